This design comes from an exercise in tuning for small area on the open sky130 flow, not from production work. Where RTL was checked, it was by simulation tests only, not by an equivalence proof against the original. Order is by start time. A run may have started before the one above it ended, and the first run may already hold edits. Not every run is shown, and edits may drop behaviour that the tests do not exercise. The RTL of runs 1 to 8 was laid out without a check of its function. Power is estimated from default activity; no workload was simulated.

==> design/flow/design.v <==
module ecc_enc #(
  parameter K       = 4,  
  parameter P0_LSB  = 1,  
  parameter m = calculate_m(K),
  parameter n = m + K
)
(
  input  [K-1:0] d_i,       
  output [n  :0] q_o,       
  output [m  :1] p_o,       
  output         p0_o       
);
/*verilator lint_off VARHIDDEN*/
function integer calculate_m;
  input integer k;
  integer m;
begin
  m=1;
  while (2**m < m+k+1) m++;
  calculate_m = m;
end
endfunction  
/*verilator lint_on VARHIDDEN*/
function [n:1] store_dbits_in_codeword;
  input [K-1:0] d;
  integer bit_idx, cw_idx;
begin
    store_dbits_in_codeword = 0;
    bit_idx=0;  
    for (cw_idx=1; cw_idx<=n; cw_idx++)
      if (2**$clog2(cw_idx) != cw_idx)
        store_dbits_in_codeword[cw_idx] = d[bit_idx++];
end
endfunction  
function [m:1] calculate_p;
  input [n:1] cw;
  integer p_idx, cw_idx;
begin
    calculate_p = 0;
    for (p_idx =1; p_idx <=m; p_idx++)   
    for (cw_idx=1; cw_idx<=n; cw_idx++)  
      if (|(2**(p_idx-1) & cw_idx)) calculate_p[p_idx] = calculate_p[p_idx] ^ cw[cw_idx];
end
endfunction  
function [n:1] store_p_in_codeword;
  input [n:1] cw;
  input [m:1] p;
  integer i;
begin
    store_p_in_codeword = cw;
    for (i=1; i<=m; i=i+1)
      store_p_in_codeword[2**(i-1)] = p[i];
end
endfunction  
logic [n:1] cw_w_dbits;  
logic [n:1] cw;          
assign cw_w_dbits = store_dbits_in_codeword(d_i);
assign p_o = calculate_p(cw_w_dbits);
assign cw = store_p_in_codeword(cw_w_dbits, p_o);
assign p0_o = ^cw;
assign q_o  = P0_LSB ? {cw,p0_o} : {p0_o,cw};
endmodule
module ecc_dec #(
  parameter K       = 4,  
  parameter LATENCY = 0,  
  parameter P0_LSB  = 1,  
  parameter m = calculate_m(K),
  parameter n = m + K
)
(
  input              rst_ni,      
  input              clk_i,       
  input              clkena_i,    
  input      [n  :0] d_i,         
  output reg [K-1:0] q_o,         
  output reg [m  :0] syndrome_o,  
  output reg         sb_err_o,    
  output reg         db_err_o,    
  output reg         sb_fix_o     
);
/*verilator lint_off VARHIDDEN*/
function integer calculate_m(input integer k);
  integer m;
begin
  m=1;
  while (2**m < m+k+1) m++;
  calculate_m = m;
end
endfunction  
/*verilator lint_on VARHIDDEN*/
function [m:1] calculate_syndrome(input [n:0] cw);
  integer p_idx, cw_idx;
begin
    calculate_syndrome = 0;
    for (p_idx =1; p_idx <=m; p_idx++)   
    for (cw_idx=1; cw_idx<=n; cw_idx++)  
      if (|(2**(p_idx-1) & cw_idx)) calculate_syndrome[p_idx] = calculate_syndrome[p_idx] ^ cw[cw_idx];
end
endfunction  
function [n:0] correct_codeword(input [n:0] cw, input [m:1] syndrome);
    correct_codeword = cw;
    correct_codeword[syndrome] = ~correct_codeword[syndrome];
endfunction  
function [K-1:0] extract_q(input [n:0] cw);
  integer bit_idx, cw_idx;
begin
    bit_idx=0;  
    for (cw_idx=1; cw_idx<=n; cw_idx++)  
      if (2**$clog2(cw_idx) != cw_idx)
        extract_q[bit_idx++] = cw[cw_idx];
end
endfunction  
function is_power_of_2(input int arg);
    is_power_of_2 = (arg & (arg-1)) == 0;
endfunction
function information_error(input [m:1] syndrome);
begin
    information_error = |syndrome & !is_power_of_2(syndrome);
end
endfunction  
wire          parity;       
logic         parity_reg;
wire  [m  :1] syndrome;     
logic [m  :1] syndrome_reg;
wire  [n  :0] cw_fixed;     
wire  [n  :0] d;
logic [n  :0] d_reg;
wire  [K-1:0] q;
wire          sb_err;
wire          db_err;
wire          sb_fix;
assign d = P0_LSB ? d_i : {d_i[n-1:0],d_i[n]};
assign parity = ^d;
assign syndrome = calculate_syndrome(d);
generate
  if (LATENCY > 1)
  begin : gen_regi
      always @(posedge clk_i or negedge rst_ni)
        if (!rst_ni)
        begin
            d_reg        <= {n+1{1'b0}};
            parity_reg   <= 1'b0;
            syndrome_reg <= {m{1'b0}};
        end
        else if (clkena_i)
        begin
            d_reg        <= d;
            parity_reg   <= parity;
            syndrome_reg <= syndrome;
        end
  end
  else
  begin : gen_noregi
      assign d_reg        = d;
      assign parity_reg   = parity;
      assign syndrome_reg = syndrome;
  end
endgenerate
assign cw_fixed = correct_codeword(d_reg, syndrome_reg); 
assign q = extract_q(cw_fixed);
assign sb_err =  parity_reg & |syndrome_reg;
assign db_err = ~parity_reg & |syndrome_reg;
assign sb_fix =  parity_reg & |information_error(syndrome_reg);
generate
  if (LATENCY > 0) 
  begin : gen_rego  
      always @(posedge clk_i or negedge rst_ni)
        if (!rst_ni)
        begin
            q_o        <= {K{1'b0}};
            syndrome_o <= {m+1{1'b0}};
            sb_err_o   <= 1'b0;
            db_err_o   <= 1'b0;
            sb_fix_o   <= 1'b0;
        end
        else if (clkena_i)
        begin
            q_o        <= q;
            syndrome_o <= P0_LSB ? {syndrome_reg, parity_reg} : {parity_reg, syndrome_reg};
            sb_err_o   <= sb_err;
            db_err_o   <= db_err;
            sb_fix_o   <= sb_fix;
        end
  end
  else
  begin : gen_norego  
      always_comb
      begin
          q_o        = q;
          syndrome_o = P0_LSB ? {syndrome_reg, parity_reg} : {parity_reg, syndrome_reg};
          sb_err_o   = sb_err;
          db_err_o   = db_err;
          sb_fix_o   = sb_fix;
      end
  end
endgenerate
endmodule
module ecc_codec (
  input  logic        clk,
  input  logic        rst_n,      
  input  logic        en,         
  input  logic [71:0] enc_d,      
  output logic [79:0] enc_q,      
  input  logic [79:0] dec_d,      
  output logic [71:0] dec_q,      
  output logic [7:0]  dec_syndrome,
  output logic        dec_sb_err,
  output logic        dec_db_err,
  output logic        dec_sb_fix
);
  logic [79:0] enc_cw;
  ecc_enc #(
    .K      ( 72 ),
    .P0_LSB ( 0  ))
  enc_inst (
    .d_i  ( enc_d  ),
    .q_o  ( enc_cw ),
    .p_o  (        ),
    .p0_o (        ));
  always_ff @(posedge clk or negedge rst_n)
    if (!rst_n)  enc_q <= 80'h0;
    else if (en) enc_q <= enc_cw;
  ecc_dec #(
    .K       ( 72 ),
    .LATENCY ( 2  ),
    .P0_LSB  ( 0  ))
  dec_inst (
    .rst_ni     ( rst_n        ),
    .clk_i      ( clk          ),
    .clkena_i   ( en           ),
    .d_i        ( dec_d        ),
    .q_o        ( dec_q        ),
    .syndrome_o ( dec_syndrome ),
    .sb_err_o   ( dec_sb_err   ),
    .db_err_o   ( dec_db_err   ),
    .sb_fix_o   ( dec_sb_fix   ));
endmodule
==> design/flow/run.sh <==
#!/bin/bash
# synth_recipe.tcl (not shown) runs the flow's synth.tcl, then flattens the netlist and writes it again
# the make line also repeats each setting of config.mk as NAME=value (left out here)
make -C /OpenROAD-flow-scripts/flow DESIGN_CONFIG=/design/flow/config.mk WORK_HOME=/design/flow/orfs CLKGATE_MAP_FILE= SYNTH_SCRIPT=/design/flow/synth_recipe.tcl finish
==> design/flow/config.mk <==
export PLATFORM = sky130hd
export DESIGN_NAME = ecc_codec
export DESIGN_NICKNAME = ecc_codec
export VERILOG_FILES = /design/flow/design.v
export SDC_FILE = /design/flow/constraint.sdc
export NUM_CORES = 4
export LEC_CHECK = 0
export CAP_MARGIN = 20
export CORE_MARGIN = 2
export CORE_UTILIZATION = 40
export SLEW_MARGIN = 20
==> design/flow/constraint.sdc <==
create_clock -name core_clock -period 4.0 [get_ports {clk}]
set_input_delay 0.8000 -clock core_clock [delete_from_list [all_inputs] [get_ports {clk}]]
set_output_delay 0.8000 -clock core_clock [all_outputs]
set_load 0.01 [all_outputs]
==> results of run 1 <==
-- logic make-up after synthesis --
group / count (synthesis) / share of synthesized area
compound gates: 139 / 0.0601
xor+xnor: 286 / 0.200
fa+ha+maj: 5 / 0.00427
buf+inv: 75 / 0.0230
flops: 251 / 0.447
mux: 230 / 0.201
simple gates: 206 / 0.0653
-- final timing paths --
kind / start / endpoint / slack, ns / depth (start not counted)
min: rst_n / enc_q[32]$_DFFE_PN0P_ / 0.27 / 1
max in group asynchronous: rst_n / enc_q[10]$_DFFE_PN0P_ / 2.68 / 2
min in group core_clock: enc_q[64]$_DFFE_PN0P_ / enc_q[64]$_DFFE_PN0P_ / 0.50 / 1
max: dec_inst.syndrome_reg[3]$_DFFE_PN0P_ / dec_inst.q_o[14]$_DFFE_PN0P_ / 0.51 / 7
max reg2reg: dec_inst.syndrome_reg[3]$_DFFE_PN0P_ / dec_inst.q_o[14]$_DFFE_PN0P_ / 0.51 / 7
min reg2reg: enc_q[64]$_DFFE_PN0P_ / enc_q[64]$_DFFE_PN0P_ / 0.50 / 1
-- metal layers --
metal  wire (um)  global-route usage  vias up
met5           0                   0        -
met1       19200               0.323     5191
met3        3340              0.0409       73
met2       21500               0.412      434
li1            -                   -     4776
met4        1170              0.0624        0
-- placed cells by master (no fill, tap or decap), drive strengths merged, types with 5 or more instances in the layout --
cell type / instances
clkdlybuf4s50: 315
dfrtp: 251
xnor2: 231
mux2: 202
nor2: 85
nand2: 63
o21ai: 52
a31oi: 45
xor2: 37
clkbuf: 36
buf: 32
mux4: 21
xnor3: 18
nand3: 15
a21oi: 14
inv: 12
nor2b: 8
bufinv: 8
mux2i: 7
and3: 7
clkinv: 7
or3: 5
a22oi: 5
nor3: 5
-- power groups by stage --
stage	Clock [mW]	Sequential (mW)	Combinational [mW]
CTS	3.14	3.33	5.16
detailed placement	0	3.37	5.13
global route	3.24	3.38	5.51
floorplan	0	3.35	3.12
global placement	0	3.36	5.12
finish	3.08	3.33	5.17
-- per-stage QoR --
| stage | hold slack, ns | area (sq um) | setup WS, ns | utilization | std cells |
|---|---|---|---|---|---|
| 6_report | 0.271 | 18900 | 0.513 | 0.548 | 1983 |
| 5_1_grt | 0.344 | 18900 | 0.302 | 0.548 | 1983 |
| 4_1_cts | 0.314 | 18900 | 0.657 | 0.548 | 1983 |
| 3_5_place_dp | 0.494 | 17800 | 0.215 | 0.516 | 1930 |
| 3_3_place_gp | 0.486 | 17800 | 0.207 | 0.516 | 1930 |
| 2_1_floorplan | 0.475 | 14100 | 0.909 | - | 1192 |
-- layout make-up --
class,count,area [sq um]
timing repair buffer,347,3460
sequential,251,6280
clock inverter,17,303
tap,455,569
fill,3013,15600
inverter,11,41.3
clock buffer,36,812
multi-input combinational,866,7460
==> notes.md, run 1 <==
Outcome:
- The run finished with no timing, DRC or antenna violations.

CTS:
- The hold buffer count at cts is 0.
- The TritonCTS buffer count is 29.
- The post-cts sizing count is 0.
- The clock passes through at most 3 buffers.
- Buffers added to address setup during post-CTS repair amount to 0.
- TritonCTS built the clock tree.
- Clock-pin slew was measured on the worst setup and hold paths at 0.06 ns.
- The cell chosen for the clock root is clkbuf_16.
- Clock tree synthesis found a total of 251 sinks.
- The clock latency at the later pin of the worst-skew pair is 0.55 ns.
- The deepest level of the CTS H-tree is 1.

Placed design:
- Port buffering added 317 buffers.
- The placer's final routability congestion estimate is 0.915.
- The HPWL after detailed placement is 34.5 mm.

Timing:
- The number of hold violations in the final report is 0.
- For the pin with the worst max-slew slack, the measured transition is 0.806 ns.
- The count of final max-slew check failures is 0.
- The max-slew headroom at the worst pin is 0.463.
- Setup violations remaining at the end of the flow were counted as 0.
- The share of the clock period used by the worst path after layout is 0.872.
- The setup total negative slack is 0 ns.
- The worst setup skew after layout is 0.00861 ns.
- The maximum achievable frequency is 287 MHz.
- Setup repair after global routing left no endpoint under its margin.
- Subtracting the final worst setup slack from the clock period gives 3.49 ns.

Floorplanning:
- The core outline area is 0.0345 sq mm.
- During I/O placement, the number of pins put on the boundary was 318.
- The die area is 0.0367 sq mm.
- The die is 192 um tall.
- The initial cell density of the core is 0.407.
- In this run the horizontal extent of the chip is 192 um.
- The standard-cell row count is 68.

Route:
- The count of unresolved DRC violations after routing is 0.
- In this run the remaining antenna-violating nets after routing total 0.
- The first routing iteration left 521 violations.
- The number of optimization iterations in the first detailed-route pass is 5.
- The routed design has 45.3 mm of wire.
- The average wire length per cell after detail routing is 22.8 um.
- The routed layout has 10500 vias.
- Using the TritonRoute via totals, the vias-per-cell ratio works out to 5.28.

Logic synthesis:
- The fraction of post-synthesis cell area in the top cell type by area is 0.447.
- The number of flip-flops and latches in the synthesized netlist is 251.
- In the synthesized netlist, the cells that appear most often are 251 x dfrtp_1, 226 x xnor2_1, 199 x mux2_2.
- Yosys attributes the largest share of cell area to dfrtp_1 45%, mux2_2 16%, xnor2_1 14%.
- Summed over all instances, the cell type with the most area after synthesis is dfrtp_1.
- In this run the cell area of the synthesized design comes to 0.0141 sq mm.
- For this run, the number of Yosys warnings is 3.
- The proportion of synthesized flip-flops having asynchronous set or reset is 1.00.
- The most instantiated library cell after synthesis is dfrtp_1.
- The share of the yosys chip area belonging to registers is 0.447.
- The netlist uses 60 different library cells.
- The synthesized instance count is 1192.
- A synthesized cell averages 11.8 sq um.
- The prevailing post-synth register cell is dfrtp_1.
- The number of flops mapped to enable cells by yosys is 0.
- Counting every net in the synthesized netlist gives 1351.

Job:
- Max-cap violations in this run came to 0.

Setup path:
- The largest individual stage delay along the critical path comes from the cell nor3b_2.
- The data arrival time at the worst-slack endpoint is 3.96 ns.
- Along the worst path, the maximum fanout reaches 16.
- The worst setup path category is reg2reg.
- STA classifies the critical path endpoint as a flip-flop.
- On the worst path, the slowest cell contributes a delay of 0.70 ns.
- Together, buffers and inverters on the worst path number 0.
- The kind of cell adding the most delay to the critical path is simple AND/OR/NAND/NOR gates.
- Walking the worst path, the cells encountered are nor3_1, nand3_1, xor2_1, o211ai_1, nor3b_2, nand2_1, a31oi_1.
- STA classifies the critical path startpoint as a flip-flop.
- Data on the critical path is required at its endpoint by 4.47 ns.

Global routing:
- The via count of the first global-routing pass came to 10600.
- The number of antenna violations at the first check in global routing is 0.
- The global-route wire length before repair is 66.9 mm.
- Entering global routing, the biggest net connects 104 pins.
- In the global route stage, overall resource usage came out at 0.243.
- The remaining global-route overflow is 0.

Layout:
- At the end of the flow, the number of nets in the layout was 1665.
- Compared with the post-synthesis result, the final layout area differs by 34.6%.
- The repair_antennas step left the layout with diodes totalling 0.
- Of the cells placed in the final design, the portion with a size suffix greater than 1 is 0.213.

Power and ir drop:
- For this design the total switching power over the nets is 4.09 mW.
- The share of total power dissipated in sequential elements is 0.288.
- In this run the power density over the cells is 612 mW/mm^2.
- Of the total power, the clock network draws 0.266.
- Of the total power, combinational logic draws 0.447.
- The peak supply drop is 0.362 mV.
- Internal power comes to 7.48 mW.
- The design draws 11.6 mW.
- Of the total power, the share spent switching nets is 0.353.
- In this run the static leakage power is 7.38 nW.

Hold path:
- The min-delay analysis places its worst path in the category in2async.
==> inputs of run 2 (changes only) <==
==> design/flow/design.v (replaced) <==
module ecc_enc (
  input  [71:0] d_i,
  output [79:0] q_o
);
  wire e0 = d_i[11] ^ d_i[12];
  wire e1 = d_i[13] ^ d_i[14];
  wire e2 = d_i[15] ^ d_i[16];
  wire e3 = d_i[17] ^ d_i[18];
  wire e4 = d_i[19] ^ d_i[20];
  wire e5 = d_i[21] ^ d_i[22];
  wire e6 = d_i[23] ^ d_i[24];
  wire e7 = d_i[25] ^ d_i[41];
  wire e8 = d_i[42] ^ d_i[43];
  wire e9 = d_i[44] ^ d_i[45];
  wire e10 = d_i[46] ^ d_i[47];
  wire e11 = d_i[48] ^ d_i[49];
  wire e12 = d_i[50] ^ d_i[51];
  wire e13 = d_i[52] ^ d_i[53];
  wire e14 = d_i[54] ^ d_i[55];
  wire e15 = e0 ^ e1;
  wire e16 = e2 ^ e3;
  wire e17 = e4 ^ e5;
  wire e18 = e6 ^ e7;
  wire e19 = e8 ^ e9;
  wire e20 = e10 ^ e11;
  wire e21 = e12 ^ e13;
  wire e22 = e14 ^ d_i[56];
  wire e23 = e15 ^ e16;
  wire e24 = e17 ^ e18;
  wire e25 = e19 ^ e20;
  wire e26 = e21 ^ e22;
  wire e27 = e23 ^ e24;
  wire e28 = e25 ^ e26;
  wire e29 = e27 ^ e28;
  wire e30 = d_i[0] ^ d_i[13];
  wire e31 = d_i[1] ^ d_i[15];
  wire e32 = d_i[2] ^ d_i[16];
  wire e33 = d_i[3] ^ d_i[17];
  wire e34 = d_i[4] ^ d_i[19];
  wire e35 = d_i[5] ^ d_i[20];
  wire e36 = d_i[6] ^ d_i[21];
  wire e37 = d_i[7] ^ d_i[22];
  wire e38 = d_i[8] ^ d_i[23];
  wire e39 = d_i[9] ^ d_i[24];
  wire e40 = d_i[10] ^ d_i[25];
  wire e41 = d_i[26] ^ d_i[42];
  wire e42 = d_i[27] ^ d_i[43];
  wire e43 = d_i[28] ^ d_i[44];
  wire e44 = d_i[29] ^ d_i[45];
  wire e45 = d_i[30] ^ d_i[46];
  wire e46 = d_i[31] ^ d_i[47];
  wire e47 = d_i[32] ^ d_i[48];
  wire e48 = d_i[33] ^ d_i[49];
  wire e49 = d_i[34] ^ d_i[50];
  wire e50 = d_i[35] ^ d_i[51];
  wire e51 = d_i[36] ^ d_i[52];
  wire e52 = d_i[37] ^ d_i[53];
  wire e53 = d_i[38] ^ d_i[54];
  wire e54 = d_i[39] ^ d_i[55];
  wire e55 = d_i[40] ^ d_i[56];
  wire e56 = d_i[41] ^ e41;
  wire e57 = e42 ^ e43;
  wire e58 = e44 ^ e45;
  wire e59 = e46 ^ e47;
  wire e60 = e48 ^ e49;
  wire e61 = e50 ^ e51;
  wire e62 = e52 ^ e53;
  wire e63 = e54 ^ e55;
  wire e64 = e56 ^ e57;
  wire e65 = e58 ^ e59;
  wire e66 = e60 ^ e61;
  wire e67 = e62 ^ e63;
  wire e68 = e64 ^ e65;
  wire e69 = e66 ^ e67;
  wire e70 = e68 ^ e69;
  wire e71 = d_i[11] ^ e41;
  wire e72 = d_i[12] ^ e42;
  wire e73 = e30 ^ e43;
  wire e74 = d_i[14] ^ e44;
  wire e75 = e31 ^ e45;
  wire e76 = e32 ^ e46;
  wire e77 = e33 ^ e47;
  wire e78 = d_i[18] ^ e48;
  wire e79 = e34 ^ e49;
  wire e80 = e35 ^ e50;
  wire e81 = e36 ^ e51;
  wire e82 = e37 ^ e52;
  wire e83 = e38 ^ e53;
  wire e84 = e39 ^ e54;
  wire e85 = e40 ^ e55;
  wire e86 = d_i[57] ^ d_i[58];
  wire e87 = d_i[59] ^ d_i[60];
  wire e88 = d_i[61] ^ d_i[62];
  wire e89 = d_i[63] ^ d_i[64];
  wire e90 = d_i[65] ^ d_i[66];
  wire e91 = d_i[67] ^ d_i[68];
  wire e92 = d_i[69] ^ d_i[70];
  wire e93 = e86 ^ e87;
  wire e94 = e88 ^ e89;
  wire e95 = e90 ^ e91;
  wire e96 = e92 ^ d_i[71];
  wire e97 = e93 ^ e94;
  wire e98 = e95 ^ e96;
  wire e99 = e97 ^ e98;
  wire e100 = e71 ^ d_i[57];
  wire e101 = e72 ^ d_i[58];
  wire e102 = e73 ^ d_i[59];
  wire e103 = e74 ^ d_i[60];
  wire e104 = e75 ^ d_i[61];
  wire e105 = e76 ^ d_i[62];
  wire e106 = e77 ^ d_i[63];
  wire e107 = e78 ^ d_i[64];
  wire e108 = e79 ^ d_i[65];
  wire e109 = e80 ^ d_i[66];
  wire e110 = e81 ^ d_i[67];
  wire e111 = e82 ^ d_i[68];
  wire e112 = e83 ^ d_i[69];
  wire e113 = e84 ^ d_i[70];
  wire e114 = e85 ^ d_i[71];
  wire e115 = e100 ^ e102;
  wire e116 = e104 ^ e106;
  wire e117 = e108 ^ e110;
  wire e118 = e112 ^ e114;
  wire e119 = e115 ^ e116;
  wire e120 = e117 ^ e118;
  wire e121 = e119 ^ e120;
  wire e122 = d_i[41] ^ e100;
  wire e123 = e101 ^ e102;
  wire e124 = e103 ^ e104;
  wire e125 = e105 ^ e106;
  wire e126 = e107 ^ e108;
  wire e127 = e109 ^ e110;
  wire e128 = e111 ^ e112;
  wire e129 = e113 ^ e114;
  wire e130 = e123 ^ e125;
  wire e131 = e127 ^ e129;
  wire e132 = e130 ^ e131;
  wire e133 = e122 ^ e123;
  wire e134 = e124 ^ e125;
  wire e135 = e126 ^ e127;
  wire e136 = e128 ^ e129;
  wire e137 = e134 ^ e136;
  wire e138 = e133 ^ e134;
  wire e139 = e135 ^ e136;
  wire e140 = e138 ^ e139;
  wire e141 = e140 ^ e121;
  wire e142 = e132 ^ e137;
  wire e143 = e139 ^ e29;
  wire e144 = e70 ^ e99;
  wire e145 = e141 ^ e142;
  wire e146 = e143 ^ e144;
  wire e147 = e145 ^ e146;
  assign q_o[2] = d_i[0];
  assign q_o[4] = d_i[1];
  assign q_o[5] = d_i[2];
  assign q_o[6] = d_i[3];
  assign q_o[8] = d_i[4];
  assign q_o[9] = d_i[5];
  assign q_o[10] = d_i[6];
  assign q_o[11] = d_i[7];
  assign q_o[12] = d_i[8];
  assign q_o[13] = d_i[9];
  assign q_o[14] = d_i[10];
  assign q_o[16] = d_i[11];
  assign q_o[17] = d_i[12];
  assign q_o[18] = d_i[13];
  assign q_o[19] = d_i[14];
  assign q_o[20] = d_i[15];
  assign q_o[21] = d_i[16];
  assign q_o[22] = d_i[17];
  assign q_o[23] = d_i[18];
  assign q_o[24] = d_i[19];
  assign q_o[25] = d_i[20];
  assign q_o[26] = d_i[21];
  assign q_o[27] = d_i[22];
  assign q_o[28] = d_i[23];
  assign q_o[29] = d_i[24];
  assign q_o[30] = d_i[25];
  assign q_o[32] = d_i[26];
  assign q_o[33] = d_i[27];
  assign q_o[34] = d_i[28];
  assign q_o[35] = d_i[29];
  assign q_o[36] = d_i[30];
  assign q_o[37] = d_i[31];
  assign q_o[38] = d_i[32];
  assign q_o[39] = d_i[33];
  assign q_o[40] = d_i[34];
  assign q_o[41] = d_i[35];
  assign q_o[42] = d_i[36];
  assign q_o[43] = d_i[37];
  assign q_o[44] = d_i[38];
  assign q_o[45] = d_i[39];
  assign q_o[46] = d_i[40];
  assign q_o[47] = d_i[41];
  assign q_o[48] = d_i[42];
  assign q_o[49] = d_i[43];
  assign q_o[50] = d_i[44];
  assign q_o[51] = d_i[45];
  assign q_o[52] = d_i[46];
  assign q_o[53] = d_i[47];
  assign q_o[54] = d_i[48];
  assign q_o[55] = d_i[49];
  assign q_o[56] = d_i[50];
  assign q_o[57] = d_i[51];
  assign q_o[58] = d_i[52];
  assign q_o[59] = d_i[53];
  assign q_o[60] = d_i[54];
  assign q_o[61] = d_i[55];
  assign q_o[62] = d_i[56];
  assign q_o[64] = d_i[57];
  assign q_o[65] = d_i[58];
  assign q_o[66] = d_i[59];
  assign q_o[67] = d_i[60];
  assign q_o[68] = d_i[61];
  assign q_o[69] = d_i[62];
  assign q_o[70] = d_i[63];
  assign q_o[71] = d_i[64];
  assign q_o[72] = d_i[65];
  assign q_o[73] = d_i[66];
  assign q_o[74] = d_i[67];
  assign q_o[75] = d_i[68];
  assign q_o[76] = d_i[69];
  assign q_o[77] = d_i[70];
  assign q_o[78] = d_i[71];
  assign q_o[0] = e121;
  assign q_o[1] = e132;
  assign q_o[3] = e137;
  assign q_o[7] = e139;
  assign q_o[15] = e29;
  assign q_o[31] = e70;
  assign q_o[63] = e99;
  assign q_o[79] = e147;
endmodule
module ecc_dec (
  input             rst_ni,
  input             clk_i,
  input             clkena_i,
  input      [79:0] d_i,
  output reg [71:0] q_o,
  output     [7:0]  syndrome_o,
  output            sb_err_o,
  output            db_err_o,
  output            sb_fix_o
);
  wire x0 = d_i[0] ^ d_i[2];
  wire x1 = d_i[4] ^ d_i[6];
  wire x2 = d_i[8] ^ d_i[10];
  wire x3 = d_i[12] ^ d_i[14];
  wire x4 = d_i[16] ^ d_i[18];
  wire x5 = d_i[20] ^ d_i[22];
  wire x6 = d_i[24] ^ d_i[26];
  wire x7 = d_i[28] ^ d_i[30];
  wire x8 = d_i[32] ^ d_i[34];
  wire x9 = d_i[36] ^ d_i[38];
  wire x10 = d_i[40] ^ d_i[42];
  wire x11 = d_i[44] ^ d_i[46];
  wire x12 = d_i[48] ^ d_i[50];
  wire x13 = d_i[52] ^ d_i[54];
  wire x14 = d_i[56] ^ d_i[58];
  wire x15 = d_i[60] ^ d_i[62];
  wire x16 = d_i[64] ^ d_i[66];
  wire x17 = d_i[68] ^ d_i[70];
  wire x18 = d_i[72] ^ d_i[74];
  wire x19 = d_i[76] ^ d_i[78];
  wire x20 = x0 ^ x1;
  wire x21 = x2 ^ x3;
  wire x22 = x4 ^ x5;
  wire x23 = x6 ^ x7;
  wire x24 = x8 ^ x9;
  wire x25 = x10 ^ x11;
  wire x26 = x12 ^ x13;
  wire x27 = x14 ^ x15;
  wire x28 = x16 ^ x17;
  wire x29 = x18 ^ x19;
  wire x30 = x20 ^ x21;
  wire x31 = x22 ^ x23;
  wire x32 = x24 ^ x25;
  wire x33 = x26 ^ x27;
  wire x34 = x28 ^ x29;
  wire x35 = x30 ^ x31;
  wire x36 = x32 ^ x33;
  wire x37 = x35 ^ x36;
  wire x38 = x37 ^ x34;
  wire x39 = d_i[79] ^ d_i[0];
  wire x40 = d_i[1] ^ d_i[2];
  wire x41 = d_i[3] ^ d_i[4];
  wire x42 = d_i[5] ^ d_i[6];
  wire x43 = d_i[7] ^ d_i[8];
  wire x44 = d_i[9] ^ d_i[10];
  wire x45 = d_i[11] ^ d_i[12];
  wire x46 = d_i[13] ^ d_i[14];
  wire x47 = d_i[15] ^ d_i[16];
  wire x48 = d_i[17] ^ d_i[18];
  wire x49 = d_i[19] ^ d_i[20];
  wire x50 = d_i[21] ^ d_i[22];
  wire x51 = d_i[23] ^ d_i[24];
  wire x52 = d_i[25] ^ d_i[26];
  wire x53 = d_i[27] ^ d_i[28];
  wire x54 = d_i[29] ^ d_i[30];
  wire x55 = d_i[31] ^ d_i[32];
  wire x56 = d_i[33] ^ d_i[34];
  wire x57 = d_i[35] ^ d_i[36];
  wire x58 = d_i[37] ^ d_i[38];
  wire x59 = d_i[39] ^ d_i[40];
  wire x60 = d_i[41] ^ d_i[42];
  wire x61 = d_i[43] ^ d_i[44];
  wire x62 = d_i[45] ^ d_i[46];
  wire x63 = d_i[47] ^ d_i[48];
  wire x64 = d_i[49] ^ d_i[50];
  wire x65 = d_i[51] ^ d_i[52];
  wire x66 = d_i[53] ^ d_i[54];
  wire x67 = d_i[55] ^ d_i[56];
  wire x68 = d_i[57] ^ d_i[58];
  wire x69 = d_i[59] ^ d_i[60];
  wire x70 = d_i[61] ^ d_i[62];
  wire x71 = d_i[63] ^ d_i[64];
  wire x72 = d_i[65] ^ d_i[66];
  wire x73 = d_i[67] ^ d_i[68];
  wire x74 = d_i[69] ^ d_i[70];
  wire x75 = d_i[71] ^ d_i[72];
  wire x76 = d_i[73] ^ d_i[74];
  wire x77 = d_i[75] ^ d_i[76];
  wire x78 = d_i[77] ^ d_i[78];
  wire x79 = x40 ^ x42;
  wire x80 = x44 ^ x46;
  wire x81 = x48 ^ x50;
  wire x82 = x52 ^ x54;
  wire x83 = x56 ^ x58;
  wire x84 = x60 ^ x62;
  wire x85 = x64 ^ x66;
  wire x86 = x68 ^ x70;
  wire x87 = x72 ^ x74;
  wire x88 = x76 ^ x78;
  wire x89 = x79 ^ x80;
  wire x90 = x81 ^ x82;
  wire x91 = x83 ^ x84;
  wire x92 = x85 ^ x86;
  wire x93 = x87 ^ x88;
  wire x94 = x89 ^ x90;
  wire x95 = x91 ^ x92;
  wire x96 = x94 ^ x95;
  wire x97 = x96 ^ x93;
  wire x98 = x39 ^ x40;
  wire x99 = x41 ^ x42;
  wire x100 = x43 ^ x44;
  wire x101 = x45 ^ x46;
  wire x102 = x47 ^ x48;
  wire x103 = x49 ^ x50;
  wire x104 = x51 ^ x52;
  wire x105 = x53 ^ x54;
  wire x106 = x55 ^ x56;
  wire x107 = x57 ^ x58;
  wire x108 = x59 ^ x60;
  wire x109 = x61 ^ x62;
  wire x110 = x63 ^ x64;
  wire x111 = x65 ^ x66;
  wire x112 = x67 ^ x68;
  wire x113 = x69 ^ x70;
  wire x114 = x71 ^ x72;
  wire x115 = x73 ^ x74;
  wire x116 = x75 ^ x76;
  wire x117 = x77 ^ x78;
  wire x118 = x99 ^ x101;
  wire x119 = x103 ^ x105;
  wire x120 = x107 ^ x109;
  wire x121 = x111 ^ x113;
  wire x122 = x115 ^ x117;
  wire x123 = x118 ^ x119;
  wire x124 = x120 ^ x121;
  wire x125 = x123 ^ x124;
  wire x126 = x125 ^ x122;
  wire x127 = x98 ^ x99;
  wire x128 = x100 ^ x101;
  wire x129 = x102 ^ x103;
  wire x130 = x104 ^ x105;
  wire x131 = x106 ^ x107;
  wire x132 = x108 ^ x109;
  wire x133 = x110 ^ x111;
  wire x134 = x112 ^ x113;
  wire x135 = x114 ^ x115;
  wire x136 = x116 ^ x117;
  wire x137 = x128 ^ x130;
  wire x138 = x132 ^ x134;
  wire x139 = x137 ^ x138;
  wire x140 = x139 ^ x136;
  wire x141 = x127 ^ x128;
  wire x142 = x129 ^ x130;
  wire x143 = x131 ^ x132;
  wire x144 = x133 ^ x134;
  wire x145 = x135 ^ x136;
  wire x146 = x142 ^ x144;
  wire x147 = x141 ^ x142;
  wire x148 = x143 ^ x144;
  wire x149 = x147 ^ x148;
  wire x150 = x149 ^ x145;
  wire [6:0] syn = {x145, x148, x146, x140, x126, x97, x38};
  wire [71:0] dat = {d_i[78], d_i[77], d_i[76], d_i[75], d_i[74], d_i[73], d_i[72], d_i[71], d_i[70], d_i[69], d_i[68], d_i[67], d_i[66], d_i[65], d_i[64], d_i[62], d_i[61], d_i[60], d_i[59], d_i[58], d_i[57], d_i[56], d_i[55], d_i[54], d_i[53], d_i[52], d_i[51], d_i[50], d_i[49], d_i[48], d_i[47], d_i[46], d_i[45], d_i[44], d_i[43], d_i[42], d_i[41], d_i[40], d_i[39], d_i[38], d_i[37], d_i[36], d_i[35], d_i[34], d_i[33], d_i[32], d_i[30], d_i[29], d_i[28], d_i[27], d_i[26], d_i[25], d_i[24], d_i[23], d_i[22], d_i[21], d_i[20], d_i[19], d_i[18], d_i[17], d_i[16], d_i[14], d_i[13], d_i[12], d_i[11], d_i[10], d_i[9], d_i[8], d_i[6], d_i[5], d_i[4], d_i[2]};
  reg [71:0] d1;
  reg [6:0]  s1;
  reg        p1;
  reg [6:0]  s2;
  reg        p2;
  wire [7:0] lo = 8'd1 << s1[2:0];
  wire [9:0] hi;
  genvar u;
  generate for (u = 0; u < 10; u = u + 1) begin : g_hi
    assign hi[u] = (s1[6:3] == u);
  end endgenerate
  wire [71:0] fix;
  assign fix[0] = hi[0] & lo[3];
  assign fix[1] = hi[0] & lo[5];
  assign fix[2] = hi[0] & lo[6];
  assign fix[3] = hi[0] & lo[7];
  assign fix[4] = hi[1] & lo[1];
  assign fix[5] = hi[1] & lo[2];
  assign fix[6] = hi[1] & lo[3];
  assign fix[7] = hi[1] & lo[4];
  assign fix[8] = hi[1] & lo[5];
  assign fix[9] = hi[1] & lo[6];
  assign fix[10] = hi[1] & lo[7];
  assign fix[11] = hi[2] & lo[1];
  assign fix[12] = hi[2] & lo[2];
  assign fix[13] = hi[2] & lo[3];
  assign fix[14] = hi[2] & lo[4];
  assign fix[15] = hi[2] & lo[5];
  assign fix[16] = hi[2] & lo[6];
  assign fix[17] = hi[2] & lo[7];
  assign fix[18] = hi[3] & lo[0];
  assign fix[19] = hi[3] & lo[1];
  assign fix[20] = hi[3] & lo[2];
  assign fix[21] = hi[3] & lo[3];
  assign fix[22] = hi[3] & lo[4];
  assign fix[23] = hi[3] & lo[5];
  assign fix[24] = hi[3] & lo[6];
  assign fix[25] = hi[3] & lo[7];
  assign fix[26] = hi[4] & lo[1];
  assign fix[27] = hi[4] & lo[2];
  assign fix[28] = hi[4] & lo[3];
  assign fix[29] = hi[4] & lo[4];
  assign fix[30] = hi[4] & lo[5];
  assign fix[31] = hi[4] & lo[6];
  assign fix[32] = hi[4] & lo[7];
  assign fix[33] = hi[5] & lo[0];
  assign fix[34] = hi[5] & lo[1];
  assign fix[35] = hi[5] & lo[2];
  assign fix[36] = hi[5] & lo[3];
  assign fix[37] = hi[5] & lo[4];
  assign fix[38] = hi[5] & lo[5];
  assign fix[39] = hi[5] & lo[6];
  assign fix[40] = hi[5] & lo[7];
  assign fix[41] = hi[6] & lo[0];
  assign fix[42] = hi[6] & lo[1];
  assign fix[43] = hi[6] & lo[2];
  assign fix[44] = hi[6] & lo[3];
  assign fix[45] = hi[6] & lo[4];
  assign fix[46] = hi[6] & lo[5];
  assign fix[47] = hi[6] & lo[6];
  assign fix[48] = hi[6] & lo[7];
  assign fix[49] = hi[7] & lo[0];
  assign fix[50] = hi[7] & lo[1];
  assign fix[51] = hi[7] & lo[2];
  assign fix[52] = hi[7] & lo[3];
  assign fix[53] = hi[7] & lo[4];
  assign fix[54] = hi[7] & lo[5];
  assign fix[55] = hi[7] & lo[6];
  assign fix[56] = hi[7] & lo[7];
  assign fix[57] = hi[8] & lo[1];
  assign fix[58] = hi[8] & lo[2];
  assign fix[59] = hi[8] & lo[3];
  assign fix[60] = hi[8] & lo[4];
  assign fix[61] = hi[8] & lo[5];
  assign fix[62] = hi[8] & lo[6];
  assign fix[63] = hi[8] & lo[7];
  assign fix[64] = hi[9] & lo[0];
  assign fix[65] = hi[9] & lo[1];
  assign fix[66] = hi[9] & lo[2];
  assign fix[67] = hi[9] & lo[3];
  assign fix[68] = hi[9] & lo[4];
  assign fix[69] = hi[9] & lo[5];
  assign fix[70] = hi[9] & lo[6];
  assign fix[71] = hi[9] & lo[7];
  always @(posedge clk_i or negedge rst_ni)
    if (!rst_ni) begin
      d1 <= 72'h0; s1 <= 7'h0; p1 <= 1'b0;
      q_o <= 72'h0; s2 <= 7'h0; p2 <= 1'b0;
    end else if (clkena_i) begin
      d1 <= dat; s1 <= syn; p1 <= x150;
      q_o <= d1 ^ fix; s2 <= s1; p2 <= p1;
    end
  wire nz = |s2;
  wire pow2 = ~|(s2 & (s2 - 7'd1));
  assign syndrome_o = {p2, s2};
  assign sb_err_o   =  p2 & nz;
  assign db_err_o   = ~p2 & nz;
  assign sb_fix_o   =  p2 & nz & ~pow2;
endmodule
module ecc_codec (
  input  logic        clk,
  input  logic        rst_n,      
  input  logic        en,         
  input  logic [71:0] enc_d,      
  output logic [79:0] enc_q,      
  input  logic [79:0] dec_d,      
  output logic [71:0] dec_q,      
  output logic [7:0]  dec_syndrome,
  output logic        dec_sb_err,
  output logic        dec_db_err,
  output logic        dec_sb_fix
);
  logic [71:0] enc_r;
  always_ff @(posedge clk or negedge rst_n)
    if (!rst_n)  enc_r <= 72'h0;
    else if (en) enc_r <= enc_d;
  ecc_enc enc_inst (
    .d_i ( enc_r ),
    .q_o ( enc_q ));
  ecc_dec dec_inst (
    .rst_ni     ( rst_n        ),
    .clk_i      ( clk          ),
    .clkena_i   ( en           ),
    .d_i        ( dec_d        ),
    .q_o        ( dec_q        ),
    .syndrome_o ( dec_syndrome ),
    .sb_err_o   ( dec_sb_err   ),
    .db_err_o   ( dec_db_err   ),
    .sb_fix_o   ( dec_sb_fix   ));
endmodule
==> run 2 against run 1 <==
Clock power down 17%. Via count down 18%. Hold slack worse by 0.0075 ns. Non-clock buffer count down 9. Register-to-register slack better by 1.3 ns. First-iteration DRC count down 17%. Cell count down 9.6%. Clock skew up 0.0025 ns. Combinational power up 6.4%. Power down 3.9%.
==> notes.md, run 2 <==
Outcome:
- The run finished with no timing, DRC or antenna violations.

Layout:
- In the layout the commonest cells are 314 x clkdlybuf4s50_1, 232 x dfrtp_1, 216 x xnor2_1.
- The ratio of cells with drive above 1 in the final layout was 0.179 (-0.0337).
- The most common library cell in the layout ignoring fill and taps is clkdlybuf4s50_1.
- The area growth from synthesis to layout is 38.1%.
- The footprint of the multi-input gates came to 0.00647 sq mm (-13%).
- The post-route cell area was 0.0171 sq mm (-9.8%).
- The layout net count is 1536 (-7.7%).
- The number of diodes added for antenna fixing came to 0 (unchanged).
- The area of all sequential standard cells was 0.00581 sq mm (-7.6%).
- The final-layout fill cell count was 2689 (-11%).

Placed design:
- The placed cell area is 0.0160 sq mm (-10%).
- The worst-case setup slack after placement is 0.170 ns (-0.0450 ns).
- The sum of net half-perimeters after detailed placement came to 28.1 mm (-19%).
- The placer's final routability congestion estimate is 0.837 (-8.4%).
- The quantity of I/O buffers inserted on ports is 317 (unchanged).

Hold path:
- In this run the worst hold path is classified as in2async.

Power and ir drop:
- The leakage power total is 6.63 nW (-10%).
- The power per standard cell area is 652 mW/mm^2 (+6.5%).
- The peak supply drop is 0.646 mV (+78%).

Logic synthesis:
- The average footprint of a synthesized cell is 11.6 sq um (-1.3%).
- The most instantiated library cell after synthesis is dfrtp_1.
- The number of flip-flops and latches in the synthesized netlist came to 232 (-7.6%).
- The post-synthesis share of cell area spent on full adders, half adders and majority gates is 0.000810 (-0.00346).
- The combinational family with the most area after synthesis is XOR/XNOR gates.
- The total nets after synthesis was 1216 (-10%).
- The number of warnings printed during yosys synthesis came to 2 (-1).
- By count the netlist is led by 232 x dfrtp_1, 226 x xnor2_1, 152 x mux2_2.
- The number of different library cells in the post-synthesis netlist is 27 (-55%).
- The simple-gate share of the synthesized area is 0.0598 (-0.00547).
- The synthesized instance count was 1061 (-11%).
- The proportion of synthesized flip-flops having asynchronous set or reset is 1.00 (unchanged).
- The synthesized design spends more area on one cell type than any other, namely dfrtp_1.
- The share of the yosys chip area belonging to registers is 0.470 (+0.0232).
- The xor and xnor fraction of the mapped netlist area is 0.279 (+0.0790).
- The fraction of the mapped netlist area in compound gates is 0.0344 (-0.0257).
- The number of flops mapped to enable cells by yosys was 0 (unchanged).
- The post-synthesis mux area share was 0.139 (-0.0621).
- By area the synthesized netlist is led by dfrtp_1 47%, xnor2_1 16%, mux2_2 14%.
- The prevailing post-synth register cell is dfrtp_1.
- The fraction of post-synthesis cell area in the top cell type by area is 0.470 (+0.0232).
- The synthesized cell area is 0.0124 sq mm (-12%).

Timing:
- Setup repair after global routing left no endpoint under its margin.
- The worst setup skew after layout is 0.0111 ns (+0.00251 ns).
- The setup total negative slack is 0 ns (unchanged).
- The number of hold violations in the final report is 0 (unchanged).
- The count of final max-slew check failures is 0 (unchanged).
- The maximum achievable frequency was 262 MHz (-8.5%).
- The max-slew headroom at the worst pin is 0.227 (-0.235).
- The measured slew at the worst slew-check pin is 1.15 ns (+0.344 ns).
- The final period demand of the worst path was 3.81 ns (+0.326 ns).
- The total setup violations reported at the end of the flow is 0 (unchanged).
- The share of the clock period used by the worst path after layout is 0.953 (+0.0814).
- The minimum setup slack in the final design is 0.187 ns (-0.326 ns).

Floorplanning:
- The die width was 180 um (-6.1%).
- The core outline area was 0.0305 sq mm (-12%).
- The initial cell density of the core is 0.405 (-0.00207).
- The standard-cell row count is 64 (-5.9%).
- The die area is 0.0323 sq mm (-12%).
- The boundary pin count is 318 (unchanged).
- The height of the die is 180 um (-6.1%).

Setup path:
- The cell at the slowest stage of the critical path is xnor3_1.
- The data arrival time at the worst-slack endpoint is 3.01 ns (-0.95 ns).
- Traced cell by cell, the critical path runs through xnor3_1, xor2_2, xnor2_2, xnor2_1, xor2_1, xnor2_1, xnor3_1, clkdlybuf4s15_2.
- STA classifies the critical path startpoint as a flip-flop.
- The worst setup slack for register-to-register paths came to 1.85 ns (+1.34 ns).
- The kind of cell adding the most delay to the critical path is XOR/XNOR gates.
- The largest stage delay on the critical path is 0.46 ns (-0.24 ns).
- The worst setup path is captured at an output pin.
- The highest fanout seen on the critical path was 4 (-12).
- The required time at the worst-slack endpoint was 3.20 ns (-1.27 ns).
- The number of buffer and inverter stages on the critical path came to 1 (+1).
- The critical path is of the reg2out type.

Route:
- The average wire length per cell after detail routing came to 20.7 um (-9.3%).
- The number of optimization iterations in the first detailed-route pass is 4 (-1).
- The count of unresolved DRC violations after routing is 0 (unchanged).
- The detail-routed via count per cell is 4.78 (-9.6%).
- The aggregate routed wire length is 37.1 mm (-18%).
- The number of nets with antenna violations after detailed routing is 0 (unchanged).
- The number of DRC violations after detailed-routing iteration 0 is 431 (-17%).
- The via count was 8565 (-18%).

CTS:
- The clock latency at the later pin of the worst-skew pair is 0.54 ns (about the same).
- The TritonCTS buffer count is 29 (unchanged).
- The deepest level of the CTS H-tree is 1 (unchanged).
- The number of buffers between clock root and the deepest sink is 3 (unchanged).
- The hold buffer count at cts is 0 (unchanged).
- The cell chosen for the clock root is clkbuf_16.
- The CTS sink count is 232 (-7.6%).
- The clock transition time at the flip-flop clock pins of the worst setup and hold paths is 0.05 ns (about the same).
- TritonCTS built the clock tree.

Global routing:
- The global-route wire length before repair was 56.7 mm (-15%).
- The via count of the first global-routing pass is 9094 (-14%).
- The pin count of the biggest net entering global routing is 92 (-12%).
- The remaining global-route overflow is 0 (unchanged).
- The total routing usage reported by global routing is 0.229 (-0.0145).
- The number of antenna violations at the first check in global routing is 2 (+2).

Job:
- The number of maximum-capacitance violations is 0 (unchanged).
[run 2: cell types whose count changed after synthesis, sizes merged, moves of 15 or more]
cell	before	now
a21oi	14	81
a31oi	45	0
dfrtp	251	232
mux2	202	152
mux4	21	0
nand3	15	0
o21ai	52	1
xor2	37	108
[run 2: area by class of cell]
cell class,instances,area share
clock buffer,41,0.0487
clock inverter,6,0.00491
multi-input combinational,780,0.379
sequential,232,0.340
tap,396,0.0290
timing repair buffer,338,0.198
[run 2: metrics by stage]
step / util / total power, mW / std cells / hold slack (ns)
2_1_floorplan: - / 6.72 / 1061 / 0.480
3_3_place_gp: 0.524 / 8.54 / 1742 / 0.491
3_5_place_dp: 0.524 / 8.60 / 1742 / 0.511
4_1_cts: 0.557 / 11.2 / 1793 / 0.284
5_1_grt: 0.559 / 11.7 / 1793 / 0.317
6_report: 0.559 / 11.1 / 1793 / 0.264
[run 2: timing repair]
action | CTS | global route
endpoints found under the setup margin | 1 | 1
endpoints found under the hold margin | 0 | 0
setup buffers | 4 | 0
resized for setup | 11 | 10
gates cloned | 0 | 0
pin swaps | 12 | 5
[run 2: logic make-up after synthesis]
family | after synthesis
compound gates | 84
xor+xnor | 358
fa+ha+maj | 1
buf+inv | 49
flops | 232
mux | 152
simple gates | 185
[run 2: routing by layer]
| metal | global-route usage | wire (um) | vias up |
|---|---|---|---|
| met5 | 0 | 25 | - |
| met4 | 0.0553 | 913 | 4 |
| met3 | 0.0490 | 2140 | 57 |
| met2 | 0.386 | 17700 | 259 |
| met1 | 0.301 | 16300 | 4140 |
| li1 | - | - | 4105 |
[run 2: worst paths after layout]
path                                                 to                          from  depth (start not counted)
min                        dec_inst.q_o[14]$_DFFE_PN0P_                         rst_n                          1
min reg2reg                dec_inst.q_o[53]$_DFFE_PN0P_  dec_inst.q_o[53]$_DFFE_PN0P_                          2
max in group asynchronous       dec_inst.p1$_DFFE_PN0P_                         rst_n                          2
max reg2reg                 dec_inst.q_o[6]$_DFFE_PN0P_    dec_inst.s1[4]$_DFFE_PN0P_                          5
min in group core_clock    dec_inst.q_o[53]$_DFFE_PN0P_  dec_inst.q_o[53]$_DFFE_PN0P_                          2
max                                           enc_q[79]         enc_r[13]$_DFFE_PN0P_                          8
[run 2: where the power goes]
group	internal [mW]	switching (mW)	leakage [nW]
sequential	2.69	0.384	2.67
combinational	3.02	2.48	3.51
clock	1.55	0.996	0.452
total	7.26	3.86	6.63
==> inputs of run 3 (changes only) <==
==> design/flow/flow/run.sh (new file) <==
#!/bin/bash
# The standard layout, with the smallest buffer (buf_1) on every input and output port.
set -euo pipefail
export BUFFER_PORTS_ARGS="-buffer_cell sky130_fd_sc_hd__buf_1"
bash standard.sh > standard_flow.log 2>&1
==> design/flow/standard.sh (new file) <==
#!/bin/bash
# synth_recipe.tcl (not shown) runs the flow's synth.tcl, then flattens the netlist and writes it again
# the make line also repeats each setting of config.mk as NAME=value (left out here)
make -C /OpenROAD-flow-scripts/flow DESIGN_CONFIG=/design/flow/config.mk WORK_HOME=/design/flow/orfs CLKGATE_MAP_FILE= SYNTH_SCRIPT=/design/flow/synth_recipe.tcl "${@:-finish}"
removed: design/flow/run.sh
==> run 3 against run 2 <==
Still clean. Utilization shrank 6.9 points. Synthesized cell count is the same. Register-to-register slack gained 0.02 ns. Die area is the same. Wire length shrank 7.5%. First-iteration DRC count shrank 27%. Critical path depth is the same. Via count is essentially flat. Clock power shrank 5%. Area after synthesis is the same. Critical endpoint unchanged.
==> notes.md, run 3 <==
Outcome:
- The flow ran to the end and the layout has no timing, DRC or antenna violations.

Placed design:
- The number of cells in the design after placement is 1744 (+0.11%).
- The quantity of I/O buffers inserted on ports is 317 (unchanged).
- The sum of net half-perimeters after detailed placement was 26.4 mm (-6.1%).
- The placed cell area is 0.0141 sq mm (-12%).
- The placer's final routability congestion estimate is 0.836 (-0.20%).

Global routing:
- In this run the most used layer during global routing was met2.
- The met3 routing resource usage after global routing was 0.0389 (-0.0101).
- The met2 routing resource usage after global routing was 0.358 (-0.0276).
- The via count of the first global-routing pass is 8824 (-3.0%).
- The global-route wire length before repair is 52.7 mm (-7.1%).
- The met1 global-route usage was 0.278 (-0.0221).
- The total routing usage reported by global routing was 0.210 (-0.0186).
- The pin count of the biggest net entering global routing is 58 (-37%).
- The remaining global-route overflow is 0 (unchanged).
- The number of antenna violations at the first check in global routing is 2 (unchanged).

Timing:
- The worst setup skew after layout is 0.0115 ns (+0.000403 ns).
- The measured slew at the worst slew-check pin was 1.14 ns (-0.00597 ns).
- The count of final max-slew check failures was 0 (unchanged).
- The max-slew headroom at the worst pin is 0.231 (+0.00401).
- The setup total negative slack came to 0 ns (unchanged).
- The number of hold violations in the final report was 0 (unchanged).
- The share of the clock period used by the worst path after layout was 0.977 (+0.0239).
- The final period demand of the worst path is 3.91 ns (+0.0957 ns).
- The maximum achievable frequency is 256 MHz (-2.4%).
- The total setup violations reported at the end of the flow is 0 (unchanged).
- Setup repair after global routing left no endpoint under its margin.

Logic synthesis:
- The average footprint of a synthesized cell is 11.6 sq um (unchanged).
- The number of different library cells in the post-synthesis netlist was 27 (unchanged).
- The share of the yosys chip area belonging to registers came to 0.470 (unchanged).
- The synthesized cell area is 0.0124 sq mm (unchanged).
- The most used flip-flop cell after synthesis is dfrtp_1.
- Sorting the synthesized cells by how often they occur yields 232 x dfrtp_1, 226 x xnor2_1, 152 x mux2_2.
- The number of flops mapped to enable cells by yosys came to 0 (unchanged).
- Sorting the synthesized cells by area gives the leading types as dfrtp_1 47%, xnor2_1 16%, mux2_2 14%.
- The fraction of post-synthesis cell area in the top cell type by area is 0.470 (unchanged).
- The total nets after synthesis is 1216 (unchanged).
- The synthesized instance count was 1061 (unchanged).
- The cell accounting for the most synthesized area is dfrtp_1.
- The number of warnings printed during yosys synthesis is 2 (unchanged).
- Among all cell types in the netlist, the one instantiated most often is dfrtp_1.
- The number of flip-flops and latches in the synthesized netlist came to 232 (unchanged).
- The proportion of synthesized flip-flops having asynchronous set or reset is 1.00 (unchanged).

CTS:
- The CTS tree is built.
- The TritonCTS buffer count is 27 (-6.9%).
- The clock transition time at the flip-flop clock pins of the worst setup and hold paths is 0.06 ns (about the same).
- The CTS sink count is 232 (unchanged).
- The deepest level of the CTS H-tree was 1 (unchanged).
- CTS placed an instance of clkbuf_16 at the clock tree root.
- The number of buffers between clock root and the deepest sink is 3 (unchanged).
- The number of buffers inserted by post-CTS setup repair is 0 (-4).
- The clock latency at the later pin of the worst-skew pair is 0.53 ns (about the same).

Floorplanning:
- The die area was 0.0323 sq mm (unchanged).
- The initial cell density of the core is 0.405 (unchanged).
- The standard-cell row count is 64 (unchanged).
- The die width is 180 um (unchanged).
- The boundary pin count is 318 (unchanged).
- The height of the die is 180 um (unchanged).
- The core outline area is 0.0305 sq mm (unchanged).

Layout:
- Leaving out fill and tap cells, the most frequent cells in the layout are 315 x buf_1, 232 x dfrtp_1, 223 x xnor2_1.
- The post-route cell area is 0.0150 sq mm (-12%).
- The most common library cell in the layout ignoring fill and taps is buf_1.
- The final-layout fill cell count was 2858 (+6.3%).
- The ratio of cells with drive above 1 in the final layout is 0.168 (-0.0105).
- The non-filler instance count after layout came to 1791 (-0.11%).
- The area of all sequential standard cells came to 0.00581 sq mm (unchanged).
- Compared with the post-synthesis result, the final layout area differs by 21.1%.
- The number of diodes added for antenna fixing was 0 (unchanged).
- The footprint of the multi-input gates is 0.00637 sq mm (-1.6%).
- The final standard cell utilization of the core was 0.491 (-0.0688).
- The layout net count is 1532 (-0.26%).

Setup path:
- The startpoint type of the worst setup path is a flip-flop.
- The type of element capturing the critical path is an output pin.
- The length in cells of the worst reg-to-reg path came to 5 (unchanged).
- The worst setup path is of the reg2out kind.
- The highest fanout seen on the critical path came to 4 (unchanged).
- The data arrival time at the worst-slack endpoint is 3.11 ns (+0.10 ns).
- The required time at the worst-slack endpoint is 3.20 ns (about the same).

Route:
- The number of nets with antenna violations after detailed routing is 0 (unchanged).
- The via count is 8560 (-0.058%).
- The count of unresolved DRC violations after routing was 0 (unchanged).
- The average wire length per cell after detail routing is 19.2 um (-7.4%).
- The detail-routed via count per cell is 4.78 (about the same).
- The number of DRC violations after detailed-routing iteration 0 is 316 (-27%).
- The number of optimization iterations in the first detailed-route pass is 4 (unchanged).
- The aggregate routed wire length is 34.3 mm (-7.5%).

Power and ir drop:
- The power per standard cell area is 676 mW/mm^2 (+3.7%).
- The leakage power total came to 5.69 nW (-14%).
- The peak supply drop is 0.796 mV (+23%).

Job:
- The number of maximum-capacitance violations is 0 (unchanged).

Hold path:
- The path class of the tightest hold or removal check is in2async.
-- run 3: worst max-delay path: stages, from the launching register on --
cell and delay (ns):
dfrtp_1 0.41, xnor3_2 0.50, xnor2_2 0.19, xor2_2 0.20, xnor2_1 0.26, xnor2_2 0.17
xor3_1 0.25, xnor3_1 0.43, buf_1 0.17
-- run 3: final timing paths --
kind	start	to	slack, ns
max	enc_r[66]$_DFFE_PN0P_	enc_q[79]	0.09
min	rst_n	dec_inst.d1[16]$_DFFE_PN0P_	0.41
max reg2reg	dec_inst.s1[3]$_DFFE_PN0P_	dec_inst.q_o[23]$_DFFE_PN0P_	1.87
min reg2reg	dec_inst.p1$_DFFE_PN0P_	dec_inst.p2$_DFFE_PN0P_	0.51
max in group asynchronous	rst_n	dec_inst.q_o[45]$_DFFE_PN0P_	2.73
min in group core_clock	enc_d[7]	enc_r[7]$_DFFE_PN0P_	0.50
-- run 3: metal layers --
| layer | vias up | share of wire |
|---|---|---|
| met1 | 4130 | 0.43 |
| met2 | 262 | 0.49 |
| met5 | - | 0.00055 |
| met3 | 46 | 0.056 |
| li1 | 4118 | - |
| met4 | 4 | 0.022 |
-- run 3: repair_timing --
action                                  4_1_cts  5_1_grt
resized for setup                             1        4
endpoints found under the setup margin        1        1
pin swaps                                     0        1
hold buffers                                  0        0
-- run 3: logic make-up after synthesis --
| logic type | after synthesis | share of synthesized area |
|---|---|---|
| compound gates | 84 | 0.0344 |
| xor+xnor | 358 | 0.279 |
| fa+ha+maj | 1 | 0.000810 |
| buf+inv | 49 | 0.0176 |
| flops | 232 | 0.470 |
| mux | 152 | 0.139 |
| simple gates | 185 | 0.0598 |
-- run 3: layout make-up --
class                           count  share of cell area
Multi-Input combinational cell    780               0.426
Tap cell                          396              0.0331
Sequential cell                   232               0.388
Clock buffer                       39              0.0515
Clock inverter                      8             0.00652
Timing Repair Buffer              336              0.0954
-- run 3: through the flow --
stage / hold slack (ns) / setup slack, ns / power, mW
after floorplan: 0.480 / 0.786 / 6.72
after global placement: 0.497 / 0.623 / 7.66
after detailed placement: 0.493 / 0.581 / 7.68
after CTS: 0.429 / 0.0245 / 10.2
after global routing: 0.466 / 0.00797 / 10.7
final: 0.414 / 0.0913 / 10.1
-- run 3: report_power, final --
part	internal (mW)	total, mW	leakage [nW]	switching [mW]
Sequential	2.69	3.06	2.67	0.375
Clock	1.46	2.43	0.429	0.976
Combinational	2.19	4.62	2.60	2.44
Total	6.33	10.1	5.69	3.79
==> inputs of run 4 (changes only) <==
--- a/design/flow/config.mk
+++ b/design/flow/config.mk
@@ -6,4 +6,5 @@
 export NUM_CORES = 4
 export LEC_CHECK = 0
+export ABC_AREA = 1
 export CAP_MARGIN = 20
 export CORE_MARGIN = 2
==> run 4 against run 3 <==
Die area increased by 11%. Still clean. Clock skew increased by 0.0079 ns. Sequential share of layout area decreased by 3.4 points. Setup slack improved by 0.29 ns. Combinational power decreased by 29%. Critical path depth increased by 14. Critical path type unchanged. Highest routed layer is now met4.
==> notes.md, run 4 <==
Setup path:
- The startpoint type of the worst setup path is a flip-flop.
- The type of element capturing the critical path is an output pin.
- The largest stage delay on the critical path is 0.49 ns (about the same).
- The worst setup path category is reg2out.
- The slowest stage of the critical path is the dfrtp_1 cell.
- The most numerous cell type found on the critical path is nand2_1.
- The required time at the worst-slack endpoint is 3.20 ns (about the same).
- The highest fanout seen on the critical path was 5 (+1).
- The critical path startpoint is enc_r[41]$_DFFE_PN0P_.
- The data arrival time at the worst-slack endpoint is 2.82 ns (-0.29 ns).
- Traced cell by cell, the critical path runs through inv_1, nand2_1, nand2_1, inv_1, nand2_1, nand2_1, nand2_1, nand2_1, inv_1, nand2_1, nand2_1, nand2_1, nand2_1, nand2_1, nand3_1, nand2_1, nand2_1, nand2_1, nand2_1, inv_1, nor2_2, buf_1.
- In this run the critical register-to-register path is launched from dec_inst.s1[0]$_DFFE_PN0P_.

Layout:
- The final-layout fill cell count came to 3424 (+20%).
- The layout net count is 2318 (+51%).
- The ratio of cells with drive above 1 in the final layout is 0.0426 (-0.126).
- The most common library cell in the layout ignoring fill and taps is nand2_1.
- The top cell types in the final layout, fill and taps aside, are 865 x nand2_1, 315 x buf_1, 231 x dfrtp_1.
- From synthesis to final layout, the design area changed by 19.8%.

Floorplanning:
- The boundary pin count came to 318 (unchanged).
- The die area is 0.0358 sq mm (+11%).
- The initial cell density of the core is 0.408 (+0.00287).
- The height of the die came to 189 um (+5.2%).
- The die width is 189 um (+5.2%).
- The standard-cell row count came to 67 (+4.7%).
- The core outline area is 0.0336 sq mm (+10%).

Job:
- The number of maximum-capacitance violations came to 0 (unchanged).

Timing:
- The measured slew at the worst slew-check pin is 1.12 ns (-0.0215 ns).
- The number of hold violations in the final report is 0 (unchanged).
- Setup repair after global routing left no endpoint under its margin.
- The final period demand of the worst path came to 3.62 ns (-0.294 ns).
- The setup total negative slack is 0 ns (unchanged).
- The count of final max-slew check failures is 0 (unchanged).
- The share of the clock period used by the worst path after layout is 0.904 (-0.0734).
- The maximum achievable frequency is 277 MHz (+8.1%).
- The max-slew headroom at the worst pin is 0.247 (+0.0161).
- The worst setup skew after layout was 0.0194 ns (+0.00789 ns).
- The total setup violations reported at the end of the flow came to 0 (unchanged).

Route:
- The average wire length per cell after detail routing was 15.4 um (-19%).
- The number of DRC violations after detailed-routing iteration 0 is 772 (+140%).
- The via count is 12400 (+45%).
- The number of optimization iterations in the first detailed-route pass is 8 (+4).
- The number of nets with antenna violations after detailed routing is 0 (unchanged).
- The aggregate routed wire length is 40.7 mm (+18%).
- The count of unresolved DRC violations after routing came to 0 (unchanged).
- The detail-routed via count per cell is 4.72 (-1.3%).

Global routing:
- The met1 global-route usage is 0.289 (+0.0110).
- The remaining global-route overflow is 0 (unchanged).
- The global-route wire length before repair is 63.5 mm (+21%).
- The layer carrying the most global-route usage is met2.
- The via count of the first global-routing pass was 11800 (+34%).
- The total routing usage reported by global routing is 0.223 (+0.0131).
- The met2 routing resource usage after global routing is 0.380 (+0.0217).
- The pin count of the biggest net entering global routing is 125 (+120%).
- The number of antenna violations at the first check in global routing is 2 (unchanged).
- The met3 routing resource usage after global routing came to 0.0447 (+0.00577).

Logic synthesis:
- The number of flops mapped to enable cells by yosys is 0 (unchanged).
- The number of warnings printed during yosys synthesis is 2 (unchanged).
- The synthesized cell area is 0.0137 sq mm (+11%).
- By area, the combinational part of the netlist is dominated by simple AND/OR/NAND/NOR gates.
- The simple-gate share of the synthesized area is 0.284 (+0.224).
- The number of different library cells in the post-synthesis netlist is 24 (-11%).
- The post-synthesis mux area share was 0 (-0.139).
- The cell accounting for the most synthesized area is dfrtp_1.
- Sorting the synthesized cells by area gives the leading types as dfrtp_1 42%, nand2_1 24%, xnor2_1 8.0%.
- The post-synthesis share of cell area spent on full adders, half adders and majority gates is 0 (-0.000810).
- The fraction of the mapped netlist area in compound gates came to 0.0656 (+0.0312).
- The fraction of post-synthesis cell area in the top cell type by area is 0.423 (-0.0464).
- The number of flip-flops and latches in the synthesized netlist was 232 (unchanged).
- The total nets after synthesis is 2019 (+66%).
- The prevailing post-synth register cell is dfrtp_1.
- The average footprint of a synthesized cell came to 7.36 sq um (-37%).
- In the synthesized netlist, the cells that appear most often are 865 x nand2_1, 232 x dfrtp_1, 162 x o21ai_0.
- The share of the yosys chip area belonging to registers is 0.423 (-0.0464).
- nand2_1 is the most common cell in the netlist.
- The synthesized instance count is 1864 (+76%).
- The proportion of synthesized flip-flops having asynchronous set or reset is 1.00 (unchanged).
- The xor and xnor fraction of the mapped netlist area is 0.168 (-0.111).

Placed design:
- The placer's final routability congestion estimate was 0.873 (+4.4%).
- The quantity of I/O buffers inserted on ports is 317 (unchanged).
- The sum of net half-perimeters after detailed placement is 30.5 mm (+16%).

Power and ir drop:
- The power per standard cell area is 551 mW/mm^2 (-19%).
- The peak supply drop is 0.355 mV (-55%).
- The total power of the final layout was 9.05 mW (-11%).
- The leakage power total is 7.91 nW (+39%).

CTS:
- The cell chosen for the clock root is clkbuf_16.
- The clock transition time at the flip-flop clock pins of the worst setup and hold paths is 0.06 ns (about the same).
- The number of buffers between clock root and the deepest sink is 3 (unchanged).
- The TritonCTS buffer count is 28 (+3.7%).
- The deepest level of the CTS H-tree is 1 (unchanged).
- The CTS tree is built.
- The clock latency at the later pin of the worst-skew pair came to 0.56 ns (+0.03 ns).
- The hold buffer count at cts is 0 (unchanged).
- The CTS sink count is 232 (unchanged).

Hold path:
- The path class of the tightest hold or removal check is in2async.

Outcome:
- The run finished with no timing, DRC or antenna violations.
[run 4: cell types whose count changed after synthesis, sizes merged, moves of 6 or more]
cell,change
nand2,+791
o21ai,+161
mux2,-152
inv,+137
xnor2,-102
a21oi,-79
nand3,+70
nor2,-48
xor2,+13
a31oi,+10
xnor3,-10
clkbuf,+9
buf,+7
nor3,+6
[run 4: final cells by class]
type | instances | area [sq um] | area share
clock buffers | 38 | 808 | 0.0492
flip-flops and latches | 232 | 5810 | 0.353
clock inverters | 14 | 214 | 0.0130
multi-input cells | 1427 | 7120 | 0.433
well taps | 448 | 561 | 0.0341
diodes | 1 | 2.50 | 0.000152
inverters | 140 | 531 | 0.0323
repair buffers | 334 | 1390 | 0.0844
[run 4: final timing paths]
path                            slack [ns]  cells after the start                            to
worst max-delay path                  0.38                     22                     enc_q[79]
worst max register to register        1.72                      5  dec_inst.q_o[50]$_DFFE_PN0P_
min in group core_clock               0.44                      3         enc_r[70]$_DFFE_PN0P_
worst min register to register        0.48                      2  dec_inst.q_o[55]$_DFFE_PN0P_
max in group asynchronous             2.70                      2         enc_r[15]$_DFFE_PN0P_
worst min-delay path                  0.37                      1         enc_r[54]$_DFFE_PN0P_
[run 4: report_power, final]
part           internal [mW]  switching (mW)
combinational           1.10            2.17
sequential              2.66           0.307
clock                   1.74            1.07
total                   5.50            3.55
[run 4: what timing repair did]
action / in CTS / in global routing
setup buffers: 0 / 0
gates resized for setup: 0 / 2
endpoints found under the hold margin: 0 / 0
setup endpoints to repair: 0 / 1
[run 4: cells by family after synthesis]
family                    count (synthesis)
and+or+nand+nor                         995
xor gates and xnor gates                256
DFF                                     232
buffers and inverters                   205
AOI/OAI and AO/OA                       176
[run 4: critical path: cells and delay by family (launching register included)]
| family | cells | cell delay (ns) |
|---|---|---|
| buffers and inverters | 5 | 0.58 |
| and+or+nand+nor | 17 | 1.20 |
| DFF | 1 | 0.49 |
[run 4: layer usage]
metal	vias to the layer above	wire [um]
met5	-	0
met4	0	997
met3	59	2810
met2	343	19300
met1	5696	17500
li1	6327	-
[run 4: stage by stage]
| stage | util | hold WS (ns) | setup slack [ns] | area [sq um] | cells |
|---|---|---|---|---|---|
| after global routing | 0.489 | 0.417 | 0.0296 | 16400 | 2633 |
| after detailed placement | 0.458 | 0.475 | 0.830 | 15400 | 2581 |
| final | 0.489 | 0.373 | 0.385 | 16400 | 2634 |
| after floorplan | - | 0.453 | 1.28 | 13700 | 1864 |
| after CTS | 0.488 | 0.385 | 0.229 | 16400 | 2633 |
| after global placement | 0.458 | 0.465 | 0.816 | 15400 | 2581 |
==> inputs of run 5 (changes only) <==
--- a/design/flow/config.mk
+++ b/design/flow/config.mk
@@ -6,7 +6,7 @@
 export NUM_CORES = 4
 export LEC_CHECK = 0
-export ABC_AREA = 1
 export CAP_MARGIN = 20
 export CORE_MARGIN = 2
 export CORE_UTILIZATION = 40
+export CTS_BUF_LIST = sky130_fd_sc_hd__clkbuf_4 sky130_fd_sc_hd__clkbuf_8
 export SLEW_MARGIN = 20
==> run 5 against run 4 <==
Still clean. Die area decreased by 9.7%. First-iteration DRC count fell by 53%. Register-to-register slack better by 0.20 ns. Combinational power increased by 43%. Clock power decreased by 22%. Clock skew rose by 0.0064 ns. Sequential share of layout area grew 3.4 points. Wire length decreased by 14%. Synthesized cell count decreased by 43%. Area after synthesis decreased by 9.9%. Sequential cell count is the same. Cell area fell by 8.9%. Highest routed layer is now met5.
==> notes.md, run 5 <==
Timing:
- The worst setup skew after layout is 0.0258 ns (+0.00641 ns).
- The setup total negative slack is 0 ns (unchanged).
- The max-slew headroom at the worst pin is 0.268 (+0.0210).
- The share of the clock period used by the worst path after layout is 0.974 (+0.0700).
- The maximum achievable frequency is 257 MHz (-7.2%).
- The post-route worst hold slack is 0.402 ns (+0.0286 ns).
- The total setup violations reported at the end of the flow is 0 (unchanged).
- The final period demand of the worst path came to 3.90 ns (+0.280 ns).
- The number of hold violations in the final report is 0 (unchanged).
- The measured slew at the worst slew-check pin is 1.09 ns (-0.0338 ns).
- The minimum setup slack in the final design is 0.105 ns (-0.280 ns).
- The count of final max-slew check failures came to 0 (unchanged).

Route:
- The number of nets with antenna violations after detailed routing was 0 (unchanged).
- The via count came to 8677 (-30%).
- The detail-routed via count per cell came to 4.78 (+1.4%).
- The number of DRC violations after detailed-routing iteration 0 is 363 (-53%).
- The average wire length per cell after detail routing is 19.2 um (+24%).
- The aggregate routed wire length is 34.8 mm (-14%).
- The number of optimization iterations in the first detailed-route pass is 4 (-4).
- The count of unresolved DRC violations after routing is 0 (unchanged).

Power and ir drop:
- The peak supply drop is 0.797 mV (+120%).
- The power per standard cell area is 663 mW/mm^2 (+20%).
- The leakage power total is 5.73 nW (-28%).

Global routing:
- The via count of the first global-routing pass is 9002 (-24%).
- The total routing usage reported by global routing is 0.213 (-0.0104).
- The pin count of the biggest net entering global routing came to 58 (-54%).
- The global-route wire length before repair is 53.0 mm (-17%).
- The remaining global-route overflow is 0 (unchanged).
- The number of antenna violations at the first check in global routing was 2 (unchanged).

Floorplanning:
- The core outline area came to 0.0305 sq mm (-9.2%).
- The initial cell density of the core is 0.405 (-0.00287).
- The die width is 180 um (-5.0%).
- The standard-cell row count is 64 (-4.5%).
- The height of the die is 180 um (-5.0%).
- The die area is 0.0323 sq mm (-9.7%).
- The boundary pin count came to 318 (unchanged).

Layout:
- The ratio of cells with drive above 1 in the final layout was 0.192 (+0.149).
- The post-route cell area is 0.0150 sq mm (-8.9%).
- The layout net count is 1548 (-33%).
- The library cells used most frequently in the layout, excluding fill and tap cells, are 315 x buf_1, 232 x dfrtp_1, 217 x xnor2_1.
- The area growth from synthesis to layout is 21.1%.
- Leaving out fill and tap cells, the most frequent cell in the layout is buf_1.
- The number of diodes added for antenna fixing came to 0 (-1).

CTS:
- The TritonCTS buffer count is 42 (+50%).
- The clock transition time at the flip-flop clock pins of the worst setup and hold paths came to 0.06 ns (about the same).
- The number of buffers between clock root and the deepest sink is 3 (unchanged).
- In this run the clock root is driven by a clkbuf_8.
- The hold buffer count at cts is 0 (unchanged).
- The clock latency at the later pin of the worst-skew pair is 0.56 ns (about the same).
- The deepest level of the CTS H-tree came to 2 (+1).
- The CTS sink count came to 232 (unchanged).
- TritonCTS built the clock tree.
- The number of buffers inserted by post-CTS setup repair came to 0 (unchanged).

Setup path:
- The most numerous cell type found on the critical path is xnor2_2.
- The required time at the worst-slack endpoint is 3.20 ns (about the same).
- The critical path in this run is classified as reg2out.
- Walking the worst path, the cells encountered are xnor3_2, xnor2_4, xor2_2, xnor2_2, xnor2_2, xor3_1, xnor3_1, buf_1.
- The largest individual stage delay along the critical path comes from the cell xnor3_2.
- The type of element capturing the critical path is an output pin.
- The largest stage delay on the critical path is 0.53 ns (+0.04 ns).
- The highest fanout seen on the critical path is 4 (-1).
- The startpoint type of the worst setup path is a flip-flop.
- The data arrival time at the worst-slack endpoint is 3.10 ns (+0.28 ns).

Job:
- The number of maximum-capacitance violations is 0 (unchanged).

Logic synthesis:
- The number of warnings printed during yosys synthesis is 2 (unchanged).
- The fraction of post-synthesis cell area in the top cell type by area came to 0.470 (+0.0464).
- The number of different library cells in the post-synthesis netlist was 27 (+13%).
- The prevailing post-synth register cell is dfrtp_1.
- The share of the yosys chip area belonging to registers is 0.470 (+0.0464).
- By area the synthesized netlist is led by dfrtp_1 47%, xnor2_1 16%, mux2_2 14%.
- The number of flops mapped to enable cells by yosys was 0 (unchanged).
- The number of flip-flops and latches in the synthesized netlist is 232 (unchanged).
- The synthesized cell area came to 0.0124 sq mm (-9.9%).
- The synthesized instance count is 1061 (-43%).
- The average footprint of a synthesized cell came to 11.6 sq um (+58%).
- The largest total area in the synthesized netlist belongs to dfrtp_1.
- The total nets after synthesis is 1216 (-40%).
- The most instantiated library cell after synthesis is dfrtp_1.
- The proportion of synthesized flip-flops having asynchronous set or reset came to 1.00 (unchanged).
- After synthesis, the most frequently instantiated cells are 232 x dfrtp_1, 226 x xnor2_1, 152 x mux2_2.

Hold path:
- The path category of the worst min-delay check is in2async.

Placed design:
- The sum of net half-perimeters after detailed placement is 26.4 mm (-14%).
- The quantity of I/O buffers inserted on ports is 317 (unchanged).
- The placed cell area is 0.0141 sq mm (-8.6%).
- The placer's final routability congestion estimate is 0.836 (-4.3%).
- The worst-case setup slack after placement came to 0.581 ns (-0.249 ns).

Outcome:
- The run finished with no timing, DRC or antenna violations.
-- run 5: changes by cell type in the layout (fill, tap and decap cells not counted), moves of 9 or more --
cell	previous run	this run
nand2_1	865	76
o21ai_0	162	1
mux2_2	0	152
inv_1	136	0
xnor2_1	126	217
a21oi_1	2	81
nand3_1	70	0
nor2_1	39	89
clkbuf_8	7	43
clkbuf_16	28	0
clkbuf_4	2	24
xor2_1	121	104
a31oi_1	10	0
nor3_2	9	0
-- run 5: metal layers --
layer / track usage / wire length, um / up-vias
met1: 0.277 / 14500 / 4179
li1: - / - / 4150
met2: 0.360 / 16900 / 289
met5: 0 / 21 / -
met4: 0.0491 / 667 / 4
met3: 0.0504 / 2690 / 55
-- run 5: cell families (layout without fill, tap and decap cells) --
logic type                 count (synthesis)  after routing  share of synthesized area
and+or+nand+nor                          185            185                     0.0598
xor gates and xnor gates                 358            358                      0.279
DFF                                      232            232                      0.470
AOI/OAI and AO/OA                         84             84                     0.0344
muxes                                    152            152                      0.139
adders and majority gates                  1              1                   0.000810
buffers and inverters                     49            406                     0.0176
-- run 5: worst max-delay path: cells and delay by family (launching register included) --
family | cells | cell delay [ns]
buf+inv | 1 | 0.16
flops | 1 | 0.41
xor+xnor | 7 | 1.98
-- run 5: path summary, 6_finish.rpt --
check,slack (ns),from,end,cells past startpoint
max reg2reg,1.92,dec_inst.s1[3]$_DFFE_PN0P_,dec_inst.q_o[23]$_DFFE_PN0P_,5
max,0.10,enc_r[66]$_DFFE_PN0P_,enc_q[79],8
min reg2reg,0.51,dec_inst.p1$_DFFE_PN0P_,dec_inst.p2$_DFFE_PN0P_,1
min,0.40,rst_n,dec_inst.q_o[29]$_DFFE_PN0P_,1
min in group core_clock,0.47,enc_d[7],enc_r[7]$_DFFE_PN0P_,2
max in group asynchronous,2.73,rst_n,dec_inst.d1[41]$_DFFE_PN0P_,2
-- run 5: timing repair --
action,CTS,global route
cloned,0,0
endpoints found under the setup margin,1,1
resized for setup,2,13
pin swaps,0,4
-- run 5: per-stage QoR --
stage           util  std cells  power [mW]
2_1_floorplan      -       1061        6.72
3_3_place_gp   0.461       1744        7.66
3_5_place_dp   0.461       1744        7.68
4_1_cts        0.487       1813        9.95
5_1_grt        0.491       1814        10.5
6_report       0.491       1814        9.92
-- run 5: final cells by class --
type / count / area (sq um)
Clock buffer: 65 / 757
Clock inverter: 4 / 28.8
Fill cell: 2883 / 15500
Multi-Input combinational cell: 780 / 6450
Sequential cell: 232 / 5810
Tap cell: 396 / 495
Timing Repair Buffer: 337 / 1430
-- run 5: where the power goes --
part | switching [mW] | internal (mW)
combinational | 2.45 | 2.23
sequential | 0.375 | 2.69
clock | 0.982 | 1.19
total | 3.81 | 6.12
==> inputs of run 6 (changes only) <==
--- a/design/flow/config.mk
+++ b/design/flow/config.mk
@@ -9,4 +9,5 @@
 export CORE_MARGIN = 2
 export CORE_UTILIZATION = 40
-export CTS_BUF_LIST = sky130_fd_sc_hd__clkbuf_4 sky130_fd_sc_hd__clkbuf_8
+export CTS_CLUSTER_DIAMETER = 100
+export CTS_CLUSTER_SIZE = 30
 export SLEW_MARGIN = 20
==> run 6 against run 5 <==
Wire length shrank 2.3%. Sequential cell count is the same. Critical endpoint unchanged. Count of clock-buffer cells in the layout shrank 50.
==> notes.md, run 6 <==
Route:
- The number of DRC violations after detailed-routing iteration 0 is 392 (+8.0%).
- The count of unresolved DRC violations after routing is 0 (unchanged).
- The via count is 8462 (-2.5%).
- The detail-routed via count per cell came to 4.80 (+0.29%).
- The number of optimization iterations in the first detailed-route pass is 5 (+1).
- The average wire length per cell after detail routing is 19.3 um (+0.45%).
- The aggregate routed wire length is 34.0 mm (-2.3%).
- The number of nets with antenna violations after detailed routing is 0 (unchanged).

Setup path:
- The cell that appears most often on the critical path is xnor2_2.
- The number of buffer and inverter stages on the critical path came to 1 (unchanged).
- The kind of cell with the highest combined delay along the critical path is XOR/XNOR gates.
- The signal on the critical path passes through xnor3_2, xnor2_2, xor2_1, xnor2_1, xnor2_2, xor3_1, xnor3_1, buf_1.
- The largest individual stage delay along the critical path comes from the cell xnor3_2.
- The largest stage delay on the critical path is 0.51 ns (-0.02 ns).
- STA classifies the critical path startpoint as a flip-flop.
- The critical path is of the reg2out type.
- The data arrival time at the worst-slack endpoint is 3.07 ns (-0.03 ns).
- The required time at the worst-slack endpoint came to 3.20 ns (about the same).
- The highest fanout seen on the critical path is 4 (unchanged).
- STA classifies the critical path endpoint as an output pin.

Job:
- The number of maximum-capacitance violations is 0 (unchanged).

Layout:
- The number of diodes added for antenna fixing is 0 (unchanged).
- In the layout the commonest cells are 315 x buf_1, 232 x dfrtp_1, 224 x xnor2_1.
- The area growth from synthesis to layout is 17.2%.
- The most common library cell in the layout ignoring fill and taps is buf_1.
- The layout net count is 1518 (-1.9%).
- The ratio of cells with drive above 1 in the final layout is 0.156 (-0.0361).

Logic synthesis:
- The number of flops mapped to enable cells by yosys is 0 (unchanged).
- The prevailing post-synth register cell is dfrtp_1.
- The average footprint of a synthesized cell is 11.6 sq um (unchanged).
- The fraction of post-synthesis cell area in the top cell type by area came to 0.470 (unchanged).
- The commonest cells after synthesis are 232 x dfrtp_1, 226 x xnor2_1, 152 x mux2_2.
- The number of flip-flops and latches in the synthesized netlist is 232 (unchanged).
- The synthesized instance count was 1061 (unchanged).
- The number of different library cells in the post-synthesis netlist is 27 (unchanged).
- The biggest area contributor in the post-synthesis netlist is dfrtp_1.
- The synthesized cell area was 0.0124 sq mm (unchanged).
- The number of warnings printed during yosys synthesis is 2 (unchanged).
- The most instantiated library cell after synthesis is dfrtp_1.
- The share of the yosys chip area belonging to registers is 0.470 (unchanged).
- After synthesis, the cell types taking the most area are dfrtp_1 47%, xnor2_1 16%, mux2_2 14%.
- The total nets after synthesis is 1216 (unchanged).
- The proportion of synthesized flip-flops having asynchronous set or reset came to 1.00 (unchanged).

CTS:
- The CTS sink count is 232 (unchanged).
- The post-cts sizing count is 0 (-2).
- The CTS tree is built.
- The deepest level of the CTS H-tree is 1 (-1).
- The clock latency at the later pin of the worst-skew pair is 0.49 ns (-0.07 ns).
- The hold buffer count at cts is 0 (unchanged).
- The cell chosen for the clock root is clkbuf_16.
- The TritonCTS buffer count was 12 (-71%).
- The number of buffers between clock root and the deepest sink is 3 (unchanged).
- The number of buffers inserted by post-CTS setup repair is 0 (unchanged).
- The clock transition time at the flip-flop clock pins of the worst setup and hold paths is 0.12 ns (+0.06 ns).

Timing:
- The maximum achievable frequency came to 259 MHz (+0.74%).
- The measured slew at the worst slew-check pin is 1.13 ns (+0.0457 ns).
- The final period demand of the worst path is 3.87 ns (-0.0287 ns).
- The count of final max-slew check failures was 0 (unchanged).
- The setup total negative slack came to 0 ns (unchanged).
- The total setup violations reported at the end of the flow is 0 (unchanged).
- The worst setup skew after layout is 0.0170 ns (-0.00882 ns).
- The number of hold violations in the final report was 0 (unchanged).
- The minimum setup slack in the final design was 0.134 ns (+0.0287 ns).
- The max-slew headroom at the worst pin is 0.238 (-0.0307).
- The share of the clock period used by the worst path after layout is 0.967 (-0.00717).

Global routing:
- The remaining global-route overflow came to 0 (unchanged).
- The total routing usage reported by global routing is 0.207 (-0.00608).
- The pin count of the biggest net entering global routing is 58 (unchanged).
- The global-route wire length before repair came to 51.9 mm (-2.0%).
- The number of antenna violations at the first check in global routing is 2 (unchanged).
- The via count of the first global-routing pass is 8655 (-3.9%).

Power and ir drop:
- The leakage power total is 5.46 nW (-4.7%).
- The power per standard cell area is 629 mW/mm^2 (-5.1%).
- The peak supply drop is 0.781 mV (-2.0%).

Floorplanning:
- The core outline area came to 0.0305 sq mm (unchanged).
- The boundary pin count is 318 (unchanged).
- The height of the die came to 180 um (unchanged).
- The standard-cell row count is 64 (unchanged).
- The initial cell density of the core is 0.405 (unchanged).
- The die width is 180 um (unchanged).
- The die area was 0.0323 sq mm (unchanged).

Placed design:
- The sum of net half-perimeters after detailed placement is 26.4 mm (unchanged).
- The quantity of I/O buffers inserted on ports is 317 (unchanged).
- The worst-case setup slack after placement came to 0.581 ns (unchanged).
- The placer's final routability congestion estimate is 0.836 (unchanged).

Hold path:
- In this run the worst hold path is classified as in2async.

Outcome:
- The flow ran to the end and the layout has no timing, DRC or antenna violations.
[run 6: cell counts after synthesis]
Identical to the previous run, type by type.
[run 6: logic make-up (layout without fill, tap and decap cells)]
| kind of cell | Yosys count | in the layout | share of synthesized area |
|---|---|---|---|
| AO/OA/AOI/OAI | 84 | 84 | 0.0344 |
| flip-flops | 232 | 232 | 0.470 |
| buffers and inverters | 49 | 356 | 0.0176 |
| AND/OR/NAND/NOR | 185 | 185 | 0.0598 |
| adder cells (fa/ha/maj) | 1 | 1 | 0.000810 |
| multiplexers | 152 | 152 | 0.139 |
| XOR/XNOR | 358 | 358 | 0.279 |
[run 6: final timing paths]
path / end / start / depth (start not counted) / slack (ns)
max: enc_q[79] / enc_r[66]$_DFFE_PN0P_ / 8 / 0.13
min: dec_inst.q_o[14]$_DFFE_PN0P_ / rst_n / 1 / 0.42
max reg2reg: dec_inst.q_o[23]$_DFFE_PN0P_ / dec_inst.s1[3]$_DFFE_PN0P_ / 5 / 1.87
min reg2reg: dec_inst.p2$_DFFE_PN0P_ / dec_inst.p1$_DFFE_PN0P_ / 1 / 0.52
max in group asynchronous: dec_inst.q_o[45]$_DFFE_PN0P_ / rst_n / 2 / 2.69
min in group core_clock: dec_inst.p2$_DFFE_PN0P_ / dec_inst.p1$_DFFE_PN0P_ / 1 / 0.52
[run 6: layout make-up]
class / count / area [sq um]
clock buffers: 15 / 353
clock inverters: 4 / 42.5
fillers: 2910 / 16000
multi-input cells: 780 / 6360
flip-flops and latches: 232 / 5810
well taps: 396 / 495
repair buffers: 337 / 1430
[run 6: routing by layer]
metal / GRT usage / up-vias / wire, um
met2: 0.355 / 250 / 16700
met1: 0.276 / 4107 / 14800
li1: - / 4068 / -
met3: 0.0403 / 33 / 1970
met4: 0.0309 / 4 / 514
met5: 0 / - / 21
[run 6: where the power goes]
part	internal [mW]	switching, mW
Combinational	2.17	2.41
Clock	0.652	0.822
Sequential	2.68	0.374
[run 6: per-stage QoR]
step / power [mW] / hold slack [ns] / cell area, sq um / util / instances
2_1_floorplan: 6.72 / 0.480 / 12400 / - / 1061
3_3_place_gp: 7.66 / 0.497 / 14100 / 0.461 / 1744
3_5_place_dp: 7.68 / 0.493 / 14100 / 0.461 / 1744
4_1_cts: 9.20 / 0.465 / 14500 / 0.474 / 1763
5_1_grt: 9.65 / 0.475 / 14500 / 0.475 / 1764
6_report: 9.11 / 0.424 / 14500 / 0.475 / 1764
==> inputs of run 7 (changes only) <==
--- a/design/flow/config.mk
+++ b/design/flow/config.mk
@@ -9,5 +9,5 @@
 export CORE_MARGIN = 2
 export CORE_UTILIZATION = 40
-export CTS_CLUSTER_DIAMETER = 100
-export CTS_CLUSTER_SIZE = 30
+export CTS_CLUSTER_DIAMETER = 80
+export CTS_CLUSTER_SIZE = 20
 export SLEW_MARGIN = 20
==> run 7 against run 6 <==
Cell count up 0.45%. Highest routed layer unchanged. Hold slack worse by 0.016 ns. Setup slack worse by 0.037 ns. Power increased by 3.5%. Critical path depth is the same. Cell area is 0.97% higher. Count of clock-buffer cells in the layout up 4. Register-to-register slack gained 0.02 ns. Still clean on timing, DRC and antenna.
==> notes.md, run 7 <==
Logic synthesis:
- The proportion of synthesized flip-flops having asynchronous set or reset is 1.00 (unchanged).
- The cell accounting for the most synthesized area is dfrtp_1.
- The synthesized cell area came to 0.0124 sq mm (unchanged).
- The number of warnings printed during yosys synthesis is 2 (unchanged).
- The most instantiated library cell after synthesis is dfrtp_1.
- The number of flops mapped to enable cells by yosys was 0 (unchanged).
- The synthesized instance count is 1061 (unchanged).
- The number of flip-flops and latches in the synthesized netlist is 232 (unchanged).
- The average footprint of a synthesized cell is 11.6 sq um (unchanged).
- The share of the yosys chip area belonging to registers is 0.470 (unchanged).
- The fraction of post-synthesis cell area in the top cell type by area came to 0.470 (unchanged).
- Sorting the synthesized cells by area gives the leading types as dfrtp_1 47%, xnor2_1 16%, mux2_2 14%.
- The total nets after synthesis is 1216 (unchanged).
- In the synthesized netlist the dominant register cell turns out to be dfrtp_1.
- After synthesis, the most frequently instantiated cells are 232 x dfrtp_1, 226 x xnor2_1, 152 x mux2_2.
- The number of different library cells in the post-synthesis netlist was 27 (unchanged).

Layout:
- The most common library cell in the layout ignoring fill and taps is buf_1.
- The footprint of the multi-input gates is 0.00636 sq mm (+0.12%).
- The top cell types in the final layout, fill and taps aside, are 315 x buf_1, 232 x dfrtp_1, 224 x xnor2_1.
- Relative to the synthesized area, the layout overhead comes to 18.3%.
- The non-filler instance count after layout was 1772 (+0.45%).
- The number of diodes added for antenna fixing was 0 (unchanged).
- The post-route cell area is 0.0146 sq mm (+0.97%).
- The ratio of cells with drive above 1 in the final layout is 0.160 (+0.00418).
- The final-layout fill cell count is 2885 (-0.86%).
- The area of all sequential standard cells is 0.00581 sq mm (unchanged).
- The layout net count is 1523 (+0.33%).

CTS:
- The TritonCTS buffer count is 17 (+5).
- The clock transition time at the flip-flop clock pins of the worst setup and hold paths was 0.09 ns (-0.03 ns).
- The number of buffers between clock root and the deepest sink is 3 (unchanged).
- The deepest level of the CTS H-tree was 1 (unchanged).
- The CTS tree is built.
- The clock latency at the later pin of the worst-skew pair is 0.50 ns (about the same).
- The CTS sink count is 232 (unchanged).
- The tree is rooted in a clkbuf_16.

Timing:
- The setup total negative slack was 0 ns (unchanged).
- The measured slew at the worst slew-check pin is 1.15 ns (+0.0186 ns).
- The final period demand of the worst path is 3.90 ns (+0.0372 ns).
- The total setup violations reported at the end of the flow is 0 (unchanged).
- The maximum achievable frequency is 256 MHz (-0.95%).
- The minimum setup slack in the final design is 0.0964 ns (-0.0372 ns).
- The share of the clock period used by the worst path after layout was 0.976 (+0.00931).
- The number of hold violations in the final report came to 0 (unchanged).
- The worst setup skew after layout is 0.0152 ns (-0.00175 ns).
- The max-slew headroom at the worst pin was 0.225 (-0.0125).
- The count of final max-slew check failures is 0 (unchanged).

Route:
- The count of unresolved DRC violations after routing was 0 (unchanged).
- The via count came to 8473 (+0.13%).
- The average wire length per cell after detail routing was 19.3 um (about the same).
- The aggregate routed wire length is 34.1 mm (+0.47%).
- The number of DRC violations after detailed-routing iteration 0 was 392 (unchanged).
- The number of optimization iterations in the first detailed-route pass is 4 (-1).
- The number of nets with antenna violations after detailed routing came to 0 (unchanged).
- The detail-routed via count per cell is 4.78 (-0.32%).

Setup path:
- The slowest stage of the critical path is the xnor3_2 cell.
- STA classifies the critical path startpoint as a flip-flop.
- Among the stages of the critical path, the cell type that occurs most often is xnor2_2.
- The type of element capturing the critical path is an output pin.
- The largest stage delay on the critical path is 0.51 ns (about the same).
- The required time at the worst-slack endpoint is 3.20 ns (about the same).
- The length in cells of the worst reg-to-reg path is 5 (unchanged).
- The data arrival time at the worst-slack endpoint is 3.10 ns (+0.03 ns).
- The highest fanout seen on the critical path came to 4 (unchanged).
- The critical path is of the reg2out type.
- Traced cell by cell, the critical path runs through xnor3_2, xnor2_2, xor2_2, xnor2_1, xnor2_2, xor3_1, xnor3_1, buf_1.

Hold path:
- The worst hold path belongs to the class in2async.

Placed design:
- The placed cell area is 0.0141 sq mm (unchanged).
- The quantity of I/O buffers inserted on ports is 317 (unchanged).
- The sum of net half-perimeters after detailed placement is 26.4 mm (unchanged).
- The number of cells in the design after placement was 1744 (unchanged).
- The worst-case setup slack after placement is 0.581 ns (unchanged).
- The placer's final routability congestion estimate is 0.836 (unchanged).

Outcome:
- The flow ran to the end and the layout has no timing, DRC or antenna violations.

Global routing:
- The total routing usage reported by global routing is 0.208 (+0.00140).
- The remaining global-route overflow is 0 (unchanged).
- The number of antenna violations at the first check in global routing was 2 (unchanged).
- The global-route wire length before repair is 52.3 mm (+0.77%).
- The via count of the first global-routing pass is 8748 (+1.1%).
- The pin count of the biggest net entering global routing is 58 (unchanged).

Job:
- The number of maximum-capacitance violations is 0 (unchanged).

Floorplanning:
- The die width is 180 um (unchanged).
- The core outline area is 0.0305 sq mm (unchanged).
- The height of the die is 180 um (unchanged).
- The die area came to 0.0323 sq mm (unchanged).
- The standard-cell row count came to 64 (unchanged).
- The initial cell density of the core is 0.405 (unchanged).
- The boundary pin count is 318 (unchanged).

Power and ir drop:
- The peak supply drop is 0.803 mV (+2.8%).
- The power per standard cell area is 645 mW/mm^2 (+2.5%).
- The leakage power total is 5.52 nW (+1.1%).
- The total power of the final layout is 9.43 mW (+3.5%).
## run 7: cell counts after synthesis
No cell type changed its count.
## run 7: path summary, 6_finish.rpt
check	start	endpoint	slack, ns
worst min-delay path	rst_n	dec_inst.q_o[14]$_DFFE_PN0P_	0.41
max in group asynchronous	rst_n	dec_inst.q_o[31]$_DFFE_PN0P_	2.70
worst max register to register	dec_inst.s1[3]$_DFFE_PN0P_	dec_inst.q_o[23]$_DFFE_PN0P_	1.89
worst max-delay path	enc_r[66]$_DFFE_PN0P_	enc_q[79]	0.1
min in group core_clock	dec_inst.p1$_DFFE_PN0P_	dec_inst.p2$_DFFE_PN0P_	0.51
worst min register to register	dec_inst.p1$_DFFE_PN0P_	dec_inst.p2$_DFFE_PN0P_	0.51
## run 7: metal layers
metal / global-route usage / wire length (um) / vias up
li1: - / - / 4072
met5: 0 / 21 / -
met4: 0.0371 / 520 / 4
met1: 0.277 / 14800 / 4111
met2: 0.356 / 16700 / 248
met3: 0.0401 / 2060 / 38
## run 7: where the power goes
group | switching (mW) | internal (mW) | total (mW)
clock | 0.897 | 0.868 | 1.76
combinational | 2.43 | 2.18 | 4.61
sequential | 0.371 | 2.68 | 3.06
total | 3.70 | 5.73 | 9.43
## run 7: timing repair
item                                    4_1_cts  5_1_grt
hold buffers                                  0        0
resized for setup                             0        4
buffers inserted                              0        0
endpoints found under the setup margin        0        1
## run 7: layout make-up
| type | instances | area share |
|---|---|---|
| clock inverter | 8 | 0.00650 |
| timing repair buffer | 337 | 0.0980 |
| sequential | 232 | 0.397 |
| tap | 396 | 0.0339 |
| clock buffer | 19 | 0.0296 |
| multi-input combinational | 780 | 0.435 |
## run 7: kinds of logic after synthesis
group,after synthesis,share of synthesized area
compound gates,84,0.0344
xor+xnor,358,0.279
fa+ha+maj,1,0.000810
buf+inv,49,0.0176
flops,232,0.470
mux,152,0.139
simple gates,185,0.0598
## run 7: worst max-delay path, delay by kind of cell (launching register included)
kind                   cells  cell delay, ns
buffers and inverters      1            0.17
flip-flops                 1            0.42
XOR/XNOR                   7            2.02
## run 7: stage by stage
step | utilization | hold slack (ns)
CTS | 0.478 | 0.452
detailed placement | 0.461 | 0.493
finish | 0.479 | 0.408
global placement | 0.461 | 0.497
floorplan | - | 0.480
global route | 0.479 | 0.470
==> inputs of run 8 (changes only) <==
--- a/design/flow/config.mk
+++ b/design/flow/config.mk
@@ -9,5 +9,5 @@
 export CORE_MARGIN = 2
 export CORE_UTILIZATION = 40
-export CTS_CLUSTER_DIAMETER = 80
-export CTS_CLUSTER_SIZE = 20
+export CTS_CLUSTER_DIAMETER = 60
+export CTS_CLUSTER_SIZE = 25
 export SLEW_MARGIN = 20
==> run 8 against run 7 <==
Still clean on timing, DRC and antenna. Synthesized cell count unchanged. Wire length up 1.6%. Area after synthesis unchanged.
==> notes.md, run 8 <==
Global routing:
- The met3 routing resource usage after global routing is 0.0411 (+0.00101).
- The met1 global-route usage was 0.277 (about the same).
- The remaining global-route overflow is 0 (unchanged).
- The global-route wire length before repair is 52.9 mm (+1.2%).
- The via count of the first global-routing pass came to 8891 (+1.6%).
- The total routing usage reported by global routing is 0.210 (+0.00248).
- The pin count of the biggest net entering global routing was 58 (unchanged).
- The number of antenna violations at the first check in global routing is 3 (+1).
- The layer carrying the most global-route usage is met2.
- The met2 routing resource usage after global routing came to 0.357 (+0.00107).

Setup path:
- The cell at the slowest stage of the critical path is xnor3_2.
- The number of buffer and inverter stages on the critical path came to 1 (unchanged).
- The number of cells on the critical path was 8 (unchanged).
- The startpoint type of the worst setup path is a flip-flop.
- The length in cells of the worst reg-to-reg path is 5 (unchanged).
- The largest stage delay on the critical path was 0.50 ns (about the same).
- The worst setup path category is reg2out.
- The cell occurring most often along the worst timing path is xnor2_2.
- The worst setup path is captured at an output pin.
- Traced cell by cell, the critical path runs through xnor3_2, xnor2_2, xor2_2, xnor2_2, xnor2_2, xor3_1, xnor3_1, buf_1.
- The required time at the worst-slack endpoint is 3.20 ns (about the same).
- The data arrival time at the worst-slack endpoint is 3.09 ns (about the same).
- The highest fanout seen on the critical path is 4 (unchanged).
- The kind of cell adding the most delay to the critical path is XOR/XNOR gates.

CTS:
- The number of buffers between clock root and the deepest sink came to 3 (unchanged).
- The clock transition time at the flip-flop clock pins of the worst setup and hold paths is 0.08 ns (about the same).
- The cell sitting at the root of the clock tree is a clkbuf_16.
- TritonCTS built the clock tree.
- The TritonCTS buffer count is 24 (+7).
- The CTS sink count is 232 (unchanged).
- The deepest level of the CTS H-tree is 1 (unchanged).
- The clock latency at the later pin of the worst-skew pair is 0.54 ns (+0.04 ns).

Logic synthesis:
- After synthesis, the most frequently instantiated cells are 232 x dfrtp_1, 226 x xnor2_1, 152 x mux2_2.
- The synthesized instance count is 1061 (unchanged).
- The number of flip-flops and latches in the synthesized netlist is 232 (unchanged).
- The total nets after synthesis came to 1216 (unchanged).
- The prevailing post-synth register cell is dfrtp_1.
- The number of different library cells in the post-synthesis netlist is 27 (unchanged).
- The number of flops mapped to enable cells by yosys was 0 (unchanged).
- The number of warnings printed during yosys synthesis is 2 (unchanged).
- The share of the yosys chip area belonging to registers is 0.470 (unchanged).
- The average footprint of a synthesized cell came to 11.6 sq um (unchanged).
- The fraction of post-synthesis cell area in the top cell type by area is 0.470 (unchanged).
- The cell accounting for the most synthesized area is dfrtp_1.
- The synthesized cell area is 0.0124 sq mm (unchanged).
- The proportion of synthesized flip-flops having asynchronous set or reset is 1.00 (unchanged).
- By area the synthesized netlist is led by dfrtp_1 47%, xnor2_1 16%, mux2_2 14%.
- By instance count, the leading cell after synthesis is dfrtp_1.

Timing:
- The number of hold violations in the final report came to 0 (unchanged).
- The worst setup skew after layout came to 0.0158 ns (+0.000552 ns).
- The final period demand of the worst path is 3.89 ns (-0.0154 ns).
- The max-slew headroom at the worst pin is 0.242 (+0.0170).
- The post-route worst hold slack is 0.388 ns (-0.0193 ns).
- The setup total negative slack is 0 ns (unchanged).
- The total setup violations reported at the end of the flow is 0 (unchanged).
- The measured slew at the worst slew-check pin is 1.13 ns (-0.0253 ns).
- The share of the clock period used by the worst path after layout was 0.972 (-0.00384).
- The maximum achievable frequency is 257 MHz (+0.40%).
- The minimum setup slack in the final design was 0.112 ns (+0.0154 ns).
- The count of final max-slew check failures is 0 (unchanged).

Floorplanning:
- The initial cell density of the core came to 0.405 (unchanged).
- The die area is 0.0323 sq mm (unchanged).
- The boundary pin count is 318 (unchanged).
- The die width is 180 um (unchanged).
- The height of the die is 180 um (unchanged).
- The core outline area is 0.0305 sq mm (unchanged).
- The standard-cell row count is 64 (unchanged).

Placed design:
- The number of cells in the design after placement is 1744 (unchanged).
- The worst-case setup slack after placement is 0.581 ns (unchanged).
- The quantity of I/O buffers inserted on ports is 317 (unchanged).
- The placer's final routability congestion estimate was 0.836 (unchanged).
- The sum of net half-perimeters after detailed placement is 26.4 mm (unchanged).

Layout:
- The ratio of cells with drive above 1 in the final layout was 0.175 (+0.0153).
- The footprint of the multi-input gates is 0.00641 sq mm (+0.67%).
- From synthesis to final layout, the design area changed by 21.7%.
- The final-layout fill cell count came to 2863 (-0.76%).
- The final standard cell utilization of the core came to 0.493 (+0.0137).
- The area of all sequential standard cells is 0.00581 sq mm (unchanged).
- The top cell types in the final layout, fill and taps aside, are 315 x buf_1, 232 x dfrtp_1, 220 x xnor2_1.
- The non-filler instance count after layout is 1790 (+1.0%).
- The layout net count was 1530 (+0.46%).
- The library cell used most frequently in the layout, excluding fill and tap cells, is buf_1.

Job:
- The number of maximum-capacitance violations is 0 (unchanged).

Power and ir drop:
- The leakage power total is 5.72 nW (+3.6%).
- The peak supply drop came to 0.804 mV (+0.18%).
- The power per standard cell area was 681 mW/mm^2 (+5.6%).

Route:
- The count of unresolved DRC violations after routing is 0 (unchanged).
- The average wire length per cell after detail routing is 19.4 um (+0.62%).
- The via count is 8600 (+1.5%).
- The aggregate routed wire length is 34.7 mm (+1.6%).
- The number of DRC violations after detailed-routing iteration 0 was 357 (-8.9%).
- The number of nets with antenna violations after detailed routing is 0 (unchanged).
- The detail-routed via count per cell is 4.80 (+0.48%).
- The number of optimization iterations in the first detailed-route pass was 4 (unchanged).

Outcome:
- The flow ran to the end and the layout has no timing, DRC or antenna violations.

Hold path:
- The path category of the worst min-delay check is in2async.
[run 8: changes by cell type in the layout (fill, tap and decap cells not counted), moves of 2 or more]
cell / before / now
xnor2_1: 224 / 220
clkinv_8: 1 / 7
bufinv_16: 1 / 3
clkbuf_16: 17 / 24
clkbuf_1: 2 / 0
xnor2_2: 11 / 15
inv_6: 2 / 4
[run 8: timing repair]
action                     CTS  global route
hold endpoints to repair     0             0
hold buffers                 0             0
buffers inserted             0             0
gates cloned                 0             0
setup endpoints to repair    1             1
pin swaps                    0             3
resized for setup            1             9
[run 8: per-layer routing]
| metal | routed length, um | share of wire |
|---|---|---|
| met1 | 15000 | 0.43 |
| met2 | 16800 | 0.48 |
| met5 | 21 | 0.00061 |
| met4 | 826 | 0.024 |
| met3 | 2010 | 0.058 |
[run 8: area by class of cell]
class / instances / area share
multi-input combinational: 780 / 0.426
sequential: 232 / 0.386
timing repair buffer: 337 / 0.0952
clock buffer: 24 / 0.0399
tap: 396 / 0.0329
clock inverter: 20 / 0.0200
antenna: 1 / 0.000166
[run 8: path summary, 6_finish.rpt]
kind | end | start | slack (ns)
setup reg to reg | dec_inst.q_o[27]$_DFFE_PN0P_ | dec_inst.s1[6]$_DFFE_PN0P_ | 1.91
hold / removal | dec_inst.q_o[14]$_DFFE_PN0P_ | rst_n | 0.39
max in group asynchronous | dec_inst.q_o[41]$_DFFE_PN0P_ | rst_n | 2.74
setup / recovery | enc_q[79] | enc_r[66]$_DFFE_PN0P_ | 0.11
hold reg to reg | dec_inst.p2$_DFFE_PN0P_ | dec_inst.p1$_DFFE_PN0P_ | 0.50
min in group core_clock | enc_r[35]$_DFFE_PN0P_ | enc_d[35] | 0.49
[run 8: cell families after synthesis]
logic type / synth area share
AOI/OAI and AO/OA: 0.0344
muxes: 0.139
DFF: 0.470
and+or+nand+nor: 0.0598
adders and majority gates: 0.000810
xor gates and xnor gates: 0.279
buffers and inverters: 0.0176
[run 8: power by group]
group	switching (mW)	total [mW]	internal [mW]
sequential	0.375	3.06	2.68
combinational	2.45	4.67	2.21
clock	1.14	2.52	1.37
[run 8: metrics by stage]
stage          power, mW  instance area (sq um)
2_1_floorplan       6.72                  12400
5_1_grt             10.8                  15000
3_5_place_dp        7.68                  14100
6_report            10.2                  15000
3_3_place_gp        7.66                  14100
4_1_cts             10.3                  15000
==> inputs of run 9 (changes only) <==
--- a/design/flow/design.v
+++ b/design/flow/design.v
@@ -480,11 +480,21 @@
   assign fix[70] = hi[9] & lo[6];
   assign fix[71] = hi[9] & lo[7];
+  always @(posedge clk_i)
+    if (clkena_i) begin
+      d1 <= dat; s1 <= syn; p1 <= x150;
+    end
+  reg v1;
+  always @(posedge clk_i or negedge rst_ni)
+    if (!rst_ni)        v1 <= 1'b0;
+    else if (clkena_i) v1 <= 1'b1;
+  wire ld   = clkena_i & v1;
+  wire hold = ~clkena_i;
   always @(posedge clk_i or negedge rst_ni)
     if (!rst_ni) begin
-      d1 <= 72'h0; s1 <= 7'h0; p1 <= 1'b0;
       q_o <= 72'h0; s2 <= 7'h0; p2 <= 1'b0;
-    end else if (clkena_i) begin
-      d1 <= dat; s1 <= syn; p1 <= x150;
-      q_o <= d1 ^ fix; s2 <= s1; p2 <= p1;
+    end else begin
+      q_o <= ({72{ld}} & (d1 ^ fix)) | ({72{hold}} & q_o);
+      s2  <= ({7{ld}} & s1) | ({7{hold}} & s2);
+      p2  <= (ld & p1) | (hold & p2);
     end
   wire nz = |s2;
==> design/flow/flow/run.sh (replaced) <==
#!/bin/bash
# The standard layout with two changes:
#  - synthesis maps the logic with an area-oriented ABC script (flow/area.abc) instead of
#    ORFS's speed script; the flip-flops are mapped before ABC runs, so they are the same
#    as the standard synthesis's;
#  - every input and output port gets the smallest buffer (buf_1).
set -euo pipefail
ABC_DONT_USE_EXTRA="sky130_fd_sc_hd__mux2_1 sky130_fd_sc_hd__mux2_2 sky130_fd_sc_hd__mux2_4 sky130_fd_sc_hd__mux2_8 sky130_fd_sc_hd__mux2i_1 sky130_fd_sc_hd__o22ai_1"
W=$PWD
# synthesis script: synth_recipe.tcl with ABC's speed script replaced by flow/area.abc
{
  head -n 1 synth_recipe.tcl
  cat <<TCL
proc abc {args} {
  set i [lsearch -exact \$args -script]
  if {\$i >= 0 && [string match *abc_speed.script [lindex \$args [expr {\$i + 1}]]]} {
    lset args [expr {\$i + 1}] $W/flow/area.abc
    lappend args {*}$(for c in $ABC_DONT_USE_EXTRA; do printf -- '-dont_use %s ' "$c"; done)
  }
  yosys abc {*}\$args
}
TCL
  tail -n +2 synth_recipe.tcl
} > own_synth.tcl
sed "s#SYNTH_SCRIPT=[^ ]*synth_recipe.tcl#SYNTH_SCRIPT=$W/own_synth.tcl#" standard.sh > own_standard.sh
grep -q "SYNTH_SCRIPT=$W/own_synth.tcl" own_standard.sh
export BUFFER_PORTS_ARGS="-buffer_cell sky130_fd_sc_hd__buf_1"
bash own_standard.sh > own_flow.log 2>&1
==> design/flow/flow/area.abc (new file) <==
strash
dch
amap
--- a/design/flow/config.mk
+++ b/design/flow/config.mk
@@ -9,5 +9,5 @@
 export CORE_MARGIN = 2
 export CORE_UTILIZATION = 40
-export CTS_CLUSTER_DIAMETER = 60
-export CTS_CLUSTER_SIZE = 25
+export CTS_CLUSTER_DIAMETER = 80
+export CTS_CLUSTER_SIZE = 20
 export SLEW_MARGIN = 20
==> run 9 against run 8 <==
Now fails the layout checks on setup timing. Area after synthesis fell by 6.5%. Non-clock buffer count rose by 9. Wire length rose by 2.6%. Count of clock-buffer cells in the layout did not move. Clock skew rose by 0.014 ns. Sequential cell count rose by 1. Critical path depth rose by 9. Clock power fell by 33%. Hold slack improved by 0.083 ns. Power fell by 32%. Via count rose by 23%. Synthesized cell count rose by 22%. Highest routed layer is now met4.
==> notes.md, run 9 <==
Floorplanning:
- The core outline area is 0.0285 sq mm (-6.4%).
- The standard-cell row count is 62 (-3.1%).
- The initial cell density of the core is 0.405 (about the same).
- The die width is 174 um (-3.2%).
- The height of the die is 174 um (-3.2%).
- The boundary pin count is 318 (unchanged).
- The die area came to 0.0303 sq mm (-6.4%).

Layout:
- The number of diodes added for antenna fixing was 0 (-1).
- The final-layout fill cell count is 2779 (-2.9%).
- The layout net count was 1806 (+18%).
- The post-route cell area came to 0.0142 sq mm (-5.8%).
- The library cell used most frequently in the layout, excluding fill and tap cells, is buf_1.
- The ratio of cells with drive above 1 in the final layout is 0.0680 (-0.107).
- The non-filler instance count after layout is 2045 (+14%).
- In the layout the commonest cells are 314 x buf_1, 292 x nor2_1, 196 x a21oi_1.
- The area growth from synthesis to layout is 22.7%.
- The final standard cell utilization of the core is 0.496 (+0.00338).

CTS:
- The clock transition time at the flip-flop clock pins of the worst setup and hold paths is 0.09 ns (about the same).
- The number of buffers between clock root and the deepest sink was 3 (unchanged).
- The clock latency at the later pin of the worst-skew pair is 0.51 ns (-0.03 ns).
- The deepest level of the CTS H-tree was 1 (unchanged).
- The TritonCTS buffer count is 16 (-33%).
- The cell chosen for the clock root is clkbuf_16.
- TritonCTS built the clock tree.
- The CTS sink count is 233 (+0.43%).

Timing:
- The measured slew at the worst slew-check pin is 0.909 ns (-0.219 ns).
- The final period demand of the worst path is 4.17 ns (+0.282 ns).
- The count of final max-slew check failures is 0 (unchanged).
- Setup repair after global routing could not meet its margin everywhere.
- The maximum achievable frequency is 240 MHz (-6.8%).
- The max-slew headroom at the worst pin was 0.394 (+0.152).
- The total setup violations reported at the end of the flow is 1 (+1).
- The worst setup skew after layout came to 0.0294 ns (+0.0136 ns).
- The minimum setup slack in the final design is -0.171 ns (-0.282 ns).
- The share of the clock period used by the worst path after layout is 1.04 (+0.0706).
- The number of hold violations in the final report is 0 (unchanged).

Hold path:
- The startpoint identified for the worst hold timing path is dec_inst.p1$_DFFE_PP_.
- The path category of the worst min-delay check is reg2reg.

Logic synthesis:
- The average footprint of a synthesized cell is 8.91 sq um (-23%).
- The total nets after synthesis is 1451 (+19%).
- After synthesis, the largest family of logic cells by area is compound AO/OA/AOI/OAI gates.
- The synthesized cell area is 0.0116 sq mm (-6.5%).
- Among all flip-flop cells after synthesis, the most frequent one is dfrtp_1.
- The number of flops mapped to enable cells by yosys is 80 (+80).
- The fraction of the mapped netlist area in compound gates came to 0.265 (+0.231).
- The share of the yosys chip area belonging to registers came to 0.539 (+0.0695).
- The post-synthesis share of cell area spent on full adders, half adders and majority gates is 0 (-0.000810).
- The number of warnings printed during yosys synthesis is 2 (unchanged).
- The number of flip-flops and latches in the synthesized netlist came to 233 (+0.43%).
- The synthesized instance count came to 1296 (+22%).
- The number of different library cells in the post-synthesis netlist is 22 (-19%).
- Of all cell types, the one taking the most synthesized area is dfrtp_1.
- The post-synthesis mux area share is 0 (-0.139).
- Yosys attributes the largest share of cell area to dfrtp_1 33%, edfxtp_1 21%, nor2_1 9.6%.
- The simple-gate share of the synthesized area is 0.154 (+0.0946).
- The fraction of post-synthesis cell area in the top cell type by area is 0.331 (-0.138).
- By count the netlist is led by 297 x nor2_1, 220 x a21oi_1, 153 x dfrtp_1.
- The xor and xnor fraction of the mapped netlist area came to 0.0136 (-0.265).
- Yosys instantiated no cell more often than nor2_1.
- The proportion of synthesized flip-flops having asynchronous set or reset is 0.657 (-0.343).

Power and ir drop:
- The peak supply drop is 0.279 mV (-65%).
- The power per standard cell area is 492 mW/mm^2 (-28%).
- The leakage power total is 5.54 nW (-3.1%).

Global routing:
- The global-route wire length before repair was 54.5 mm (+3.0%).
- The total routing usage reported by global routing is 0.228 (+0.0173).
- The pin count of the biggest net entering global routing is 154 (+170%).
- The via count of the first global-routing pass is 9934 (+12%).
- The number of antenna violations at the first check in global routing is 0 (-3).
- The remaining global-route overflow is 0 (unchanged).

Placed design:
- The placed cell area is 0.0133 sq mm (-5.6%).
- The sum of net half-perimeters after detailed placement was 24.9 mm (-5.6%).
- The number of cells in the design after placement is 1998 (+15%).
- The placer's final routability congestion estimate came to 0.851 (+1.8%).
- The quantity of I/O buffers inserted on ports is 317 (unchanged).

Outcome:
- A clean result was blocked by setup timing.
- The run finished, with violations left.

Route:
- The via count is 10600 (+23%).
- The aggregate routed wire length is 35.6 mm (+2.6%).
- The detail-routed via count per cell came to 5.16 (+7.4%).
- The number of optimization iterations in the first detailed-route pass was 5 (+1).
- The number of nets with antenna violations after detailed routing is 0 (unchanged).
- The average wire length per cell after detail routing is 17.4 um (-10%).
- The number of DRC violations after detailed-routing iteration 0 is 733 (+110%).
- The count of unresolved DRC violations after routing is 0 (unchanged).

Job:
- The number of maximum-capacitance violations was 0 (unchanged).

Setup path:
- The required time at the worst-slack endpoint is 3.20 ns (about the same).
- The setup path with the least slack is of type reg2out.
- The highest fanout seen on the critical path is 3 (-1).
- The launch instance of the worst register-to-register path is dec_inst.s1[1]$_DFFE_PP_.
- The type of element capturing the critical path is an output pin.
- The data arrival time at the worst-slack endpoint is 3.37 ns (+0.28 ns).
- The most critical setup path has its startpoint at enc_r[40]$_DFFE_PN0P_.
- STA classifies the critical path startpoint as a flip-flop.
==> run 9: cell count changes in the layout (fill, tap and decap cells not counted), sizes merged, moves of 65 or more <==
| cell | previous run | this run |
|---|---|---|
| nand2 | 76 | 141 |
| a21oi | 81 | 220 |
| mux2 | 152 | 0 |
| xor2 | 108 | 13 |
| dfrtp | 232 | 153 |
| a22o | 0 | 117 |
| xnor2 | 237 | 5 |
| nor2 | 89 | 297 |
| o21ai | 1 | 139 |
| edfxtp | 0 | 80 |
==> run 9: path summary, 6_finish.rpt <==
| check | slack [ns] | cells after the start | end |
|---|---|---|---|
| worst max register to register | 1.95 | 5 | dec_inst.q_o[54]$_DFF_PN0_ |
| max in group asynchronous | 2.87 | 2 | dec_inst.q_o[25]$_DFF_PN0_ |
| worst min-delay path | 0.47 | 1 | dec_inst.p2$_DFF_PN0_ |
| min in group asynchronous | 0.51 | 2 | enc_r[7]$_DFFE_PN0P_ |
| worst max-delay path | -0.17 | 17 | enc_q[79] |
| worst min register to register | 0.47 | 1 | dec_inst.p2$_DFF_PN0_ |
==> run 9: worst max-delay path, cell delays in order, from the launching register on <==
cell and delay (ns):
dfrtp_1 0.42, nor2_1 0.10, a21oi_4 0.15, nor2_1 0.08, a21oi_2 0.14, nor2_1 0.07
a21oi_2 0.17, clkinv_2 0.13, a21oi_4 0.20, xor2_2 0.23, clkinv_2 0.14, a22oi_2 0.20
clkinv_1 0.11, a22oi_1 0.24, nand2_1 0.10, o21ai_2 0.07, xor2_1 0.18, buf_2 0.16
==> run 9: cell families after synthesis <==
group | after synthesis
flip-flops | 233
XOR/XNOR | 18
AND/OR/NAND/NOR | 462
buffers and inverters | 75
AO/OA/AOI/OAI | 508
==> run 9: cell type report <==
cell class | instances | area (sq um) | area share
Clock inverter | 4 | 33.8 | 0.00238
Clock buffer | 24 | 472 | 0.0333
Timing Repair Buffer | 346 | 1450 | 0.103
Sequential cell | 233 | 6230 | 0.440
Inverter | 66 | 255 | 0.0180
Tap cell | 384 | 480 | 0.0339
Multi-Input combinational cell | 988 | 5250 | 0.370
==> run 9: metal layers <==
metal / wire length [um] / share of wire / vias up / GRT usage
li1: - / - / 5354 / -
met3: 2510 / 0.071 / 56 / 0.0420
met1: 15300 / 0.43 / 4763 / 0.300
met5: 0 / 0 / - / 0
met2: 16600 / 0.47 / 379 / 0.381
met4: 1080 / 0.030 / 0 / 0.0725
==> run 9: stage by stage <==
step / setup TNS [ns] / power [mW] / setup WS, ns / hold WS [ns]
detailed placement: 0 / 5.04 / 0.0167 / 0.464
global placement: 0 / 5.00 / 0.120 / 0.445
floorplan: 0 / 4.34 / 0.323 / 0.439
CTS: -0.0641 / 6.89 / -0.0641 / 0.478
global route: -0.407 / 7.41 / -0.407 / 0.492
finish: -0.171 / 6.98 / -0.171 / 0.472
==> run 9: timing repair <==
item                                    in CTS  in global routing
gates resized for setup                     54                 34
setup buffers                               11                  8
hold buffers                                 0                  0
cloned                                       0                  0
endpoints found under the setup margin       1                  1
pin swaps                                    8                 10
==> run 9: where the power goes <==
group          switching [mW]  internal, mW  leakage [nW]
combinational            1.48         0.821          2.65
sequential              0.225          2.75          2.64
clock                   0.870         0.834         0.246
total                    2.58          4.40          5.54
==> inputs of run 10 (changes only) <==
--- a/design/flow/flow/run.sh
+++ b/design/flow/flow/run.sh
@@ -6,5 +6,5 @@
 #  - every input and output port gets the smallest buffer (buf_1).
 set -euo pipefail
-ABC_DONT_USE_EXTRA="sky130_fd_sc_hd__mux2_1 sky130_fd_sc_hd__mux2_2 sky130_fd_sc_hd__mux2_4 sky130_fd_sc_hd__mux2_8 sky130_fd_sc_hd__mux2i_1 sky130_fd_sc_hd__o22ai_1"
+ABC_DONT_USE_EXTRA=""
 W=$PWD
 # synthesis script: synth_recipe.tcl with ABC's speed script replaced by flow/area.abc
==> design/flow/flow/area.abc (replaced) <==
&get -n
&st
&synch2
&nf -R 1000
&put
==> run 10 against run 9 <==
First-iteration DRC count fell by 46%. Sequential power up 6%. Global-route usage is 2.2 points lower. Power grew 30%. Area after synthesis grew 0.94%. Setup slack improved by 0.37 ns. Now clean on timing, DRC and antenna. Fmax up 9.7%. Critical path depth is 7 lower. Largest power group is now combinational cells.
==> notes.md, run 10 <==
Layout:
- The area growth from synthesis to layout is 19.8%.
- The final-layout fill cell count is 2760 (-0.68%).
- The footprint of the multi-input gates was 0.00510 sq mm (-2.8%).
- The area of all sequential standard cells is 0.00623 sq mm (about the same).
- The ratio of cells with drive above 1 in the final layout is 0.0299 (-0.0382).
- The final standard cell utilization of the core is 0.487 (-0.00979).
- The layout net count is 1451 (-20%).
- The number of diodes added for antenna fixing is 0 (unchanged).
- Leaving out fill and tap cells, the most frequent cell in the layout is buf_1.
- The top cell types in the final layout, fill and taps aside, are 315 x buf_1, 255 x xnor2_1, 153 x dfrtp_1.
- The post-route cell area is 0.0140 sq mm (-1.4%).

Timing:
- The total setup violations reported at the end of the flow is 0 (-1).
- The minimum setup slack in the final design is 0.199 ns (+0.370 ns).
- The share of the clock period used by the worst path after layout is 0.950 (-0.0925).
- The count of final max-slew check failures was 0 (unchanged).
- The final period demand of the worst path is 3.80 ns (-0.370 ns).
- The number of hold violations in the final report was 0 (unchanged).
- The max-slew headroom at the worst pin was 0.274 (-0.120).
- Setup repair after global routing left no endpoint under its margin.
- The maximum achievable frequency is 263 MHz (+9.7%).
- The worst setup skew after layout is 0.0236 ns (-0.00578 ns).
- The setup total negative slack is 0 ns (+0.171 ns).
- The measured slew at the worst slew-check pin is 1.08 ns (+0.176 ns).

Global routing:
- The pin count of the biggest net entering global routing came to 78 (-49%).
- The number of antenna violations at the first check in global routing is 2 (+2).
- The total routing usage reported by global routing came to 0.206 (-0.0219).
- The remaining global-route overflow came to 0 (unchanged).
- The via count of the first global-routing pass is 8000 (-19%).
- The global-route wire length before repair came to 48.2 mm (-12%).

Outcome:
- The run finished with no timing, DRC or antenna violations.

Route:
- The count of unresolved DRC violations after routing is 0 (unchanged).
- The met1 routed wirelength after detailed routing is 13.3 mm (-14%).
- The met3 wire length was 2.21 mm (-12%).
- The aggregate routed wire length came to 31.8 mm (-11%).
- The via count is 7933 (-25%).
- The detail-routed via count per cell came to 4.69 (-9.0%).
- The number of DRC violations after detailed-routing iteration 0 is 399 (-46%).
- The detailed-routed wire length on met2 is 15.8 mm (-5.4%).
- The highest routed metal layer is met5.
- The number of optimization iterations in the first detailed-route pass is 6 (+1).
- The average wire length per cell after detail routing is 18.8 um (+8.1%).
- The number of nets with antenna violations after detailed routing is 0 (unchanged).

Placed design:
- The placed cell area was 0.0134 sq mm (+1.0%).
- The placer's final routability congestion estimate is 0.828 (-2.7%).
- The worst-case setup slack after placement is 0.613 ns (+0.596 ns).
- The quantity of I/O buffers inserted on ports is 317 (unchanged).
- The sum of net half-perimeters after detailed placement is 24.1 mm (-3.3%).

Setup path:
- The data arrival time at the worst-slack endpoint is 3.00 ns (-0.37 ns).
- In this design, the largest share of critical-path delay is due to XOR/XNOR gates.
- The critical path goes through xnor2_1, xnor2_2, xnor2_1, xnor2_1, xnor2_1, xnor2_1, xnor2_1, xnor2_1, xnor2_1, buf_1.
- The cell occurring most often along the worst timing path is xnor2_1.
- The required time at the worst-slack endpoint is 3.20 ns (about the same).
- The number of buffer and inverter stages on the critical path is 1 (-3).
- The worst setup slack for register-to-register paths came to 1.77 ns (-0.18 ns).
- The largest individual stage delay along the critical path comes from the cell dfrtp_1.
- STA classifies the critical path startpoint as a flip-flop.
- The worst register-to-register path begins at dec_inst.s1[0]$_DFFE_PP_.
- Tracing the worst setup path back leads to its startpoint at enc_r[17]$_DFFE_PN0P_.
- The length in cells of the worst reg-to-reg path was 5 (unchanged).
- The worst setup path endpoint is enc_q[79].
- The highest fanout seen on the critical path was 4 (+1).
- The terminus of the critical flop-to-flop path is dec_inst.q_o[26]$_DFF_PN0_.
- The largest stage delay on the critical path is 0.43 ns (about the same).
- The worst setup path is captured at an output pin.
- The number of cells on the critical path is 10 (-7).
- The worst setup path category is reg2out.

CTS:
- The hold buffer count at cts is 0 (unchanged).
- The post-cts sizing count is 0 (-100%).
- The clock latency at the later pin of the worst-skew pair is 0.50 ns (about the same).
- The number of buffers between clock root and the deepest sink is 3 (unchanged).
- The TritonCTS buffer count is 16 (unchanged).
- The cell chosen for the clock root is clkbuf_16.
- The number of buffers inserted by post-CTS setup repair is 0 (-11).
- The CTS sink count was 233 (unchanged).
- The clock transition time at the flip-flop clock pins of the worst setup and hold paths is 0.08 ns (about the same).
- The CTS tree is built.
- The deepest level of the CTS H-tree was 1 (unchanged).

Logic synthesis:
- The number of flip-flops and latches in the synthesized netlist was 233 (unchanged).
- xnor2_1 is the most common cell in the netlist.
- The prevailing post-synth register cell is dfrtp_1.
- The fraction of post-synthesis cell area in the top cell type by area came to 0.328 (-0.00309).
- The share of the yosys chip area belonging to registers is 0.534 (-0.00503).
- The total nets after synthesis is 1116 (-23%).
- The synthesized cell area is 0.0117 sq mm (+0.94%).
- The number of warnings printed during yosys synthesis was 2 (unchanged).
- The average footprint of a synthesized cell came to 12.1 sq um (+36%).
- The synthesized instance count is 961 (-26%).
- The proportion of synthesized flip-flops having asynchronous set or reset was 0.657 (unchanged).
- Yosys attributes the largest share of cell area to dfrtp_1 33%, edfxtp_1 21%, xnor2_1 19%.
- The number of different library cells in the post-synthesis netlist is 26 (+18%).
- In the synthesized netlist, the cells that appear most often are 257 x xnor2_1, 153 x dfrtp_1, 108 x xor2_1.
- The cell accounting for the most synthesized area is dfrtp_1.
- The number of flops mapped to enable cells by yosys came to 80 (unchanged).

Floorplanning:
- The core outline area is 0.0287 sq mm (+0.54%).
- The die area is 0.0305 sq mm (+0.92%).
- The standard-cell row count is 62 (unchanged).
- The initial cell density of the core is 0.406 (+0.00160).
- The height of the die is 175 um (+0.46%).
- The die width is 175 um (+0.46%).
- The boundary pin count is 318 (unchanged).

Power and ir drop:
- The peak supply drop is 0.488 mV (+75%).
- The leakage power total is 4.86 nW (-12%).
- The power per standard cell area is 647 mW/mm^2 (+31%).

Job:
- The number of maximum-capacitance violations is 0 (unchanged).

Hold path:
- In this run the worst hold path is classified as in2async.
==> run 10: cell families (layout without fill, tap and decap cells) <==
kind of cell	Yosys count	count (layout)	share of synthesized area
xor+xnor	367	367	0.278
flops	233	233	0.534
simple gates	114	114	0.0410
buf+inv	90	435	0.0319
compound gates	84	84	0.0444
mux	72	72	0.0695
fa+ha+maj	1	1	0.000858
==> run 10: worst min path at each step <==
| stage | startpoint | endpoint | depth (start not counted) |
|---|---|---|---|
| floorplan | dec_inst.p1$_DFFE_PP_ | dec_inst.p2$_DFF_PN0_ | 2 |
| global placement | dec_inst.p1$_DFFE_PP_ | dec_inst.p2$_DFF_PN0_ | 2 |
| detailed placement | dec_inst.p1$_DFFE_PP_ | dec_inst.p2$_DFF_PN0_ | 2 |
| CTS | rst_n | dec_inst.q_o[26]$_DFF_PN0_ | 1 |
| global route | rst_n | dec_inst.q_o[27]$_DFF_PN0_ | 1 |
| finish | rst_n | dec_inst.q_o[26]$_DFF_PN0_ | 1 |
==> run 10: layer usage <==
metal	GRT usage	vias to the layer above
li1	-	3863
met1	0.265	3759
met2	0.360	275
met3	0.0453	32
met4	0.0365	4
met5	0	-
==> run 10: area by class of cell <==
| cell class | count | share of cell area |
|---|---|---|
| Inverter | 81 | 0.0218 |
| Timing Repair Buffer | 326 | 0.0941 |
| Tap cell | 384 | 0.0344 |
| Clock inverter | 3 | 0.00385 |
| Sequential cell | 233 | 0.446 |
| Multi-Input combinational cell | 638 | 0.365 |
| Clock buffer | 25 | 0.0348 |
==> run 10: worst reg2reg max path, cell delays in order (launching register included) <==
cell and delay (ns):
edfxtp_1 0.58, nor3b_1 0.82, buf_4 0.31, nand2_1 0.08, xor2_1 0.19, o22ai_1 0.09
==> run 10: per-stage QoR <==
step,power (mW),std cells,hold WS (ns)
floorplan,6.41,961,0.426
global placement,7.23,1662,0.478
detailed placement,7.29,1662,0.477
CTS,9.09,1690,0.405
global route,9.56,1690,0.418
finish,9.04,1690,0.374
==> run 10: report_power, final <==
part           total (mW)  switching [mW]  internal, mW
clock                1.78           0.864         0.916
combinational        4.10            2.36          1.74
sequential           3.16           0.321          2.84
total                9.04            3.55          5.50
==> inputs of run 11 (changes only) <==
==> design/flow/flow/run.sh (replaced) <==
#!/bin/bash
# The standard layout, with the smallest buffer (buf_1) on every input and output port.
set -euo pipefail
export BUFFER_PORTS_ARGS="-buffer_cell sky130_fd_sc_hd__buf_1"
bash standard.sh > standard_flow.log 2>&1
removed: design/flow/flow/area.abc
==> run 11 against run 10 <==
Count of clock-buffer cells in the layout decreased by 2. Hold slack worse by 0.060 ns. Synthesized cell count rose by 1.8%. First-iteration DRC count rose by 19%.
==> notes.md, run 11 <==
Power and ir drop:
- The total power of the final layout was 9.61 mW (+6.3%).
- The power per standard cell area was 676 mW/mm^2 (+4.4%).
- The peak supply drop is 0.642 mV (+31%).
- The total net switching power was 3.58 mW (+0.80%).
- The internal power consumption was 6.04 mW (+9.9%).
- The switching power as a share of total power is 0.372 (-0.0203).
- The leakage power total is 5.37 nW (+10%).
- The sequential power share is 0.327 (-0.023).
- The part of the total power dissipated in combinational logic is 0.487 (+0.034).
- The clock group share of total power is 0.185 (-0.012).

Timing:
- The minimum setup slack in the final design is 0.180 ns (-0.0197 ns).
- The share of the clock period used by the worst path after layout is 0.955 (+0.00491).
- The setup total negative slack is 0 ns (unchanged).
- The count of final max-slew check failures is 0 (unchanged).
- The maximum achievable frequency is 262 MHz (-0.51%).
- The measured slew at the worst slew-check pin is 1.16 ns (+0.0759 ns).
- Setup repair after global routing left no endpoint under its margin.
- The worst setup skew after layout is 0.0311 ns (+0.00744 ns).
- The final period demand of the worst path came to 3.82 ns (+0.0197 ns).
- The max-slew headroom at the worst pin is 0.223 (-0.0513).
- The total setup violations reported at the end of the flow is 0 (unchanged).
- The number of hold violations in the final report was 0 (unchanged).

Setup path:
- The worst setup slack for register-to-register paths is 1.83 ns (+0.06 ns).
- The highest fanout seen on the critical path is 4 (unchanged).
- By startpoint and endpoint, the worst setup path is classified as reg2out.
- The terminus of the critical flop-to-flop path is dec_inst.q_o[4]$_DFF_PN0_.
- The data arrival time at the worst-slack endpoint is 3.02 ns (+0.02 ns).
- The launch instance of the worst register-to-register path is dec_inst.s1[4]$_DFFE_PP_.
- The length in cells of the worst reg-to-reg path came to 5 (unchanged).
- STA classifies the critical path endpoint as an output pin.
- The startpoint type of the worst setup path is a flip-flop.
- The required time at the worst-slack endpoint is 3.20 ns (about the same).

Logic synthesis:
- The average footprint of a synthesized cell is 12.2 sq um (+0.63%).
- The synthesized cell area was 0.0119 sq mm (+2.4%).
- The proportion of synthesized flip-flops having asynchronous set or reset was 0.657 (unchanged).
- Yosys attributes the largest share of cell area to dfrtp_1 32%, edfxtp_1 20%, xnor2_1 16%.
- The most instantiated library cell after synthesis is xnor2_1.
- Ranked by instance count, the synthesized netlist is headed by 220 x xnor2_1, 153 x dfrtp_1, 108 x xor2_1.
- The number of warnings printed during yosys synthesis is 2 (unchanged).
- The number of flops mapped to enable cells by yosys is 80 (unchanged).
- The cell accounting for the most synthesized area is dfrtp_1.
- The number of different library cells in the post-synthesis netlist came to 29 (+12%).
- The synthesized instance count came to 978 (+1.8%).
- The total nets after synthesis is 1133 (+1.5%).
- In the synthesized netlist the dominant register cell turns out to be dfrtp_1.
- The fraction of post-synthesis cell area in the top cell type by area is 0.321 (-0.00774).
- The number of flip-flops and latches in the synthesized netlist was 233 (unchanged).
- The share of the yosys chip area belonging to registers is 0.522 (-0.0126).

CTS:
- The clock transition time at the flip-flop clock pins of the worst setup and hold paths came to 0.09 ns (about the same).
- The CTS tree is built.
- The tree is rooted in a clkbuf_16.
- The number of buffers between clock root and the deepest sink is 3 (unchanged).
- The deepest level of the CTS H-tree came to 1 (unchanged).
- The hold buffer count at cts is 0 (unchanged).
- The TritonCTS buffer count is 17 (+1).
- The clock latency at the later pin of the worst-skew pair is 0.51 ns (about the same).
- The CTS sink count is 233 (unchanged).

Route:
- The via count was 8089 (+2.0%).
- The met1 routed wirelength after detailed routing came to 14.9 mm (+12%).
- The detail-routed via count per cell is 4.79 (+2.0%).
- Signal routing reaches up to met4.
- The number of nets with antenna violations after detailed routing is 0 (unchanged).
- The aggregate routed wire length came to 33.8 mm (+6.1%).
- The met3 wire length came to 2.19 mm (-1.1%).
- The number of DRC violations after detailed-routing iteration 0 is 473 (+19%).
- The number of optimization iterations in the first detailed-route pass is 6 (unchanged).
- The count of unresolved DRC violations after routing was 0 (unchanged).
- The average wire length per cell after detail routing was 20.0 um (+6.2%).
- The detailed-routed wire length on met2 was 15.8 mm (+0.58%).

Floorplanning:
- The initial cell density of the core is 0.404 (-0.00226).
- The boundary pin count is 318 (unchanged).
- The height of the die is 177 um (+1.2%).
- The die area came to 0.0313 sq mm (+2.4%).
- The die width came to 177 um (+1.2%).
- The core outline area was 0.0296 sq mm (+3.0%).
- The standard-cell row count was 63 (+1.6%).

Placed design:
- The sum of net half-perimeters after detailed placement is 25.4 mm (+5.4%).
- The number of cells in the design after placement is 1654 (-0.48%).
- The worst-case setup slack after placement is 0.621 ns (+0.00825 ns).
- The placed cell area was 0.0136 sq mm (+1.3%).
- The quantity of I/O buffers inserted on ports is 317 (unchanged).
- The placer's final routability congestion estimate was 0.825 (-0.36%).

Outcome:
- The run finished with no timing, DRC or antenna violations.

Hold path:
- The path category of the worst min-delay check is in2async.

Global routing:
- The remaining global-route overflow is 0 (unchanged).
- The number of antenna violations at the first check in global routing is 1 (-1).
- The global-route wire length before repair is 49.0 mm (+1.6%).
- The pin count of the biggest net entering global routing is 93 (+19%).
- The via count of the first global-routing pass was 8062 (+0.78%).
- The total routing usage reported by global routing came to 0.210 (+0.00402).

Layout:
- The library cell used most frequently in the layout, excluding fill and tap cells, is buf_1.
- The non-filler instance count after layout is 1689 (-0.059%).
- The layout net count came to 1442 (-0.62%).
- The ratio of cells with drive above 1 in the final layout is 0.103 (+0.0727).
- In the layout the commonest cells are 314 x buf_1, 214 x xnor2_1, 153 x dfrtp_1.
- Compared with the post-synthesis result, the final layout area differs by 19.1%.
- The post-route cell area is 0.0142 sq mm (+1.8%).
- The final-layout fill cell count came to 2771 (+0.40%).

Job:
- The number of maximum-capacitance violations is 0 (unchanged).
-- run 11: final cells by class --
cell class,instances,area (sq um),share of cell area
timing repair buffer,331,1350,0.0952
clock buffer,23,458,0.0322
inverter,80,300,0.0211
antenna,2,5.00,0.000352
sequential,233,6230,0.438
tap,390,488,0.0343
multi-input combinational,624,5300,0.373
clock inverter,6,83.8,0.00590
-- run 11: through the flow --
stage	utilization	hold slack, ns
after global placement	0.460	0.515
final	0.481	0.314
after detailed placement	0.460	0.519
after global routing	0.481	0.346
after CTS	0.478	0.329
after floorplan	-	0.458
-- run 11: power groups by stage --
stage / clock network [mW] / logic [mW] / registers [mW]
2_1_floorplan: 0 / 3.67 / 3.20
3_3_place_gp: 0 / 4.41 / 3.18
3_5_place_dp: 0 / 4.45 / 3.19
4_1_cts: 1.83 / 4.48 / 3.14
5_1_grt: 1.92 / 5.05 / 3.19
6_report: 1.78 / 4.68 / 3.15
-- run 11: how the worst max path moves through the flow --
stage	start	depth (start not counted)	slack [ns]	end
after global routing	enc_r[67]$_DFFE_PN0P_	7	0.007	enc_q[79]
after global placement	enc_r[67]$_DFFE_PN0P_	7	0.72	enc_q[79]
after CTS	enc_r[63]$_DFFE_PN0P_	7	0.07	enc_q[79]
after floorplan	enc_r[71]$_DFFE_PN0P_	7	0.85	enc_q[79]
final	enc_r[13]$_DFFE_PN0P_	8	0.18	enc_q[79]
after detailed placement	enc_r[63]$_DFFE_PN0P_	7	0.62	enc_q[79]
-- run 11: critical path, stage by stage (launching register included) --
cell	delay (ns)
dfrtp_1	0.42
xor2_1	0.21
xnor2_1	0.32
xnor2_1	0.12
xnor2_1	0.30
xor2_2	0.22
xnor3_1	0.44
xnor3_1	0.37
clkbuf_2	0.14
-- run 11: per-layer routing --
layer,up-vias,track usage
met1,3920,0.287
li1,3842,-
met4,0,0.0551
met5,-,0
met3,44,0.0391
met2,283,0.344
-- run 11: repair_timing --
action,CTS,global route
buffers inserted,0,4
gates resized for setup,0,8
endpoints found under the setup margin,0,1
-- run 11: cells by family after synthesis --
| kind of cell | count (synthesis) | share of synthesized area |
|---|---|---|
| compound gates | 86 | 0.0438 |
| simple gates | 113 | 0.0406 |
| buf+inv | 121 | 0.0409 |
| xor+xnor | 353 | 0.285 |
| flops | 233 | 0.522 |
| mux | 72 | 0.0679 |
==> inputs of run 12 (changes only) <==
--- a/design/flow/design.v
+++ b/design/flow/design.v
@@ -18,12 +18,12 @@
   wire e13 = d_i[52] ^ d_i[53];
   wire e14 = d_i[54] ^ d_i[55];
-  wire e15 = e0 ^ e1;
-  wire e16 = e2 ^ e3;
-  wire e17 = e4 ^ e5;
-  wire e18 = e6 ^ e7;
-  wire e19 = e8 ^ e9;
-  wire e20 = e10 ^ e11;
-  wire e21 = e12 ^ e13;
-  wire e22 = e14 ^ d_i[56];
+  wire e15 = d_i[56] ^ e0;
+  wire e16 = e1 ^ e2;
+  wire e17 = e3 ^ e4;
+  wire e18 = e5 ^ e6;
+  wire e19 = e7 ^ e8;
+  wire e20 = e9 ^ e10;
+  wire e21 = e11 ^ e12;
+  wire e22 = e13 ^ e14;
   wire e23 = e15 ^ e16;
   wire e24 = e17 ^ e18;
@@ -96,26 +96,26 @@
   wire e91 = d_i[67] ^ d_i[68];
   wire e92 = d_i[69] ^ d_i[70];
-  wire e93 = e86 ^ e87;
-  wire e94 = e88 ^ e89;
-  wire e95 = e90 ^ e91;
-  wire e96 = e92 ^ d_i[71];
+  wire e93 = d_i[71] ^ e86;
+  wire e94 = e87 ^ e88;
+  wire e95 = e89 ^ e90;
+  wire e96 = e91 ^ e92;
   wire e97 = e93 ^ e94;
   wire e98 = e95 ^ e96;
   wire e99 = e97 ^ e98;
-  wire e100 = e71 ^ d_i[57];
-  wire e101 = e72 ^ d_i[58];
-  wire e102 = e73 ^ d_i[59];
-  wire e103 = e74 ^ d_i[60];
-  wire e104 = e75 ^ d_i[61];
-  wire e105 = e76 ^ d_i[62];
-  wire e106 = e77 ^ d_i[63];
-  wire e107 = e78 ^ d_i[64];
-  wire e108 = e79 ^ d_i[65];
-  wire e109 = e80 ^ d_i[66];
-  wire e110 = e81 ^ d_i[67];
-  wire e111 = e82 ^ d_i[68];
-  wire e112 = e83 ^ d_i[69];
-  wire e113 = e84 ^ d_i[70];
-  wire e114 = e85 ^ d_i[71];
+  wire e100 = d_i[57] ^ e71;
+  wire e101 = d_i[58] ^ e72;
+  wire e102 = d_i[59] ^ e73;
+  wire e103 = d_i[60] ^ e74;
+  wire e104 = d_i[61] ^ e75;
+  wire e105 = d_i[62] ^ e76;
+  wire e106 = d_i[63] ^ e77;
+  wire e107 = d_i[64] ^ e78;
+  wire e108 = d_i[65] ^ e79;
+  wire e109 = d_i[66] ^ e80;
+  wire e110 = d_i[67] ^ e81;
+  wire e111 = d_i[68] ^ e82;
+  wire e112 = d_i[69] ^ e83;
+  wire e113 = d_i[70] ^ e84;
+  wire e114 = d_i[71] ^ e85;
   wire e115 = e100 ^ e102;
   wire e116 = e104 ^ e106;
@@ -144,9 +144,9 @@
   wire e139 = e135 ^ e136;
   wire e140 = e138 ^ e139;
-  wire e141 = e140 ^ e121;
-  wire e142 = e132 ^ e137;
-  wire e143 = e139 ^ e29;
-  wire e144 = e70 ^ e99;
-  wire e145 = e141 ^ e142;
+  wire e141 = e99 ^ e29;
+  wire e142 = e70 ^ e121;
+  wire e143 = e132 ^ e137;
+  wire e144 = e139 ^ e141;
+  wire e145 = e140 ^ e142;
   wire e146 = e143 ^ e144;
   wire e147 = e145 ^ e146;
@@ -280,6 +280,6 @@
   wire x35 = x30 ^ x31;
   wire x36 = x32 ^ x33;
-  wire x37 = x35 ^ x36;
-  wire x38 = x37 ^ x34;
+  wire x37 = x34 ^ x35;
+  wire x38 = x36 ^ x37;
   wire x39 = d_i[79] ^ d_i[0];
   wire x40 = d_i[1] ^ d_i[2];
@@ -339,6 +339,6 @@
   wire x94 = x89 ^ x90;
   wire x95 = x91 ^ x92;
-  wire x96 = x94 ^ x95;
-  wire x97 = x96 ^ x93;
+  wire x96 = x93 ^ x94;
+  wire x97 = x95 ^ x96;
   wire x98 = x39 ^ x40;
   wire x99 = x41 ^ x42;
@@ -368,6 +368,6 @@
   wire x123 = x118 ^ x119;
   wire x124 = x120 ^ x121;
-  wire x125 = x123 ^ x124;
-  wire x126 = x125 ^ x122;
+  wire x125 = x122 ^ x123;
+  wire x126 = x124 ^ x125;
   wire x127 = x98 ^ x99;
   wire x128 = x100 ^ x101;
@@ -382,6 +382,6 @@
   wire x137 = x128 ^ x130;
   wire x138 = x132 ^ x134;
-  wire x139 = x137 ^ x138;
-  wire x140 = x139 ^ x136;
+  wire x139 = x136 ^ x137;
+  wire x140 = x138 ^ x139;
   wire x141 = x127 ^ x128;
   wire x142 = x129 ^ x130;
@@ -393,5 +393,5 @@
   wire x148 = x143 ^ x144;
   wire x149 = x147 ^ x148;
-  wire x150 = x149 ^ x145;
+  wire x150 = x145 ^ x149;
   wire [6:0] syn = {x145, x148, x146, x140, x126, x97, x38};
   wire [71:0] dat = {d_i[78], d_i[77], d_i[76], d_i[75], d_i[74], d_i[73], d_i[72], d_i[71], d_i[70], d_i[69], d_i[68], d_i[67], d_i[66], d_i[65], d_i[64], d_i[62], d_i[61], d_i[60], d_i[59], d_i[58], d_i[57], d_i[56], d_i[55], d_i[54], d_i[53], d_i[52], d_i[51], d_i[50], d_i[49], d_i[48], d_i[47], d_i[46], d_i[45], d_i[44], d_i[43], d_i[42], d_i[41], d_i[40], d_i[39], d_i[38], d_i[37], d_i[36], d_i[35], d_i[34], d_i[33], d_i[32], d_i[30], d_i[29], d_i[28], d_i[27], d_i[26], d_i[25], d_i[24], d_i[23], d_i[22], d_i[21], d_i[20], d_i[19], d_i[18], d_i[17], d_i[16], d_i[14], d_i[13], d_i[12], d_i[11], d_i[10], d_i[9], d_i[8], d_i[6], d_i[5], d_i[4], d_i[2]};
==> design/flow/flow/run.sh (replaced) <==
#!/bin/bash
# The standard layout with these changes:
#  - synthesis maps each 2:1 mux (the registers' clock enables) to an a22o cell with a shared
#    inverted select (flow/mux_a22o.v), then maps the rest of the logic with an area-oriented
#    ABC script (flow/area.abc) instead of ORFS's speed script. The flip-flops are mapped
#    before ABC runs, so they are the standard synthesis's;
#  - every input and output port gets the smallest buffer (buf_1).
set -euo pipefail
W=$PWD
# synthesis script: synth_recipe.tcl with a wrapper around ABC's logic mapping
{
  head -n 1 synth_recipe.tcl
  cat <<TCL
proc abc {args} {
  set i [lsearch -exact \$args -script]
  if {\$i >= 0 && [string match *abc_speed.script [lindex \$args [expr {\$i + 1}]]]} {
    yosys techmap -map $W/flow/mux_a22o.v \$::env(DESIGN_NAME)
    yosys opt_merge
    lset args [expr {\$i + 1}] $W/flow/area.abc
  }
  yosys abc {*}\$args
}
TCL
  tail -n +2 synth_recipe.tcl
} > own_synth.tcl
sed "s#SYNTH_SCRIPT=[^ ]*synth_recipe.tcl#SYNTH_SCRIPT=$W/own_synth.tcl#" standard.sh > own_standard.sh
grep -q "SYNTH_SCRIPT=$W/own_synth.tcl" own_standard.sh
export BUFFER_PORTS_ARGS="-buffer_cell sky130_fd_sc_hd__buf_1"
bash own_standard.sh > own_flow.log 2>&1
==> design/flow/flow/area.abc (new file) <==
&get -n
&st
&synch2
&nf -R 1000
&put
==> design/flow/flow/mux_a22o.v (new file) <==
module \$_MUX_ (input A, input B, input S, output Y);
  sky130_fd_sc_hd__a22o_1 _TECHMAP_REPLACE_ (.A1(S), .A2(B), .B1(~S), .B2(A), .X(Y));
endmodule
==> run 12 against run 11 <==
The flow now stops in 1_2_yosys.
==> notes.md, run 12 <==
Outcome:
- The run stopped with a tool error.
- The stage where the run ended is 1_2_yosys.
- The first error in the log reads "ERROR: Found 1 problems in 'check -assert'".

Logic synthesis:
- The number of warnings printed during yosys synthesis is 2 (unchanged).
==> inputs of run 13 (changes only) <==
==> design/flow/flow/mux_a22o.v (replaced) <==
// Each 2:1 mux as an a22o cell with an inverted select; opt_merge shares the inverters.
module \$_MUX_ (input A, input B, input S, output Y);
  wire sn;
  \$_NOT_ inv (.A(S), .Y(sn));
  sky130_fd_sc_hd__a22o_1 _TECHMAP_REPLACE_ (.A1(S), .A2(B), .B1(sn), .B2(A), .X(Y));
endmodule
==> run 13 against run 12 <==
The run now finishes clean.
==> notes.md, run 13 <==
Outcome:
- The flow ran to the end and the layout has no timing, DRC or antenna violations.

Logic synthesis:
- The synthesized cell area is 0.0114 sq mm.
- The proportion of synthesized flip-flops having asynchronous set or reset is 0.657.
- Measured against the total synthesized area, the mux share comes to 0.
- The simple-gate share of the synthesized area is 0.0396.
- The cell accounting for the most synthesized area is dfrtp_1.
- The post-synthesis share of cell area spent on full adders, half adders and majority gates is 0.000880.
- The number of flip-flops and latches in the synthesized netlist is 233.
- Synthesis handed over a netlist of 881 instances.
- By area the synthesized netlist is led by dfrtp_1 34%, xnor2_1 25%, edfxtp_1 21%.
- Of the post-synthesis cell area, the dominant cell type holds 0.337.
- The number of different library cells in the post-synthesis netlist is 24.
- The xor and xnor fraction of the mapped netlist area is 0.285.
- The most used flip-flop cell after synthesis is dfrtp_1.
- The most instantiated library cell after synthesis is xnor2_1.
- The number of warnings printed during yosys synthesis is 2 (unchanged).
- In this run, synthesis inferred 80 flip-flops with an integrated enable.
- The total nets after synthesis is 1036.
- The average footprint of a synthesized cell is 12.9 sq um.
- After synthesis, the most frequently instantiated cells are 329 x xnor2_1, 153 x dfrtp_1, 150 x a22o_1.
- The fraction of the mapped netlist area in compound gates was 0.119.
- The combinational family with the most area after synthesis is XOR/XNOR gates.
- The share of the yosys chip area belonging to registers is 0.548.

Timing:
- The count of final max-slew check failures is 0.
- The number of hold violations in the final report is 0.
- The final period demand of the worst path is 3.74 ns.
- Derived from the worst setup path, the maximum achievable clock frequency is 267 MHz.
- The measured slew at the worst slew-check pin is 1.05 ns.
- Setup repair after global routing left no endpoint under its margin.
- Summed over all failing endpoints, the final setup total negative slack is 0 ns.
- The total setup violations reported at the end of the flow is 0.
- The worst pin sits at a relative slew slack of 0.296.
- The worst setup skew after layout is 0.0356 ns.
- Of the available clock period, the critical path in the final layout requires 0.936.

Layout:
- Fill cells in the final layout number 2606.
- In the final layout, the share of cells above drive strength 1 is 0.0349.
- The layout net count is 1377.
- The area growth from synthesis to layout is 20.2%.
- In the layout the commonest cells are 329 x xnor2_1, 315 x buf_1, 153 x dfrtp_1.
- The most common library cell in the layout ignoring fill and taps is xnor2_1.
- The final standard cell utilization of the core is 0.491.

Route:
- The number of optimization iterations in the first detailed-route pass is 5.
- The average wire length per cell after detail routing is 20.8 um.
- For this run, design rule violations remaining after detail routing come to 0.
- The via count is 8035.
- The number of nets with antenna violations after detailed routing is 0.
- The detail-routed via count per cell is 4.98.
- For this block, the initial DRC count from the detailed router was 412.
- The aggregate routed wire length is 33.5 mm.

CTS:
- CTS built an H-tree with a depth of 1.
- The number of hold buffers added after CTS was 0.
- The root buffer cell chosen for the clock tree is clkbuf_16.
- Gates resized during post-CTS repair numbered 0.
- The CTS tree is built.
- TritonCTS created 17 clock buffers.
- The clock latency at the later pin of the worst-skew pair is 0.52 ns.
- In this run the post-CTS setup repair buffer count came out at 0.
- No sink is reached through more buffers than the 3 on the longest clock path.
- Clock-pin slew was measured on the worst setup and hold paths at 0.09 ns.
- The CTS sink count is 233.

Floorplanning:
- The standard-cell row count is 61.
- The height of the die is 173 um.
- For this configuration, the core starts out at a cell density of 0.408.
- The die width is 173 um.
- The boundary pin count is 318.
- The die area is 0.0298 sq mm.
- The core region is 0.0279 sq mm.

Setup path:
- The worst setup path is launched from a flip-flop.
- The type of element capturing the critical path is an output pin.
- The largest stage delay on the critical path is 0.43 ns.
- The highest fanout seen on the critical path is 4.
- The number of buffer and inverter stages on the critical path is 1.
- The critical path in this run is classified as reg2out.
- The critical path startpoint is enc_r[40]$_DFFE_PN0P_.
- The signal on the critical path passes through xor2_1, xnor2_1, xnor2_1, xnor2_1, xnor2_1, xnor2_1, xnor2_1, xnor2_1, xnor2_1, buf_1.
- The required time at the worst-slack endpoint is 3.20 ns.
- The cell at the slowest stage of the critical path is dfrtp_1.
- The worst register-to-register path begins at dec_inst.s1[4]$_DFFE_PP_.
- The data arrival time at the worst-slack endpoint is 2.94 ns.
- The kind of cell adding the most delay to the critical path is XOR/XNOR gates.
- The cell that appears most often on the critical path is xnor2_1.

Power and ir drop:
- Across the VDD grid, the largest voltage drop is 0.615 mV.
- The sequential power share is 0.360.
- The internal portion of the total power is 5.30 mW.
- The share of total power dissipated in combinational logic is 0.433.
- The clock group share of total power is 0.207.
- For this design the total switching power over the nets is 3.27 mW.
- The power per standard cell area is 627 mW/mm^2.
- The total power of the final layout is 8.57 mW.
- The leakage power total is 5.04 nW.
- Of the total power, the share spent switching nets is 0.381.

Global routing:
- The pin count of the biggest net entering global routing is 85.
- Across every metal layer, demand over resource in global routing totals 0.219.
- The number of antenna violations at the first check in global routing came to 2.
- The remaining global-route overflow is 0.
- The global-route wire length before repair is 50.2 mm.
- The via count of the first global-routing pass is 8172.

Placed design:
- Summed over all nets, the half-perimeter wirelength after detailed placement is 24.4 mm.
- The quantity of I/O buffers inserted on ports is 317.
- The congestion estimate from routability-driven global placement came to 0.840.

Job:
- The number of maximum-capacitance violations is 0.

Hold path:
- The path class of the tightest hold or removal check is in2async.
==> run 13: logic make-up after synthesis <==
kind of cell | Yosys count
AO/OA/AOI/OAI | 157
adder cells (fa/ha/maj) | 1
flip-flops | 233
buffers and inverters | 14
other | 1
XOR/XNOR | 367
AND/OR/NAND/NOR | 108
==> run 13: per-stage QoR <==
stage                     std cells  setup WS (ns)  area (sq um)  hold slack [ns]
after global routing           1610         0.0793         13700            0.401
after CTS                      1610          0.204         13700            0.374
final                          1612          0.256         13700            0.359
after floorplan                 881          0.341         11400            0.439
after detailed placement       1581          0.751         13100            0.465
after global placement         1580          0.817         13100            0.454
==> run 13: final cells by class <==
cell class	instances	area [sq um]	area share
Tap cell	378	473	0.0346
Sequential cell	233	6230	0.456
Timing Repair Buffer	331	1340	0.0978
Clock inverter	6	68.8	0.00503
Clock buffer	23	469	0.0343
Antenna cell	2	5.00	0.000366
Inverter	5	21.3	0.00156
Multi-Input combinational cell	634	5070	0.371
==> run 13: routing by layer <==
layer | vias to the layer above | global-route usage | wire length, um
met2 | 318 | 0.381 | 16500
met4 | 0 | 0.0424 | 620
met1 | 3923 | 0.282 | 14000
met3 | 28 | 0.0464 | 2420
met5 | - | 0 | 0
li1 | 3766 | - | -
==> run 13: final timing paths <==
check                                        endpoint  slack, ns  cells past startpoint
max                                         enc_q[79]       0.26                     10
min                        dec_inst.q_o[36]$_DFF_PN0_       0.36                      1
max reg2reg                 dec_inst.q_o[5]$_DFF_PN0_       1.75                      5
min reg2reg                   dec_inst.v1$_DFFE_PN0P_       0.50                      1
max in group asynchronous        enc_r[6]$_DFFE_PN0P_       2.75                      2
min in group core_clock     dec_inst.d1[23]$_DFFE_PP_       0.50                      1
==> run 13: power groups by stage <==
stage / logic (mW) / clock network, mW / registers [mW]
floorplan: 2.99 / 0 / 3.13
global placement: 3.74 / 0 / 3.12
CTS: 3.76 / 1.83 / 3.08
detailed placement: 3.75 / 0 / 3.13
global route: 4.01 / 1.92 / 3.12
finish: 3.71 / 1.77 / 3.08
==> inputs of run 14 (changes only) <==
--- a/design/flow/flow/run.sh
+++ b/design/flow/flow/run.sh
@@ -5,5 +5,6 @@
 #    ABC script (flow/area.abc) instead of ORFS's speed script. The flip-flops are mapped
 #    before ABC runs, so they are the standard synthesis's;
-#  - every input and output port gets the smallest buffer (buf_1).
+#  - every input and output port gets the smallest buffer (buf_1);
+#  - clock tree synthesis takes its arguments from flow/cts_args when that file exists.
 set -euo pipefail
 W=$PWD
@@ -26,4 +27,8 @@
 sed "s#SYNTH_SCRIPT=[^ ]*synth_recipe.tcl#SYNTH_SCRIPT=$W/own_synth.tcl#" standard.sh > own_standard.sh
 grep -q "SYNTH_SCRIPT=$W/own_synth.tcl" own_standard.sh
+# clock tree synthesis arguments, if flow/cts_args gives them
+if [[ -f flow/cts_args ]]; then
+  export CTS_ARGS="$(cat flow/cts_args)"
+fi
 export BUFFER_PORTS_ARGS="-buffer_cell sky130_fd_sc_hd__buf_1"
 bash own_standard.sh > own_flow.log 2>&1
==> design/flow/flow/cts_args (new file) <==
-sink_clustering_enable -repair_clock_nets -sink_clustering_size 20 -sink_clustering_max_diameter 80 -dont_use_dummy_load
==> run 14 against run 13 <==
Setup slack better by 0.023 ns. Sequential cell count unchanged. Combinational power hardly changed. Cell area shrank 0.82%. Sequential share of layout area grew 0.38 points. Sequential power about the same. Cell count decreased by 0.74%. Global-route usage down 0.076 points. Still clean.
==> notes.md, run 14 <==
Outcome:
- The run finished with no timing, DRC or antenna violations.

Setup path:
- The number of buffer and inverter stages on the critical path came to 1 (unchanged).
- The data arrival time at the worst-slack endpoint is 2.92 ns (-0.02 ns).
- The critical path is of the reg2out type.
- The worst setup path is launched from a flip-flop.
- The endpoint identified for the worst register-to-register timing path is dec_inst.q_o[5]$_DFF_PN0_.
- The largest stage delay on the critical path is 0.43 ns (about the same).
- In this run the worst setup path begins at enc_r[40]$_DFFE_PN0P_.
- The required time at the worst-slack endpoint was 3.20 ns (about the same).
- The highest fanout seen on the critical path is 4 (unchanged).
- The type of element capturing the critical path is an output pin.
- The launch instance of the worst register-to-register path is dec_inst.s1[4]$_DFFE_PP_.
- The length in cells of the worst reg-to-reg path is 5 (unchanged).
- Walking the worst path, the cells encountered are xor2_1, xnor2_1, xnor2_1, xnor2_1, xnor2_1, xnor2_1, xnor2_1, xnor2_1, xnor2_1, buf_1.
- On the critical path, the stage with the largest delay is an instance of dfrtp_1.
- The worst setup slack for register-to-register paths was 1.76 ns (about the same).
- The kind of cell adding the most delay to the critical path is XOR/XNOR gates.
- The cell that appears most often on the critical path is xnor2_1.

CTS:
- The clock transition time at the flip-flop clock pins of the worst setup and hold paths is 0.09 ns (about the same).
- The number of buffers inserted by post-CTS setup repair is 0 (unchanged).
- The CTS sink count is 233 (unchanged).
- TritonCTS built the clock tree.
- The deepest level of the CTS H-tree is 1 (unchanged).
- CTS placed an instance of clkbuf_16 at the clock tree root.
- The number of buffers between clock root and the deepest sink is 3 (unchanged).
- The TritonCTS buffer count is 17 (unchanged).
- The hold buffer count at cts is 0 (unchanged).
- The clock latency at the later pin of the worst-skew pair is 0.51 ns (about the same).
- The post-cts sizing count is 0 (unchanged).

Layout:
- The library cells used most frequently in the layout, excluding fill and tap cells, are 329 x xnor2_1, 315 x buf_1, 153 x dfrtp_1.
- The layout net count is 1377 (unchanged).
- The non-filler instance count after layout is 1600 (-0.74%).
- The ratio of cells with drive above 1 in the final layout is 0.0295 (-0.00539).
- The post-route cell area is 0.0136 sq mm (-0.82%).
- The final standard cell utilization of the core came to 0.487 (-0.00404).
- The most common library cell in the layout ignoring fill and taps is xnor2_1.
- Compared with the post-synthesis result, the final layout area differs by 19.2%.

Global routing:
- The pin count of the biggest net entering global routing is 85 (unchanged).
- The number of antenna violations at the first check in global routing is 2 (unchanged).
- The remaining global-route overflow is 0 (unchanged).
- The via count of the first global-routing pass is 8131 (-0.50%).
- The total routing usage reported by global routing is 0.218 (-0.000763).
- The global-route wire length before repair is 50.1 mm (-0.29%).

Route:
- The aggregate routed wire length was 33.5 mm (about the same).
- The number of optimization iterations in the first detailed-route pass is 7 (+2).
- The average wire length per cell after detail routing is 21.0 um (+0.74%).
- The via count was 8000 (-0.44%).
- The number of DRC violations after detailed-routing iteration 0 is 381 (-7.5%).
- The number of nets with antenna violations after detailed routing is 0 (unchanged).
- The detail-routed via count per cell is 5.00 (+0.31%).
- The count of unresolved DRC violations after routing came to 0 (unchanged).

Timing:
- The measured slew at the worst slew-check pin is 1.04 ns (-0.00342 ns).
- The number of hold violations in the final report is 0 (unchanged).
- Setup repair after global routing left no endpoint under its margin.
- The total setup violations reported at the end of the flow is 0 (unchanged).
- The setup total negative slack was 0 ns (unchanged).
- The share of the clock period used by the worst path after layout was 0.930 (-0.00571).
- The final period demand of the worst path is 3.72 ns (-0.0229 ns).
- The count of final max-slew check failures is 0 (unchanged).
- The maximum achievable frequency is 269 MHz (+0.61%).
- The worst setup skew after layout is 0.0633 ns (+0.0277 ns).
- The max-slew headroom at the worst pin was 0.298 (+0.00230).
- The minimum setup slack in the final design is 0.279 ns (+0.0229 ns).

Logic synthesis:
- The share of the yosys chip area belonging to registers was 0.548 (unchanged).
- Among all cell types in the netlist, the one instantiated most often is xnor2_1.
- The synthesized instance count is 881 (unchanged).
- The average footprint of a synthesized cell came to 12.9 sq um (unchanged).
- The number of different library cells in the post-synthesis netlist was 24 (unchanged).
- The prevailing post-synth register cell is dfrtp_1.
- The number of flip-flops and latches in the synthesized netlist is 233 (unchanged).
- The proportion of synthesized flip-flops having asynchronous set or reset is 0.657 (unchanged).
- The total nets after synthesis is 1036 (unchanged).
- The number of flops mapped to enable cells by yosys was 80 (unchanged).
- Counting instances in the post-synthesis netlist gives the leading cell types as 329 x xnor2_1, 153 x dfrtp_1, 150 x a22o_1.
- The synthesized cell area is 0.0114 sq mm (unchanged).
- Yosys attributes the largest share of cell area to dfrtp_1 34%, xnor2_1 25%, edfxtp_1 21%.
- The cell accounting for the most synthesized area is dfrtp_1.
- The fraction of post-synthesis cell area in the top cell type by area is 0.337 (unchanged).
- The number of warnings printed during yosys synthesis is 2 (unchanged).

Placed design:
- The sum of net half-perimeters after detailed placement came to 24.4 mm (unchanged).
- The quantity of I/O buffers inserted on ports is 317 (unchanged).
- The placed cell area is 0.0131 sq mm (unchanged).
- The worst-case setup slack after placement was 0.751 ns (unchanged).
- The placer's final routability congestion estimate came to 0.840 (unchanged).
- The number of cells in the design after placement came to 1581 (unchanged).

Floorplanning:
- The standard-cell row count was 61 (unchanged).
- The core outline area came to 0.0279 sq mm (unchanged).
- The die width is 173 um (unchanged).
- The die area is 0.0298 sq mm (unchanged).
- The boundary pin count is 318 (unchanged).
- The height of the die is 173 um (unchanged).
- The initial cell density of the core is 0.408 (unchanged).

Hold path:
- In this run the worst hold path is classified as in2async.

Power and ir drop:
- The power per standard cell area is 617 mW/mm^2 (-1.5%).
- The leakage power total is 4.99 nW (-0.93%).
- The peak supply drop is 0.615 mV (about the same).

Job:
- The number of maximum-capacitance violations came to 0 (unchanged).
-- run 14: cell families after synthesis --
family,count (synthesis),share of synthesized area
adders and majority gates,1,0.000880
AOI/OAI and AO/OA,157,0.119
DFF,233,0.548
buffers and inverters,14,0.00759
xor gates and xnor gates,367,0.285
and+or+nand+nor,108,0.0396
other,1,0.000330
-- run 14: how the worst max path moves through the flow --
| stage | to | slack (ns) | depth (start not counted) |
|---|---|---|---|
| floorplan | dec_inst.v1$_DFFE_PN0P_ | 0.34 | 2 |
| global placement | enc_q[79] | 0.82 | 10 |
| detailed placement | enc_q[79] | 0.75 | 10 |
| CTS | enc_q[79] | 0.22 | 10 |
| global route | enc_q[79] | 0.1 | 10 |
| finish | enc_q[79] | 0.28 | 10 |
-- run 14: power breakdown --
group	total [mW]	switching (mW)	internal (mW)
Sequential	3.08	0.282	2.80
Clock	1.58	0.821	0.757
Combinational	3.71	2.06	1.64
Total	8.37	3.17	5.20
-- run 14: layout make-up --
cell class,instances,area (sq um)
Fill cell,2618,14300
Multi-Input combinational cell,634,5070
Sequential cell,233,6230
Antenna cell,2,5.00
Tap cell,378,473
Clock buffer,17,425
Inverter,5,21.3
Timing Repair Buffer,331,1340
-- run 14: layer usage --
metal | vias to the layer above | GRT usage | routed length (um)
li1 | 3747 | - | -
met1 | 3909 | 0.282 | 14100
met2 | 317 | 0.381 | 16500
met3 | 27 | 0.0464 | 2400
met4 | 0 | 0.0395 | 569
met5 | - | 0 | 0
-- run 14: worst reg2reg max path, delay by kind of cell (launching register included) --
family	cells	cell delay (ns)
flip-flops	1	0.49
AO/OA/AOI/OAI	1	0.19
AND/OR/NAND/NOR	3	1.25
XOR/XNOR	1	0.19
-- run 14: per-stage QoR --
| step | hold WS (ns) | power, mW |
|---|---|---|
| after floorplan | 0.439 | 6.13 |
| after global placement | 0.454 | 6.85 |
| after detailed placement | 0.465 | 6.88 |
| after CTS | 0.373 | 8.48 |
| after global routing | 0.409 | 8.84 |
| final | 0.367 | 8.37 |
==> inputs of run 15 (changes only) <==
==> design/flow/flow/cts_args (replaced) <==
-sink_clustering_enable -repair_clock_nets -sink_clustering_size 14 -sink_clustering_max_diameter 60 -dont_use_dummy_load -buf_list {sky130_fd_sc_hd__clkbuf_8} -root_buf sky130_fd_sc_hd__clkbuf_16
==> run 15 against run 14 <==
Count of clock-buffer cells in the layout is 10 higher. Sequential power hardly changed. Setup slack worse by 0.012 ns. Power is 0.70% lower. Fmax is 0.32% lower. Largest power group unchanged. Non-clock buffer count stayed put. Wire length is 0.25% higher. Critical path type unchanged. Cell area is 0.15% lower. Hold slack worse by 0.0062 ns. First-iteration DRC count is 0.79% higher. Combinational power hardly changed.
==> notes.md, run 15 <==
Setup path:
- The critical path starts at enc_r[40]$_DFFE_PN0P_.
- The terminus of the critical flop-to-flop path is dec_inst.q_o[5]$_DFF_PN0_.
- The worst setup path is launched from a flip-flop.
- The launch instance of the worst register-to-register path is dec_inst.s1[4]$_DFFE_PP_.
- The highest fanout seen on the critical path is 4 (unchanged).
- The length in cells of the worst reg-to-reg path is 5 (unchanged).
- The most critical setup path has its endpoint at enc_q[79].
- By startpoint and endpoint, the worst setup path is classified as reg2out.
- The type of element capturing the critical path is an output pin.
- The worst setup slack for register-to-register paths is 1.76 ns (about the same).
- The data arrival time at the worst-slack endpoint came to 2.93 ns (about the same).
- The required time at the worst-slack endpoint is 3.20 ns (about the same).

Route:
- The via count came to 8064 (+0.80%).
- The number of optimization iterations in the first detailed-route pass is 5 (-2).
- The count of unresolved DRC violations after routing is 0 (unchanged).
- The number of nets with antenna violations after detailed routing came to 0 (unchanged).
- The aggregate routed wire length is 33.6 mm (+0.25%).
- The detail-routed via count per cell is 5.01 (+0.17%).
- The number of DRC violations after detailed-routing iteration 0 was 384 (+0.79%).
- The average wire length per cell after detail routing is 20.9 um (-0.38%).

Floorplanning:
- The boundary pin count was 318 (unchanged).
- The initial cell density of the core is 0.408 (unchanged).
- The height of the die was 173 um (unchanged).
- The die area is 0.0298 sq mm (unchanged).
- The die width was 173 um (unchanged).
- The standard-cell row count is 61 (unchanged).
- The core outline area was 0.0279 sq mm (unchanged).

CTS:
- The deepest level of the CTS H-tree is 1 (unchanged).
- The post-cts sizing count came to 0 (unchanged).
- The number of buffers inserted by post-CTS setup repair is 0 (unchanged).
- The CTS sink count is 233 (unchanged).
- The clock transition time at the flip-flop clock pins of the worst setup and hold paths is 0.09 ns (about the same).
- The CTS tree is built.
- Clock tree synthesis selected as its root buffer the cell clkbuf_16.
- The TritonCTS buffer count was 27 (+10).
- The hold buffer count at cts is 0 (unchanged).
- The number of buffers between clock root and the deepest sink is 3 (unchanged).
- The clock latency at the later pin of the worst-skew pair is 0.51 ns (about the same).

Logic synthesis:
- The average footprint of a synthesized cell is 12.9 sq um (unchanged).
- The prevailing post-synth register cell is dfrtp_1.
- The proportion of synthesized flip-flops having asynchronous set or reset was 0.657 (unchanged).
- The synthesized cell area is 0.0114 sq mm (unchanged).
- The fraction of post-synthesis cell area in the top cell type by area was 0.337 (unchanged).
- The share of the yosys chip area belonging to registers is 0.548 (unchanged).
- The cell accounting for the most synthesized area is dfrtp_1.
- The total nets after synthesis came to 1036 (unchanged).
- By area the synthesized netlist is led by dfrtp_1 34%, xnor2_1 25%, edfxtp_1 21%.
- The number of different library cells in the post-synthesis netlist was 24 (unchanged).
- The number of warnings printed during yosys synthesis is 2 (unchanged).
- The commonest cells after synthesis are 329 x xnor2_1, 153 x dfrtp_1, 150 x a22o_1.
- The most common cell in the synthesized netlist is xnor2_1.
- The number of flops mapped to enable cells by yosys is 80 (unchanged).
- The number of flip-flops and latches in the synthesized netlist was 233 (unchanged).
- The synthesized instance count was 881 (unchanged).

Outcome:
- The flow ran to the end and the layout has no timing, DRC or antenna violations.

Power and ir drop:
- The total net switching power is 3.19 mW (+0.87%).
- The sequential power share was 0.371 (+0.003).
- The internal power consumption is 5.12 mW (-1.7%).
- The peak supply drop was 0.620 mV (+0.90%).
- The leakage power total is 4.99 nW (about the same).
- The part of the total power dissipated in combinational logic came to 0.448 (+0.005).
- The clock group share of total power is 0.181 (-0.007).
- The power per standard cell area was 614 mW/mm^2 (-0.56%).
- The switching power as a share of total power came to 0.384 (+0.00600).

Global routing:
- After global routing, the most crowded layer is met2.
- The pin count of the biggest net entering global routing came to 85 (unchanged).
- The met1 global-route usage was 0.282 (+0.000407).
- The number of antenna violations at the first check in global routing is 2 (unchanged).
- The met3 routing resource usage after global routing came to 0.0464 (unchanged).
- The global-route wire length before repair came to 50.4 mm (+0.69%).
- The remaining global-route overflow is 0 (unchanged).
- The via count of the first global-routing pass came to 8229 (+1.2%).
- The met2 routing resource usage after global routing is 0.381 (+0.000669).
- The total routing usage reported by global routing is 0.219 (+0.00170).

Timing:
- The number of hold violations in the final report is 0 (unchanged).
- The count of final max-slew check failures is 0 (unchanged).
- The worst setup skew after layout is 0.0636 ns (+0.000353 ns).
- The post-route worst hold slack is 0.361 ns (-0.00620 ns).
- The final period demand of the worst path was 3.73 ns (+0.0121 ns).
- The share of the clock period used by the worst path after layout was 0.933 (+0.00302).
- Setup repair after global routing left no endpoint under its margin.
- The measured slew at the worst slew-check pin is 1.09 ns (+0.0427 ns).
- The max-slew headroom at the worst pin is 0.269 (-0.0287).
- The total setup violations reported at the end of the flow is 0 (unchanged).
- The minimum setup slack in the final design is 0.267 ns (-0.0121 ns).
- The setup total negative slack is 0 ns (unchanged).
- The maximum achievable frequency is 268 MHz (-0.32%).

Layout:
- The layout net count is 1387 (+0.73%).
- The area growth from synthesis to layout is 19.0%.
- The ratio of cells with drive above 1 in the final layout came to 0.0374 (+0.00789).
- The area of all sequential standard cells is 0.00623 sq mm (unchanged).
- The final-layout fill cell count is 2629 (+0.42%).
- The most common library cell in the layout ignoring fill and taps is xnor2_1.
- In the layout the commonest cells are 329 x xnor2_1, 315 x buf_1, 153 x dfrtp_1.
- The footprint of the multi-input gates is 0.00507 sq mm (unchanged).

Placed design:
- The worst-case setup slack after placement came to 0.751 ns (unchanged).
- The quantity of I/O buffers inserted on ports is 317 (unchanged).
- The sum of net half-perimeters after detailed placement is 24.4 mm (unchanged).
- The placer's final routability congestion estimate is 0.840 (unchanged).

Hold path:
- The path category of the worst min-delay check is in2async.

Job:
- The number of maximum-capacitance violations is 0 (unchanged).
run 15: cell types whose count changed in the layout (fill, tap and decap cells not counted):
cell	delta
clkbuf_16	-14
clkbuf_8	+24
run 15: layer usage:
metal | up-vias | routed length, um
met4 | 0 | 698
li1 | 3764 | -
met3 | 39 | 2300
met1 | 3945 | 14100
met5 | - | 0
met2 | 316 | 16500
run 15: final cells by class:
class                           count  area share
Tap cell                          378      0.0349
Antenna cell                        2    0.000370
Clock buffer                       27      0.0299
Multi-Input combinational cell    634       0.374
Inverter                            5     0.00157
Sequential cell                   233       0.460
Timing Repair Buffer              331      0.0988
run 15: cell families after synthesis:
family / synth area share
other: 0.000330
AND/OR/NAND/NOR: 0.0396
XOR/XNOR: 0.285
AO/OA/AOI/OAI: 0.119
buffers and inverters: 0.00759
adder cells (fa/ha/maj): 0.000880
flip-flops: 0.548
run 15: stage by stage:
stage / total power, mW / cells / util / instance area (sq um)
after floorplan: 6.13 / 881 / - / 11400
after global placement: 6.85 / 1580 / 0.471 / 13100
after detailed placement: 6.88 / 1581 / 0.471 / 13100
after CTS: 8.41 / 1608 / 0.486 / 13500
after global routing: 8.78 / 1608 / 0.486 / 13500
final: 8.31 / 1610 / 0.486 / 13500
run 15: critical path, stage by stage (launching register included):
cell and delay (ns):
dfrtp_1 0.43, xor2_1 0.18, xnor2_1 0.26, xnor2_1 0.22, xnor2_1 0.17, xnor2_1 0.38
xnor2_1 0.19, xnor2_1 0.15, xnor2_1 0.15, xnor2_1 0.15, buf_1 0.17
run 15: worst min-delay path by stage:
stage / depth (start not counted) / endpoint / from / slack (ns)
3_3_place_gp: 1 / dec_inst.p2$_DFF_PN0_ / dec_inst.p1$_DFFE_PP_ / 0.45
5_1_grt: 1 / dec_inst.q_o[63]$_DFF_PN0_ / rst_n / 0.40
4_1_cts: 1 / dec_inst.q_o[63]$_DFF_PN0_ / rst_n / 0.37
6_report: 1 / dec_inst.q_o[26]$_DFF_PN0_ / rst_n / 0.36
2_1_floorplan: 1 / dec_inst.p2$_DFF_PN0_ / dec_inst.p1$_DFFE_PP_ / 0.44
3_5_place_dp: 1 / dec_inst.p2$_DFF_PN0_ / dec_inst.p1$_DFFE_PP_ / 0.46
run 15: power groups by stage:
stage | registers [mW] | logic (mW) | clock network [mW]
2_1_floorplan | 3.13 | 2.99 | 0
3_3_place_gp | 3.12 | 3.74 | 0
3_5_place_dp | 3.13 | 3.75 | 0
4_1_cts | 3.08 | 3.77 | 1.56
5_1_grt | 3.12 | 4.02 | 1.64
6_report | 3.08 | 3.73 | 1.50
==> inputs of run 16 (changes only) <==
==> design/flow/flow/cts_args (replaced) <==
-sink_clustering_enable -repair_clock_nets -sink_clustering_size 16 -sink_clustering_max_diameter 50 -dont_use_dummy_load -buf_list {sky130_fd_sc_hd__clkbuf_8} -root_buf sky130_fd_sc_hd__clkbuf_16
==> run 16 against run 15 <==
Still clean. Clock skew fell by 0.018 ns. Critical path depth did not move. Hold slack better by 0.040 ns. Sequential cell count is the same. Non-clock buffer count is the same. Cell count increased by 0.37%. Fmax is 0.51% higher. Area after synthesis is the same. Synthesized cell count is the same. Wire length about the same.
==> notes.md, run 16 <==
Logic synthesis:
- The synthesized cell area is 0.0114 sq mm (unchanged).
- The proportion of synthesized flip-flops having asynchronous set or reset is 0.657 (unchanged).
- The cell accounting for the most synthesized area is dfrtp_1.
- The synthesized instance count was 881 (unchanged).
- The fraction of post-synthesis cell area in the top cell type by area was 0.337 (unchanged).
- The most used flip-flop cell after synthesis is dfrtp_1.
- The average footprint of a synthesized cell is 12.9 sq um (unchanged).
- The share of the yosys chip area belonging to registers came to 0.548 (unchanged).
- By instance count, the leading cell after synthesis is xnor2_1.
- The number of flip-flops and latches in the synthesized netlist is 233 (unchanged).
- Sorting the synthesized cells by how often they occur yields 329 x xnor2_1, 153 x dfrtp_1, 150 x a22o_1.
- The total nets after synthesis is 1036 (unchanged).
- The number of flops mapped to enable cells by yosys is 80 (unchanged).
- After synthesis, the cell types taking the most area are dfrtp_1 34%, xnor2_1 25%, edfxtp_1 21%.
- The number of different library cells in the post-synthesis netlist is 24 (unchanged).
- The number of warnings printed during yosys synthesis is 2 (unchanged).

Placed design:
- The number of cells in the design after placement is 1581 (unchanged).
- The quantity of I/O buffers inserted on ports is 317 (unchanged).
- The sum of net half-perimeters after detailed placement was 24.4 mm (unchanged).
- The worst-case setup slack after placement was 0.751 ns (unchanged).
- The placer's final routability congestion estimate was 0.840 (unchanged).
- The placed cell area came to 0.0131 sq mm (unchanged).

Layout:
- The non-filler instance count after layout came to 1616 (+0.37%).
- The final standard cell utilization of the core is 0.490 (+0.00418).
- The most common library cell in the layout ignoring fill and taps is xnor2_1.
- In the layout the commonest cells are 329 x xnor2_1, 315 x buf_1, 153 x dfrtp_1.
- The area growth from synthesis to layout is 20.0%.
- The final-layout fill cell count was 2623 (-0.23%).
- The area of all sequential standard cells is 0.00623 sq mm (unchanged).
- The layout net count was 1394 (+0.50%).
- The ratio of cells with drive above 1 in the final layout is 0.0428 (+0.00545).
- The post-route cell area is 0.0137 sq mm (+0.86%).
- The footprint of the multi-input gates is 0.00507 sq mm (unchanged).

Timing:
- The max-slew headroom at the worst pin is 0.257 (-0.0129).
- The number of hold violations in the final report was 0 (unchanged).
- The count of final max-slew check failures is 0 (unchanged).
- The minimum setup slack in the final design is 0.286 ns (+0.0189 ns).
- The share of the clock period used by the worst path after layout is 0.928 (-0.00474).
- The measured slew at the worst slew-check pin is 1.11 ns (+0.0192 ns).
- The worst setup skew after layout came to 0.0453 ns (-0.0183 ns).
- The post-route worst hold slack is 0.400 ns (+0.0396 ns).
- The setup total negative slack is 0 ns (unchanged).
- The total setup violations reported at the end of the flow came to 0 (unchanged).
- The final period demand of the worst path is 3.71 ns (-0.0189 ns).
- Setup repair after global routing left no endpoint under its margin.
- The maximum achievable frequency is 269 MHz (+0.51%).

Global routing:
- The total routing usage reported by global routing is 0.220 (+0.000858).
- The pin count of the biggest net entering global routing is 85 (unchanged).
- The via count of the first global-routing pass is 8284 (+0.67%).
- The number of antenna violations at the first check in global routing is 1 (-1).
- The global-route wire length before repair is 50.5 mm (+0.12%).
- The remaining global-route overflow is 0 (unchanged).

Power and ir drop:
- The peak supply drop came to 0.636 mV (+2.6%).
- The power per standard cell area is 624 mW/mm^2 (+1.6%).
- The leakage power total came to 5.05 nW (+1.2%).
- The total power of the final layout is 8.52 mW (+2.5%).

Route:
- The aggregate routed wire length is 33.6 mm (about the same).
- The average wire length per cell after detail routing was 20.8 um (-0.29%).
- The number of nets with antenna violations after detailed routing was 0 (unchanged).
- The number of optimization iterations in the first detailed-route pass is 4 (-1).
- The via count is 8095 (+0.38%).
- The number of DRC violations after detailed-routing iteration 0 came to 378 (-1.6%).
- The count of unresolved DRC violations after routing came to 0 (unchanged).
- The detail-routed via count per cell is 5.01 (about the same).
- The met1 routed wirelength after detailed routing is 14.2 mm (+0.95%).
- The highest routed metal layer is met4.
- The detailed-routed wire length on met2 is 16.5 mm (-0.20%).
- The met3 wire length came to 2.36 mm (+2.5%).

CTS:
- The TritonCTS buffer count is 34 (+26%).
- The cell chosen for the clock root is clkbuf_16.
- The number of buffers between clock root and the deepest sink is 3 (unchanged).
- The hold buffer count at cts is 0 (unchanged).
- The CTS tree is built.
- The post-cts sizing count is 0 (unchanged).
- The deepest level of the CTS H-tree is 2 (+1).
- The number of buffers inserted by post-CTS setup repair is 0 (unchanged).
- The clock latency at the later pin of the worst-skew pair is 0.48 ns (-0.03 ns).
- The clock transition time at the flip-flop clock pins of the worst setup and hold paths is 0.09 ns (about the same).
- The CTS sink count was 233 (unchanged).

Floorplanning:
- The boundary pin count is 318 (unchanged).
- The die width is 173 um (unchanged).
- The initial cell density of the core was 0.408 (unchanged).
- The die area is 0.0298 sq mm (unchanged).
- The standard-cell row count is 61 (unchanged).
- The core outline area is 0.0279 sq mm (unchanged).
- The height of the die is 173 um (unchanged).

Outcome:
- The run finished with no timing, DRC or antenna violations.

Setup path:
- The data arrival time at the worst-slack endpoint came to 2.91 ns (-0.02 ns).
- The highest fanout seen on the critical path is 4 (unchanged).
- The worst setup path is captured at an output pin.
- The required time at the worst-slack endpoint is 3.20 ns (about the same).
- The startpoint type of the worst setup path is a flip-flop.
- The worst setup path category is reg2out.

Hold path:
- The path category of the worst min-delay check is in2async.

Job:
- The number of maximum-capacitance violations is 0 (unchanged).
run 16: per-layer routing:
metal / up-vias / global-route usage
met2: 327 / 0.381
met4: 0 / 0.0466
met5: - / 0
met3: 40 / 0.0521
met1: 3948 / 0.282
li1: 3780 / -
run 16: final cells by class:
class,instances,share of cell area
diodes,1,0.000183
repair buffers,331,0.0979
flip-flops and latches,233,0.456
well taps,378,0.0346
multi-input cells,634,0.371
clock buffers,34,0.0384
inverters,5,0.00156
run 16: power breakdown:
part	internal, mW	switching [mW]
combinational	1.64	2.06
sequential	2.80	0.282
clock	0.866	0.863
run 16: worst paths after layout:
check	from	endpoint	slack (ns)	cells after the start
min in group core_clock	dec_inst.p1$_DFFE_PP_	dec_inst.p2$_DFF_PN0_	0.46	1
setup / recovery	enc_r[40]$_DFFE_PN0P_	enc_q[79]	0.29	10
hold reg to reg	dec_inst.p1$_DFFE_PP_	dec_inst.p2$_DFF_PN0_	0.46	1
hold / removal	rst_n	dec_inst.q_o[26]$_DFF_PN0_	0.40	1
max in group asynchronous	rst_n	enc_r[43]$_DFFE_PN0P_	2.69	2
setup reg to reg	dec_inst.s1[4]$_DFFE_PP_	dec_inst.q_o[5]$_DFF_PN0_	1.74	5
run 16: cells by family (layout without fill, tap and decap cells):
logic type / Yosys count / in the layout / synth area share
flops: 233 / 233 / 0.548
fa+ha+maj: 1 / 1 / 0.000880
compound gates: 157 / 157 / 0.119
simple gates: 108 / 108 / 0.0396
xor+xnor: 367 / 367 / 0.285
buf+inv: 14 / 370 / 0.00759
other cells: 1 / 2 / 0.000330
run 16: worst max-delay path: stages, from the launching register on:
cell and delay, ns:
dfrtp_1 0.43, xor2_1 0.19, xnor2_1 0.26, xnor2_1 0.22, xnor2_1 0.17, xnor2_1 0.38
xnor2_1 0.19, xnor2_1 0.16, xnor2_1 0.15, xnor2_1 0.15, buf_1 0.17
==> inputs of run 17 (changes only) <==
--- a/design/flow/design.v
+++ b/design/flow/design.v
@@ -3,152 +3,145 @@
   output [79:0] q_o
 );
-  wire e0 = d_i[11] ^ d_i[12];
-  wire e1 = d_i[13] ^ d_i[14];
-  wire e2 = d_i[15] ^ d_i[16];
-  wire e3 = d_i[17] ^ d_i[18];
-  wire e4 = d_i[19] ^ d_i[20];
-  wire e5 = d_i[21] ^ d_i[22];
-  wire e6 = d_i[23] ^ d_i[24];
-  wire e7 = d_i[25] ^ d_i[41];
-  wire e8 = d_i[42] ^ d_i[43];
-  wire e9 = d_i[44] ^ d_i[45];
-  wire e10 = d_i[46] ^ d_i[47];
-  wire e11 = d_i[48] ^ d_i[49];
-  wire e12 = d_i[50] ^ d_i[51];
-  wire e13 = d_i[52] ^ d_i[53];
-  wire e14 = d_i[54] ^ d_i[55];
-  wire e15 = d_i[56] ^ e0;
-  wire e16 = e1 ^ e2;
-  wire e17 = e3 ^ e4;
-  wire e18 = e5 ^ e6;
-  wire e19 = e7 ^ e8;
-  wire e20 = e9 ^ e10;
-  wire e21 = e11 ^ e12;
-  wire e22 = e13 ^ e14;
-  wire e23 = e15 ^ e16;
-  wire e24 = e17 ^ e18;
-  wire e25 = e19 ^ e20;
-  wire e26 = e21 ^ e22;
-  wire e27 = e23 ^ e24;
-  wire e28 = e25 ^ e26;
-  wire e29 = e27 ^ e28;
-  wire e30 = d_i[0] ^ d_i[13];
-  wire e31 = d_i[1] ^ d_i[15];
-  wire e32 = d_i[2] ^ d_i[16];
-  wire e33 = d_i[3] ^ d_i[17];
-  wire e34 = d_i[4] ^ d_i[19];
-  wire e35 = d_i[5] ^ d_i[20];
-  wire e36 = d_i[6] ^ d_i[21];
-  wire e37 = d_i[7] ^ d_i[22];
-  wire e38 = d_i[8] ^ d_i[23];
-  wire e39 = d_i[9] ^ d_i[24];
-  wire e40 = d_i[10] ^ d_i[25];
-  wire e41 = d_i[26] ^ d_i[42];
-  wire e42 = d_i[27] ^ d_i[43];
-  wire e43 = d_i[28] ^ d_i[44];
-  wire e44 = d_i[29] ^ d_i[45];
-  wire e45 = d_i[30] ^ d_i[46];
-  wire e46 = d_i[31] ^ d_i[47];
-  wire e47 = d_i[32] ^ d_i[48];
-  wire e48 = d_i[33] ^ d_i[49];
-  wire e49 = d_i[34] ^ d_i[50];
-  wire e50 = d_i[35] ^ d_i[51];
-  wire e51 = d_i[36] ^ d_i[52];
-  wire e52 = d_i[37] ^ d_i[53];
-  wire e53 = d_i[38] ^ d_i[54];
-  wire e54 = d_i[39] ^ d_i[55];
-  wire e55 = d_i[40] ^ d_i[56];
-  wire e56 = d_i[41] ^ e41;
-  wire e57 = e42 ^ e43;
-  wire e58 = e44 ^ e45;
-  wire e59 = e46 ^ e47;
-  wire e60 = e48 ^ e49;
-  wire e61 = e50 ^ e51;
-  wire e62 = e52 ^ e53;
-  wire e63 = e54 ^ e55;
-  wire e64 = e56 ^ e57;
-  wire e65 = e58 ^ e59;
-  wire e66 = e60 ^ e61;
-  wire e67 = e62 ^ e63;
-  wire e68 = e64 ^ e65;
-  wire e69 = e66 ^ e67;
-  wire e70 = e68 ^ e69;
-  wire e71 = d_i[11] ^ e41;
-  wire e72 = d_i[12] ^ e42;
-  wire e73 = e30 ^ e43;
-  wire e74 = d_i[14] ^ e44;
-  wire e75 = e31 ^ e45;
-  wire e76 = e32 ^ e46;
-  wire e77 = e33 ^ e47;
-  wire e78 = d_i[18] ^ e48;
-  wire e79 = e34 ^ e49;
-  wire e80 = e35 ^ e50;
-  wire e81 = e36 ^ e51;
-  wire e82 = e37 ^ e52;
-  wire e83 = e38 ^ e53;
-  wire e84 = e39 ^ e54;
-  wire e85 = e40 ^ e55;
-  wire e86 = d_i[57] ^ d_i[58];
-  wire e87 = d_i[59] ^ d_i[60];
-  wire e88 = d_i[61] ^ d_i[62];
-  wire e89 = d_i[63] ^ d_i[64];
-  wire e90 = d_i[65] ^ d_i[66];
-  wire e91 = d_i[67] ^ d_i[68];
-  wire e92 = d_i[69] ^ d_i[70];
-  wire e93 = d_i[71] ^ e86;
-  wire e94 = e87 ^ e88;
-  wire e95 = e89 ^ e90;
-  wire e96 = e91 ^ e92;
-  wire e97 = e93 ^ e94;
-  wire e98 = e95 ^ e96;
-  wire e99 = e97 ^ e98;
-  wire e100 = d_i[57] ^ e71;
-  wire e101 = d_i[58] ^ e72;
-  wire e102 = d_i[59] ^ e73;
-  wire e103 = d_i[60] ^ e74;
-  wire e104 = d_i[61] ^ e75;
-  wire e105 = d_i[62] ^ e76;
-  wire e106 = d_i[63] ^ e77;
-  wire e107 = d_i[64] ^ e78;
-  wire e108 = d_i[65] ^ e79;
-  wire e109 = d_i[66] ^ e80;
-  wire e110 = d_i[67] ^ e81;
-  wire e111 = d_i[68] ^ e82;
-  wire e112 = d_i[69] ^ e83;
-  wire e113 = d_i[70] ^ e84;
-  wire e114 = d_i[71] ^ e85;
-  wire e115 = e100 ^ e102;
-  wire e116 = e104 ^ e106;
-  wire e117 = e108 ^ e110;
-  wire e118 = e112 ^ e114;
-  wire e119 = e115 ^ e116;
-  wire e120 = e117 ^ e118;
-  wire e121 = e119 ^ e120;
-  wire e122 = d_i[41] ^ e100;
-  wire e123 = e101 ^ e102;
-  wire e124 = e103 ^ e104;
-  wire e125 = e105 ^ e106;
-  wire e126 = e107 ^ e108;
-  wire e127 = e109 ^ e110;
-  wire e128 = e111 ^ e112;
-  wire e129 = e113 ^ e114;
-  wire e130 = e123 ^ e125;
-  wire e131 = e127 ^ e129;
-  wire e132 = e130 ^ e131;
-  wire e133 = e122 ^ e123;
-  wire e134 = e124 ^ e125;
-  wire e135 = e126 ^ e127;
-  wire e136 = e128 ^ e129;
-  wire e137 = e134 ^ e136;
-  wire e138 = e133 ^ e134;
-  wire e139 = e135 ^ e136;
-  wire e140 = e138 ^ e139;
-  wire e141 = e99 ^ e29;
-  wire e142 = e70 ^ e121;
-  wire e143 = e132 ^ e137;
-  wire e144 = e139 ^ e141;
-  wire e145 = e140 ^ e142;
-  wire e146 = e143 ^ e144;
-  wire e147 = e145 ^ e146;
+  wire e0 = d_i[41] ^ d_i[47];
+  wire e1 = d_i[53] ^ d_i[51];
+  wire e2 = d_i[43] ^ d_i[56];
+  wire e3 = d_i[44] ^ d_i[46];
+  wire e4 = d_i[54] ^ d_i[55];
+  wire e5 = d_i[50] ^ d_i[45];
+  wire e6 = d_i[42] ^ d_i[48];
+  wire e7 = d_i[52] ^ d_i[49];
+  wire e8 = e3 ^ e2;
+  wire e9 = e1 ^ e0;
+  wire e10 = e4 ^ e5;
+  wire e11 = e6 ^ e7;
+  wire e12 = e8 ^ e9;
+  wire e13 = e10 ^ e11;
+  wire e14 = e12 ^ e13;
+  wire e15 = d_i[12] ^ e3;
+  wire e16 = d_i[25] ^ d_i[55];
+  wire e17 = d_i[13] ^ e16;
+  wire e18 = e2 ^ e17;
+  wire e19 = d_i[16] ^ d_i[21];
+  wire e20 = d_i[48] ^ e19;
+  wire e21 = d_i[20] ^ d_i[52];
+  wire e22 = d_i[71] ^ d_i[58];
+  wire e23 = d_i[36] ^ d_i[63];
+  wire e24 = d_i[35] ^ d_i[27];
+  wire e25 = d_i[40] ^ d_i[31];
+  wire e26 = d_i[24] ^ d_i[59];
+  wire e27 = d_i[28] ^ d_i[62];
+  wire e28 = d_i[66] ^ d_i[70];
+  wire e29 = d_i[67] ^ d_i[32];
+  wire e30 = d_i[17] ^ d_i[39];
+  wire e31 = d_i[46] ^ d_i[51];
+  wire e32 = d_i[47] ^ e21;
+  wire e33 = e22 ^ e23;
+  wire e34 = e24 ^ e25;
+  wire e35 = e26 ^ e27;
+  wire e36 = e28 ^ e29;
+  wire e37 = e30 ^ e31;
+  wire e38 = e20 ^ e15;
+  wire e39 = e32 ^ e33;
+  wire e40 = e34 ^ e35;
+  wire e41 = e36 ^ e37;
+  wire e42 = e18 ^ e38;
+  wire e43 = e39 ^ e40;
+  wire e44 = e41 ^ e42;
+  wire e45 = e43 ^ e44;
+  wire e46 = d_i[38] ^ d_i[36];
+  wire e47 = d_i[26] ^ d_i[32];
+  wire e48 = d_i[69] ^ d_i[67];
+  wire e49 = d_i[23] ^ e1;
+  wire e50 = d_i[14] ^ e15;
+  wire e51 = d_i[29] ^ d_i[27];
+  wire e52 = d_i[11] ^ d_i[17];
+  wire e53 = e0 ^ e52;
+  wire e54 = d_i[57] ^ d_i[63];
+  wire e55 = d_i[64] ^ d_i[70];
+  wire e56 = d_i[33] ^ d_i[39];
+  wire e57 = d_i[18] ^ d_i[24];
+  wire e58 = d_i[50] ^ e57;
+  wire e59 = d_i[60] ^ d_i[58];
+  wire e60 = d_i[5] ^ d_i[0];
+  wire e61 = d_i[10] ^ d_i[2];
+  wire e62 = d_i[21] ^ d_i[56];
+  wire e63 = e59 ^ e56;
+  wire e64 = e55 ^ e54;
+  wire e65 = e51 ^ e48;
+  wire e66 = e47 ^ e46;
+  wire e67 = e60 ^ e61;
+  wire e68 = e62 ^ e58;
+  wire e69 = e53 ^ e49;
+  wire e70 = e63 ^ e64;
+  wire e71 = e65 ^ e66;
+  wire e72 = e67 ^ e50;
+  wire e73 = e68 ^ e69;
+  wire e74 = e70 ^ e71;
+  wire e75 = e72 ^ e73;
+  wire e76 = e74 ^ e75;
+  wire e77 = d_i[19] ^ d_i[49];
+  wire e78 = e77 ^ e50;
+  wire e79 = d_i[34] ^ d_i[40];
+  wire e80 = e51 ^ e79;
+  wire e81 = e80 ^ e14;
+  wire e82 = d_i[6] ^ d_i[2];
+  wire e83 = d_i[65] ^ d_i[71];
+  wire e84 = e59 ^ e83;
+  wire e85 = d_i[37] ^ d_i[35];
+  wire e86 = e47 ^ e85;
+  wire e87 = d_i[68] ^ d_i[66];
+  wire e88 = e54 ^ e87;
+  wire e89 = e84 ^ e88;
+  wire e90 = d_i[9] ^ d_i[0];
+  wire e91 = e90 ^ e45;
+  wire e92 = d_i[22] ^ d_i[54];
+  wire e93 = e21 ^ e92;
+  wire e94 = e53 ^ e93;
+  wire e95 = e94 ^ e78;
+  wire e96 = d_i[7] ^ d_i[4];
+  wire e97 = e82 ^ e16;
+  wire e98 = e96 ^ e86;
+  wire e99 = e97 ^ e89;
+  wire e100 = e98 ^ e99;
+  wire e101 = e95 ^ e81;
+  wire e102 = e100 ^ e101;
+  wire e103 = e91 ^ e102;
+  wire e104 = d_i[61] ^ d_i[59];
+  wire e105 = e55 ^ e104;
+  wire e106 = d_i[8] ^ e76;
+  wire e107 = d_i[15] ^ d_i[45];
+  wire e108 = e107 ^ e58;
+  wire e109 = e18 ^ e108;
+  wire e110 = d_i[3] ^ d_i[5];
+  wire e111 = e82 ^ e110;
+  wire e112 = d_i[30] ^ d_i[28];
+  wire e113 = e56 ^ e112;
+  wire e114 = e113 ^ e81;
+  wire e115 = d_i[1] ^ d_i[4];
+  wire e116 = e115 ^ e111;
+  wire e117 = e105 ^ e84;
+  wire e118 = e116 ^ e117;
+  wire e119 = e109 ^ e78;
+  wire e120 = e118 ^ e119;
+  wire e121 = e114 ^ e120;
+  wire e122 = e106 ^ e121;
+  wire e123 = d_i[7] ^ e115;
+  wire e124 = e123 ^ e76;
+  wire e125 = d_i[62] ^ e48;
+  wire e126 = e105 ^ e125;
+  wire e127 = e89 ^ e126;
+  wire e128 = d_i[31] ^ e46;
+  wire e129 = e86 ^ e128;
+  wire e130 = e129 ^ e114;
+  wire e131 = d_i[42] ^ e49;
+  wire e132 = e20 ^ e131;
+  wire e133 = e109 ^ e132;
+  wire e134 = e95 ^ e133;
+  wire e135 = e14 ^ e45;
+  wire e136 = e106 ^ e135;
+  wire e137 = e103 ^ e136;
+  wire e138 = e122 ^ e103;
+  wire e139 = d_i[10] ^ e111;
+  wire e140 = e139 ^ e91;
   assign q_o[2] = d_i[0];
   assign q_o[4] = d_i[1];
@@ -223,12 +216,12 @@
   assign q_o[77] = d_i[70];
   assign q_o[78] = d_i[71];
-  assign q_o[0] = e121;
-  assign q_o[1] = e132;
-  assign q_o[3] = e137;
-  assign q_o[7] = e139;
-  assign q_o[15] = e29;
-  assign q_o[31] = e70;
-  assign q_o[63] = e99;
-  assign q_o[79] = e147;
+  assign q_o[0] = e122;
+  assign q_o[1] = e140;
+  assign q_o[3] = e138;
+  assign q_o[7] = e137;
+  assign q_o[15] = e134;
+  assign q_o[31] = e130;
+  assign q_o[63] = e127;
+  assign q_o[79] = e124;
 endmodule
 module ecc_dec (
==> design/flow/flow/cts_args (replaced) <==
-sink_clustering_enable -repair_clock_nets -sink_clustering_size 14 -sink_clustering_max_diameter 60 -dont_use_dummy_load -buf_list {sky130_fd_sc_hd__clkbuf_8} -root_buf sky130_fd_sc_hd__clkbuf_16
==> run 17 against run 16 <==
Still clean. Setup slack worse by 0.10 ns. First-iteration DRC count rose by 1.3%. Cell area down 0.48%. Die area fell by 0.31%. Cell count fell by 0.62%. Sequential share of layout area increased by 0.22 points. Hold slack gained 0.055 ns. Fmax decreased by 2.7%. Clock power fell by 13%. Sequential power is essentially flat. Utilization down 0.23 points. Area after synthesis decreased by 0.32%. Critical path type unchanged. Largest cell class unchanged.
==> notes.md, run 17 <==
Logic synthesis:
- The number of warnings printed during yosys synthesis is 2 (unchanged).
- xnor2_1 is the most common cell in the netlist.
- The number of flops mapped to enable cells by yosys is 80 (unchanged).
- The number of flip-flops and latches in the synthesized netlist was 233 (unchanged).
- The synthesized instance count is 880 (-0.11%).
- The share of the yosys chip area belonging to registers is 0.549 (+0.00175).
- The fraction of post-synthesis cell area in the top cell type by area was 0.338 (+0.00108).
- The total nets after synthesis is 1035 (-0.097%).
- The largest total area in the synthesized netlist belongs to dfrtp_1.
- The proportion of synthesized flip-flops having asynchronous set or reset is 0.657 (unchanged).
- The synthesized cell area is 0.0113 sq mm (-0.32%).
- The average footprint of a synthesized cell is 12.9 sq um (-0.21%).
- In the synthesized netlist the dominant register cell turns out to be dfrtp_1.
- By count the netlist is led by 325 x xnor2_1, 153 x dfrtp_1, 150 x a22o_1.
- By area the synthesized netlist is led by dfrtp_1 34%, xnor2_1 25%, edfxtp_1 21%.
- The number of different library cells in the post-synthesis netlist is 23 (-4.2%).

Timing:
- The worst setup skew after layout is 0.0431 ns (-0.00222 ns).
- The maximum achievable frequency is 262 MHz (-2.7%).
- Setup repair after global routing left no endpoint under its margin.
- The max-slew headroom at the worst pin was 0.276 (+0.0190).
- The post-route worst hold slack is 0.455 ns (+0.0550 ns).
- The setup total negative slack is 0 ns (unchanged).
- The total setup violations reported at the end of the flow is 0 (unchanged).
- The final period demand of the worst path is 3.82 ns (+0.104 ns).
- The count of final max-slew check failures was 0 (unchanged).
- The measured slew at the worst slew-check pin came to 1.08 ns (-0.0283 ns).
- The number of hold violations in the final report is 0 (unchanged).
- The share of the clock period used by the worst path after layout was 0.954 (+0.0260).

CTS:
- The clock transition time at the flip-flop clock pins of the worst setup and hold paths came to 0.09 ns (about the same).
- The number of buffers inserted by post-CTS setup repair is 0 (unchanged).
- TritonCTS built the clock tree.
- The CTS sink count was 233 (unchanged).
- The deepest level of the CTS H-tree is 1 (-1).
- The hold buffer count at cts is 0 (unchanged).
- The number of buffers between clock root and the deepest sink came to 3 (unchanged).
- The clock latency at the later pin of the worst-skew pair was 0.50 ns (+0.02 ns).
- The TritonCTS buffer count is 28 (-18%).
- The tree is rooted in a clkbuf_16.

Global routing:
- The layer flagged by global routing as most heavily used is met2.
- The met2 routing resource usage after global routing is 0.374 (-0.00692).
- The remaining global-route overflow is 0 (unchanged).
- The pin count of the biggest net entering global routing is 154 (+81%).
- The via count of the first global-routing pass is 8121 (-2.0%).
- The number of antenna violations at the first check in global routing was 1 (unchanged).
- The global-route wire length before repair is 48.0 mm (-4.9%).
- The met1 global-route usage is 0.269 (-0.0129).
- The total routing usage reported by global routing came to 0.216 (-0.00458).
- The met3 routing resource usage after global routing was 0.0467 (-0.00542).

Route:
- The via count is 8019 (-0.94%).
- The count of unresolved DRC violations after routing was 0 (unchanged).
- The number of DRC violations after detailed-routing iteration 0 is 383 (+1.3%).
- The number of nets with antenna violations after detailed routing is 0 (unchanged).
- The number of optimization iterations in the first detailed-route pass is 5 (+1).
- The average wire length per cell after detail routing is 20.5 um (-1.7%).
- The detail-routed via count per cell is 4.99 (-0.32%).
- The aggregate routed wire length is 32.9 mm (-2.3%).

Floorplanning:
- The die width was 172 um (-0.16%).
- The standard-cell row count is 61 (unchanged).
- The boundary pin count is 318 (unchanged).
- The initial cell density of the core is 0.407 (-0.00130).
- The height of the die is 172 um (-0.16%).
- The core outline area is 0.0279 sq mm (unchanged).
- The die area is 0.0297 sq mm (-0.31%).

Placed design:
- The placer's final routability congestion estimate was 0.828 (-1.5%).
- The sum of net half-perimeters after detailed placement was 23.9 mm (-2.4%).
- The quantity of I/O buffers inserted on ports is 317 (unchanged).

Layout:
- From synthesis to final layout, the design area changed by 19.8%.
- Leaving out fill and tap cells, the most frequent cells in the layout are 318 x xnor2_1, 315 x buf_1, 153 x dfrtp_1.
- The ratio of cells with drive above 1 in the final layout was 0.0472 (+0.00439).
- The number of diodes added for antenna fixing is 0 (-1).
- The final-layout fill cell count is 2620 (-0.11%).
- The layout net count came to 1385 (-0.65%).
- The most common library cell in the layout ignoring fill and taps is xnor2_1.

Power and ir drop:
- The leakage power total is 5.02 nW (-0.65%).
- The power per standard cell area came to 651 mW/mm^2 (+4.3%).
- The peak supply drop is 0.564 mV (-11%).

Setup path:
- The largest stage delay on the critical path was 0.45 ns (+0.02 ns).
- The signal on the critical path passes through xor2_1, xnor2_1, xnor2_1, xnor2_1, xnor2_1, xnor2_2, xnor2_2, xnor2_1, xor2_1, buf_1.
- The type of element capturing the critical path is an output pin.
- The kind of cell adding the most delay to the critical path is XOR/XNOR gates.
- The worst setup path is launched from a flip-flop.
- The number of buffer and inverter stages on the critical path is 1 (unchanged).
- The cell that appears most often on the critical path is xnor2_1.
- The worst setup path category is reg2out.
- Among all stages on the critical path, the largest delay is contributed by dfrtp_1.
- The highest fanout seen on the critical path is 4 (unchanged).
- The required time at the worst-slack endpoint is 3.20 ns (about the same).
- The data arrival time at the worst-slack endpoint came to 3.02 ns (+0.11 ns).

Hold path:
- The path class of the tightest hold or removal check is in2async.

Job:
- The number of maximum-capacitance violations is 0 (unchanged).

Outcome:
- The run finished with no timing, DRC or antenna violations.
run 17: path summary, 6_finish.rpt:
path	endpoint	slack, ns	from	depth (start not counted)
max	enc_q[3]	0.18	enc_r[56]$_DFFE_PN0P_	10
min	dec_inst.q_o[42]$_DFF_PN0_	0.46	rst_n	2
max reg2reg	dec_inst.q_o[45]$_DFF_PN0_	1.80	dec_inst.s1[1]$_DFFE_PP_	5
min reg2reg	dec_inst.p2$_DFF_PN0_	0.46	dec_inst.p1$_DFFE_PP_	1
max in group asynchronous	enc_r[69]$_DFFE_PN0P_	2.80	rst_n	2
min in group core_clock	dec_inst.p2$_DFF_PN0_	0.46	dec_inst.p1$_DFFE_PP_	1
run 17: routing by layer:
metal  part of all wire  vias up  wire [um]
met1               0.41     3888      13600
met3              0.071       48       2340
li1                   -     3762          -
met2               0.48      319      15900
met5            0.00040        -         13
met4              0.030        2        971
run 17: cell families after synthesis:
logic type	share of synthesized area
xor+xnor	0.283
flops	0.549
compound gates	0.119
simple gates	0.0397
buf+inv	0.00761
fa+ha+maj	0.000883
other cells	0.000331
run 17: timing repair:
action                                  CTS  global route
pin swaps                                 0             1
gates resized for setup                   1             9
endpoints found under the setup margin    1             1
run 17: worst register-to-register path, cell delays in order, from the launching register on:
cell and delay (ns):
edfxtp_1 0.51, nor3b_1 0.83, buf_4 0.31, nand2_1 0.08, xnor2_1 0.15, a22o_1 0.20
run 17: stage by stage:
stage,power [mW],util,area (sq um),std cells,setup WS (ns)
4_1_cts,8.87,0.485,13500,1606,0.00803
3_3_place_gp,7.30,0.470,13100,1578,0.572
5_1_grt,9.38,0.488,13600,1606,0.00100
3_5_place_dp,7.32,0.470,13100,1578,0.478
6_report,8.84,0.488,13600,1606,0.182
2_1_floorplan,6.57,-,11300,880,0.341
run 17: final cells by class:
| type | instances | area [sq um] | area share |
|---|---|---|---|
| clock buffers | 28 | 419 | 0.0308 |
| inverters | 5 | 21.3 | 0.00157 |
| multi-input cells | 633 | 5120 | 0.377 |
| flip-flops and latches | 233 | 6230 | 0.458 |
| well taps | 378 | 473 | 0.0348 |
| repair buffers | 329 | 1330 | 0.0975 |
run 17: power by group:
group	switching (mW)	total [mW]	internal (mW)
registers	0.272	3.07	2.80
logic	2.41	4.26	1.85
clock network	0.821	1.51	0.690
==> inputs of run 18 (changes only) <==
==> design/flow/design.v: back to that of run 12 <==
==> design/flow/flow/cts_args (replaced) <==
-sink_clustering_enable -repair_clock_nets -sink_clustering_size 12 -sink_clustering_max_diameter 60 -dont_use_dummy_load -buf_list {sky130_fd_sc_hd__clkbuf_4 sky130_fd_sc_hd__clkbuf_8} -root_buf sky130_fd_sc_hd__clkbuf_16
==> run 18 against run 17 <==
Count of clock-buffer cells in the layout is 1 lower. Wire length is 1.9% higher. Critical endpoint is now enc_q[79]. Setup slack better by 0.090 ns. Combinational power is 13% lower. Clock skew is 0.026 ns higher. Via count is 0.34% higher. Synthesized cell count is 0.11% higher. Cell area is 0.38% lower. Area after synthesis is 0.32% higher.
==> notes.md, run 18 <==
Outcome:
- The run finished with no timing, DRC or antenna violations.

Global routing:
- The remaining global-route overflow is 0 (unchanged).
- The global-route wire length before repair is 50.3 mm (+4.9%).
- The number of antenna violations at the first check in global routing was 2 (+1).
- The via count of the first global-routing pass is 8211 (+1.1%).
- The pin count of the biggest net entering global routing is 85 (-45%).
- The total routing usage reported by global routing came to 0.219 (+0.00320).

CTS:
- In this run the clock root is driven by a clkbuf_16.
- The TritonCTS buffer count is 27 (-3.6%).
- The clock latency at the later pin of the worst-skew pair was 0.51 ns (about the same).
- TritonCTS built the clock tree.
- The clock transition time at the flip-flop clock pins of the worst setup and hold paths is 0.08 ns (about the same).
- The number of buffers inserted by post-CTS setup repair was 0 (unchanged).
- The post-cts sizing count is 0 (-1).
- The CTS sink count is 233 (unchanged).
- The hold buffer count at cts was 0 (unchanged).
- The deepest level of the CTS H-tree came to 1 (unchanged).
- The number of buffers between clock root and the deepest sink is 3 (unchanged).

Hold path:
- The path category of the worst min-delay check is in2async.

Logic synthesis:
- After synthesis, the most frequently instantiated cells are 329 x xnor2_1, 153 x dfrtp_1, 150 x a22o_1.
- The cell accounting for the most synthesized area is dfrtp_1.
- The number of warnings printed during yosys synthesis is 2 (unchanged).
- The fraction of post-synthesis cell area in the top cell type by area is 0.337 (-0.00108).
- In the post-synthesis netlist, the biggest area contributors are dfrtp_1 34%, xnor2_1 25%, edfxtp_1 21%.
- The most common cell in the synthesized netlist is xnor2_1.
- The number of different library cells in the post-synthesis netlist is 24 (+4.3%).
- The synthesized cell area was 0.0114 sq mm (+0.32%).
- The share of the yosys chip area belonging to registers is 0.548 (-0.00175).
- The number of flops mapped to enable cells by yosys was 80 (unchanged).
- The synthesized instance count is 881 (+0.11%).
- The prevailing post-synth register cell is dfrtp_1.
- The total nets after synthesis is 1036 (+0.097%).
- The number of flip-flops and latches in the synthesized netlist is 233 (unchanged).
- The proportion of synthesized flip-flops having asynchronous set or reset was 0.657 (unchanged).
- The average footprint of a synthesized cell is 12.9 sq um (+0.21%).

Layout:
- The final-layout fill cell count is 2631 (+0.42%).
- The layout net count was 1387 (+0.14%).
- The ratio of cells with drive above 1 in the final layout is 0.0374 (-0.00983).
- The area growth from synthesis to layout is 19.0%.
- Leaving out fill and tap cells, the most frequent cell in the layout is xnor2_1.
- In the layout the commonest cells are 329 x xnor2_1, 315 x buf_1, 153 x dfrtp_1.
- The post-route cell area is 0.0135 sq mm (-0.38%).

Setup path:
- The cell at the slowest stage of the critical path is dfrtp_1.
- The worst setup path is of the reg2out kind.
- The type of element capturing the critical path is an output pin.
- The largest stage delay on the critical path is 0.43 ns (-0.02 ns).
- The data arrival time at the worst-slack endpoint is 2.93 ns (-0.09 ns).
- The critical path goes through xor2_1, xnor2_1, xnor2_1, xnor2_1, xnor2_1, xnor2_1, xnor2_1, xnor2_1, xnor2_1, buf_1.
- STA classifies the critical path startpoint as a flip-flop.
- The required time at the worst-slack endpoint is 3.20 ns (about the same).
- The highest fanout seen on the critical path is 4 (unchanged).
- The cell occurring most often along the worst timing path is xnor2_1.

Timing:
- The maximum achievable frequency is 268 MHz (+2.4%).
- The post-route worst hold slack is 0.375 ns (-0.0798 ns).
- The final period demand of the worst path came to 3.73 ns (-0.0900 ns).
- The count of final max-slew check failures was 0 (unchanged).
- The number of hold violations in the final report is 0 (unchanged).
- Setup repair after global routing left no endpoint under its margin.
- The share of the clock period used by the worst path after layout came to 0.932 (-0.0225).
- The max-slew headroom at the worst pin is 0.260 (-0.0160).
- The total setup violations reported at the end of the flow came to 0 (unchanged).
- The measured slew at the worst slew-check pin is 1.10 ns (+0.0238 ns).
- The worst setup skew after layout is 0.0689 ns (+0.0258 ns).
- The setup total negative slack was 0 ns (unchanged).

Route:
- The aggregate routed wire length is 33.5 mm (+1.9%).
- The number of optimization iterations in the first detailed-route pass is 4 (-1).
- The detail-routed via count per cell is 5.00 (about the same).
- The via count is 8046 (+0.34%).
- The number of nets with antenna violations after detailed routing is 0 (unchanged).
- The average wire length per cell after detail routing was 20.8 um (+1.6%).
- The count of unresolved DRC violations after routing came to 0 (unchanged).
- The number of DRC violations after detailed-routing iteration 0 is 366 (-4.4%).

Floorplanning:
- The core outline area is 0.0279 sq mm (unchanged).
- The die area is 0.0298 sq mm (+0.31%).
- The height of the die is 173 um (+0.16%).
- The boundary pin count was 318 (unchanged).
- The die width came to 173 um (+0.16%).
- The initial cell density of the core came to 0.408 (+0.00130).
- The standard-cell row count is 61 (unchanged).

Job:
- The number of maximum-capacitance violations came to 0 (unchanged).

Placed design:
- The placer's final routability congestion estimate is 0.840 (+1.5%).
- The placed cell area is 0.0131 sq mm (+0.33%).
- The sum of net half-perimeters after detailed placement is 24.4 mm (+2.4%).
- The quantity of I/O buffers inserted on ports is 317 (unchanged).

Power and ir drop:
- The power per standard cell area came to 612 mW/mm^2 (-5.9%).
- The peak supply drop is 0.618 mV (+9.4%).
- The leakage power total is 4.99 nW (-0.55%).
[run 18: area by class of cell]
class,count,area [sq um],area share
diodes,2,5.00,0.000370
clock buffers,27,405,0.0299
inverters,5,21.3,0.00157
multi-input cells,634,5070,0.374
flip-flops and latches,233,6230,0.460
well taps,378,473,0.0349
repair buffers,331,1340,0.0988
[run 18: critical path: cells and delay by family, from the launching register on]
kind                   cells  cell delay (ns)
buffers and inverters      1             0.17
XOR/XNOR                   9             1.85
flip-flops                 1             0.43
[run 18: final timing paths]
path / depth (start not counted) / slack, ns / end / from
worst max-delay path: 10 / 0.27 / enc_q[79] / enc_r[40]$_DFFE_PN0P_
worst min-delay path: 1 / 0.38 / dec_inst.q_o[59]$_DFF_PN0_ / rst_n
worst max register to register: 5 / 1.74 / dec_inst.q_o[5]$_DFF_PN0_ / dec_inst.s1[4]$_DFFE_PP_
worst min register to register: 1 / 0.49 / dec_inst.p2$_DFF_PN0_ / dec_inst.p1$_DFFE_PP_
max in group asynchronous: 2 / 2.71 / enc_r[43]$_DFFE_PN0P_ / rst_n
min in group core_clock: 1 / 0.49 / dec_inst.p2$_DFF_PN0_ / dec_inst.p1$_DFFE_PP_
[run 18: logic make-up after synthesis]
family,count (synthesis),share of synthesized area
compound gates,157,0.119
xor+xnor,367,0.285
fa+ha+maj,1,0.000880
buf+inv,14,0.00759
flops,233,0.548
other cells,1,0.000330
simple gates,108,0.0396
[run 18: where the power goes]
group / total, mW / switching, mW / internal [mW]
clock network: 1.50 / 0.829 / 0.669
registers: 3.08 / 0.283 / 2.80
logic: 3.71 / 2.06 / 1.64
[run 18: through the flow]
step                      total power [mW]  std cells  setup slack (ns)  utilization
after CTS                             8.40       1608             0.210        0.486
after floorplan                       6.13        881             0.341            -
final                                 8.29       1610             0.272        0.486
after global routing                  8.78       1608            0.0930        0.486
after detailed placement              6.88       1581             0.751        0.471
after global placement                6.85       1580             0.817        0.471
[run 18: metal layers]
metal,wire length [um],GRT usage,part of all wire,up-vias
met3,2270,0.0486,0.068,38
li1,-,-,-,3770
met5,0,0,0,-
met1,14100,0.283,0.42,3926
met2,16500,0.381,0.49,312
met4,621,0.0410,0.019,0
==> inputs of run 19 (changes only) <==
==> design/flow/flow/cts_args (replaced) <==
-sink_clustering_enable -repair_clock_nets -sink_clustering_size 10 -sink_clustering_max_diameter 50 -dont_use_dummy_load -buf_list {sky130_fd_sc_hd__clkbuf_4} -root_buf sky130_fd_sc_hd__clkbuf_16
==> run 19 against run 18 <==
Synthesized cell count is the same. Die area is the same. Cell area shrank 0.30%. Combinational power is essentially flat. Non-clock buffer count is the same. Hold slack gained 0.0053 ns. Count of clock-buffer cells in the layout grew 10. Critical endpoint unchanged. Largest cell class unchanged.
==> notes.md, run 19 <==
Layout:
- In the layout the commonest cells are 329 x xnor2_1, 315 x buf_1, 153 x dfrtp_1.
- The post-route cell area is 0.0135 sq mm (-0.30%).
- The final standard cell utilization of the core is 0.485 (-0.00144).
- The ratio of cells with drive above 1 in the final layout is 0.0452 (+0.00776).
- The area growth from synthesis to layout is 18.7%.
- The non-filler instance count after layout is 1620 (+0.62%).
- The layout net count was 1397 (+0.72%).
- The most common library cell in the layout ignoring fill and taps is xnor2_1.
- The area of all sequential standard cells is 0.00623 sq mm (unchanged).
- The footprint of the multi-input gates is 0.00507 sq mm (unchanged).
- The final-layout fill cell count is 2651 (+0.76%).

Route:
- The met1 routed wirelength after detailed routing is 14.3 mm (+1.2%).
- After detailed routing, no signal wire sits above met4.
- The met3 wire length was 2.36 mm (+3.8%).
- The via count is 8127 (+1.0%).
- The aggregate routed wire length was 33.7 mm (+0.63%).
- The number of DRC violations after detailed-routing iteration 0 came to 371 (+1.4%).
- The average wire length per cell after detail routing came to 20.8 um (about the same).
- The number of optimization iterations in the first detailed-route pass is 4 (unchanged).
- The detail-routed via count per cell is 5.02 (+0.38%).
- The detailed-routed wire length on met2 came to 16.4 mm (-0.33%).
- The number of nets with antenna violations after detailed routing came to 0 (unchanged).
- The count of unresolved DRC violations after routing came to 0 (unchanged).

Timing:
- The maximum achievable frequency came to 268 MHz (about the same).
- The max-slew headroom at the worst pin is 0.273 (+0.0129).
- The setup total negative slack is 0 ns (unchanged).
- The total setup violations reported at the end of the flow is 0 (unchanged).
- The number of hold violations in the final report is 0 (unchanged).
- The final period demand of the worst path was 3.73 ns (-0.000519 ns).
- The share of the clock period used by the worst path after layout is 0.932 (about the same).
- The post-route worst hold slack is 0.381 ns (+0.00532 ns).
- Setup repair after global routing left no endpoint under its margin.
- The measured slew at the worst slew-check pin was 1.08 ns (-0.0192 ns).
- The count of final max-slew check failures is 0 (unchanged).
- The worst setup skew after layout is 0.0610 ns (-0.00781 ns).
- The minimum setup slack in the final design was 0.273 ns (+0.000519 ns).

Setup path:
- The highest fanout seen on the critical path is 4 (unchanged).
- The type of element capturing the critical path is an output pin.
- The startpoint type of the worst setup path is a flip-flop.
- The setup path with the least slack is of type reg2out.
- The required time at the worst-slack endpoint came to 3.20 ns (about the same).
- The length in cells of the worst reg-to-reg path is 5 (unchanged).
- The data arrival time at the worst-slack endpoint is 2.93 ns (about the same).

Power and ir drop:
- The leakage power total came to 4.99 nW (about the same).
- The power per standard cell area is 609 mW/mm^2 (-0.53%).
- The total power of the final layout is 8.22 mW (-0.83%).
- The peak supply drop is 0.636 mV (+3.0%).

Placed design:
- The worst-case setup slack after placement is 0.751 ns (unchanged).
- The placer's final routability congestion estimate is 0.840 (unchanged).
- The number of cells in the design after placement was 1581 (unchanged).
- The sum of net half-perimeters after detailed placement is 24.4 mm (unchanged).
- The placed cell area is 0.0131 sq mm (unchanged).
- The quantity of I/O buffers inserted on ports came to 317 (unchanged).

CTS:
- The cell chosen for the clock root is clkbuf_16.
- The TritonCTS buffer count was 37 (+37%).
- TritonCTS built the clock tree.
- The number of buffers between clock root and the deepest sink is 3 (unchanged).
- The hold buffer count at cts came to 0 (unchanged).
- The CTS sink count is 233 (unchanged).
- The deepest level of the CTS H-tree is 2 (+1).
- The clock transition time at the flip-flop clock pins of the worst setup and hold paths is 0.11 ns (+0.03 ns).
- The post-cts sizing count was 0 (unchanged).
- The number of buffers inserted by post-CTS setup repair is 0 (unchanged).
- The clock latency at the later pin of the worst-skew pair was 0.50 ns (about the same).

Floorplanning:
- The die area is 0.0298 sq mm (unchanged).
- The die width came to 173 um (unchanged).
- The standard-cell row count came to 61 (unchanged).
- The height of the die is 173 um (unchanged).
- The initial cell density of the core is 0.408 (unchanged).
- The boundary pin count is 318 (unchanged).
- The core outline area is 0.0279 sq mm (unchanged).

Logic synthesis:
- The number of flip-flops and latches in the synthesized netlist is 233 (unchanged).
- The cell accounting for the most synthesized area is dfrtp_1.
- The simple-gate share of the synthesized area is 0.0396 (unchanged).
- Counting instances in the post-synthesis netlist gives the leading cell types as 329 x xnor2_1, 153 x dfrtp_1, 150 x a22o_1.
- The number of flops mapped to enable cells by yosys is 80 (unchanged).
- The average footprint of a synthesized cell is 12.9 sq um (unchanged).
- The share of the yosys chip area belonging to registers was 0.548 (unchanged).
- The fraction of the mapped netlist area in compound gates was 0.119 (unchanged).
- Yosys instantiated no cell more often than xnor2_1.
- The synthesized cell area came to 0.0114 sq mm (unchanged).
- The synthesized instance count was 881 (unchanged).
- The post-synthesis mux area share was 0 (unchanged).
- The number of different library cells in the post-synthesis netlist came to 24 (unchanged).
- The fraction of post-synthesis cell area in the top cell type by area came to 0.337 (unchanged).
- The prevailing post-synth register cell is dfrtp_1.
- The proportion of synthesized flip-flops having asynchronous set or reset is 0.657 (unchanged).
- The number of warnings printed during yosys synthesis is 2 (unchanged).
- The post-synthesis share of cell area spent on full adders, half adders and majority gates is 0.000880 (unchanged).
- The total nets after synthesis came to 1036 (unchanged).
- The xor and xnor fraction of the mapped netlist area is 0.285 (unchanged).
- After synthesis, the largest family of logic cells by area is XOR/XNOR gates.
- Yosys attributes the largest share of cell area to dfrtp_1 34%, xnor2_1 25%, edfxtp_1 21%.

Outcome:
- The run finished with no timing, DRC or antenna violations.

Global routing:
- The number of antenna violations at the first check in global routing is 2 (unchanged).
- The pin count of the biggest net entering global routing is 85 (unchanged).
- The remaining global-route overflow was 0 (unchanged).
- The via count of the first global-routing pass is 8316 (+1.3%).
- The global-route wire length before repair is 50.5 mm (+0.40%).
- The total routing usage reported by global routing is 0.221 (+0.00195).

Hold path:
- The path category of the worst min-delay check is in2async.

Job:
- The number of maximum-capacitance violations was 0 (unchanged).
## run 19: cell counts after synthesis
Identical to the previous run, type by type.
## run 19: worst max-delay path, cell delays in order (launching register included)
cell     delay [ns]
dfrtp_1        0.43
xor2_1         0.18
xnor2_1        0.26
xnor2_1        0.22
xnor2_1        0.17
xnor2_1        0.38
xnor2_1        0.19
xnor2_1        0.15
xnor2_1        0.15
xnor2_1        0.15
buf_1          0.17
## run 19: routing by layer
| layer | GRT usage | vias up |
|---|---|---|
| met3 | 0.0526 | 51 |
| li1 | - | 3808 |
| met4 | 0.0558 | 0 |
| met2 | 0.381 | 306 |
| met1 | 0.280 | 3962 |
| met5 | 0 | - |
## run 19: worst paths after layout
kind | start | endpoint | slack [ns]
min in group core_clock | dec_inst.p1$_DFFE_PP_ | dec_inst.p2$_DFF_PN0_ | 0.46
worst min-delay path | rst_n | dec_inst.q_o[63]$_DFF_PN0_ | 0.38
worst max register to register | dec_inst.s1[1]$_DFFE_PP_ | dec_inst.q_o[53]$_DFF_PN0_ | 1.75
max in group asynchronous | rst_n | enc_r[43]$_DFFE_PN0P_ | 2.70
worst min register to register | dec_inst.p1$_DFFE_PP_ | dec_inst.p2$_DFF_PN0_ | 0.46
worst max-delay path | enc_r[40]$_DFFE_PN0P_ | enc_q[79] | 0.27
## run 19: final cells by class
class | instances | share of cell area
antenna | 2 | 0.000371
multi-input combinational | 634 | 0.375
tap | 378 | 0.0350
sequential | 233 | 0.462
timing repair buffer | 331 | 0.0991
clock buffer | 37 | 0.0271
inverter | 5 | 0.00158
## run 19: cells by family (layout without fill, tap and decap cells)
family                   after synthesis  count (layout)
AO/OA/AOI/OAI                        157             157
buffers and inverters                 14             373
XOR/XNOR                             367             367
adder cells (fa/ha/maj)                1               1
other                                  1               3
flip-flops                           233             233
AND/OR/NAND/NOR                      108             108
## run 19: power breakdown
part | leakage, nW | total [mW] | internal [mW] | switching [mW]
logic | 2.05 | 3.71 | 1.64 | 2.06
registers | 2.73 | 3.08 | 2.80 | 0.282
clock network | 0.209 | 1.43 | 0.596 | 0.839
total | 4.99 | 8.22 | 5.04 | 3.18
==> inputs of run 20 (changes only) <==
==> design/flow/flow/cts_args (replaced) <==
-sink_clustering_enable -repair_clock_nets -sink_clustering_size 12 -sink_clustering_max_diameter 60 -dont_use_dummy_load -buf_list {sky130_fd_sc_hd__clkbuf_4 sky130_fd_sc_hd__clkbuf_8} -root_buf sky130_fd_sc_hd__clkbuf_16
--- a/design/flow/config.mk
+++ b/design/flow/config.mk
@@ -8,6 +8,4 @@
 export CAP_MARGIN = 20
 export CORE_MARGIN = 2
-export CORE_UTILIZATION = 40
-export CTS_CLUSTER_DIAMETER = 80
-export CTS_CLUSTER_SIZE = 20
+export CORE_UTILIZATION = 55
 export SLEW_MARGIN = 20
==> run 20 against run 19 <==
Power fell by 0.41%. Highest routed layer unchanged. Critical path depth unchanged. Via count is 1.6% lower. Cell count decreased by 7.8%. Register-to-register slack lost 0.04 ns. Sequential power about the same.
==> notes.md, run 20 <==
Floorplanning:
- The core outline area is 0.0203 sq mm (-27%).
- The die width came to 148 um (-14%).
- The die area was 0.0219 sq mm (-27%).
- The initial cell density of the core is 0.560 (+0.152).
- The boundary pin count is 318 (unchanged).
- The standard-cell row count is 52 (-15%).
- The height of the die is 148 um (-14%).

Timing:
- The final period demand of the worst path was 3.76 ns (+0.0315 ns).
- The max-slew headroom at the worst pin is 0.263 (-0.00955).
- The worst setup skew after layout came to 0.0232 ns (-0.0379 ns).
- The maximum achievable frequency is 266 MHz (-0.84%).
- The share of the clock period used by the worst path after layout is 0.940 (+0.00788).
- The number of hold violations in the final report came to 0 (unchanged).
- The count of final max-slew check failures is 0 (unchanged).
- The setup total negative slack was 0 ns (unchanged).
- The total setup violations reported at the end of the flow is 0 (unchanged).
- Setup repair after global routing left no endpoint under its margin.
- The post-route worst hold slack is 0.360 ns (-0.0205 ns).
- The measured slew at the worst slew-check pin is 1.10 ns (+0.0142 ns).

Layout:
- In the layout the commonest cells are 329 x xnor2_1, 315 x buf_1, 153 x dfrtp_1.
- The footprint of the multi-input gates came to 0.00507 sq mm (about the same).
- The most common library cell in the layout ignoring fill and taps is xnor2_1.
- The area of all sequential standard cells is 0.00623 sq mm (unchanged).
- The area growth from synthesis to layout is 17.3%.
- The layout net count was 1381 (-1.1%).
- The number of diodes added for antenna fixing came to 0 (-2).
- The ratio of cells with drive above 1 in the final layout came to 0.0335 (-0.0117).
- The final-layout fill cell count is 1714 (-35%).

Setup path:
- The worst setup path category is reg2out.
- The kind of cell adding the most delay to the critical path is XOR/XNOR gates.
- The data arrival time at the worst-slack endpoint is 2.96 ns (+0.03 ns).
- The largest stage delay on the critical path came to 0.43 ns (about the same).
- The number of buffer and inverter stages on the critical path is 1 (unchanged).
- Walking the worst path, the cells encountered are xor2_1, xnor2_1, xnor2_1, xnor2_1, xnor2_1, xnor2_1, xnor2_1, xnor2_1, xnor2_1, buf_1.
- The startpoint type of the worst setup path is a flip-flop.
- STA classifies the critical path endpoint as an output pin.
- The required time at the worst-slack endpoint was 3.20 ns (about the same).
- The largest individual stage delay along the critical path comes from the cell dfrtp_1.
- The highest fanout seen on the critical path is 4 (unchanged).
- The cell occurring most often along the worst timing path is xnor2_1.

CTS:
- The clock latency at the later pin of the worst-skew pair is 0.49 ns (about the same).
- The clock transition time at the flip-flop clock pins of the worst setup and hold paths is 0.08 ns (-0.03 ns).
- The number of buffers inserted by post-CTS setup repair is 0 (unchanged).
- The deepest level of the CTS H-tree was 1 (-1).
- The TritonCTS buffer count came to 23 (-38%).
- The CTS sink count is 233 (unchanged).
- The hold buffer count at cts was 0 (unchanged).
- The number of buffers between clock root and the deepest sink is 3 (unchanged).
- TritonCTS built the clock tree.
- The cell sitting at the root of the clock tree is a clkbuf_16.
- The post-cts sizing count is 0 (unchanged).

Global routing:
- The via count of the first global-routing pass is 7918 (-4.8%).
- The remaining global-route overflow is 0 (unchanged).
- The total routing usage reported by global routing is 0.276 (+0.0548).
- The global-route wire length before repair is 46.2 mm (-8.6%).
- The number of antenna violations at the first check in global routing is 0 (-2).
- The pin count of the biggest net entering global routing is 101 (+19%).

Power and ir drop:
- The internal power consumption came to 5.02 mW (-0.46%).
- The power per standard cell area came to 614 mW/mm^2 (+0.78%).
- The total net switching power is 3.17 mW (-0.32%).
- The sequential power share is 0.375 (about the same).
- The switching power as a share of total power is 0.387 (about the same).
- The leakage power total is 4.95 nW (-0.72%).
- The peak supply drop is 0.591 mV (-7.1%).
- The part of the total power dissipated in combinational logic was 0.459 (+0.008).
- The clock group share of total power is 0.166 (-0.008).

Route:
- The met3 wire length is 1.82 mm (-23%).
- The via count was 7994 (-1.6%).
- The highest layer touched by signal routing is met4.
- The number of DRC violations after detailed-routing iteration 0 was 324 (-13%).
- The met1 routed wirelength after detailed routing is 12.4 mm (-13%).
- The average wire length per cell after detail routing is 20.5 um (-1.2%).
- The aggregate routed wire length is 30.7 mm (-8.9%).
- The count of unresolved DRC violations after routing is 0 (unchanged).
- The number of optimization iterations in the first detailed-route pass is 4 (unchanged).
- The number of nets with antenna violations after detailed routing is 0 (unchanged).
- The detailed-routed wire length on met2 is 15.5 mm (-5.5%).
- The detail-routed via count per cell is 5.35 (+6.7%).

Logic synthesis:
- The fraction of the mapped netlist area in compound gates is 0.119 (unchanged).
- The share of the yosys chip area belonging to registers came to 0.548 (unchanged).
- The combinational family with the most area after synthesis is XOR/XNOR gates.
- The average footprint of a synthesized cell was 12.9 sq um (unchanged).
- The number of flip-flops and latches in the synthesized netlist is 233 (unchanged).
- The prevailing post-synth register cell is dfrtp_1.
- The post-synthesis mux area share is 0 (unchanged).
- By area the synthesized netlist is led by dfrtp_1 34%, xnor2_1 25%, edfxtp_1 21%.
- The proportion of synthesized flip-flops having asynchronous set or reset came to 0.657 (unchanged).
- The xor and xnor fraction of the mapped netlist area is 0.285 (unchanged).
- dfrtp_1 takes more of the synthesized area than any other cell.
- The synthesized cell area is 0.0114 sq mm (unchanged).
- By instance count, the leading cell after synthesis is xnor2_1.
- The number of warnings printed during yosys synthesis is 2 (unchanged).
- The total nets after synthesis is 1036 (unchanged).
- The simple-gate share of the synthesized area is 0.0396 (unchanged).
- The number of flops mapped to enable cells by yosys is 80 (unchanged).
- The fraction of post-synthesis cell area in the top cell type by area was 0.337 (unchanged).
- The post-synthesis share of cell area spent on full adders, half adders and majority gates came to 0.000880 (unchanged).
- The number of different library cells in the post-synthesis netlist is 24 (unchanged).
- The synthesized instance count came to 881 (unchanged).
- Counting instances in the post-synthesis netlist gives the leading cell types as 329 x xnor2_1, 153 x dfrtp_1, 150 x a22o_1.

Placed design:
- The quantity of I/O buffers inserted on ports was 317 (unchanged).
- The placer's final routability congestion estimate was 0.840 (about the same).
- The sum of net half-perimeters after detailed placement is 22.5 mm (-7.9%).

Outcome:
- The flow ran to the end and the layout has no timing, DRC or antenna violations.

Hold path:
- The path class of the tightest hold or removal check is in2async.

Job:
- The number of maximum-capacitance violations is 0 (unchanged).
## run 20: cell counts after synthesis
No cell type changed its count.
## run 20: worst paths after layout
path / startpoint / to / slack (ns) / cells after the start
hold reg to reg: dec_inst.q_o[10]$_DFF_PN0_ / dec_inst.q_o[10]$_DFF_PN0_ / 0.51 / 1
min in group core_clock: dec_inst.q_o[10]$_DFF_PN0_ / dec_inst.q_o[10]$_DFF_PN0_ / 0.51 / 1
setup reg to reg: dec_inst.s1[2]$_DFFE_PP_ / dec_inst.q_o[35]$_DFF_PN0_ / 1.71 / 5
hold / removal: rst_n / dec_inst.q_o[2]$_DFF_PN0_ / 0.36 / 1
max in group asynchronous: rst_n / dec_inst.q_o[55]$_DFF_PN0_ / 2.81 / 2
setup / recovery: enc_r[40]$_DFFE_PN0P_ / enc_q[79] / 0.24 / 10
## run 20: routing by layer
| layer | global-route usage | vias to the layer above |
|---|---|---|
| met5 | 0 | - |
| met4 | 0.0790 | 0 |
| met3 | 0.0454 | 44 |
| met2 | 0.482 | 278 |
| met1 | 0.357 | 3911 |
| li1 | - | 3761 |
## run 20: cell families after synthesis
logic type | after synthesis
AO/OA/AOI/OAI | 157
XOR/XNOR | 367
adder cells (fa/ha/maj) | 1
buffers and inverters | 14
flip-flops | 233
other | 1
AND/OR/NAND/NOR | 108
## run 20: stage by stage
step / utilization / std cells / worst slack (ns) / cell area, sq um / power, mW
final: 0.657 / 1494 / 0.241 / 13300 / 8.19
after CTS: 0.657 / 1494 / 0.181 / 13300 / 8.26
after global routing: 0.657 / 1494 / 0.0540 / 13300 / 8.62
after global placement: 0.639 / 1471 / 0.758 / 13000 / 6.86
after floorplan: - / 881 / 0.341 / 11400 / 6.13
after detailed placement: 0.640 / 1471 / 0.702 / 13000 / 6.91
## run 20: power groups by stage
stage               Sequential [mW]  Clock (mW)  Combinational (mW)
finish                         3.07        1.36                3.76
floorplan                      3.13           0                2.99
detailed placement             3.11           0                3.80
global placement               3.10           0                3.76
CTS                            3.06        1.39                3.81
global route                   3.10        1.48                4.04
## run 20: cell type report
class / instances / share of cell area
repair buffers: 329 / 0.0996
flip-flops and latches: 233 / 0.467
well taps: 270 / 0.0253
clock buffers: 23 / 0.0263
inverters: 5 / 0.00159
multi-input cells: 634 / 0.380
==> inputs of run 21 (changes only) <==
--- a/design/flow/config.mk
+++ b/design/flow/config.mk
@@ -8,4 +8,4 @@
 export CAP_MARGIN = 20
 export CORE_MARGIN = 2
-export CORE_UTILIZATION = 55
+export CORE_UTILIZATION = 65
 export SLEW_MARGIN = 20
==> run 21 against run 20 <==
First-iteration DRC count up 81%. Cell area fell by 0.49%. Wire length down 1.8%. Fmax fell by 0.29%. Critical path type unchanged. Largest cell class unchanged.
==> notes.md, run 21 <==
Floorplanning:
- The standard-cell row count was 48 (-7.7%).
- The initial cell density of the core came to 0.662 (+0.102).
- The boundary pin count is 318 (unchanged).
- The die area is 0.0186 sq mm (-15%).
- The height of the die is 136 um (-7.8%).
- The core outline area is 0.0172 sq mm (-15%).
- The die width is 136 um (-7.8%).

CTS:
- The deepest level of the CTS H-tree came to 1 (unchanged).
- The number of buffers between clock root and the deepest sink is 3 (unchanged).
- The post-cts sizing count is 0 (unchanged).
- TritonCTS built the clock tree.
- In this run the clock root is driven by a clkbuf_16.
- The CTS sink count is 233 (unchanged).
- The number of buffers inserted by post-CTS setup repair is 0 (unchanged).
- The clock latency at the later pin of the worst-skew pair is 0.49 ns (about the same).
- The clock transition time at the flip-flop clock pins of the worst setup and hold paths is 0.08 ns (about the same).
- The TritonCTS buffer count came to 23 (unchanged).
- The hold buffer count at cts is 0 (unchanged).

Route:
- The number of optimization iterations in the first detailed-route pass is 5 (+1).
- The number of DRC violations after detailed-routing iteration 0 is 588 (+81%).
- The aggregate routed wire length is 30.1 mm (-1.8%).
- The average wire length per cell after detail routing was 20.8 um (+1.4%).
- The detail-routed via count per cell is 5.65 (+5.6%).
- The via count is 8179 (+2.3%).
- The count of unresolved DRC violations after routing is 0 (unchanged).
- The number of nets with antenna violations after detailed routing was 0 (unchanged).

Layout:
- The final-layout fill cell count is 1181 (-31%).
- The number of diodes added for antenna fixing is 0 (unchanged).
- The ratio of cells with drive above 1 in the final layout is 0.0311 (-0.00240).
- The final standard cell utilization of the core is 0.773 (+0.116).
- The top cell types in the final layout, fill and taps aside, are 328 x xnor2_1, 315 x buf_1, 153 x dfrtp_1.
- The layout net count is 1379 (-0.14%).
- Compared with the post-synthesis result, the final layout area differs by 16.7%.
- The non-filler instance count after layout is 1447 (-3.1%).
- Leaving out fill and tap cells, the most frequent cell in the layout is xnor2_1.

Timing:
- The count of final max-slew check failures is 0 (unchanged).
- The total setup violations reported at the end of the flow came to 0 (unchanged).
- The setup total negative slack was 0 ns (unchanged).
- The share of the clock period used by the worst path after layout was 0.942 (+0.00276).
- Setup repair after global routing left no endpoint under its margin.
- The maximum achievable frequency came to 265 MHz (-0.29%).
- The number of hold violations in the final report is 0 (unchanged).
- The measured slew at the worst slew-check pin came to 1.09 ns (-0.0103 ns).
- The max-slew headroom at the worst pin is 0.273 (+0.00981).
- The worst setup skew after layout is 0.0387 ns (+0.0156 ns).
- The final period demand of the worst path is 3.77 ns (+0.0110 ns).

Global routing:
- The global-route wire length before repair was 44.7 mm (-3.2%).
- The remaining global-route overflow is 0 (unchanged).
- The total routing usage reported by global routing is 0.318 (+0.0418).
- The pin count of the biggest net entering global routing is 152 (+50%).
- The number of antenna violations at the first check in global routing was 0 (unchanged).
- The via count of the first global-routing pass is 8065 (+1.9%).

Power and ir drop:
- The part of the total power dissipated in combinational logic was 0.462 (+0.003).
- The total net switching power is 3.20 mW (+0.86%).
- The leakage power total is 4.95 nW (about the same).
- The power per standard cell area was 620 mW/mm^2 (+0.95%).
- The clock group share of total power is 0.166 (about the same).
- The sequential power share was 0.373 (-0.002).
- The internal power consumption is 5.03 mW (+0.21%).
- The switching power as a share of total power is 0.389 (+0.00154).
- The peak supply drop is 1.18 mV (+99%).

Logic synthesis:
- The proportion of synthesized flip-flops having asynchronous set or reset is 0.657 (unchanged).
- The share of the yosys chip area belonging to registers is 0.548 (unchanged).
- The synthesized instance count came to 881 (unchanged).
- The average footprint of a synthesized cell is 12.9 sq um (unchanged).
- The number of warnings printed during yosys synthesis was 2 (unchanged).
- After synthesis, the cell types taking the most area are dfrtp_1 34%, xnor2_1 25%, edfxtp_1 21%.
- The cell accounting for the most synthesized area is dfrtp_1.
- The number of flip-flops and latches in the synthesized netlist is 233 (unchanged).
- The number of flops mapped to enable cells by yosys came to 80 (unchanged).
- The number of different library cells in the post-synthesis netlist was 24 (unchanged).
- The synthesized cell area is 0.0114 sq mm (unchanged).
- The most common cell in the synthesized netlist is xnor2_1.
- The fraction of post-synthesis cell area in the top cell type by area is 0.337 (unchanged).
- By count the netlist is led by 329 x xnor2_1, 153 x dfrtp_1, 150 x a22o_1.
- The prevailing post-synth register cell is dfrtp_1.
- The total nets after synthesis was 1036 (unchanged).

Placed design:
- The placer's final routability congestion estimate came to 0.949 (+13%).
- The number of cells in the design after placement came to 1424 (-3.2%).
- The sum of net half-perimeters after detailed placement is 21.8 mm (-3.2%).
- The quantity of I/O buffers inserted on ports is 317 (unchanged).

Job:
- The number of maximum-capacitance violations is 0 (unchanged).

Setup path:
- The kind of cell adding the most delay to the critical path is XOR/XNOR gates.
- The type of element capturing the critical path is an output pin.
- The cell occurring most often along the worst timing path is xnor2_1.
- The cell at the slowest stage of the critical path is dfrtp_1.
- Walking the worst path, the cells encountered are xor2_1, xnor2_1, xnor2_1, xnor2_1, xnor2_2, xnor2_1, xnor2_1, xnor2_1, xnor2_1, buf_1.
- The worst setup path is launched from a flip-flop.
- In this run the worst setup path begins at enc_r[39]$_DFFE_PN0P_.
- The number of cells on the critical path is 10 (unchanged).
- In this run the critical register-to-register path is captured at dec_inst.q_o[29]$_DFF_PN0_.
- The required time at the worst-slack endpoint came to 3.20 ns (about the same).
- The largest stage delay on the critical path was 0.43 ns (about the same).
- The number of buffer and inverter stages on the critical path is 1 (unchanged).
- The highest fanout seen on the critical path is 4 (unchanged).
- The launch instance of the worst register-to-register path is dec_inst.s1[1]$_DFFE_PP_.
- The most critical setup path has its endpoint at enc_q[79].
- The data arrival time at the worst-slack endpoint is 2.97 ns (about the same).
- The worst setup slack for register-to-register paths is 1.73 ns (+0.02 ns).
- The length in cells of the worst reg-to-reg path is 5 (unchanged).
- The critical path is of the reg2out type.

Hold path:
- The path category of the worst min-delay check is in2async.

Outcome:
- The flow ran to the end and the layout has no timing, DRC or antenna violations.
[run 21: area by class of cell]
type	count	area [sq um]	share of cell area
inverter	5	21.3	0.00160
tap	225	282	0.0212
clock buffer	23	350	0.0264
sequential	233	6230	0.469
multi-input combinational	634	5070	0.382
timing repair buffer	327	1320	0.0996
[run 21: metrics by stage]
step | worst slack, ns | hold slack, ns | power [mW] | cell area (sq um)
after global routing | 0.0740 | 0.429 | 8.63 | 13300
after floorplan | 0.341 | 0.439 | 6.13 | 11400
after detailed placement | 0.730 | 0.446 | 6.86 | 12900
after global placement | 0.816 | 0.452 | 6.81 | 12900
after CTS | 0.217 | 0.401 | 8.22 | 13300
final | 0.230 | 0.373 | 8.23 | 13300
[run 21: logic make-up after synthesis]
group / count (synthesis) / synth area share
flops: 233 / 0.548
fa+ha+maj: 1 / 0.000880
other cells: 1 / 0.000330
simple gates: 108 / 0.0396
xor+xnor: 367 / 0.285
buf+inv: 14 / 0.00759
compound gates: 157 / 0.119
[run 21: worst min-delay path by stage]
stage | start | end | slack, ns
2_1_floorplan | dec_inst.p1$_DFFE_PP_ | dec_inst.p2$_DFF_PN0_ | 0.44
3_3_place_gp | dec_inst.p1$_DFFE_PP_ | dec_inst.p2$_DFF_PN0_ | 0.45
3_5_place_dp | dec_inst.p1$_DFFE_PP_ | dec_inst.p2$_DFF_PN0_ | 0.45
4_1_cts | rst_n | dec_inst.q_o[67]$_DFF_PN0_ | 0.40
5_1_grt | rst_n | dec_inst.q_o[6]$_DFF_PN0_ | 0.43
6_report | rst_n | dec_inst.q_o[6]$_DFF_PN0_ | 0.37
[run 21: per-layer routing]
metal / vias to the layer above / track usage / part of all wire
met5: - / 0 / 0
met4: 0 / 0.112 / 0.036
met3: 70 / 0.0533 / 0.070
met2: 340 / 0.544 / 0.50
met1: 4026 / 0.410 / 0.39
li1: 3743 / - / -
[run 21: power groups by stage]
stage | Clock (mW) | Combinational, mW | Sequential, mW
6_report | 1.36 | 3.80 | 3.07
5_1_grt | 1.47 | 4.06 | 3.10
4_1_cts | 1.38 | 3.78 | 3.06
3_5_place_dp | 0 | 3.76 | 3.11
3_3_place_gp | 0 | 3.72 | 3.09
2_1_floorplan | 0 | 2.99 | 3.13
==> inputs of run 22 (changes only) <==
==> design/flow/design.v: back to that of run 17 <==
==> design/flow/flow/cts_args (replaced) <==
-sink_clustering_enable -repair_clock_nets -sink_clustering_size 8 -sink_clustering_max_diameter 40 -dont_use_dummy_load -buf_list {sky130_fd_sc_hd__clkbuf_4} -root_buf sky130_fd_sc_hd__clkbuf_8
==> run 22 against run 21 <==
Count of clock-buffer cells in the layout is 14 higher. Cell area is 0.43% lower. Sequential power hardly changed. Area after synthesis is 0.32% lower. Setup slack worse by 0.12 ns. Sequential cell count stayed put. Sequential share of layout area is 0.20 points higher. Highest routed layer unchanged.
==> notes.md, run 22 <==
Setup path:
- The highest fanout seen on the critical path came to 4 (unchanged).
- The critical path is of the reg2out type.
- The type of element capturing the critical path is an output pin.
- The startpoint type of the worst setup path is a flip-flop.
- The data arrival time at the worst-slack endpoint was 3.09 ns (+0.12 ns).
- The required time at the worst-slack endpoint is 3.20 ns (about the same).

Timing:
- The post-route worst hold slack was 0.351 ns (-0.0212 ns).
- The worst setup skew after layout is 0.0463 ns (+0.00751 ns).
- The maximum achievable frequency is 257 MHz (-3.1%).
- The minimum setup slack in the final design is 0.111 ns (-0.119 ns).
- The measured slew at the worst slew-check pin is 1.14 ns (+0.0545 ns).
- The total setup violations reported at the end of the flow came to 0 (unchanged).
- The final period demand of the worst path is 3.89 ns (+0.119 ns).
- The number of hold violations in the final report is 0 (unchanged).
- The share of the clock period used by the worst path after layout is 0.972 (+0.0298).
- The count of final max-slew check failures is 0 (unchanged).
- The max-slew headroom at the worst pin came to 0.236 (-0.0365).

Route:
- The number of DRC violations after detailed-routing iteration 0 came to 490 (-17%).
- The average wire length per cell after detail routing is 20.2 um (-3.2%).
- The number of nets with antenna violations after detailed routing was 0 (unchanged).
- The via count is 8168 (-0.13%).
- The count of unresolved DRC violations after routing is 0 (unchanged).
- The aggregate routed wire length came to 29.5 mm (-2.2%).
- The detail-routed via count per cell is 5.59 (-1.2%).
- The number of optimization iterations in the first detailed-route pass is 5 (unchanged).

CTS:
- The cell chosen for the clock root is clkbuf_8.
- TritonCTS built the clock tree.
- The TritonCTS buffer count was 37 (+61%).
- The clock latency at the later pin of the worst-skew pair is 0.54 ns (+0.05 ns).
- The number of buffers between clock root and the deepest sink is 3 (unchanged).
- The hold buffer count at cts is 0 (unchanged).
- The deepest level of the CTS H-tree is 2 (+1).
- The CTS sink count is 233 (unchanged).
- The clock transition time at the flip-flop clock pins of the worst setup and hold paths is 0.10 ns (+0.02 ns).

Placed design:
- The placed cell area came to 0.0129 sq mm (-0.42%).
- The sum of net half-perimeters after detailed placement came to 21.4 mm (-1.6%).
- The worst-case setup slack after placement is 0.630 ns (-0.0998 ns).
- The placer's final routability congestion estimate came to 0.914 (-3.7%).
- The quantity of I/O buffers inserted on ports is 317 (unchanged).

Layout:
- The area growth from synthesis to layout is 16.5%.
- The layout net count is 1394 (+1.1%).
- In the layout the commonest cells are 320 x xnor2_1, 315 x buf_1, 153 x dfrtp_1.
- The final-layout fill cell count is 1243 (+5.2%).
- The most common library cell in the layout ignoring fill and taps is xnor2_1.
- The number of diodes added for antenna fixing is 0 (unchanged).
- The ratio of cells with drive above 1 in the final layout is 0.0469 (+0.0158).
- The post-route cell area was 0.0132 sq mm (-0.43%).

Logic synthesis:
- Among all cell types in the netlist, the one instantiated most often is xnor2_1.
- The synthesized instance count is 880 (-0.11%).
- The number of flip-flops and latches in the synthesized netlist is 233 (unchanged).
- The fraction of post-synthesis cell area in the top cell type by area is 0.338 (+0.00108).
- The synthesized cell area came to 0.0113 sq mm (-0.32%).
- In the synthesized netlist the dominant register cell turns out to be dfrtp_1.
- The number of flops mapped to enable cells by yosys came to 80 (unchanged).
- The average footprint of a synthesized cell is 12.9 sq um (-0.21%).
- The proportion of synthesized flip-flops having asynchronous set or reset came to 0.657 (unchanged).
- The number of different library cells in the post-synthesis netlist is 23 (-4.2%).
- The share of the yosys chip area belonging to registers is 0.549 (+0.00175).
- The number of warnings printed during yosys synthesis came to 2 (unchanged).
- The cell accounting for the most synthesized area is dfrtp_1.
- In the post-synthesis netlist, the biggest area contributors are dfrtp_1 34%, xnor2_1 25%, edfxtp_1 21%.
- The commonest cells after synthesis are 325 x xnor2_1, 153 x dfrtp_1, 150 x a22o_1.
- The total nets after synthesis came to 1035 (-0.097%).

Power and ir drop:
- The total power of the final layout is 8.57 mW (+4.2%).
- The sequential power share is 0.356 (-0.017).
- The peak supply drop is 1.73 mV (+47%).
- The part of the total power dissipated in combinational logic is 0.494 (+0.032).
- The power per standard cell area was 648 mW/mm^2 (+4.6%).
- The clock group share of total power is 0.150 (-0.016).
- The total net switching power was 3.45 mW (+7.9%).
- The switching power as a share of total power is 0.403 (+0.0137).
- The internal power consumption is 5.12 mW (+1.8%).
- The leakage power total is 4.96 nW (+0.20%).

Floorplanning:
- The standard-cell row count came to 48 (unchanged).
- The die area came to 0.0185 sq mm (-0.31%).
- The initial cell density of the core is 0.660 (-0.00211).
- The die width is 136 um (-0.15%).
- The core outline area is 0.0172 sq mm (unchanged).
- The height of the die is 136 um (-0.15%).
- The boundary pin count is 318 (unchanged).

Global routing:
- The remaining global-route overflow is 0 (unchanged).
- The via count of the first global-routing pass is 8084 (+0.24%).
- The pin count of the biggest net entering global routing is 95 (-38%).
- The number of antenna violations at the first check in global routing is 0 (unchanged).
- The total routing usage reported by global routing came to 0.314 (-0.00395).
- The global-route wire length before repair was 43.7 mm (-2.3%).

Outcome:
- The flow ran to the end and the layout has no timing, DRC or antenna violations.

Hold path:
- The path category of the worst min-delay check is in2async.

Job:
- The number of maximum-capacitance violations is 0 (unchanged).
==> run 22: cell count changes after synthesis <==
cell     delta
xor2_1      +5
xnor2_1     -4
xnor3_1     -2
==> run 22: worst max-delay path: stages, from the launching register on <==
cell	delay, ns
dfrtp_1	0.44
xor2_1	0.29
xnor2_1	0.18
xnor2_1	0.16
xnor2_1	0.14
buf_4	0.15
xor2_1	0.27
xnor2_1	0.23
xnor2_1	0.13
xnor2_1	0.25
xor2_1	0.16
buf_1	0.16
==> run 22: layer usage <==
metal | vias to the layer above | global-route usage | part of all wire
li1 | 3789 | - | -
met1 | 3954 | 0.397 | 0.39
met3 | 67 | 0.0597 | 0.077
met4 | 0 | 0.135 | 0.037
met5 | - | 0 | 0
met2 | 358 | 0.529 | 0.50
==> run 22: kinds of logic (layout without fill, tap and decap cells) <==
logic type,after synthesis,after routing,share of synthesized area
and+or+nand+nor,108,108,0.0397
xor gates and xnor gates,366,366,0.283
DFF,233,233,0.549
buffers and inverters,14,371,0.00761
other,1,1,0.000331
adders and majority gates,1,1,0.000883
AOI/OAI and AO/OA,157,157,0.119
==> run 22: worst paths after layout <==
check / start / to / slack (ns) / cells past startpoint
worst max-delay path: enc_r[50]$_DFFE_PN0P_ / enc_q[3] / 0.11 / 11
worst min-delay path: rst_n / dec_inst.q_o[59]$_DFF_PN0_ / 0.35 / 1
worst max register to register: dec_inst.s1[6]$_DFFE_PP_ / dec_inst.q_o[29]$_DFF_PN0_ / 1.74 / 5
worst min register to register: dec_inst.p1$_DFFE_PP_ / dec_inst.p2$_DFF_PN0_ / 0.49 / 1
max in group asynchronous: rst_n / enc_r[37]$_DFFE_PN0P_ / 2.67 / 2
min in group core_clock: dec_inst.p1$_DFFE_PP_ / dec_inst.p2$_DFF_PN0_ / 0.49 / 1
==> run 22: area by class of cell <==
| type | count | area (sq um) | share of cell area |
|---|---|---|---|
| clock buffers | 37 | 309 | 0.0234 |
| multi-input cells | 633 | 5060 | 0.383 |
| repair buffers | 329 | 1310 | 0.0993 |
| flip-flops and latches | 233 | 6230 | 0.471 |
| well taps | 225 | 282 | 0.0213 |
| inverters | 5 | 21.3 | 0.00161 |
==> run 22: what timing repair did <==
item	in CTS	in global routing
resized for setup	0	5
setup endpoints to repair	0	2
setup buffers	0	1
==> run 22: per-stage QoR <==
| step | cells | TNS (ns) | utilization |
|---|---|---|---|
| final | 1462 | 0 | 0.770 |
| after global routing | 1462 | -0.0383 | 0.770 |
| after CTS | 1461 | 0 | 0.767 |
| after detailed placement | 1424 | 0 | 0.749 |
| after global placement | 1424 | 0 | 0.749 |
| after floorplan | 880 | 0 | - |
==> run 22: power groups by stage <==
stage	registers, mW	logic [mW]	clock network (mW)
6_report	3.05	4.23	1.28
5_1_grt	3.09	4.50	1.40
4_1_cts	3.05	4.12	1.30
3_5_place_dp	3.10	4.10	0
3_3_place_gp	3.08	4.05	0
2_1_floorplan	3.12	3.45	0
==> inputs of run 23 (changes only) <==
==> design/flow/flow/cts_args (replaced) <==
-sink_clustering_enable -repair_clock_nets -sink_clustering_size 10 -sink_clustering_max_diameter 40 -dont_use_dummy_load -buf_list {sky130_fd_sc_hd__clkbuf_4} -root_buf sky130_fd_sc_hd__clkbuf_16
==> run 23 against run 22 <==
Still clean on timing, DRC and antenna. Wire length is 0.23% higher. Sequential power hardly changed. Sequential cell count stayed put. Area after synthesis stayed put. Critical path depth is 1 lower. Combinational power is 2% lower. Non-clock buffer count is 1 lower. First-iteration DRC count is 1.8% higher. Hold slack better by 0.027 ns. Global-route usage is 0.068 points higher. Clock skew is 0.013 ns lower. Critical path type unchanged. Critical endpoint unchanged. Largest cell class unchanged.
==> notes.md, run 23 <==
Timing:
- The maximum achievable frequency was 255 MHz (-0.78%).
- The worst setup skew after layout is 0.0336 ns (-0.0127 ns).
- The count of final max-slew check failures is 0 (unchanged).
- The total setup violations reported at the end of the flow was 0 (unchanged).
- The minimum setup slack in the final design was 0.0804 ns (-0.0307 ns).
- The max-slew headroom at the worst pin was 0.247 (+0.0106).
- The share of the clock period used by the worst path after layout is 0.980 (+0.00767).
- The number of hold violations in the final report is 0 (unchanged).
- The measured slew at the worst slew-check pin is 1.13 ns (-0.0159 ns).
- The final period demand of the worst path came to 3.92 ns (+0.0307 ns).

Floorplanning:
- The boundary pin count is 318 (unchanged).
- The die width was 136 um (unchanged).
- The initial cell density of the core is 0.660 (unchanged).
- The core outline area is 0.0172 sq mm (unchanged).
- The die area came to 0.0185 sq mm (unchanged).
- The height of the die was 136 um (unchanged).
- The standard-cell row count was 48 (unchanged).

Power and ir drop:
- The peak supply drop is 1.66 mV (-4.3%).
- The power per standard cell area is 645 mW/mm^2 (-0.45%).
- The total power of the final layout is 8.55 mW (-0.23%).
- The leakage power total came to 4.97 nW (+0.12%).

CTS:
- The deepest level of the CTS H-tree is 2 (unchanged).
- The tree is rooted in a clkbuf_16.
- The clock transition time at the flip-flop clock pins of the worst setup and hold paths is 0.11 ns (about the same).
- The number of buffers inserted by post-CTS setup repair came to 0 (unchanged).
- The number of buffers between clock root and the deepest sink came to 3 (unchanged).
- The TritonCTS buffer count is 35 (-5.4%).
- The CTS sink count is 233 (unchanged).
- The clock latency at the later pin of the worst-skew pair came to 0.49 ns (-0.05 ns).
- The CTS tree is built.

Layout:
- The top cell types in the final layout, fill and taps aside, are 321 x xnor2_1, 315 x buf_1, 153 x dfrtp_1.
- The post-route cell area was 0.0132 sq mm (+0.22%).
- The final-layout fill cell count was 1232 (-0.88%).
- The layout net count came to 1391 (-0.22%).
- The most common library cell in the layout ignoring fill and taps is xnor2_1.
- The area growth from synthesis to layout is 16.8%.
- The ratio of cells with drive above 1 in the final layout came to 0.0438 (-0.00313).

Logic synthesis:
- The prevailing post-synth register cell is dfrtp_1.
- Ranked by instance count, the synthesized netlist is headed by 325 x xnor2_1, 153 x dfrtp_1, 150 x a22o_1.
- The number of flip-flops and latches in the synthesized netlist was 233 (unchanged).
- The number of different library cells in the post-synthesis netlist is 23 (unchanged).
- The proportion of synthesized flip-flops having asynchronous set or reset was 0.657 (unchanged).
- The synthesized instance count was 880 (unchanged).
- The share of the yosys chip area belonging to registers is 0.549 (unchanged).
- The number of warnings printed during yosys synthesis was 2 (unchanged).
- The total nets after synthesis is 1035 (unchanged).
- The synthesized cell area came to 0.0113 sq mm (unchanged).
- After synthesis, the cell types taking the most area are dfrtp_1 34%, xnor2_1 25%, edfxtp_1 21%.
- The most instantiated library cell after synthesis is xnor2_1.
- The fraction of post-synthesis cell area in the top cell type by area is 0.338 (unchanged).
- The cell accounting for the most synthesized area is dfrtp_1.
- The average footprint of a synthesized cell is 12.9 sq um (unchanged).
- The number of flops mapped to enable cells by yosys is 80 (unchanged).

Setup path:
- Among the stages of the critical path, the cell type that occurs most often is xnor2_1.
- The critical path goes through xnor2_2, xnor2_1, xnor2_1, xnor2_1, xor2_1, xnor2_1, xnor2_1, xnor2_1, xor2_1, buf_1.
- The number of buffer and inverter stages on the critical path is 1 (-1).
- The worst setup path category is reg2out.
- The kind of cell adding the most delay to the critical path is XOR/XNOR gates.
- The required time at the worst-slack endpoint came to 3.20 ns (about the same).
- The highest fanout seen on the critical path is 4 (unchanged).
- The worst setup path is launched from a flip-flop.
- The data arrival time at the worst-slack endpoint is 3.12 ns (+0.03 ns).
- The cell at the slowest stage of the critical path is dfrtp_1.
- The worst setup path is captured at an output pin.
- The largest stage delay on the critical path is 0.47 ns (+0.03 ns).

Placed design:
- The placed cell area is 0.0129 sq mm (unchanged).
- The worst-case setup slack after placement came to 0.630 ns (unchanged).
- The placer's final routability congestion estimate is 0.914 (unchanged).
- The sum of net half-perimeters after detailed placement is 21.4 mm (unchanged).
- The quantity of I/O buffers inserted on ports is 317 (unchanged).

Global routing:
- The via count of the first global-routing pass came to 8112 (+0.35%).
- The global-route wire length before repair is 43.9 mm (+0.65%).
- The number of antenna violations at the first check in global routing was 0 (unchanged).
- The total routing usage reported by global routing is 0.314 (+0.000684).
- The pin count of the biggest net entering global routing came to 95 (unchanged).
- The remaining global-route overflow is 0 (unchanged).

Route:
- The average wire length per cell after detail routing came to 20.2 um (+0.37%).
- The count of unresolved DRC violations after routing came to 0 (unchanged).
- The aggregate routed wire length was 29.5 mm (+0.23%).
- The detail-routed via count per cell was 5.62 (+0.63%).
- The number of DRC violations after detailed-routing iteration 0 is 499 (+1.8%).
- The number of nets with antenna violations after detailed routing came to 0 (unchanged).
- The number of optimization iterations in the first detailed-route pass was 4 (-1).
- The via count is 8208 (+0.49%).

Hold path:
- The min-delay analysis places its worst path in the category in2async.

Job:
- The number of maximum-capacitance violations is 0 (unchanged).

Outcome:
- The run finished with no timing, DRC or antenna violations.
==> run 23: cell counts after synthesis <==
Identical to the previous run, type by type.
==> run 23: cell type report <==
class	count	area, sq um	area share
repair buffers	328	1310	0.0985
diodes	1	2.50	0.000189
multi-input cells	633	5050	0.382
well taps	225	282	0.0213
clock buffers	35	350	0.0264
flip-flops and latches	233	6230	0.470
inverters	5	21.3	0.00161
==> run 23: cells by family after synthesis <==
family,share of synthesized area
xor+xnor,0.283
fa+ha+maj,0.000883
other cells,0.000331
flops,0.549
compound gates,0.119
simple gates,0.0397
buf+inv,0.00761
==> run 23: path summary, 6_finish.rpt <==
path / start / end / slack, ns / depth (start not counted)
setup / recovery: enc_r[46]$_DFFE_PN0P_ / enc_q[3] / 0.08 / 10
hold / removal: rst_n / dec_inst.q_o[68]$_DFF_PN0_ / 0.38 / 1
setup reg to reg: dec_inst.s1[6]$_DFFE_PP_ / dec_inst.q_o[26]$_DFF_PN0_ / 1.73 / 5
hold reg to reg: dec_inst.p1$_DFFE_PP_ / dec_inst.p2$_DFF_PN0_ / 0.50 / 1
max in group asynchronous: rst_n / enc_r[35]$_DFFE_PN0P_ / 2.66 / 2
min in group core_clock: dec_inst.p1$_DFFE_PP_ / dec_inst.p2$_DFF_PN0_ / 0.50 / 1
==> run 23: report_power, final <==
group / internal [mW] / switching [mW] / total, mW
clock network: 0.572 / 0.790 / 1.36
logic: 1.78 / 2.35 / 4.13
registers: 2.80 / 0.254 / 3.05
==> run 23: worst reg2reg max path, cell delays in order, from the launching register on <==
cell      delay [ns]
edfxtp_1        0.49
nand2b_1        0.24
nor3_1          0.85
nand2_1         0.18
xnor2_1         0.17
a22o_1          0.20
==> run 23: per-stage QoR <==
| step | instances | util | setup TNS (ns) | hold slack, ns |
|---|---|---|---|---|
| 6_report | 1460 | 0.771 | 0 | 0.379 |
| 3_5_place_dp | 1424 | 0.749 | 0 | 0.449 |
| 5_1_grt | 1459 | 0.771 | -0.106 | 0.430 |
| 3_3_place_gp | 1424 | 0.749 | 0 | 0.442 |
| 4_1_cts | 1459 | 0.769 | 0 | 0.401 |
| 2_1_floorplan | 880 | - | 0 | 0.439 |
==> run 23: layer usage <==
layer,track usage,routed length (um),vias up
met5,0,0,-
met4,0.138,1100,0
met3,0.0686,2320,75
met2,0.533,14900,345
met1,0.388,11300,4005
li1,-,-,3783
==> run 23: repair_timing <==
item / in CTS / in global routing
setup endpoints to repair: 0 / 1
hold buffers: 0 / 0
gates resized for setup: 0 / 4
==> inputs of run 24 (changes only) <==
==> design/flow/flow/cts_args (replaced) <==
-sink_clustering_enable -repair_clock_nets -sink_clustering_size 12 -sink_clustering_max_diameter 60 -dont_use_dummy_load -buf_list {sky130_fd_sc_hd__clkbuf_4 sky130_fd_sc_hd__clkbuf_8} -root_buf sky130_fd_sc_hd__clkbuf_16
==> run 24 against run 23 <==
Clock skew is 0.0033 ns lower. Setup slack improved by 0.086 ns. Hold slack improved by 0.0085 ns. Wire length decreased by 0.78%. Fmax increased by 2.2%. Critical path type unchanged. Combinational power barely moved. Largest power group unchanged. Sequential share of layout area up 0.089 points.
==> notes.md, run 24 <==
Logic synthesis:
- The total nets after synthesis came to 1035 (unchanged).
- The commonest cells after synthesis are 325 x xnor2_1, 153 x dfrtp_1, 150 x a22o_1.
- The prevailing post-synth register cell is dfrtp_1.
- The fraction of post-synthesis cell area in the top cell type by area is 0.338 (unchanged).
- The proportion of synthesized flip-flops having asynchronous set or reset is 0.657 (unchanged).
- The number of warnings printed during yosys synthesis is 2 (unchanged).
- The number of flops mapped to enable cells by yosys is 80 (unchanged).
- The number of different library cells in the post-synthesis netlist is 23 (unchanged).
- The share of the yosys chip area belonging to registers is 0.549 (unchanged).
- The number of flip-flops and latches in the synthesized netlist is 233 (unchanged).
- The synthesized cell area was 0.0113 sq mm (unchanged).
- The average footprint of a synthesized cell was 12.9 sq um (unchanged).
- Yosys attributes the largest share of cell area to dfrtp_1 34%, xnor2_1 25%, edfxtp_1 21%.
- The cell accounting for the most synthesized area is dfrtp_1.
- The synthesized instance count is 880 (unchanged).
- The most common cell in the synthesized netlist is xnor2_1.

Floorplanning:
- The boundary pin count came to 318 (unchanged).
- The die area is 0.0185 sq mm (unchanged).
- The core outline area is 0.0172 sq mm (unchanged).
- The height of the die is 136 um (unchanged).
- The standard-cell row count is 48 (unchanged).
- The die width is 136 um (unchanged).
- The initial cell density of the core came to 0.660 (unchanged).

CTS:
- The number of buffers inserted by post-CTS setup repair is 0 (unchanged).
- The cell chosen for the clock root is clkbuf_16.
- The hold buffer count at cts is 0 (unchanged).
- The TritonCTS buffer count is 23 (-34%).
- The post-cts sizing count came to 0 (unchanged).
- The clock latency at the later pin of the worst-skew pair is 0.49 ns (about the same).
- The number of buffers between clock root and the deepest sink is 3 (unchanged).
- TritonCTS built the clock tree.
- The deepest level of the CTS H-tree was 1 (-1).
- The CTS sink count is 233 (unchanged).
- The clock transition time at the flip-flop clock pins of the worst setup and hold paths came to 0.08 ns (-0.03 ns).

Setup path:
- The type of element capturing the critical path is an output pin.
- The length in cells of the worst reg-to-reg path is 5 (unchanged).
- STA classifies the critical path startpoint as a flip-flop.
- The highest fanout seen on the critical path was 4 (unchanged).
- The data arrival time at the worst-slack endpoint is 3.03 ns (-0.09 ns).
- Tracing the worst setup path back leads to its startpoint at enc_r[56]$_DFFE_PN0P_.
- The largest stage delay on the critical path is 0.43 ns (-0.04 ns).
- The required time at the worst-slack endpoint came to 3.20 ns (about the same).
- The cell occurring most often along the worst timing path is xnor2_1.
- The cell at the slowest stage of the critical path is dfrtp_1.
- The worst setup path endpoint is enc_q[3].
- Walking the worst path, the cells encountered are xor2_1, xnor2_1, xnor2_1, xnor2_1, xnor2_1, xnor2_1, xnor2_1, xnor2_1, xor2_1, buf_1.
- The worst setup slack for register-to-register paths is 1.74 ns (about the same).
- In this run the critical register-to-register path is launched from dec_inst.s1[2]$_DFFE_PP_.
- The critical path is of the reg2out type.
- The worst register-to-register path ends at dec_inst.q_o[26]$_DFF_PN0_.

Global routing:
- The pin count of the biggest net entering global routing came to 95 (unchanged).
- The via count of the first global-routing pass was 8002 (-1.4%).
- The global-route wire length before repair is 43.6 mm (-0.76%).
- The total routing usage reported by global routing is 0.310 (-0.00431).
- The number of antenna violations at the first check in global routing is 0 (unchanged).
- The remaining global-route overflow came to 0 (unchanged).

Timing:
- The number of hold violations in the final report came to 0 (unchanged).
- The worst setup skew after layout is 0.0302 ns (-0.00334 ns).
- The maximum achievable frequency was 261 MHz (+2.2%).
- The max-slew headroom at the worst pin is 0.217 (-0.0296).
- The total setup violations reported at the end of the flow came to 0 (unchanged).
- Setup repair after global routing left no endpoint under its margin.
- The measured slew at the worst slew-check pin is 1.17 ns (+0.0442 ns).
- The final period demand of the worst path is 3.83 ns (-0.0855 ns).
- The setup total negative slack is 0 ns (unchanged).
- The share of the clock period used by the worst path after layout is 0.959 (-0.0214).
- The count of final max-slew check failures is 0 (unchanged).
- The post-route worst hold slack is 0.387 ns (+0.00848 ns).

Route:
- The aggregate routed wire length was 29.3 mm (-0.78%).
- The average wire length per cell after detail routing is 20.2 um (+0.12%).
- The detail-routed via count per cell is 5.67 (+0.79%).
- The number of optimization iterations in the first detailed-route pass is 5 (+1).
- The count of unresolved DRC violations after routing is 0 (unchanged).
- The via count is 8199 (-0.11%).
- The number of nets with antenna violations after detailed routing is 0 (unchanged).
- The number of DRC violations after detailed-routing iteration 0 is 471 (-5.6%).

Power and ir drop:
- The total net switching power is 3.37 mW (-0.88%).
- The peak supply drop is 1.67 mV (+0.55%).
- The internal power consumption is 5.16 mW (about the same).
- The switching power as a share of total power was 0.395 (-0.00230).
- The leakage power total is 4.93 nW (-0.71%).
- The part of the total power dissipated in combinational logic was 0.483 (about the same).
- The clock group share of total power is 0.158 (about the same).
- The power per standard cell area is 645 mW/mm^2 (-0.11%).
- The sequential power share is 0.358 (about the same).

Placed design:
- The sum of net half-perimeters after detailed placement is 21.4 mm (unchanged).
- The placer's final routability congestion estimate is 0.914 (unchanged).
- The quantity of I/O buffers inserted on ports is 317 (unchanged).

Layout:
- Leaving out fill and tap cells, the most frequent cells in the layout are 324 x xnor2_1, 315 x buf_1, 153 x dfrtp_1.
- The layout net count is 1379 (-0.86%).
- The area growth from synthesis to layout is 16.6%.
- The ratio of cells with drive above 1 in the final layout came to 0.0319 (-0.0118).
- Leaving out fill and tap cells, the most frequent cell in the layout is xnor2_1.
- The number of diodes added for antenna fixing is 0 (-1).

Outcome:
- The run finished with no timing, DRC or antenna violations.

Job:
- The number of maximum-capacitance violations is 0 (unchanged).

Hold path:
- The path category of the worst min-delay check is in2async.
==> run 24: cell counts after synthesis <==
No cell type changed its count.
==> run 24: through the flow <==
stage / instance area (sq um) / util / total power [mW] / instances / setup slack, ns
after floorplan: 11300 / - / 6.57 / 880 / 0.341
final: 13200 / 0.770 / 8.52 / 1447 / 0.166
after detailed placement: 12900 / 0.749 / 7.20 / 1424 / 0.630
after global routing: 13200 / 0.770 / 8.95 / 1447 / 0.000984
after CTS: 13200 / 0.769 / 8.53 / 1447 / 0.135
after global placement: 12900 / 0.749 / 7.13 / 1424 / 0.697
==> run 24: cell type report <==
cell class                 instances  area, sq um
timing repair buffer             328         1310
fill                            1237         3960
tap                              225          282
multi-input combinational        633         5030
sequential                       233         6230
inverter                           5         21.3
clock buffer                      23          350
==> run 24: worst min path at each step <==
stage                          start                         end  slack, ns
2_1_floorplan  dec_inst.p1$_DFFE_PP_       dec_inst.p2$_DFF_PN0_       0.44
3_3_place_gp   dec_inst.p1$_DFFE_PP_       dec_inst.p2$_DFF_PN0_       0.44
3_5_place_dp   dec_inst.p1$_DFFE_PP_       dec_inst.p2$_DFF_PN0_       0.45
4_1_cts                        rst_n  dec_inst.q_o[69]$_DFF_PN0_       0.41
5_1_grt                        rst_n  dec_inst.q_o[69]$_DFF_PN0_       0.44
6_report                       rst_n  dec_inst.q_o[69]$_DFF_PN0_       0.39
==> run 24: critical path, delay by kind of cell, from the launching register on <==
family / cells / cell delay, ns
flip-flops: 1 / 0.43
buffers and inverters: 1 / 0.16
XOR/XNOR: 9 / 1.97
==> run 24: cells by family (layout without fill, tap and decap cells) <==
kind of cell,count (synthesis),in the layout,share of synthesized area
other,1,1,0.000331
adders and majority gates,1,1,0.000883
AOI/OAI and AO/OA,157,157,0.119
and+or+nand+nor,108,108,0.0397
xor gates and xnor gates,366,366,0.283
buffers and inverters,14,356,0.00761
DFF,233,233,0.549
==> run 24: layer usage <==
metal  vias to the layer above  share of wire  track usage
met2                       371           0.51        0.532
met1                      4025           0.38        0.395
li1                       3739              -            -
met3                        64          0.077       0.0597
met5                         -              0            0
met4                         0          0.033        0.108
==> run 24: power by group through the flow <==
stage | sequential, mW | clock [mW] | combinational (mW)
2_1_floorplan | 3.12 | 0 | 3.45
3_3_place_gp | 3.08 | 0 | 4.05
3_5_place_dp | 3.10 | 0 | 4.10
4_1_cts | 3.05 | 1.37 | 4.12
5_1_grt | 3.09 | 1.46 | 4.41
6_report | 3.05 | 1.35 | 4.12
==> inputs of run 25 (changes only) <==
--- a/design/flow/config.mk
+++ b/design/flow/config.mk
@@ -8,4 +8,4 @@
 export CAP_MARGIN = 20
 export CORE_MARGIN = 2
-export CORE_UTILIZATION = 65
+export CORE_UTILIZATION = 75
 export SLEW_MARGIN = 20
==> run 25 against run 24 <==
Still clean on timing, DRC and antenna. Global-route usage is 8.7 points higher. Combinational power is 8.3% higher. Hold slack worse by 0.048 ns. Clock power hardly changed. Utilization is 13 points higher. Die area is 13% lower. Non-clock buffer count is 4 lower. Fmax is 0.75% higher. Critical path type unchanged. Critical endpoint is now enc_q[79]. Largest power group unchanged.
==> notes.md, run 25 <==
Floorplanning:
- The standard-cell row count is 44 (-8.3%).
- The initial cell density of the core came to 0.774 (+0.114).
- The boundary pin count was 318 (unchanged).
- The die width came to 127 um (-6.7%).
- The height of the die came to 127 um (-6.7%).
- The core outline area is 0.0146 sq mm (-15%).
- The die area is 0.0161 sq mm (-13%).

Route:
- The average wire length per cell after detail routing is 23.0 um (+14%).
- The aggregate routed wire length is 32.2 mm (+10%).
- The count of unresolved DRC violations after routing is 0 (unchanged).
- The number of nets with antenna violations after detailed routing is 0 (unchanged).
- The via count is 8696 (+6.1%).
- The detail-routed via count per cell was 6.20 (+9.5%).
- The number of DRC violations after detailed-routing iteration 0 is 854 (+81%).
- The number of optimization iterations in the first detailed-route pass is 5 (unchanged).

Global routing:
- The global-route wire length before repair is 48.7 mm (+12%).
- The via count of the first global-routing pass is 8835 (+10%).
- The pin count of the biggest net entering global routing is 131 (+38%).
- The total routing usage reported by global routing is 0.397 (+0.0875).
- The number of antenna violations at the first check in global routing was 0 (unchanged).
- The remaining global-route overflow came to 0 (unchanged).

Layout:
- The post-route cell area is 0.0132 sq mm (about the same).
- The number of diodes added for antenna fixing is 0 (unchanged).
- The footprint of the multi-input gates is 0.00508 sq mm (+0.99%).
- The final-layout fill cell count is 629 (-49%).
- The ratio of cells with drive above 1 in the final layout is 0.0353 (+0.00339).
- The non-filler instance count after layout is 1402 (-3.1%).
- The final standard cell utilization of the core is 0.903 (+0.133).
- The layout net count was 1375 (-0.29%).
- Leaving out fill and tap cells, the most frequent cell in the layout is xnor2_1.
- The area of all sequential standard cells is 0.00623 sq mm (unchanged).
- In the layout the commonest cells are 320 x xnor2_1, 314 x buf_1, 153 x dfrtp_1.
- The area growth from synthesis to layout is 16.5% (about the same).

Timing:
- The total setup violations reported at the end of the flow is 0 (unchanged).
- The share of the clock period used by the worst path after layout is 0.951 (-0.00716).
- The worst setup skew after layout came to 0.0372 ns (+0.00699 ns).
- The measured slew at the worst slew-check pin is 1.17 ns (+0.00516 ns).
- The number of hold violations in the final report is 0 (unchanged).
- The max-slew headroom at the worst pin is 0.211 (-0.00659).
- The setup total negative slack is 0 ns (unchanged).
- The count of final max-slew check failures is 0 (unchanged).
- Setup repair after global routing left no endpoint under its margin.
- The final period demand of the worst path is 3.81 ns (-0.0286 ns).
- The maximum achievable frequency is 263 MHz (+0.75%).

CTS:
- The clock transition time at the flip-flop clock pins of the worst setup and hold paths came to 0.09 ns (about the same).
- The CTS sink count is 233 (unchanged).
- The hold buffer count at cts is 0 (unchanged).
- The TritonCTS buffer count is 23 (unchanged).
- The CTS tree is built.
- The number of buffers between clock root and the deepest sink is 3 (unchanged).
- The number of buffers inserted by post-CTS setup repair is 0 (unchanged).
- The deepest level of the CTS H-tree is 1 (unchanged).
- The post-cts sizing count is 0 (unchanged).
- The clock latency at the later pin of the worst-skew pair is 0.49 ns (about the same).
- Clock tree synthesis selected as its root buffer the cell clkbuf_16.

Setup path:
- Tracing the worst setup path back leads to its startpoint at enc_r[63]$_DFFE_PN0P_.
- Walking the worst path, the cells encountered are xnor2_1, xnor2_1, xnor2_1, xnor2_1, xnor2_1, xnor2_1, xnor2_1, xnor2_1, buf_1.
- The highest fanout seen on the critical path is 4 (unchanged).
- The required time at the worst-slack endpoint is 3.20 ns (about the same).
- The type of element capturing the critical path is an output pin.
- The length in cells of the worst reg-to-reg path was 5 (unchanged).
- The most critical setup path has its endpoint at enc_q[79].
- The largest stage delay on the critical path came to 0.45 ns (+0.02 ns).
- In this run the critical register-to-register path is captured at dec_inst.q_o[29]$_DFF_PN0_.
- In this run the critical register-to-register path is launched from dec_inst.s1[1]$_DFFE_PP_.
- STA classifies the critical path startpoint as a flip-flop.
- The worst setup path category is reg2out.
- In this design, the critical path's most frequently occurring cell is xnor2_1.
- The worst setup slack for register-to-register paths is 1.53 ns (-0.21 ns).
- The cell at the slowest stage of the critical path is xnor2_1.
- The data arrival time at the worst-slack endpoint is 3.01 ns (-0.02 ns).

Logic synthesis:
- The synthesized cell area is 0.0113 sq mm (unchanged).
- In the post-synthesis netlist, the biggest area contributors are dfrtp_1 34%, xnor2_1 25%, edfxtp_1 21%.
- Sorting the synthesized cells by how often they occur yields 325 x xnor2_1, 153 x dfrtp_1, 150 x a22o_1.
- The number of flops mapped to enable cells by yosys is 80 (unchanged).
- The number of flip-flops and latches in the synthesized netlist is 233 (unchanged).
- The total nets after synthesis is 1035 (unchanged).
- The largest total area in the synthesized netlist belongs to dfrtp_1.
- The number of different library cells in the post-synthesis netlist is 23 (unchanged).
- The number of warnings printed during yosys synthesis came to 2 (unchanged).
- Among all flip-flop cells after synthesis, the most frequent one is dfrtp_1.
- The proportion of synthesized flip-flops having asynchronous set or reset is 0.657 (unchanged).
- xnor2_1 is the most common cell in the netlist.
- The average footprint of a synthesized cell is 12.9 sq um (unchanged).
- The synthesized instance count is 880 (unchanged).
- The fraction of post-synthesis cell area in the top cell type by area is 0.338 (unchanged).
- The share of the yosys chip area belonging to registers is 0.549 (unchanged).

Placed design:
- The sum of net half-perimeters after detailed placement was 22.1 mm (+3.0%).
- The quantity of I/O buffers inserted on ports came to 317 (unchanged).
- The placer's final routability congestion estimate is 0.879 (-3.9%).
- The number of cells in the design after placement is 1379 (-3.2%).
- The placed cell area is 0.0128 sq mm (-0.40%).

Hold path:
- The min-delay analysis places its worst path in the category in2async.

Job:
- The number of maximum-capacitance violations is 0 (unchanged).

Power and ir drop:
- The total power of the final layout is 8.90 mW (+4.4%).
- The power per standard cell area is 674 mW/mm^2 (+4.5%).
- The peak supply drop is 1.43 mV (-14%).
- The leakage power total came to 4.95 nW (+0.38%).

Outcome:
- The flow ran to the end and the layout has no timing, DRC or antenna violations.
run 25: cell families after synthesis:
| group | share of synthesized area |
|---|---|
| xor+xnor | 0.283 |
| flops | 0.549 |
| compound gates | 0.119 |
| simple gates | 0.0397 |
| buf+inv | 0.00761 |
| fa+ha+maj | 0.000883 |
| other cells | 0.000331 |
run 25: area by class of cell:
type,count,share of cell area
clock buffers,23,0.0265
inverters,5,0.00161
multi-input cells,633,0.385
flip-flops and latches,233,0.471
well taps,184,0.0174
repair buffers,324,0.0985
run 25: critical path, delay by kind of cell (launching register included):
kind | cells | cell delay (ns)
XOR/XNOR | 8 | 1.87
buffers and inverters | 1 | 0.22
flip-flops | 1 | 0.44
run 25: stage by stage:
stage | setup slack, ns | hold slack, ns
floorplan | 0.341 | 0.439
global placement | 0.684 | 0.447
detailed placement | 0.593 | 0.447
CTS | 0.0577 | 0.358
global route | 0.0311 | 0.392
finish | 0.195 | 0.339
run 25: power by group:
group	total, mW	switching (mW)	internal [mW]
Combinational	4.46	2.64	1.82
Sequential	3.09	0.286	2.80
Clock	1.35	0.768	0.583
run 25: routing by layer:
layer | track usage | wire [um]
met1 | 0.478 | 11000
met2 | 0.687 | 16000
met3 | 0.0787 | 3180
met4 | 0.206 | 2080
met5 | 0 | 0
run 25: how the worst min path moves through the flow:
stage | start | endpoint | slack (ns)
after global placement | dec_inst.p1$_DFFE_PP_ | dec_inst.p2$_DFF_PN0_ | 0.45
after CTS | rst_n | dec_inst.q_o[4]$_DFF_PN0_ | 0.36
after detailed placement | dec_inst.p1$_DFFE_PP_ | dec_inst.p2$_DFF_PN0_ | 0.45
after floorplan | dec_inst.p1$_DFFE_PP_ | dec_inst.p2$_DFF_PN0_ | 0.44
after global routing | rst_n | dec_inst.q_o[71]$_DFF_PN0_ | 0.39
final | rst_n | dec_inst.q_o[4]$_DFF_PN0_ | 0.34

separate check: timing with driven ports:
No port has a modelled driver above. Below, the same layouts with a new extraction and two added sets of constraints.
Step 1 sets driving cells, clkbuf_16 on the clock port and buf_2 on the other inputs (assumed; they add their load-dependent delay and slew).
Step 2, shift: input delay + t, output delay - t, t = (earliest + latest rising clock arrival at the registers) / 2. This alone moves slack from input paths to output paths.
Slacks: ideal ports / drivers / drivers and shift; pairs: ideal ports / drivers.
run	t, ns	slack for setup (ns)	worst slew at a driven data input, ns
run 1	0.595	0.513 / 0.513 / 0.217	0.09
run 2	0.587	0.187 / 0.137 / 0.724	0.08
run 3	0.577	0.091 / 0.042 / 0.619	0.08
run 4	0.603	0.385 / 0.335 / 0.938	0.08
run 5	0.587	0.105 / 0.061 / 0.648	0.08
run 6	0.528	0.134 / 0.087 / 0.615	0.08
run 7	0.540	0.096 / 0.050 / 0.590	0.08
run 8	0.579	0.112 / 0.065 / 0.644	0.08
run 9	0.540	-0.171 / -0.218 / 0.322	0.06
run 10	0.540	0.199 / 0.151 / 0.692	0.07
run 11	0.543	0.180 / 0.129 / 0.672	0.09
run 13	0.549	0.256 / 0.208 / 0.758	0.07
run 14	0.528	0.279 / 0.231 / 0.759	0.07
run 15	0.527	0.267 / 0.221 / 0.748	0.07
run 16	0.506	0.286 / 0.240 / 0.746	0.08
run 17	0.535	0.182 / 0.132 / 0.667	0.07
run 18	0.523	0.272 / 0.224 / 0.747	0.07
run 19	0.514	0.273 / 0.226 / 0.740	0.07
run 20	0.528	0.241 / 0.193 / 0.720	0.06
run 21	0.520	0.230 / 0.183 / 0.702	0.06
run 22	0.546	0.111 / 0.069 / 0.615	0.07
run 23	0.514	0.080 / 0.034 / 0.548	0.08
run 24	0.522	0.166 / 0.116 / 0.639	0.08
run 25	0.516	0.195 / 0.148 / 0.664	0.08
For run 1, which loses most, drivers alone change the setup slack by 0.000 ns; drivers and shift together by -0.296 ns.
